What follows belongs to an exercise in optimizing a design on an open flow for small area and a short achievable clock period; a production flow would make more cautious choices. At most, simulation tests tie the RTL to the original design; equivalence was not proved. Runs are listed by start time; runs that overlapped did not see each other's results, and the first one shown may already differ from the original design. Not every run is shown, and edits may drop behaviour that the tests do not exercise. Only the layout flow was run in runs 2 and 4; the RTL was not checked for function there. Power figures rest on the tool's default switching activity, not on a simulated workload.

==> flow/config.mk <==
export PLATFORM = sky130hd
export DESIGN_NAME = Processor
export DESIGN_NICKNAME = Processor
export VERILOG_FILES = /design/flow/design.v
export SDC_FILE = /design/flow/constraint.sdc
export NUM_CORES = 4
export LEC_CHECK = 0
export CAP_MARGIN = 20
export CELL_PAD_IN_SITES_DETAIL_PLACEMENT = 1
export CELL_PAD_IN_SITES_GLOBAL_PLACEMENT = 2
export CORE_MARGIN = 2
export CORE_UTILIZATION = 30
export GPL_ROUTABILITY_DRIVEN = 1
export PLACE_DENSITY = 0.5
export SLEW_MARGIN = 20
==> flow/constraint.sdc <==
create_clock -name core_clock -period 14.0 [get_ports {clk}]
set_input_delay 2.8000 -clock core_clock [delete_from_list [all_inputs] [get_ports {clk}]]
set_output_delay 2.8000 -clock core_clock [all_outputs]
set_load 0.01 [all_outputs]
==> flow/design.v <==
`timescale 1ns / 1ps
module mux2to1(output q,input a0,input a1,input select);
	wire d[1:0];
	assign d[0] = a0;
	assign d[1] = a1;
	assign q = d[select];
endmodule
`timescale 1ns / 1ps
module mux2to1bus(output [31:0]out,input [31:0]a,input [31:0]b,input select);
	mux2to1 M0 (out[0] ,a[0] ,b[0] ,select);
	mux2to1 M1 (out[1] ,a[1] ,b[1] ,select);
	mux2to1 M2 (out[2] ,a[2] ,b[2] ,select);
	mux2to1 M3 (out[3] ,a[3] ,b[3] ,select);
	mux2to1 M4 (out[4] ,a[4] ,b[4] ,select);
	mux2to1 M5 (out[5] ,a[5] ,b[5] ,select);
	mux2to1 M6 (out[6] ,a[6] ,b[6] ,select);
	mux2to1 M7 (out[7] ,a[7] ,b[7] ,select);
	mux2to1 M8 (out[8] ,a[8] ,b[8] ,select);
	mux2to1 M9 (out[9] ,a[9] ,b[9] ,select);
	mux2to1 M10(out[10],a[10],b[10],select);
	mux2to1 M11(out[11],a[11],b[11],select);
	mux2to1 M12(out[12],a[12],b[12],select);
	mux2to1 M13(out[13],a[13],b[13],select);
	mux2to1 M14(out[14],a[14],b[14],select);
	mux2to1 M15(out[15],a[15],b[15],select);
	mux2to1 M16(out[16],a[16],b[16],select);
	mux2to1 M17(out[17],a[17],b[17],select);
	mux2to1 M18(out[18],a[18],b[18],select);
	mux2to1 M19(out[19],a[19],b[19],select);
	mux2to1 M20(out[20],a[20],b[20],select);
	mux2to1 M21(out[21],a[21],b[21],select);
	mux2to1 M22(out[22],a[22],b[22],select);
	mux2to1 M23(out[23],a[23],b[23],select);
	mux2to1 M24(out[24],a[24],b[24],select);
	mux2to1 M25(out[25],a[25],b[25],select);
	mux2to1 M26(out[26],a[26],b[26],select);
	mux2to1 M27(out[27],a[27],b[27],select);
	mux2to1 M28(out[28],a[28],b[28],select);
	mux2to1 M29(out[29],a[29],b[29],select);
	mux2to1 M30(out[30],a[30],b[30],select);
	mux2to1 M31(out[31],a[31],b[31],select);
endmodule
`timescale 1ns / 1ps
module mux2to14bit(output [3:0]out, input [3:0]a, input [3:0] b, input select);
	mux2to1 M0 (out[0] ,a[0] ,b[0] ,select);
	mux2to1 M1 (out[1] ,a[1] ,b[1] ,select);
	mux2to1 M2 (out[2] ,a[2] ,b[2] ,select);
	mux2to1 M3 (out[3] ,a[3] ,b[3] ,select);
endmodule
`timescale 1ns / 1ps
module mux4to1bus(output [31:0]out,input [31:0]a,input [31:0]b,input [31:0]c,input [31:0]d,input [1:0]select);
	wire [31:0]out1;
	wire [31:0]out2;
	mux2to1bus M0(out1,a,b,select[0]);
	mux2to1bus M1(out2,c,d,select[0]);
	mux2to1bus M2(out,out1,out2,select[1]);
endmodule
`timescale 1ns / 1ps
module xorbus(output [31:0]out,input [31:0]A,input x);
	xor l0 (out[0] , A[0] , x);
	xor l1 (out[1] , A[1] , x);
	xor l2 (out[2] , A[2] , x);
	xor l3 (out[3] , A[3] , x);
	xor l4 (out[4] , A[4] , x);
	xor l5 (out[5] , A[5] , x);
	xor l6 (out[6] , A[6] , x);
	xor l7 (out[7] , A[7] , x);
	xor l8 (out[8] , A[8] , x);
	xor l9 (out[9] , A[9] , x);
	xor l10(out[10], A[10], x);
	xor l11(out[11], A[11], x);
	xor l12(out[12], A[12], x);
	xor l13(out[13], A[13], x);
	xor l14(out[14], A[14], x);
	xor l15(out[15], A[15], x);
	xor l16(out[16], A[16], x);
	xor l17(out[17], A[17], x);
	xor l18(out[18], A[18], x);
	xor l19(out[19], A[19], x);
	xor l20(out[20], A[20], x);
	xor l21(out[21], A[21], x);
	xor l22(out[22], A[22], x);
	xor l23(out[23], A[23], x);
	xor l24(out[24], A[24], x);
	xor l25(out[25], A[25], x);
	xor l26(out[26], A[26], x);
	xor l27(out[27], A[27], x);
	xor l28(out[28], A[28], x);
	xor l29(out[29], A[29], x);
	xor l30(out[30], A[30], x);
	xor l31(out[31], A[31], x);
endmodule
`timescale 1ns / 1ps
module generate_propogate(output G,output P,input a,input b);
	and (G,a,b);
	or  (P,a,b);
endmodule
`timescale 1ns / 1ps
module carrylookahead4bit(output [3:0]S,output g,output p,input [3:0]A,input [3:0]B,input C);
	wire [3:0]P;
	wire [3:0]G;
	generate_propogate GP0(G[0],P[0],A[0],B[0]);
	generate_propogate GP1(G[1],P[1],A[1],B[1]);
	generate_propogate GP2(G[2],P[2],A[2],B[2]);
	generate_propogate GP3(G[3],P[3],A[3],B[3]);
	wire t0,t1,t2,t3,t4,t5,t6,t7,t8,t9,C1,C2,C3,g0,g1,g2;
	and m0(t0,P[0],C);
	and m1(t1,P[1],G[0]);
	and m2(t2,P[1],P[0],C);
	and m3(t3,P[2],G[1]);
	and m4(t4,P[2],P[1],G[0]);
	and m5(t5,P[2],P[1],P[0],C);
	and m6(t6,P[3],G[2]);
	and m7(t7,P[3],P[2],G[1]);
	and m8(t8,P[3],P[2],P[1],G[0]);
	and m9(t9,P[3],P[2],P[1],P[0],C);
	or  n1(C1,G[0],t0);
	or  n2(C2,G[1],t1,t2);
	or  n3(C3,G[2],t3,t4,t5);
	xor s0(S[0],A[0],B[0],C);
	xor s1(S[1],A[1],B[1],C1);
	xor s2(S[2],A[2],B[2],C2);
	xor s3(S[3],A[3],B[3],C3);
	and f0(g0,P[3],G[2]);
	and f1(g1,P[3],P[2],G[1]);
	and f2(g2,P[3],P[2],P[1],G[0]);
	and f3(p,P[3],P[2],P[1],P[0]);
	or  f4(g,G[3],g0,g1,g2);
endmodule
`timescale 1ns / 1ps
module internibblecarrylookahead16bit(output [15:0]S, output cout, input [15:0]A, input [15:0]B, input cin);
	wire [3:1]C;
	wire [3:0]GG;
	wire [3:0]PG;
	wire t0,t2,t3,t4,t5,t6,t7,t8,t9,t10;
	carrylookahead4bit fun0(S[3:0], GG[0], PG[0], A[3:0], B[3:0], cin);
	carrylookahead4bit fun1(S[7:4], GG[1], PG[1], A[7:4], B[7:4], C[1]);
	carrylookahead4bit fun2(S[11:8], GG[2], PG[2], A[11:8], B[11:8], C[2]);
	carrylookahead4bit fun3(S[15:12], GG[3], PG[3], A[15:12], B[15:12], C[3]);
	and a0(t0, PG[0], cin);
	or  a1(C[1], GG[0], t0);
	and a2(t2, PG[1], GG[0]);		
	and a3(t3, PG[1], PG[0], cin);		
	or  a4(C[2], GG[1], t2, t3);
	and a5(t4, PG[2], GG[1]);		
	and a6(t5, PG[2], PG[1], GG[0]);
	and a7(t6, PG[2], PG[1], PG[0], cin);
	or  a8(C[3], GG[2],  t4, t5, t6);
	and a9(t7, PG[3], GG[2]);
	and a10(t8, PG[3], PG[2], GG[1]);
	and a11(t9, PG[3], PG[2], PG[1], GG[0]);
	and a12(t10, PG[3], PG[2], PG[1], PG[0], cin);
	or  a13(cout, GG[3], t7, t8, t9, t10);
endmodule
`timescale 1ns / 1ps
module adder(output[31:0] sum,output cout,input[31:0] a,input[31:0] b,input cin);
	wire c;
	internibblecarrylookahead16bit f0 (sum[15:0], c, a[15:0], b[15:0], cin);
	internibblecarrylookahead16bit f1 (sum[31:16], cout, a[31:16], b[31:16], c);
endmodule
`timescale 1ns / 1ps
module au(output [31:0]out,output cout,input [31:0]A,input [31:0]B,input [2:0]select);
	wire [31:0]one;
	assign one = 1;
	wire [31:0]temp1;	 
	wire [31:0]temp2;
	assign temp1 = 0;
	assign temp2 = 0;
	wire [31:0]in;		 
	wire [31:0]fin;
	mux4to1bus M0(in,B,temp1,one,temp2,select[1:0]);
	xorbus X120(fin,in,select[2]);
	adder A0(out,cout,A,fin,select[2]);
endmodule
`timescale 1ns / 1ps
module luunit(output out, input a, input b, input [3:0]sel);
	wire tA;
	wire tB;
	wire [3:0]t;
	not N0(tA,a);
	not N1(tB,b);
	and A0(t[0],tA,tB,sel[0]);
	and A1(t[1],tA,b,sel[1]);
	and A2(t[2],a,tB,sel[2]);
	and A3(t[3],a,b,sel[3]);
	or	O0(out,t[0],t[1],t[2],t[3]);
endmodule
`timescale 1ns / 1ps
module lu(output [31:0]out, input [31:0]A, input [31:0]B, input [3:0]sel);
	luunit l0 (out[0] , A[0] , B[0] , sel[3:0]);
	luunit l1 (out[1] , A[1] , B[1] , sel[3:0]);
	luunit l2 (out[2] , A[2] , B[2] , sel[3:0]);
	luunit l3 (out[3] , A[3] , B[3] , sel[3:0]);
	luunit l4 (out[4] , A[4] , B[4] , sel[3:0]);
	luunit l5 (out[5] , A[5] , B[5] , sel[3:0]);
	luunit l6 (out[6] , A[6] , B[6] , sel[3:0]);
	luunit l7 (out[7] , A[7] , B[7] , sel[3:0]);
	luunit l8 (out[8] , A[8] , B[8] , sel[3:0]);
	luunit l9 (out[9] , A[9] , B[9] , sel[3:0]);
	luunit l10(out[10], A[10], B[10], sel[3:0]);
	luunit l11(out[11], A[11], B[11], sel[3:0]);
	luunit l12(out[12], A[12], B[12], sel[3:0]);
	luunit l13(out[13], A[13], B[13], sel[3:0]);
	luunit l14(out[14], A[14], B[14], sel[3:0]);
	luunit l15(out[15], A[15], B[15], sel[3:0]);
	luunit l16(out[16], A[16], B[16], sel[3:0]);
	luunit l17(out[17], A[17], B[17], sel[3:0]);
	luunit l18(out[18], A[18], B[18], sel[3:0]);
	luunit l19(out[19], A[19], B[19], sel[3:0]);
	luunit l20(out[20], A[20], B[20], sel[3:0]);
	luunit l21(out[21], A[21], B[21], sel[3:0]);
	luunit l22(out[22], A[22], B[22], sel[3:0]);
	luunit l23(out[23], A[23], B[23], sel[3:0]);
	luunit l24(out[24], A[24], B[24], sel[3:0]);
	luunit l25(out[25], A[25], B[25], sel[3:0]);
	luunit l26(out[26], A[26], B[26], sel[3:0]);
	luunit l27(out[27], A[27], B[27], sel[3:0]);
	luunit l28(out[28], A[28], B[28], sel[3:0]);
	luunit l29(out[29], A[29], B[29], sel[3:0]);
	luunit l30(out[30], A[30], B[30], sel[3:0]);
	luunit l31(out[31], A[31], B[31], sel[3:0]);
endmodule
`timescale 1ns / 1ps
module su(output [31:0]out, input [31:0]A,input [1:0]select);
	supply0 gnd;
	wire temp;
	mux2to1 M0 (out[ 0],gnd  ,A[ 1],select[1]);
	mux2to1 M1 (out[ 1],A[ 0],A[ 2],select[1]);
	mux2to1 M2 (out[ 2],A[ 1],A[ 3],select[1]);
	mux2to1 M3 (out[ 3],A[ 2],A[ 4],select[1]);
	mux2to1 M4 (out[ 4],A[ 3],A[ 5],select[1]);
	mux2to1 M5 (out[ 5],A[ 4],A[ 6],select[1]);
	mux2to1 M6 (out[ 6],A[ 5],A[ 7],select[1]);
	mux2to1 M7 (out[ 7],A[ 6],A[ 8],select[1]);
	mux2to1 M8 (out[ 8],A[ 7],A[ 9],select[1]);
	mux2to1 M9 (out[ 9],A[ 8],A[10],select[1]);
	mux2to1 M10(out[10],A[ 9],A[11],select[1]);
	mux2to1 M11(out[11],A[10],A[12],select[1]);
	mux2to1 M12(out[12],A[11],A[13],select[1]);
	mux2to1 M13(out[13],A[12],A[14],select[1]);
	mux2to1 M14(out[14],A[13],A[15],select[1]);
	mux2to1 M15(out[15],A[14],A[16],select[1]);
	mux2to1 M16(out[16],A[15],A[17],select[1]);
	mux2to1 M17(out[17],A[16],A[18],select[1]);
	mux2to1 M18(out[18],A[17],A[19],select[1]);
	mux2to1 M19(out[19],A[18],A[20],select[1]);
	mux2to1 M20(out[20],A[19],A[21],select[1]);
	mux2to1 M21(out[21],A[20],A[22],select[1]);
	mux2to1 M22(out[22],A[21],A[23],select[1]);
	mux2to1 M23(out[23],A[22],A[24],select[1]);
	mux2to1 M24(out[24],A[23],A[25],select[1]);
	mux2to1 M25(out[25],A[24],A[26],select[1]);
	mux2to1 M26(out[26],A[25],A[27],select[1]);
	mux2to1 M27(out[27],A[26],A[28],select[1]);
	mux2to1 M28(out[28],A[27],A[29],select[1]);
	mux2to1 M29(out[29],A[28],A[30],select[1]);
	mux2to1 M30(out[30],A[29],A[31],select[1]);
	mux2to1 T0 (temp,A[31],gnd,select[0]);
	mux2to1 M31(out[31],A[30],temp,select[1]);
endmodule
`timescale 1ns / 1ps
module alu(output [31:0]out,output cout,input [31:0]A,input [31:0]B,input [4:0]select);
	wire [31:0]LU;
	wire [31:0]SU;
	wire [31:0]AU;
	wire [31:0]ASU;
	lu L0(LU,A,B,select[3:0]);
	au A0(AU,cout,A,B,select[2:0]);
	su S0(SU,A,select[1:0]);
	mux2to1bus M0(ASU,AU,SU,select[3]);
	mux2to1bus FM1(out,ASU,LU,select[4]);
endmodule
`timescale 1ns / 1ps
module signext(output [31:0]o, input [15:0]i);
	assign o[31] = i[15];
	assign o[30] = i[15];
	assign o[29] = i[15];
	assign o[28] = i[15];
	assign o[27] = i[15];
	assign o[26] = i[15];
	assign o[25] = i[15];
	assign o[24] = i[15];
	assign o[23] = i[15];
	assign o[22] = i[15];
	assign o[21] = i[15];
	assign o[20] = i[15];
	assign o[19] = i[15];
	assign o[18] = i[15];
	assign o[17] = i[15];
	assign o[16] = i[15];
	assign o[15:0] = i[15:0];
endmodule
`timescale 1ns / 1ps
module shiftleft2(output[31:0]out, input [31:0] in);
	supply0 gnd;
	assign out[31] = in [29];
	assign out[30] = in [28];
	assign out[29] = in [27];
	assign out[28] = in [26];
	assign out[27] = in [25];
	assign out[26] = in [24];
	assign out[25] = in [23];
	assign out[24] = in [22];
	assign out[23] = in [21];
	assign out[22] = in [20];
	assign out[21] = in [19];
	assign out[20] = in [18];
	assign out[19] = in [17];
	assign out[18] = in [16];
	assign out[17] = in [15];
	assign out[16] = in [14];
	assign out[15] = in [13];
	assign out[14] = in [12];
	assign out[13] = in [11];
	assign out[12] = in [10];
	assign out[11] = in [ 9];
	assign out[10] = in [ 8];
	assign out[ 9] = in [ 7];
	assign out[ 8] = in [ 6];
	assign out[ 7] = in [ 5];
	assign out[ 6] = in [ 4];
	assign out[ 5] = in [ 3];
	assign out[ 4] = in [ 2];
	assign out[ 3] = in [ 1];
	assign out[ 2] = in [ 0];
	assign out[ 1] = gnd;
	assign out[ 0] = gnd;
endmodule
`timescale 1ns / 1ps
module registers(output [31:0]ans, output [31:0]rd1,output [31:0]rd2,input clk,input reset,input [3:0]rs,input [3:0]rt,input [3:0]rd,input [31:0]data,input write);
	reg [31:0]R[15:0];
	integer i;
	assign rd1[31:0] = R[rs];
	assign rd2[31:0] = R[rt];
	wire test;
	assign ans = R[4];
	assign test = write && (rd!=4'b0000);
	always @(posedge clk) begin
		if(reset) begin
			for (i = 0; i < 16; i = i + 1)
				R[i] <= 0;
		end
		else if(test)
			R[rd] <= data;
	end
endmodule
`timescale 1ns / 1ps
module memory(output [31:0] data, input clk,input reset, input [31:0] addr, input [31:0] wdata, input ren, input wen);
	reg [7:0]R[63:0];
	wire [5:0] a0 = addr[5:0];
	wire [5:0] a1 = addr[5:0] + 6'd1;
	wire [5:0] a2 = addr[5:0] + 6'd2;
	wire [5:0] a3 = addr[5:0] + 6'd3;
	assign data[7:0]   = R[a0];
	assign data[15:8]  = R[a1];
	assign data[23:16] = R[a2];
	assign data[31:24] = R[a3];
	always @(posedge clk) begin
		if(~reset && wen) begin
			R[a0] <= wdata[7:0];
			R[a1] <= wdata[15:8];
			R[a2] <= wdata[23:16];
			R[a3] <= wdata[31:24];
		end
	end
endmodule
`timescale 1ns / 1ps
module Rtypeinst(output [31:0]out,output [31:0]ans,output [5:0]op, output zero, output [31:0]imem_addr, input [31:0]imem_data, input clk,input reset,input RegDst, input ALUSrc, input Mem2Reg, input MemRead, input MemWrite, input RegWrite, input PCSrc, input [4:0] ALUOp, input push, input pop, input halt);
	wire [31:0]signextout;	 
	wire [31:0]slout;			 
	wire [31:0] jsum;			 
	wire [31:0] pcsum;		 
	wire [3:0]rd;				 
	wire gnd;
	assign gnd = 1'b0;
	wire [31:0]temp;			 
	assign temp=4;			 
	wire [31:0]pcin; 			 
	reg [31:0]pc;				 
	wire [31:0]instr;			 
	wire [31:0]rwd;			 
	assign op[5:0] = instr[31:26];		 
	wire [31:0]read1;			 
	wire [31:0]read2;			 
	reg [31:0]stack;			 
	wire [31:0]pcint;					 
	wire shit1;
	wire shit2;
	wire [31:0]memout;		 
	wire [31:0]aluin2;		 
	always @(posedge clk) begin
		if (reset) begin
			pc <= 0;
			stack <= 0;
		end
		else begin
			if (~halt) begin
				if (push)
					stack <= pcsum;
				pc <= pcin;
			end
		end
	end
	assign imem_addr = pc;
	assign instr = imem_data;
	mux2to1bus rbw (rwd, out, memout, Mem2Reg);							 
	mux2to14bit rwa (rd, instr[21:18], instr [17:14],RegDst);		 
	registers R(ans,read1,read2,clk,reset,instr [25:22],instr [21:18],rd,rwd,RegWrite);
	signext s (signextout, instr[15:0]);
	mux2to1bus alui (aluin2, read2, signextout, ALUSrc); 				 
	alu A(out,zero,read1,aluin2,ALUOp);
	memory m (memout ,clk, reset, out, read2, MemRead, MemWrite);
	shiftleft2 sl (slout, signextout);
	adder apc( pcsum,shit1,pc,temp,gnd);
	adder ajmp( jsum,shit2,pc,slout,gnd);
	mux2to1bus pcnext (pcint, pcsum, jsum, PCSrc);
	mux2to1bus pcnext2 (pcin, pcint, stack, pop);
endmodule
`timescale 1ns / 1ps
module controlunit(
	output halt,
	output RegDst_w,
	output ALUSrc_w,
	output Mem2Reg_w,
	output MemRead_w,
	output MemWrite_w, 
	output RegWrite_w, 
	output PCSrc_w,
	output Push_w,
	output Pop_w,
	output [4:0]ALUOp_w,
	input reset,
	input clk, 
	output alusignal, 
	input[5:0]op_w,
	input zero, 
	input sign);
	reg RegDst,ALUSrc,Mem2Reg,MemRead,MemWrite,RegWrite,PCSrc,Push,Pop,Halt;
	reg [4:0] ALUOp;
	assign RegDst_w = RegDst;
	assign ALUSrc_w = ALUSrc;
	assign Mem2Reg_w = Mem2Reg;
	assign MemRead_w = MemRead;
	assign MemWrite_w = MemWrite;
	assign RegWrite_w = RegWrite;
	assign PCSrc_w = PCSrc;
	assign Push_w = Push;
	assign Pop_w = Pop;
	assign halt = Halt;
	assign ALUOp_w[4:0] = ALUOp[4:0];
	assign alusignal = 1'b0;
	always @* begin
		if (reset) begin
			RegDst 	= 0	;
			ALUSrc 	= 0	;
			Mem2Reg 	= 0	;
			MemRead 	= 0	;
			MemWrite = 0	;
			RegWrite = 0	;
			PCSrc 	= 0	;
			Push 		= 0	;
			Pop		= 0	;
			Halt		= 0	;
			ALUOp 	= 5'b00000;
		end
		else begin
			case(op_w)
				6'b000000 : begin  
					RegDst 	= 1	;
					ALUSrc 	= 0	;
					Mem2Reg 	= 0	;
					MemRead 	= 0	;
					MemWrite = 0	;
					RegWrite = 1	;
					PCSrc 	= 0	;
					Push 		= 0	;
					Pop		= 0	;
					Halt		= 0	;
					ALUOp 	= 5'b00000;
					end
				6'b000100 : begin  
					RegDst 	= 1	;
					ALUSrc 	= 0	;
					Mem2Reg 	= 0	;
					MemRead 	= 0	;
					MemWrite = 0	;
					RegWrite = 1	;
					PCSrc 	= 0	;
					Push 		= 0	;
					Pop		= 0	;
					Halt		= 0	;
					ALUOp 	= 5'b00100;
					end
				6'b011000 : begin  
					RegDst 	= 1	;
					ALUSrc 	= 0	;
					Mem2Reg 	= 0	;
					MemRead 	= 0	;
					MemWrite = 0	;
					RegWrite = 1	;
					PCSrc 	= 0	;
					Push 		= 0	;
					Pop		= 0	;
					Halt		= 0	;
					ALUOp 	= 5'b11000;
					end
				6'b011110 : begin  
					RegDst 	= 1	;
					ALUSrc 	= 0	;
					Mem2Reg 	= 0	;
					MemRead 	= 0	;
					MemWrite = 0	;
					RegWrite = 1	;
					PCSrc 	= 0	;
					Push 		= 0	;
					Pop		= 0	;
					Halt		= 0	;
					ALUOp 	= 5'b11110;
					end
				6'b010110 : begin  
					RegDst 	= 1	;
					ALUSrc 	= 0	;
					Mem2Reg 	= 0	;
					MemRead 	= 0	;
					MemWrite = 0	;
					RegWrite = 1	;
					PCSrc 	= 0	;
					Push 		= 0	;
					Pop		= 0	;
					Halt		= 0	;
					ALUOp 	= 5'b10110;
					end
				6'b010101 : begin  
					RegDst 	= 0	;
					ALUSrc 	= 0	;
					Mem2Reg 	= 0	;
					MemRead 	= 0	;
					MemWrite = 0	;
					RegWrite = 1	;
					PCSrc 	= 0	;
					Push 		= 0	;
					Pop		= 0	;
					Halt		= 0	;
					ALUOp 	= 5'b10101;
					end
				6'b001000 : begin  
					RegDst 	= 1	;
					ALUSrc 	= 0	;
					Mem2Reg 	= 0	;
					MemRead 	= 0	;
					MemWrite = 0	;
					RegWrite = 1	;
					PCSrc 	= 0	;
					Push 		= 0	;
					Pop		= 0	;
					Halt		= 0	;
					ALUOp 	= 5'b01000;
					end
				6'b001010 : begin  
					RegDst 	= 1	;
					ALUSrc 	= 0	;
					Mem2Reg 	= 0	;
					MemRead 	= 0	;
					MemWrite = 0	;
					RegWrite = 1	;
					PCSrc 	= 0	;
					Push 		= 0	;
					Pop		= 0	;
					Halt		= 0	;
					ALUOp 	= 5'b01010;
					end
				6'b001011 : begin  
					RegDst 	= 1	;
					ALUSrc 	= 0	;
					Mem2Reg 	= 0	;
					MemRead 	= 0	;
					MemWrite = 0	;
					RegWrite = 1	;
					PCSrc 	= 0	;
					Push 		= 0	;
					Pop		= 0	;
					Halt		= 0	;
					ALUOp 	= 5'b01011;
					end
				6'b000001 : begin  
					RegDst 	= 0	;
					ALUSrc 	= 1	;
					Mem2Reg 	= 0	;
					MemRead 	= 0	;
					MemWrite = 0	;
					RegWrite = 1	;
					PCSrc 	= 0	;
					Push 		= 0	;
					Pop		= 0	;
					Halt		= 0	;
					ALUOp 	= 5'b00000;
					end
				6'b000101 : begin  
					RegDst 	= 0	;
					ALUSrc 	= 1	;
					Mem2Reg 	= 0	;
					MemRead 	= 0	;
					MemWrite = 0	;
					RegWrite = 1	;
					PCSrc 	= 0	;
					Push 		= 0	;
					Pop		= 0	;
					Halt		= 0	;
					ALUOp 	= 5'b00100;
					end
				6'b111000 : begin  
					RegDst 	= 0	;
					ALUSrc 	= 1	;
					Mem2Reg 	= 0	;
					MemRead 	= 0	;
					MemWrite = 0	;
					RegWrite = 1	;
					PCSrc 	= 0	;
					Push 		= 0	;
					Pop		= 0	;
					Halt		= 0	;
					ALUOp 	= 5'B11000;
					end
				6'B111110 : begin  
					RegDst 	= 0	;
					ALUSrc 	= 1	;
					Mem2Reg 	= 0	;
					MemRead 	= 0	;
					MemWrite = 0	;
					RegWrite = 1	;
					PCSrc 	= 0	;
					Push 		= 0	;
					Pop		= 0	;
					Halt		= 0	;
					ALUOp 	= 5'B11110;
					end
				6'B110110 : begin  
					RegDst 	= 0	;
					ALUSrc 	= 1	;
					Mem2Reg 	= 0	;
					MemRead 	= 0	;
					MemWrite = 0	;
					RegWrite = 1	;
					PCSrc 	= 0	;
					Push 		= 0	;
					Pop		= 0	;
					Halt		= 0	;
					ALUOp 	= 5'B10110;
					end
				6'b100000 : begin  
					RegDst 	= 0	;
					ALUSrc 	= 1	;
					Mem2Reg 	= 1	;
					MemRead 	= 1	;
					MemWrite = 0	;
					RegWrite = 1	;
					PCSrc 	= 0	;
					Push 		= 0	;
					Pop		= 0	;
					Halt		= 0	;
					ALUOp 	= 5'b00000;
					end				
				6'b100001 : begin  
					RegDst 	= 0	;
					ALUSrc 	= 1	;
					Mem2Reg 	= 0	;
					MemRead 	= 0	;
					MemWrite = 1	;
					RegWrite = 0	;
					PCSrc 	= 0	;
					Push 		= 0	;
					Pop		= 0	;
					Halt		= 0	;
					ALUOp 	= 5'b00000;
					end
				6'B100100 : begin  
					RegDst 	= 0	;
					ALUSrc 	= 0	;
					Mem2Reg 	= 0	;
					MemRead 	= 0	;
					MemWrite = 0	;
					RegWrite = 0	;
					PCSrc 	= 1	;
					Push 		= 0	;
					Pop		= 0	;
					Halt		= 0	;
					ALUOp 	= 5'B00000;
					end
				6'B100101 : begin  
					RegDst 	= 0	;
					ALUSrc 	= 0	;
					Mem2Reg 	= 0	;
					MemRead 	= 0	;
					MemWrite = 0	;
					RegWrite = 0	;
					PCSrc 	= sign;			 
					Push 		= 0	;
					Pop		= 0	;
					Halt		= 0	;
					ALUOp 	= 5'B00100;
					end
				6'B100110 : begin  
					RegDst 	= 0	;
					ALUSrc 	= 0	;
					Mem2Reg 	= 0	;
					MemRead 	= 0	;
					MemWrite = 0	;
					RegWrite = 0	;
					PCSrc 	= ~sign& ~zero;			 
					Push 		= 0	;
					Pop		= 0	;
					Halt		= 0	;
					ALUOp 	= 5'B00000;
					end
				6'B100111 : begin  
					RegDst 	= 0	;
					ALUSrc 	= 0	;
					Mem2Reg 	= 0	;
					MemRead 	= 0	;
					MemWrite = 0	;
					RegWrite = 0	;
					PCSrc 	= zero;			 
					Push 		= 0	;
					Pop		= 0	;
					Halt		= 0	;
					ALUOp 	= 5'B00000;
					end
				6'b101010 : begin  
					RegDst 	= 0	;
					ALUSrc 	= 0	;
					Mem2Reg 	= 0	;
					MemRead 	= 0	;
					MemWrite = 0	;
					RegWrite = 0	;
					PCSrc 	= 1	;
					Pop		= 0	;
					Push 		= 1	;
					Halt		= 0	;
					ALUOp 	= 5'b00000;
					end
				6'b101011 : begin  
					RegDst 	= 0	;
					ALUSrc 	= 0	;
					Mem2Reg 	= 0	;
					MemRead 	= 0	;
					MemWrite = 0	;
					RegWrite = 0	;
					PCSrc 	= 0	;
					Pop		= 1	;
					Push 		= 0	;
					Halt		= 0	;
					ALUOp 	= 5'b00000;
					end
				6'b101110 : begin  
					RegDst 	= 1	;
					ALUSrc 	= 0	;
					Mem2Reg 	= 0	;
					MemRead 	= 0	;
					MemWrite = 0	;
					RegWrite = 1	;
					PCSrc 	= 0	;
					Push 		= 0	;
					Pop		= 0	;
					Halt		= 0	;
					ALUOp 	= 5'b00000;
					end
				6'b101111 : begin  
					RegDst 	= 0	;
					ALUSrc 	= 1	;
					Mem2Reg 	= 0	;
					MemRead 	= 0	;
					MemWrite = 0	;
					RegWrite = 1	;
					PCSrc 	= 0	;
					Push 		= 0	;
					Pop		= 0	;
					Halt		= 0	;
					ALUOp 	= 5'b00000;
					end
				6'b101100 : begin  
					RegDst 	= 0	;
					ALUSrc 	= 0	;
					Mem2Reg 	= 0	;
					MemRead 	= 0	;
					MemWrite = 0	;
					RegWrite = 0	;
					PCSrc 	= 0	;
					Push 		= 0	;
					Pop		= 0	;
					Halt		= 1	;
					ALUOp 	= 5'b00000;
					end
				6'b101101 : begin  
					RegDst 	= 0	;
					ALUSrc 	= 0	;
					Mem2Reg 	= 0	;
					MemRead 	= 0	;
					MemWrite = 0	;
					RegWrite = 0	;
					PCSrc 	= 0	;
					Push 		= 0	;
					Pop		= 0	;
					Halt		= 0	;
					ALUOp 	= 5'b00000;
					end
				default begin  
					RegDst 	= 0	;
					ALUSrc 	= 0	;
					Mem2Reg 	= 0	;
					MemRead 	= 0	;
					MemWrite = 0	;
					RegWrite = 0	;
					PCSrc 	= 0	;
					Push 		= 0	;
					Pop		= 0	;
					Halt		= 0	;
					ALUOp 	= 5'b00000;
					end
			endcase
		end
	end
endmodule
`timescale 1ns / 1ps
module Processor(
	output [31:0] out,
	output [31:0] ans,
	output [31:0] imem_addr,
	input [31:0] imem_data,
	input reset,
	input clk);
	wire cout;
	wire [4:0] ALUOp;
	wire [5:0] op;
	wire RegDst,ALUSrc,Mem2Reg,MemRead,MemWrite,RegWrite,PCSrc,Push,Pop;
	wire halt;
	wire alusignal;
	wire zero, temp;
	assign temp =	|out;
	assign zero = ~temp;
	wire sign;
	assign sign = out[31];
	Rtypeinst R(
		.out(out),
		.ans(ans),
		.op(op),
		.zero(cout),
		.imem_addr(imem_addr),
		.imem_data(imem_data),
		.clk(clk),
		.reset(reset),
		.RegDst(RegDst),
		.ALUSrc(ALUSrc),
		.Mem2Reg(Mem2Reg),
		.MemRead(MemRead),
		.MemWrite(MemWrite),
		.RegWrite(RegWrite),
		.PCSrc(PCSrc),
		.ALUOp(ALUOp),
		.push(Push),
		.pop(Pop),
		.halt(halt)
		);
	controlunit cu (halt,RegDst,ALUSrc,Mem2Reg,MemRead,MemWrite,RegWrite,PCSrc,Push,Pop,ALUOp,reset,clk,alusignal,op, zero, sign);
endmodule
==> flow/run.sh <==
#!/bin/bash
# synth_recipe.tcl (not shown) runs the flow's synth.tcl, then flattens the netlist and writes it again
# the make line also repeats each setting of config.mk as NAME=value (left out here)
make -C /OpenROAD-flow-scripts/flow DESIGN_CONFIG=/design/flow/config.mk WORK_HOME=/design/flow/orfs CLKGATE_MAP_FILE= SYNTH_SCRIPT=/design/flow/synth_recipe.tcl finish
==> results of run 1 <==
Yosys cell counts, drive strengths merged (10+ instances only):
master and count:
clkbuf 556, and2 95, xor2 18, a311oi 24, a21oi 282, o211ai 448, nand4 25, mux2 61
o22ai 29, a221o 10, or3 24, fa 15, mux4 440, o21ai 593, o2111ai 21, edfxtp 1024
a221oi 10, o211a 12, nor4 23, nor2 697, o21a 11, o221ai 18, xnor2 84, a31oi 45
nor3 153, mux2i 1151, a2111oi 10, a32oi 22, a22o 14, a21o 13, nand3 591, ha 138
o31ai 10, a22oi 59, nand2 1742, nor2b 21, dfxtp 64, a211o 52, buf 454, a211oi 47
and3 178, nand2b 16, inv 156
through the flow:
| stage | area [um2] | power (mW) | hold WS [ns] |
|---|---|---|---|
| floorplan | 90900 | 9.26 | 0.432 |
| global placement | 95800 | 13.5 | 0.439 |
| detailed placement | 96000 | 13.6 | 0.450 |
| CTS | 101000 | 17.6 | 0.457 |
| global route | 101000 | 18.1 | 0.481 |
| finish | 101000 | 17.9 | 0.455 |
kinds of logic after synthesis:
group / after synthesis / synth area share
AOI/OAI and AO/OA: 1818 / 0.132
xor gates and xnor gates: 102 / 0.0106
adders and majority gates: 153 / 0.0223
buffers and inverters: 1168 / 0.0616
DFF: 1088 / 0.353
muxes: 1652 / 0.245
other: 1 / 0.0000413
and+or+nand+nor: 3619 / 0.176
power groups by stage:
| stage | Combinational [mW] | Sequential (mW) | Clock, mW |
|---|---|---|---|
| after floorplan | 5.50 | 3.76 | 0 |
| after global placement | 9.74 | 3.78 | 0 |
| after detailed placement | 9.81 | 3.79 | 0 |
| after CTS | 9.83 | 3.72 | 4.02 |
| after global routing | 10.2 | 3.73 | 4.11 |
| final | 10.2 | 3.72 | 3.98 |
flip-flops by register name (all words and copies together), names as in the netlist:
| signal | cells |
|---|---|
| R.R.R | 512 |
| R.m.R | 512 |
| R.pc | 32 |
| R.stack | 32 |
path summary, 6_finish.rpt:
check,from,to,slack (ns)
min,R.stack[0],R.pc[0],0.46
max,imem_data[19],out[29],1.51
min reg2reg,R.stack[0],R.pc[0],0.46
max reg2reg,R.R.R[11][0],R.R.R[12][31],4.48
area by class of cell:
cell class              count  area (um2)
clock buffers             194        4070
fillers                 33600      200000
clock inverters            66         697
repair buffers            475        4260
flip-flops and latches   1088       32000
diodes                     43         108
inverters                 157         616
multi-input cells        7376       54300
well taps                3958        4950
per-layer routing:
metal	global-route usage	vias up
li1	-	34900
met1	0.483	45200
met2	0.605	4465
met3	0.0645	1277
met4	0.270	18
met5	0	-
critical path, stage by stage:
cell	delay [ns]
buf_6	0.44
mux4_4	0.74
mux4_4	0.79
a2111oi_4	0.43
a211o_2	0.20
xnor2_1	0.16
inv_1	0.07
ha_1	0.21
nor4b_1	0.33
o211ai_1	0.15
a21oi_1	0.29
o211a_1	0.27
nor2_1	0.13
a2111o_1	0.52
a211oi_1	0.50
o21ai_0	0.16
nand2b_1	0.12
fa_1	0.19
xor2_1	0.15
o211ai_1	0.10
o311ai_1	0.22
clkdlybuf4s50_1	0.66
==> flow_summary.json, run 1 <==
{
  "status": "no timing/DRC/antenna violations",
  "syn_to_final_growth_pct": 11.3,
  "ctsRootBufferMaster": "clkbuf_16",
  "dp_hpwl_mm": 421,
  "maximum_level_of_the_cts_h_tree": 4,
  "design.core.area_um2": 301000,
  "cts_inserted_buffers": 152,
  "crit_arrival_ns": 9.69,
  "synth.top_cells.by_area": "edfxtp_1, mux2i_1, mux4_2, nand2_1, o211ai_1",
  "final-max-slew-violation-count": 0,
  "rows": 201,
  "gp_congestion": 0.964,
  "drt_drc_violations_left": 0,
  "fin_crit_ns": 12.49,
  "tritoncts_clock_tree": "yes",
  "maxCapViolations": 0,
  "hold_violations": 0,
  "drt_first_iter_violations": 11500,
  "post-route-period-util": 0.892,
  "wl_met1_mm": 242,
  "post_cts_hold_buffer_count": 0,
  "via_count": 85800,
  "detailedRoute.firstPassIterationCount": 6,
  "synth.yosys.warnings": 5,
  "die-height_um": 554,
  "power.density_cell_area_nw_per_um2": 177,
  "worstMarginPinSlew_ns": 1.33,
  "cts_resized": 0,
  "utilization": 0.336,
  "ys_ff_latch": 1088,
  "synthDistinctLibCells": 130,
  "routed-wl-met3_mm": 44.4,
  "async_flop_share": 0,
  "grt_pass1_vias": 83500,
  "post-synth-top-area-fraction": 0.339,
  "critical_path_required_ns": 11.20,
  "drive_above_1_share": 0.140,
  "timing.final.ws_setup_ns": 1.51,
  "max-slew-margin-rel": 0.114,
  "yosysSeqAreaShare": 0.353,
  "vdd.ir_drop.worst_mv": 0.246,
  "end_kind": "output pin",
  "intPower_mw": 8.98,
  "avgRoutedWirePerCell_um": 45.7,
  "antenna_found_initial": 59,
  "final_cell_mix": "nand2_1, mux2i_1, edfxtp_1",
  "placed_cells_incl_taps": 13000,
  "power_frac_seq": 0.208,
  "rsz0062_at_grt": "false",
  "net-switching-power_mw": 8.94,
  "timing.clock.skew_ns": 0.0922,
  "grt_max_degree": 140,
  "fmaxAchievable_ghz": 0.0801,
  "power_switching_share": 0.499,
  "min_path_cells": 2,
  "overflow": 0,
  "static-leakage-power_nw": 37.4,
  "grt_first_pass_wirelength_mm": 804,
  "crit_path_max_fanout": 44,
  "drtAntennaViolNets": 0,
  "clock_insertion_delay_worst_skew_ns": 0.92,
  "netlist.top_cell.by_area": "edfxtp_1",
  "min-delay-path-class": "register to register",
  "setup_violations": 0,
  "synth_enable_flop_cells": 1024,
  "criticalPathCategory": "input port to output pin",
  "synth_area_um2": 90800,
  "detailedPlace.worstSlack_ns": 1.45,
  "detail_route.vias_per_cell": 6.43,
  "syn_inst": 9601,
  "die_area_um2": 307000,
  "clock_sink_count": 1088,
  "io_pins": 130,
  "buffers_added_on_ports": 129,
  "route.met2.wl_mm": 273,
  "worst_r2r_path_depth": 25,
  "initial_cell_density_of_the_core": 0.302,
  "die_x_um": 554,
  "share_clk_of_total_power": 0.222,
  "dr.max_layer_used": "met5",
  "layout.cells.non_filler": 13400,
  "syn_area_per_cell_um2": 9.45,
  "postRouteWirelength_mm": 610,
  "worst_setup_hold_path_clk_slew_ns": 0.06,
  "cts_post_setup_buffers_inserted": 0,
  "setup.worst_path.start_class": "input port",
  "finalSetupTns_ns": 0,
  "final_common_cell": "nand2_1",
  "global_route.usage.total": 0.386,
  "synth_ff_type": "edfxtp_1",
  "p_comb_frac": 0.570,
  "cts_max_path_buffers": 4,
  "final_net_count": 9437
}
==> run 2, diff against run 1 <==
==> flow/design.v (replaced) <==
module Processor(
	output [31:0] out,
	output [31:0] ans,
	output [31:0] imem_addr,
	input [31:0] imem_data,
	input reset,
	input clk);
	integer i;
	wire [5:0] op  = imem_data[31:26];
	wire [3:0] rs  = imem_data[25:22];
	wire [3:0] rt  = imem_data[21:18];
	wire [3:0] rdf = imem_data[17:14];
	wire [31:0] simm = {{16{imem_data[15]}}, imem_data[15:0]};
	wire op_add   = op == 6'b000000;
	wire op_sub   = op == 6'b000100;
	wire op_and   = op == 6'b011000;
	wire op_or    = op == 6'b011110;
	wire op_xor   = op == 6'b010110;
	wire op_not   = op == 6'b010101;
	wire op_sla   = op == 6'b001000;
	wire op_sra   = op == 6'b001010;
	wire op_srl   = op == 6'b001011;
	wire op_move  = op == 6'b101110;
	wire op_addi  = op == 6'b000001;
	wire op_subi  = op == 6'b000101;
	wire op_andi  = op == 6'b111000;
	wire op_ori   = op == 6'b111110;
	wire op_xori  = op == 6'b110110;
	wire op_movei = op == 6'b101111;
	wire op_ld    = op == 6'b100000;
	wire op_st    = op == 6'b100001;
	wire op_br    = op == 6'b100100;
	wire op_bmi   = op == 6'b100101;
	wire op_bpl   = op == 6'b100110;
	wire op_bz    = op == 6'b100111;
	wire op_call  = op == 6'b101010;
	wire op_ret   = op == 6'b101011;
	wire op_halt  = op == 6'b101100;
	wire alusrc = op_addi | op_subi | op_andi | op_ori | op_xori | op_movei | op_ld | op_st;
	wire regdst = op_add | op_sub | op_and | op_or | op_xor | op_sla | op_sra | op_srl | op_move;
	wire regwr  = regdst | op_not | op_addi | op_subi | op_andi | op_ori | op_xori | op_movei | op_ld;
	wire f_sub  = op_sub | op_subi | op_bmi;
	wire f_and  = op_and | op_andi;
	wire f_or   = op_or | op_ori;
	wire f_xor  = op_xor | op_xori;
	wire f_not  = op_not;
	wire f_sla  = op_sla;
	wire f_sr   = op_sra | op_srl;
	wire f_arith = ~(f_and | f_or | f_xor | f_not | f_sla | f_sr);
	reg [31:0] R [1:15];
	reg [479:0] Rf;
	always @* for (i = 1; i < 16; i = i + 1) Rf[32*(i-1) +: 32] = R[i];
	wire [15:0] rs_oh = 16'b1 << rs;
	wire [15:0] rt_oh = 16'b1 << rt;
	wire [31:0] A, RT;
	rf_read rda (.oh(rs_oh[15:1]), .R(Rf), .q(A));
	rf_read rdb (.oh(rt_oh[15:1]), .R(Rf), .q(RT));
	assign ans = R[4];
	wire [31:0] sum;
	alu u_alu (.A(A), .RT(RT), .simm(simm), .alusrc(alusrc), .f_sub(f_sub),
		.f_arith(f_arith), .f_and(f_and), .f_or(f_or), .f_xor(f_xor), .f_not(f_not),
		.f_sla(f_sla), .f_sr(f_sr), .f_sra(op_sra), .sum(sum), .out(out));
	reg [7:0] M [0:63];
	wire [1:0] s = sum[1:0];
	wire [3:0] w = sum[5:2];
	wire [3:0] w1 = w + 4'd1;
	wire [3:0] wl0 = (s != 2'd0) ? w1 : w;
	wire [3:0] wl1 = s[1] ? w1 : w;
	wire [3:0] wl2 = (s == 2'd3) ? w1 : w;
	wire [3:0] wl3 = w;
	wire [15:0] oh0 = 16'b1 << wl0;
	wire [15:0] oh1 = 16'b1 << wl1;
	wire [15:0] oh2 = 16'b1 << wl2;
	wire [15:0] oh3 = 16'b1 << wl3;
	reg [127:0] Mf0, Mf1, Mf2, Mf3;
	always @* for (i = 0; i < 16; i = i + 1) begin
		Mf0[8*i +: 8] = M[4*i+0];
		Mf1[8*i +: 8] = M[4*i+1];
		Mf2[8*i +: 8] = M[4*i+2];
		Mf3[8*i +: 8] = M[4*i+3];
	end
	wire [7:0] L0, L1, L2, L3;
	mem_lane ml0 (.oh(oh0), .M(Mf0), .q(L0));
	mem_lane ml1 (.oh(oh1), .M(Mf1), .q(L1));
	mem_lane ml2 (.oh(oh2), .M(Mf2), .q(L2));
	mem_lane ml3 (.oh(oh3), .M(Mf3), .q(L3));
	reg [31:0] memout;
	always @* begin
		case (s)
			2'd0: memout = {L3, L2, L1, L0};
			2'd1: memout = {L0, L3, L2, L1};
			2'd2: memout = {L1, L0, L3, L2};
			default: memout = {L2, L1, L0, L3};
		endcase
	end
	reg [31:0] wlane;
	always @* begin
		case (s)
			2'd0: wlane = RT;
			2'd1: wlane = {RT[23:0], RT[31:24]};
			2'd2: wlane = {RT[15:0], RT[31:16]};
			default: wlane = {RT[7:0], RT[31:8]};
		endcase
	end
	wire mwen = op_st & ~reset;
	always @(posedge clk) begin
		for (i = 0; i < 16; i = i + 1) begin
			if (mwen & oh0[i]) M[4*i+0] <= wlane[7:0];
			if (mwen & oh1[i]) M[4*i+1] <= wlane[15:8];
			if (mwen & oh2[i]) M[4*i+2] <= wlane[23:16];
			if (mwen & oh3[i]) M[4*i+3] <= wlane[31:24];
		end
	end
	wire [3:0] wa = regdst ? rdf : rt;
	wire [15:0] wa_oh = 16'b1 << wa;
	wire [31:0] rwd = op_ld ? memout : out;
	wire [31:0] rwd_r = rwd & {32{~reset}};
	always @(posedge clk) begin
		for (i = 1; i < 16; i = i + 1) begin
			if (reset | (regwr & wa_oh[i]))
				R[i] <= rwd_r;
		end
	end
	reg [29:0] pc;       
	reg [29:0] stack;
	assign imem_addr = {pc, 2'b00};
	wire [29:0] pc1 = pc + 30'd1;
	wire [29:0] pcj = pc + simm[29:0];
	wire zero = ~|sum;
	wire taken = op_br | op_call | (op_bmi & sum[31]) | (op_bpl & ~sum[31] & ~zero) | (op_bz & zero);
	wire [29:0] pcn = op_ret ? stack : taken ? pcj : pc1;
	always @(posedge clk) begin
		if (reset | ~op_halt)
			pc <= pcn & {30{~reset}};
		if (reset | (op_call & ~op_halt))
			stack <= pc1 & {30{~reset}};
	end
endmodule
module rf_read(input [15:1] oh, input [479:0] R, output reg [31:0] q);
	integer i;
	always @* begin
		q = 32'd0;
		for (i = 1; i < 16; i = i + 1)
			q = q | (R[32*(i-1) +: 32] & {32{oh[i]}});
	end
endmodule
module mem_lane(input [15:0] oh, input [127:0] M, output reg [7:0] q);
	integer i;
	always @* begin
		q = 8'd0;
		for (i = 0; i < 16; i = i + 1)
			q = q | (M[8*i +: 8] & {8{oh[i]}});
	end
endmodule
module alu(
	input [31:0] A, input [31:0] RT, input [31:0] simm,
	input alusrc, input f_sub, input f_arith, input f_and, input f_or,
	input f_xor, input f_not, input f_sla, input f_sr, input f_sra,
	output [31:0] sum, output [31:0] out);
	wire [31:0] B = alusrc ? simm : RT;
	wire [31:0] Bx = B ^ {32{f_sub}};
	wire [31:0] g0 = A & Bx;
	wire [31:0] p0 = A ^ Bx;
	wire [31:0] gg [0:5];
	wire [31:0] pp [0:5];
	assign gg[0] = {g0[31:1], g0[0] | (p0[0] & f_sub)};
	assign pp[0] = p0;
	genvar k, j;
	generate
		for (k = 0; k < 5; k = k + 1) begin : lvl
			for (j = 0; j < 32; j = j + 1) begin : bt
				if (j >= (1 << k)) begin : pf
					assign gg[k+1][j] = gg[k][j] | (pp[k][j] & gg[k][j - (1 << k)]);
					assign pp[k+1][j] = pp[k][j] & pp[k][j - (1 << k)];
				end else begin : ps
					assign gg[k+1][j] = gg[k][j];
					assign pp[k+1][j] = pp[k][j];
				end
			end
		end
	endgenerate
	wire [31:0] carry = {gg[5][30:0], f_sub};
	assign sum = p0 ^ carry;
	wire [31:0] shl = {A[30:0], 1'b0};
	wire [31:0] shr = {A[31] & f_sra, A[31:1]};
	assign out = ({32{f_arith}} & sum)
	           | ({32{f_and}} & (A & B))
	           | ({32{f_or}}  & (A | B))
	           | ({32{f_xor}} & (A ^ B))
	           | ({32{f_not}} & ~RT)
	           | ({32{f_sla}} & shl)
	           | ({32{f_sr}}  & shr);
endmodule
--- a/flow/config.mk
+++ b/flow/config.mk
@@ -12,4 +12,6 @@
 export CORE_UTILIZATION = 30
 export GPL_ROUTABILITY_DRIVEN = 1
 export PLACE_DENSITY = 0.5
+export SETUP_SLACK_MARGIN = 5
 export SLEW_MARGIN = 20
+export SYNTH_HIERARCHICAL = 1
==> run 2 against run 1 <==
  * Clock power decreased by 19%
  * Clock skew down 0.048 ns
  * Maximum frequency rose by 27%
  * Core utilization increased by 4.4 points
  * Count of clock-buffer cells in the layout decreased by 52
  * Flip-flop and latch count down 36
  * Still clean on timing, DRC and antenna
  * Register-to-register slack gained 2.6 ns
  * Final area fell by 36%
  * Combinational power fell by 14%
  * Via count is 56% lower
  * Non-clock buffer count increased by 79
  * Largest power group unchanged
==> flow_summary.json, run 2 <==
{
  "status": "no timing/DRC/antenna violations",
  "initial_cell_density_of_the_core": 0.302,
  "yosysSeqAreaShare": 0.619,
  "design.core.area_um2": 169000,
  "worst_setup_hold_path_clk_slew_ns": 0.06,
  "intPower_mw": 9.74,
  "post-synth-top-area-fraction": 0.619,
  "cts_inserted_buffers": 121,
  "ctsRootBufferMaster": "clkbuf_16",
  "detail_route.vias_per_cell": 5.86,
  "die_x_um": 416,
  "groute.layer.met2.usage": 0.406,
  "timing.clock.skew_ns": 0.0439,
  "placed_cells_incl_taps": 5899,
  "post_cts_hold_buffer_count": 0,
  "vdd.ir_drop.worst_mv": 0.199,
  "p_comb_frac": 0.521,
  "clock_sink_count": 1052,
  "final_net_count": 4286,
  "synth_ff_type": "edfxtp_1",
  "gp_congestion": 0.847,
  "top_register": "M",
  "via_count": 37700,
  "async_flop_share": 0,
  "net-switching-power_mw": 7.08,
  "global_route.usage.total": 0.247,
  "global_route.peak_usage_layer": "met2",
  "power_switching_share": 0.421,
  "io_pins": 130,
  "crit_arrival_ns": 7.07,
  "cts_max_path_buffers": 3,
  "layout.cell_area.non_filler_um2": 64300,
  "final-max-slew-violation-count": 0,
  "setup.worst_path.start_class": "input port",
  "fmaxAchievable_ghz": 0.101,
  "utilization": 0.380,
  "postRouteWirelength_mm": 218,
  "detailedRoute.firstPassIterationCount": 7,
  "max-slew-margin-rel": 0.210,
  "setup_violations": 0,
  "grt_max_degree": 64,
  "drt_first_iter_violations": 3608,
  "timing.final.ws_setup_ns": 4.13,
  "final_cell_mix": "edfxtp_1, buf_4, a22oi_1",
  "power.density_cell_area_nw_per_um2": 262,
  "post-route-period-util": 0.705,
  "clock_insertion_delay_worst_skew_ns": 0.77,
  "post_synth_most_frequent_cells": "edfxtp_1, nor2_1, a22oi_1, a221oi_1, a22o_1",
  "end_kind": "output pin",
  "detailed_place.area_um2": 54900,
  "drt_drc_violations_left": 0,
  "dp_hpwl_mm": 145,
  "avgRoutedWirePerCell_um": 34.0,
  "grt_pass1_vias": 39000,
  "criticalPathCategory": "input port to output pin",
  "fin_crit_ns": 9.87,
  "crit_path_max_fanout": 6,
  "maxCapViolations": 0,
  "tritoncts_clock_tree": "yes",
  "overflow": 0,
  "number_of_inserted_filler_cells_in_the_final_layout": 17200,
  "synth.top_cells.by_area": "edfxtp_1, a22oi_1, a221oi_1, ha_1, a22o_1",
  "syn_area_per_cell_um2": 13.8,
  "min-delay-path-class": "register to register",
  "die-height_um": 416,
  "grtUsageMet1": 0.330,
  "met3_usage": 0.0305,
  "rsz0062_at_grt": "true",
  "post-synth-top-count-cell": "edfxtp_1",
  "hold_violations": 0,
  "antenna_found_initial": 7,
  "drive_above_1_share": 0.268,
  "die_area_um2": 173000,
  "power_frac_seq": 0.287,
  "critical_path_required_ns": 11.20,
  "netlist.top_cell.by_area": "edfxtp_1",
  "final_common_cell": "edfxtp_1",
  "drtAntennaViolNets": 0,
  "rows": 151,
  "layout_top_registers": "M: 512 flops, R: 480 flops",
  "largest_register_ffs": 512,
  "buffers_added_on_ports": 127,
  "grt_first_pass_wirelength_mm": 305,
  "ys_ff_latch": 1052,
  "synth.yosys.warnings": 12,
  "worstMarginPinSlew_ns": 1.18,
  "maximum_level_of_the_cts_h_tree": 3,
  "synthDistinctLibCells": 83,
  "synth_area_um2": 51000,
  "syn_to_final_growth_pct": 26.0,
  "share_clk_of_total_power": 0.192,
  "layout.cells.non_filler": 6435,
  "static-leakage-power_nw": 22.3,
  "synth_enable_flop_cells": 1052,
  "detailedPlace.worstSlack_ns": 1.59,
  "syn_inst": 3697,
  "finalSetupTns_ns": 0
}
## run 2: cell count changes after synthesis, sizes merged, moves of 220 or more
cell	change
mux2i	-1077
a22oi	+220
nor2	-408
nand2	-1601
o21ai	-503
buf	-309
nand3	-544
mux4	-376
clkbuf	-442
o211ai	-441
## run 2: Yosys stat by module, one instance, submodules excluded
module,times used,flip-flops and latches,cells
rf_read,2,0,333
mem_lane,4,0,88
Processor,1,1052,2030
alu,1,0,649
## run 2: path summary, 6_finish.rpt
path	depth (start not counted)	startpoint	endpoint	slack (ns)
setup / recovery	21	imem_data[20]	out[30]	4.13
hold / removal	2	stack[4]	pc[4]	0.59
setup reg to reg	27	R[4][1]	R[3][28]	7.10
hold reg to reg	2	stack[4]	pc[4]	0.59
## run 2: final cells by class
cell class | instances | area [um2] | share of cell area
Antenna cell | 3 | 7.51 | 0.000117
Clock buffer | 142 | 3130 | 0.0487
Clock inverter | 79 | 880 | 0.0137
Inverter | 82 | 310 | 0.00483
Multi-Input combinational cell | 2305 | 20500 | 0.318
Sequential cell | 1052 | 31600 | 0.492
Tap cell | 2218 | 2780 | 0.0432
Timing Repair Buffer | 554 | 5110 | 0.0795
## run 2: power by group through the flow
| stage | Sequential, mW | Clock (mW) | Combinational, mW |
|---|---|---|---|
| global placement | 4.85 | 0 | 6.77 |
| global route | 4.88 | 3.42 | 9.16 |
| floorplan | 4.78 | 0 | 3.59 |
| detailed placement | 4.88 | 0 | 6.86 |
| finish | 4.82 | 3.24 | 8.76 |
| CTS | 4.82 | 3.31 | 7.92 |
## run 2: per-layer routing
layer  wire length (um)  vias to the layer above  share of wire
li1                   -                    16000              -
met1              93000                    20000           0.43
met2             103000                     1356           0.47
met3              12100                      376          0.055
met4              10800                        0          0.049
met5                  0                        -              0
## run 2: cells by family after synthesis
logic type / share of synthesized area
other cells: 0.0000735
xor+xnor: 0.0203
fa+ha+maj: 0.0337
simple gates: 0.0787
flops: 0.619
mux: 0.0430
compound gates: 0.171
buf+inv: 0.0340
## run 2: critical path, stage by stage
cell	delay, ns
buf_12	0.10
nand2b_4	0.18
nor2_4	0.08
buf_12	0.14
buf_16	0.14
buf_4	0.16
a222oi_1	0.34
and3_1	0.26
nand4_1	0.20
mux2i_2	0.27
xnor2_1	0.16
ha_2	0.34
a21o_4	0.27
a21o_1	0.20
a21oi_2	0.19
o21a_1	0.17
o21ai_0	0.14
a31o_2	0.26
xor2_2	0.16
a211o_4	0.37
buf_6	0.13
## run 2: repair_timing
item | in CTS | in global routing
setup endpoints to repair | 622 | 519
endpoints found under the hold margin | 0 | 0
resized for setup | 556 | 192
cloned | 6 | 0
buffers inserted | 232 | 74
pin swaps | 166 | 76
## run 2: per-stage QoR
step / hold slack [ns] / total power, mW
after global placement: 0.562 / 11.6
after floorplan: 0.549 / 8.36
after CTS: 0.597 / 16.1
after detailed placement: 0.575 / 11.7
final: 0.593 / 16.8
after global routing: 0.614 / 17.4
==> run 3, diff against run 2 <==
--- a/flow/design.v
+++ b/flow/design.v
@@ -52,14 +52,15 @@
 	always @* for (i = 1; i < 16; i = i + 1) Rf[32*(i-1) +: 32] = R[i];
 	wire [15:0] rs_oh = 16'b1 << rs;
 	wire [15:0] rt_oh = 16'b1 << rt;
-	wire [31:0] A, RT;
-	rf_read rda (.oh(rs_oh[15:1]), .R(Rf), .q(A));
-	rf_read rdb (.oh(rt_oh[15:1]), .R(Rf), .q(RT));
+	wire [31:0] An, RTn;
+	rf_read_n rda (.oh(rs_oh[15:1]), .R(Rf), .qn(An));
+	rf_read_n rdb (.oh(rt_oh[15:1]), .R(Rf), .qn(RTn));
+	wire [31:0] RT = ~RTn;
 	assign ans = R[4];
-	wire [31:0] sum;
-	alu u_alu (.A(A), .RT(RT), .simm(simm), .alusrc(alusrc), .f_sub(f_sub),
+	alu u_alu (.An(An), .RTn(RTn), .simm(simm), .alusrc(alusrc), .f_sub(f_sub),
 		.f_arith(f_arith), .f_and(f_and), .f_or(f_or), .f_xor(f_xor), .f_not(f_not),
-		.f_sla(f_sla), .f_sr(f_sr), .f_sra(op_sra), .sum(sum), .out(out));
+		.f_sla(f_sla), .f_sr(f_sr), .f_sra(op_sra), .out(out));
+	wire [31:0] sum = out;
 	reg [7:0] M [0:63];
 	wire [1:0] s = sum[1:0];
 	wire [3:0] w = sum[5:2];
@@ -136,13 +137,30 @@
 			stack <= pc1 & {30{~reset}};
 	end
 endmodule
-module rf_read(input [15:1] oh, input [479:0] R, output reg [31:0] q);
-	integer i;
-	always @* begin
-		q = 32'd0;
-		for (i = 1; i < 16; i = i + 1)
-			q = q | (R[32*(i-1) +: 32] & {32{oh[i]}});
-	end
+module rf_read_n(input [15:1] oh, input [479:0] R, output [31:0] qn);
+	genvar b;
+	generate
+		for (b = 0; b < 32; b = b + 1) begin : bt
+			wire [15:1] r;
+			genvar i;
+			for (i = 1; i < 16; i = i + 1) begin : rr
+				assign r[i] = R[32*(i-1) + b];
+			end
+			rd15n u_rd (.s(oh), .r(r), .yn(qn[b]));
+		end
+	endgenerate
+endmodule
+module rd15n(input [15:1] s, input [15:1] r, output yn);
+	wire [8:1] y;
+	assign y[1] = ~(s[1] & r[1] | s[2] & r[2]);
+	assign y[2] = ~(s[3] & r[3] | s[4] & r[4]);
+	assign y[3] = ~(s[5] & r[5] | s[6] & r[6]);
+	assign y[4] = ~(s[7] & r[7] | s[8] & r[8]);
+	assign y[5] = ~(s[9] & r[9] | s[10] & r[10]);
+	assign y[6] = ~(s[11] & r[11] | s[12] & r[12]);
+	assign y[7] = ~(s[13] & r[13] | s[14] & r[14]);
+	assign y[8] = ~(s[15] & r[15]);
+	assign yn = ~(~&y[4:1] | ~&y[8:5]);
 endmodule
 module mem_lane(input [15:0] oh, input [127:0] M, output reg [7:0] q);
 	integer i;
@@ -153,41 +171,95 @@
 	end
 endmodule
 module alu(
-	input [31:0] A, input [31:0] RT, input [31:0] simm,
+	input [31:0] An, input [31:0] RTn, input [31:0] simm,
 	input alusrc, input f_sub, input f_arith, input f_and, input f_or,
 	input f_xor, input f_not, input f_sla, input f_sr, input f_sra,
-	output [31:0] sum, output [31:0] out);
-	wire [31:0] B = alusrc ? simm : RT;
-	wire [31:0] Bx = B ^ {32{f_sub}};
-	wire [31:0] g0 = A & Bx;
-	wire [31:0] p0 = A ^ Bx;
-	wire [31:0] gg [0:5];
-	wire [31:0] pp [0:5];
-	assign gg[0] = {g0[31:1], g0[0] | (p0[0] & f_sub)};
-	assign pp[0] = p0;
+	output [31:0] out);
+	wire [16:0] bx0s, bx1s;
+	bpre u_bp [16:0] (.imm(simm[16:0]), .alusrc(alusrc), .inv(f_sub), .bx0(bx0s), .bx1(bx1s));
+	wire [31:0] bx0 = {{15{bx0s[16]}}, bx0s};
+	wire [31:0] bx1 = {{15{bx1s[16]}}, bx1s};
+	wire [31:0] Bxn;
+	mux2n u_bm [31:0] (.s(RTn), .d1(bx0), .d0(bx1), .y(Bxn));
+	wire [31:0] x;
+	xor2m u_x [31:0] (.a(An), .b(Bxn), .y(x));
+	wire [31:0] gl [0:5];
+	wire [31:0] tl [0:5];
+	cin_gen u_c0 (.an(An[0]), .bn(Bxn[0]), .cin(f_sub), .g(gl[0][0]));
+	assign tl[0][0] = 1'b0;
+	pg_pos u_pg [31:1] (.an(An[31:1]), .bn(Bxn[31:1]), .g(gl[0][31:1]), .t(tl[0][31:1]));
 	genvar k, j;
 	generate
-		for (k = 0; k < 5; k = k + 1) begin : lvl
+		for (k = 1; k <= 5; k = k + 1) begin : lvl
+			localparam integer D = 1 << (k - 1);
 			for (j = 0; j < 32; j = j + 1) begin : bt
-				if (j >= (1 << k)) begin : pf
-					assign gg[k+1][j] = gg[k][j] | (pp[k][j] & gg[k][j - (1 << k)]);
-					assign pp[k+1][j] = pp[k][j] & pp[k][j - (1 << k)];
-				end else begin : ps
-					assign gg[k+1][j] = gg[k][j];
-					assign pp[k+1][j] = pp[k][j];
+				if (j < D) begin : ps
+					inv1 u_i (.a(gl[k-1][j]), .y(gl[k][j]));
+					assign tl[k][j] = 1'b0;
+				end else if (j < 2 * D) begin : gonly
+					if (k % 2 == 0) begin : np
+						pre_np_g u_g (.gh(gl[k-1][j]), .th(tl[k-1][j]), .gl(gl[k-1][j-D]), .g(gl[k][j]));
+					end else begin : pn
+						pre_pn_g u_g (.gh(gl[k-1][j]), .th(tl[k-1][j]), .gl(gl[k-1][j-D]), .g(gl[k][j]));
+					end
+					assign tl[k][j] = 1'b0;
+				end else begin : full
+					if (k % 2 == 0) begin : np
+						pre_np u_p (.gh(gl[k-1][j]), .th(tl[k-1][j]), .gl(gl[k-1][j-D]), .tl(tl[k-1][j-D]), .g(gl[k][j]), .t(tl[k][j]));
+					end else begin : pn
+						pre_pn u_p (.gh(gl[k-1][j]), .th(tl[k-1][j]), .gl(gl[k-1][j-D]), .tl(tl[k-1][j-D]), .g(gl[k][j]), .t(tl[k][j]));
+					end
 				end
 			end
 		end
 	endgenerate
-	wire [31:0] carry = {gg[5][30:0], f_sub};
-	assign sum = p0 ^ carry;
-	wire [31:0] shl = {A[30:0], 1'b0};
-	wire [31:0] shr = {A[31] & f_sra, A[31:1]};
-	assign out = ({32{f_arith}} & sum)
-	           | ({32{f_and}} & (A & B))
-	           | ({32{f_or}}  & (A | B))
-	           | ({32{f_xor}} & (A ^ B))
-	           | ({32{f_not}} & ~RT)
-	           | ({32{f_sla}} & shl)
-	           | ({32{f_sr}}  & shr);
-endmodule
+	wire [31:0] cn = {gl[5][30:0], ~f_sub};
+	wire [31:0] aln = {An[30:0], 1'b1};
+	wire [31:0] arn = {~(~An[31] & f_sra), An[31:1]};
+	wire [31:0] y0n, y1n;
+	wire [3:0] m = {f_and | f_or, f_or | f_xor | f_not, f_or | f_xor, f_not};
+	res_pre u_rp [31:0] (.an(An), .bn(Bxn), .x(x), .aln(aln), .arn(arn), .f_arith(f_arith),
+		.m(m), .f_sla(f_sla), .f_sr(f_sr), .y0n(y0n), .y1n(y1n));
+	mux2n u_rm [31:0] (.s(cn), .d1(y0n), .d0(y1n), .y(out));
+endmodule
+module bpre(input imm, input alusrc, input inv, output bx0, output bx1);
+	assign bx0 = alusrc ? (imm ^ inv) : inv;
+	assign bx1 = alusrc ? (imm ^ inv) : ~inv;
+endmodule
+module mux2n(input s, input d1, input d0, output y);
+	assign y = ~(s ? d1 : d0);
+endmodule
+module xor2m(input a, input b, output y);
+	assign y = a ^ b;
+endmodule
+module inv1(input a, output y);
+	assign y = ~a;
+endmodule
+module cin_gen(input an, input bn, input cin, output g);
+	assign g = (~an & ~bn) | ((~an | ~bn) & cin);
+endmodule
+module pg_pos(input an, input bn, output g, output t);
+	assign g = ~(an | bn);
+	assign t = ~(an & bn);
+endmodule
+module pre_np(input gh, input th, input gl, input tl, output g, output t);
+	assign g = ~(gh & (th | gl));
+	assign t = ~(th | tl);
+endmodule
+module pre_np_g(input gh, input th, input gl, output g);
+	assign g = ~(gh & (th | gl));
+endmodule
+module pre_pn(input gh, input th, input gl, input tl, output g, output t);
+	assign g = ~(gh | (th & gl));
+	assign t = ~(th & tl);
+endmodule
+module pre_pn_g(input gh, input th, input gl, output g);
+	assign g = ~(gh | (th & gl));
+endmodule
+module res_pre(input an, input bn, input x, input aln, input arn, input f_arith,
+	input [3:0] m, input f_sla, input f_sr,
+	output y0n, output y1n);
+	wire l = (an ? (bn ? m[0] : m[1]) : (bn ? m[2] : m[3])) | (f_sla & ~aln) | (f_sr & ~arn);
+	assign y0n = ~((f_arith & x) | l);
+	assign y1n = ~((f_arith & ~x) | l);
+endmodule
==> flow/config.mk (replaced) <==
export PLATFORM = sky130hd
export DESIGN_NAME = Processor
export DESIGN_NICKNAME = Processor
export VERILOG_FILES = /design/flow/design.v
export SDC_FILE = /design/flow/constraint.sdc
export NUM_CORES = 4
export LEC_CHECK = 0
export CAP_MARGIN = 20
export CELL_PAD_IN_SITES_DETAIL_PLACEMENT = 0
export CELL_PAD_IN_SITES_GLOBAL_PLACEMENT = 1
export CORE_MARGIN = 2
export CORE_UTILIZATION = 60
export GPL_ROUTABILITY_DRIVEN = 1
export PLACE_DENSITY = 0.7
export SETUP_SLACK_MARGIN = 5
export SLEW_MARGIN = 20
export SYNTH_HIERARCHICAL = 1
==> run 3 against run 2 <==
  * Maximum frequency rose by 7.5%
  * Worst setup slack improved by 0.69 ns
  * Clock power decreased by about 10%
  * Synthesized area is 1.1% higher
  * First-iteration DRC count grew 74%
  * Global-route usage rose by 16 points
  * Largest cell class unchanged
  * Highest routed layer is now met5
==> flow_summary.json, run 3 <==
{
  "status": "no timing/DRC/antenna violations",
  "combinational_family_with_the_most_area_after_synthesis": "compound AO/OA/AOI/OAI gates",
  "drtAntennaViolNets": 0,
  "syn_inst": 3745,
  "timing.final.ws_setup_ns": 4.82,
  "postRouteWirelength_mm": 185,
  "buffers_added_on_ports": 127,
  "maximum_single_stage_delay_on_the_critical_path_ns": 0.45,
  "detailedRoute.firstPassIterationCount": 13,
  "end_kind": "output pin",
  "avgRoutedWirePerCell_um": 34.1,
  "final_common_cell": "edfxtp_1",
  "fmaxAchievable_ghz": 0.109,
  "power_frac_seq": 0.321,
  "min-delay-path-class": "register to register",
  "rows": 107,
  "grt_first_pass_wirelength_mm": 265,
  "final-max-slew-violation-count": 0,
  "async_flop_share": 0,
  "power.density_cell_area_nw_per_um2": 225,
  "synthAdderAreaFrac": 0.00934,
  "synthDistinctLibCells": 83,
  "layout_top_registers": "M: 512 flops, R: 480 flops",
  "reg2reg_to": "pc[29]",
  "hold_violations": 0,
  "ctsRootBufferMaster": "clkbuf_16",
  "critical_path_required_ns": 11.20,
  "path_cells": "buf_8 -> nand2b_4 -> buf_12 -> nor2_4 -> buf_4 -> buf_4 -> a22oi_1 -> nand4_1 -> nor2_4 -> mux2i_4 -> nor2_4 -> a21oi_4 -> o21ai_4 -> a21oi_2 -> o21ai_2 -> a21oi_4 -> mux2i_4 -> buf_2",
  "die_x_um": 297,
  "intPower_mw": 8.51,
  "share_clk_of_total_power": 0.203,
  "syn_area_per_cell_um2": 13.8,
  "maximum_level_of_the_cts_h_tree": 3,
  "global_route.usage.total": 0.411,
  "power_switching_share": 0.406,
  "finalSetupTns_ns": 0,
  "worstMarginPinSlew_ns": 1.02,
  "detailedPlace.worstSlack_ns": 1.54,
  "compound_gate_portion_of_the_synthesized_area": 0.177,
  "post-synth-top-area-fraction": 0.613,
  "drt_first_iter_violations": 6285,
  "overflow": 0,
  "clock_sink_count": 1052,
  "timing.clock.skew_ns": 0.0461,
  "worst_r2r_path_depth": 18,
  "timing.rr.start": "R[6][1]",
  "synth_area_um2": 51600,
  "criticalPathCategory": "input port to output pin",
  "p_comb_frac": 0.476,
  "fin_crit_ns": 9.18,
  "dp_hpwl_mm": 114,
  "synth_simple_gate_area_share": 0.0948,
  "max-slew-margin-rel": 0.319,
  "cts_inserted_buffers": 107,
  "clock_insertion_delay_worst_skew_ns": 0.73,
  "via_count": 40000,
  "synth_enable_flop_cells": 1052,
  "netlist.top_cell.by_area": "edfxtp_1",
  "detail_route.vias_per_cell": 7.37,
  "cts_max_path_buffers": 3,
  "final_cell_mix": "edfxtp_1, a22oi_1, buf_4",
  "final_net_count": 4263,
  "worst_setup_path_endpoint": "out[30]",
  "die-height_um": 297,
  "post_synth_mux_area_share": 0.0619,
  "worst_setup_path_startpoint": "imem_data[19]",
  "synth.top_cells.by_area": "edfxtp_1, a22oi_1, mux4_2, nor2_1, a22o_1",
  "synth_ff_type": "edfxtp_1",
  "die_area_um2": 88300,
  "rsz0062_at_grt": "true",
  "setup_violations": 0,
  "drive_above_1_share": 0.304,
  "worst_setup_hold_path_clk_slew_ns": 0.06,
  "crit_path_max_fanout": 9,
  "design.core.area_um2": 85100,
  "grt_max_degree": 66,
  "tritoncts_clock_tree": "yes",
  "gp_congestion": 0.975,
  "initial_cell_density_of_the_core": 0.605,
  "post_synth_most_frequent_cells": "edfxtp_1, nor2_1, a22oi_1, nand2_1, a22o_1",
  "static-leakage-power_nw": 21.5,
  "vdd.ir_drop.worst_mv": 0.174,
  "top_register": "M",
  "drt_drc_violations_left": 0,
  "ys_ff_latch": 1052,
  "fin_total_pwr_mw": 14.3,
  "synth-xor-area-share": 0.0204,
  "setup.worst_path.start_class": "input port",
  "rrSetupSlack_ns": 7.30,
  "maxCapViolations": 0,
  "hold_path_startpoint": "stack[18]",
  "antenna_found_initial": 4,
  "post-route-period-util": 0.655,
  "crit_arrival_ns": 6.38,
  "critical_path.most_common_cell": "nor2_4",
  "timing.critical_path.slowest_stage_cell": "mux2i_4",
  "syn_to_final_growth_pct": 23.4,
  "synth.yosys.warnings": 11,
  "net-switching-power_mw": 5.82,
  "largest_register_ffs": 512,
  "io_pins": 130,
  "post-synth-top-count-cell": "edfxtp_1",
  "grt_pass1_vias": 39100,
  "yosysSeqAreaShare": 0.613
}
==> run 3: cell types whose count changed after synthesis, sizes merged, moves of 74 or more <==
cell	change
a221oi	-84
a22oi	+114
ha	-98
nor2	+121
nor2b	+74
==> run 3: worst max-delay path: cells and delay by family <==
kind | cells | cell delay (ns)
AO/OA/AOI/OAI | 6 | 0.97
AND/OR/NAND/NOR | 5 | 0.83
buffers and inverters | 5 | 0.87
multiplexers | 2 | 0.86
==> run 3: cells by family after synthesis <==
| family | count (synthesis) |
|---|---|
| other cells | 2 |
| simple gates | 999 |
| mux | 201 |
| flops | 1052 |
| fa+ha+maj | 38 |
| xor+xnor | 120 |
| buf+inv | 246 |
| compound gates | 1087 |
==> run 3: Yosys stat by module, one instance, submodules excluded, excerpt <==
module	flops+latches	copies in the design	cells	cell area [um2]
mux2n	0	64	1	10.0
pg_pos	0	30	2	7.51
cin_gen	0	1	3	18.8
pre_np_g	0	10	1	5.00
Processor	1052	1	2079	38600
pre_np	0	42	2	12.5
res_pre	0	32	6	63.8
mem_lane	0	4	88	767
pre_pn_g	0	20	1	8.76
bpre	0	17	4	37.5
pre_pn	0	52	2	12.5
inv1	0	31	1	3.75
rd15n	0	64	10	70.1
alu	0	1	6	32.5
xor2m	0	32	1	8.76
==> run 3: worst min path at each step <==
stage / endpoint / slack (ns) / depth (start not counted)
after floorplan: pc[2] / 0.55 / 2
after global placement: pc[2] / 0.57 / 2
after detailed placement: pc[15] / 0.60 / 2
after CTS: pc[2] / 0.62 / 2
after global routing: pc[21] / 0.66 / 2
final: pc[18] / 0.62 / 2
==> run 3: area by class of cell <==
| type | count | area (um2) |
|---|---|---|
| clock buffer | 129 | 2780 |
| fill | 5301 | 21500 |
| multi-input combinational | 2451 | 22200 |
| antenna | 4 | 10.0 |
| clock inverter | 70 | 769 |
| timing repair buffer | 468 | 4390 |
| tap | 1144 | 1430 |
| sequential | 1052 | 31600 |
| inverter | 112 | 435 |
==> run 3: metrics by stage <==
step                cell area (um2)  utilization  hold WS, ns  std cells
floorplan                     52000            -        0.552       3746
global placement              54800        0.644        0.568       4978
detailed placement            54800        0.644        0.599       4978
CTS                           61800        0.726        0.617       5349
global route                  63600        0.747        0.658       5426
finish                        63600        0.747        0.620       5430
==> run 3: layer usage <==
| layer | up-vias | track usage | routed length, um |
|---|---|---|---|
| met1 | 19700 | 0.541 | 64500 |
| met5 | - | 0.00271 | 162 |
| met3 | 687 | 0.147 | 28300 |
| li1 | 16300 | - | - |
| met2 | 3338 | 0.601 | 81300 |
| met4 | 6 | 0.214 | 11200 |
==> run 3: power by group through the flow <==
stage	clock [mW]	combinational (mW)	sequential, mW
final	2.91	6.82	4.59
after global routing	3.03	6.95	4.63
after CTS	2.91	6.02	4.58
after detailed placement	0	5.14	4.64
after global placement	0	5.04	4.61
after floorplan	0	3.04	4.57
==> run 3: repair_timing <==
action                     in CTS  in global routing
hold buffers                    0                  0
gates cloned                    7                  6
pin swaps                     132                108
buffers inserted              165                 71
setup endpoints to repair    1344                533
resized for setup             565                237
==> run 4, diff against run 3 <==
--- a/flow/design.v
+++ b/flow/design.v
@@ -50,17 +50,22 @@
 	reg [31:0] R [1:15];
 	reg [479:0] Rf;
 	always @* for (i = 1; i < 16; i = i + 1) Rf[32*(i-1) +: 32] = R[i];
-	wire [15:0] rs_oh = 16'b1 << rs;
-	wire [15:0] rt_oh = 16'b1 << rt;
+	wire [15:0] rs_oh_lo, rs_oh_hi, rt_oh_lo, rt_oh_hi;
+	dec4 u_dsl (.a(rs), .y(rs_oh_lo));
+	dec4 u_dsh (.a(rs), .y(rs_oh_hi));
+	dec4 u_dtl (.a(rt), .y(rt_oh_lo));
+	dec4 u_dth (.a(rt), .y(rt_oh_hi));
 	wire [31:0] An, RTn;
-	rf_read_n rda (.oh(rs_oh[15:1]), .R(Rf), .qn(An));
-	rf_read_n rdb (.oh(rt_oh[15:1]), .R(Rf), .qn(RTn));
-	wire [31:0] RT = ~RTn;
+	rf_read_n rda (.ohl(rs_oh_lo[15:1]), .ohh(rs_oh_hi[15:1]), .R(Rf), .qn(An));
+	rf_read_n rdb (.ohl(rt_oh_lo[15:1]), .ohh(rt_oh_hi[15:1]), .R(Rf), .qn(RTn));
+	wire [31:0] RT;
+	inv1 u_rtinv [31:0] (.a(RTn), .y(RT));
 	assign ans = R[4];
+	wire [31:0] res;
 	alu u_alu (.An(An), .RTn(RTn), .simm(simm), .alusrc(alusrc), .f_sub(f_sub),
 		.f_arith(f_arith), .f_and(f_and), .f_or(f_or), .f_xor(f_xor), .f_not(f_not),
-		.f_sla(f_sla), .f_sr(f_sr), .f_sra(op_sra), .out(out));
-	wire [31:0] sum = out;
+		.f_sla(f_sla), .f_sr(f_sr), .f_sra(op_sra), .out(out), .res(res));
+	wire [31:0] sum = res;
 	reg [7:0] M [0:63];
 	wire [1:0] s = sum[1:0];
 	wire [3:0] w = sum[5:2];
@@ -114,7 +119,7 @@
 	end
 	wire [3:0] wa = regdst ? rdf : rt;
 	wire [15:0] wa_oh = 16'b1 << wa;
-	wire [31:0] rwd = op_ld ? memout : out;
+	wire [31:0] rwd = op_ld ? memout : res;
 	wire [31:0] rwd_r = rwd & {32{~reset}};
 	always @(posedge clk) begin
 		for (i = 1; i < 16; i = i + 1) begin
@@ -137,7 +142,21 @@
 			stack <= pc1 & {30{~reset}};
 	end
 endmodule
-module rf_read_n(input [15:1] oh, input [479:0] R, output [31:0] qn);
+module dec4(input [3:0] a, output [15:0] y);
+	wire [3:0] ln, hn;
+	pdec2n u_l (.a(a[1:0]), .yn(ln));
+	pdec2n u_h (.a(a[3:2]), .yn(hn));
+	genvar i;
+	generate
+		for (i = 0; i < 16; i = i + 1) begin : o
+			nor2m u_o (.a(ln[i % 4]), .b(hn[i / 4]), .y(y[i]));
+		end
+	endgenerate
+endmodule
+module pdec2n(input [1:0] a, output [3:0] yn);
+	assign yn = ~(4'b1 << a);
+endmodule
+module rf_read_n(input [15:1] ohl, input [15:1] ohh, input [479:0] R, output [31:0] qn);
 	genvar b;
 	generate
 		for (b = 0; b < 32; b = b + 1) begin : bt
@@ -146,7 +165,7 @@
 			for (i = 1; i < 16; i = i + 1) begin : rr
 				assign r[i] = R[32*(i-1) + b];
 			end
-			rd15n u_rd (.s(oh), .r(r), .yn(qn[b]));
+			rd15n u_rd (.s(b < 16 ? ohl : ohh), .r(r), .yn(qn[b]));
 		end
 	endgenerate
 endmodule
@@ -174,7 +193,7 @@
 	input [31:0] An, input [31:0] RTn, input [31:0] simm,
 	input alusrc, input f_sub, input f_arith, input f_and, input f_or,
 	input f_xor, input f_not, input f_sla, input f_sr, input f_sra,
-	output [31:0] out);
+	output [31:0] out, output [31:0] res);
 	wire [16:0] bx0s, bx1s;
 	bpre u_bp [16:0] (.imm(simm[16:0]), .alusrc(alusrc), .inv(f_sub), .bx0(bx0s), .bx1(bx1s));
 	wire [31:0] bx0 = {{15{bx0s[16]}}, bx0s};
@@ -185,9 +204,12 @@
 	xor2m u_x [31:0] (.a(An), .b(Bxn), .y(x));
 	wire [31:0] gl [0:5];
 	wire [31:0] tl [0:5];
+	wire [31:0] g, t;
+	pg_pos u_pg [31:0] (.an(An), .bn(Bxn), .g(g), .t(t));
 	cin_gen u_c0 (.an(An[0]), .bn(Bxn[0]), .cin(f_sub), .g(gl[0][0]));
 	assign tl[0][0] = 1'b0;
-	pg_pos u_pg [31:1] (.an(An[31:1]), .bn(Bxn[31:1]), .g(gl[0][31:1]), .t(tl[0][31:1]));
+	assign gl[0][31:1] = g[31:1];
+	assign tl[0][31:1] = t[31:1];
 	genvar k, j;
 	generate
 		for (k = 1; k <= 5; k = k + 1) begin : lvl
@@ -217,10 +239,11 @@
 	wire [31:0] aln = {An[30:0], 1'b1};
 	wire [31:0] arn = {~(~An[31] & f_sra), An[31:1]};
 	wire [31:0] y0n, y1n;
-	wire [3:0] m = {f_and | f_or, f_or | f_xor | f_not, f_or | f_xor, f_not};
-	res_pre u_rp [31:0] (.an(An), .bn(Bxn), .x(x), .aln(aln), .arn(arn), .f_arith(f_arith),
-		.m(m), .f_sla(f_sla), .f_sr(f_sr), .y0n(y0n), .y1n(y1n));
+	res_pre u_rp [31:0] (.x(x), .g(g), .t(t), .bn(Bxn), .aln(aln), .arn(arn),
+		.f_arith(f_arith), .f_ax(f_arith | f_xor), .f_xor(f_xor), .f_and(f_and), .f_or(f_or),
+		.f_not(f_not), .f_sla(f_sla), .f_sr(f_sr), .y0n(y0n), .y1n(y1n));
 	mux2n u_rm [31:0] (.s(cn), .d1(y0n), .d0(y1n), .y(out));
+	mux2n u_rm2 [31:0] (.s(cn), .d1(y0n), .d0(y1n), .y(res));
 endmodule
 module bpre(input imm, input alusrc, input inv, output bx0, output bx1);
 	assign bx0 = alusrc ? (imm ^ inv) : inv;
@@ -256,10 +279,13 @@
 module pre_pn_g(input gh, input th, input gl, output g);
 	assign g = ~(gh | (th & gl));
 endmodule
-module res_pre(input an, input bn, input x, input aln, input arn, input f_arith,
-	input [3:0] m, input f_sla, input f_sr,
-	output y0n, output y1n);
-	wire l = (an ? (bn ? m[0] : m[1]) : (bn ? m[2] : m[3])) | (f_sla & ~aln) | (f_sr & ~arn);
-	assign y0n = ~((f_arith & x) | l);
-	assign y1n = ~((f_arith & ~x) | l);
-endmodule
+module res_pre(input x, input g, input t, input bn, input aln, input arn,
+	input f_arith, input f_ax, input f_xor, input f_and, input f_or, input f_not,
+	input f_sla, input f_sr, output y0n, output y1n);
+	wire k = (f_and & g) | (f_or & t) | (f_not & bn) | (f_sla & ~aln) | (f_sr & ~arn);
+	assign y0n = ~((f_ax & x) | k);
+	assign y1n = ~((x ? f_xor : f_arith) | k);
+endmodule
+module nor2m(input a, input b, output y);
+	assign y = ~(a | b);
+endmodule
--- a/flow/config.mk
+++ b/flow/config.mk
@@ -10,6 +10,9 @@
 export CELL_PAD_IN_SITES_GLOBAL_PLACEMENT = 1
 export CORE_MARGIN = 2
 export CORE_UTILIZATION = 60
+export CTS_BUF_LIST = sky130_fd_sc_hd__clkbuf_8
+export CTS_CLUSTER_DIAMETER = 60
+export CTS_CLUSTER_SIZE = 20
 export GPL_ROUTABILITY_DRIVEN = 1
 export PLACE_DENSITY = 0.7
 export SETUP_SLACK_MARGIN = 5
==> run 4 against run 3 <==
  * Maximum frequency rose by 1.7%
  * First-iteration DRC count rose by 3.0%
  * Flip-flop and latch count did not move
  * Routed wire length fell by 4.3%
  * Sequential share of layout area rose by 2.5 points
  * Critical path depth fell by 2
  * Hold slack got worse by 0.025 ns
  * Sequential power fell by 0.9%
  * Synthesized cell count rose by 3.6%
  * Core utilization fell by 3.7 points
  * Synthesized area rose by 0.31%
  * Non-clock buffer count fell by 94
  * Critical endpoint is now out[31]
  * Largest cell class unchanged
  * Highest routed layer unchanged
==> flow_summary.json, run 4 <==
{
  "status": "no timing/DRC/antenna violations",
  "grt_pass1_vias": 38000,
  "global_route.usage.total": 0.391,
  "final_common_cell": "edfxtp_1",
  "dp_hpwl_mm": 116,
  "syn_to_final_growth_pct": 17.1,
  "final-max-slew-violation-count": 0,
  "synth.yosys.warnings": 11,
  "area.sequential_um2": 31600,
  "avgRoutedWirePerCell_um": 32.8,
  "utilization": 0.710,
  "final_net_count": 4280,
  "final_cell_mix": "edfxtp_1, a22oi_1, nor2_1",
  "crit_path_max_fanout": 16,
  "setup_violations": 0,
  "maxCapViolations": 0,
  "syn_area_per_cell_um2": 13.3,
  "vdd.ir_drop.worst_mv": 0.158,
  "min-delay-path-class": "register to register",
  "worstMarginPinSlew_ns": 1.24,
  "route.met2.wl_mm": 80.6,
  "worst_setup_hold_path_clk_slew_ns": 0.12,
  "overflow": 0,
  "post-route-period-util": 0.645,
  "criticalPathCategory": "input port to output pin",
  "multi_input_area_um2": 22100,
  "drive_above_1_share": 0.277,
  "top_register": "M",
  "detailedPlace.worstSlack_ns": 2.46,
  "drtAntennaViolNets": 0,
  "grt_first_pass_wirelength_mm": 254,
  "timing.final.ws_setup_ns": 4.98,
  "die-height_um": 298,
  "fmaxAchievable_ghz": 0.111,
  "die_area_um2": 88500,
  "cts_inserted_buffers": 80,
  "grt_max_degree": 62,
  "gp_congestion": 0.981,
  "wl_met1_mm": 62.2,
  "cts_max_path_buffers": 3,
  "ctsRootBufferMaster": "clkbuf_8",
  "rows": 107,
  "power.density_cell_area_nw_per_um2": 202,
  "die_x_um": 298,
  "fin_crit_ns": 9.02,
  "number_of_inserted_filler_cells_in_the_final_layout": 5793,
  "clock_sink_count": 1052,
  "largest_register_ffs": 512,
  "via_count": 39300,
  "initial_cell_density_of_the_core": 0.606,
  "dr.max_layer_used": "met5",
  "detail_route.vias_per_cell": 7.28,
  "end_kind": "output pin",
  "drt_first_iter_violations": 6474,
  "timing.clock.skew_ns": 0.0770,
  "syn_inst": 3879,
  "design.core.area_um2": 85300,
  "hold_violations": 0,
  "clock_insertion_delay_worst_skew_ns": 0.79,
  "setup.worst_path.start_class": "input port",
  "buffers_added_on_ports": 127,
  "critical_path_required_ns": 11.20,
  "antenna_found_initial": 7,
  "max-slew-margin-rel": 0.146,
  "crit_arrival_ns": 6.22,
  "layout_top_registers": "M: 512 flops, R: 480 flops",
  "postRouteWirelength_mm": 177,
  "detailedRoute.firstPassIterationCount": 13,
  "maximum_level_of_the_cts_h_tree": 3,
  "tritoncts_clock_tree": "yes",
  "io_pins": 130,
  "rsz0062_at_grt": "true",
  "finalSetupTns_ns": 0,
  "post_cts_hold_buffer_count": 0,
  "drt_drc_violations_left": 0,
  "fin_total_pwr_mw": 12.2,
  "routed-wl-met3_mm": 22.3,
  "static-leakage-power_nw": 20.4,
  "synth_area_um2": 51700
}
[run 4: timing repair]
action | in CTS | in global routing
pin swaps | 76 | 88
cloned | 6 | 4
endpoints found under the setup margin | 542 | 517
buffers inserted | 80 | 73
gates resized for setup | 466 | 262
[run 4: final timing paths]
check / from / cells after the start / slack, ns / to
max: imem_data[25] / 16 / 4.98 / out[31]
min: stack[2] / 2 / 0.60 / pc[2]
max reg2reg: R[6][4] / 21 / 7.30 / R[15][7]
min reg2reg: stack[2] / 2 / 0.60 / pc[2]
[run 4: area by class of cell]
| class | instances | share of cell area |
|---|---|---|
| clock buffers | 80 | 0.0182 |
| inverters | 110 | 0.00694 |
| well taps | 1144 | 0.0236 |
| flip-flops and latches | 1052 | 0.522 |
| repair buffers | 374 | 0.0547 |
| multi-input cells | 2591 | 0.365 |
| diodes | 3 | 0.000124 |
| clock inverters | 52 | 0.00959 |
[run 4: layer usage]
layer,global-route usage,vias up
li1,-,16400
met1,0.505,19300
met2,0.608,2895
met3,0.0986,736
met4,0.218,8
met5,0.00758,-
[run 4: critical path: stages]
cell and delay, ns:
clkdlybuf4s15_2 0.29, nand2b_4 0.20, nor2_1 0.05, buf_4 0.22
a222oi_1 0.45, nand3_1 0.19, nor2_4 0.31, nand2_2 0.19
a21oi_4 0.21, o21ai_2 0.11, a21oi_2 0.20, buf_4 0.16
o21ai_4 0.07, a21oi_2 0.20, mux2i_2 0.36, buf_2 0.20
[run 4: stage by stage]
stage	std cells	hold slack, ns	instance area [um2]
6_report	5406	0.596	60500
5_1_grt	5405	0.635	60500
4_1_cts	5325	0.599	58800
3_5_place_dp	5107	0.571	55000
3_3_place_gp	5105	0.564	54900
2_1_floorplan	3880	0.552	52300
[run 4: power by group]
group | internal, mW | total (mW) | switching [mW]
clock | 0.636 | 1.75 | 1.11
sequential | 4.32 | 4.55 | 0.228
combinational | 2.10 | 5.93 | 3.83
==> run 5, diff against run 4 <==
--- a/flow/design.v
+++ b/flow/design.v
@@ -62,22 +62,19 @@
 	inv1 u_rtinv [31:0] (.a(RTn), .y(RT));
 	assign ans = R[4];
 	wire [31:0] res;
-	alu u_alu (.An(An), .RTn(RTn), .simm(simm), .alusrc(alusrc), .f_sub(f_sub),
+	wire [5:0] ad;	 
+	alu u_alu (.An(An), .RTn(RTn), .simm(simm), .op(op), .alusrc(alusrc), .f_sub(f_sub),
 		.f_arith(f_arith), .f_and(f_and), .f_or(f_or), .f_xor(f_xor), .f_not(f_not),
-		.f_sla(f_sla), .f_sr(f_sr), .f_sra(op_sra), .out(out), .res(res));
+		.f_sla(f_sla), .f_sr(f_sr), .f_sra(op_sra), .out(out), .res(res), .ad(ad));
 	wire [31:0] sum = res;
 	reg [7:0] M [0:63];
-	wire [1:0] s = sum[1:0];
-	wire [3:0] w = sum[5:2];
-	wire [3:0] w1 = w + 4'd1;
-	wire [3:0] wl0 = (s != 2'd0) ? w1 : w;
-	wire [3:0] wl1 = s[1] ? w1 : w;
-	wire [3:0] wl2 = (s == 2'd3) ? w1 : w;
-	wire [3:0] wl3 = w;
-	wire [15:0] oh0 = 16'b1 << wl0;
-	wire [15:0] oh1 = 16'b1 << wl1;
-	wire [15:0] oh2 = 16'b1 << wl2;
-	wire [15:0] oh3 = 16'b1 << wl3;
+	wire [1:0] s = ad[1:0];
+	wire [15:0] ohw = 16'b1 << ad[5:2];
+	wire [15:0] ohw1 = {ohw[14:0], ohw[15]};	 
+	wire [15:0] oh0 = (s != 2'd0) ? ohw1 : ohw;
+	wire [15:0] oh1 = s[1] ? ohw1 : ohw;
+	wire [15:0] oh2 = (s == 2'd3) ? ohw1 : ohw;
+	wire [15:0] oh3 = ohw;
 	reg [127:0] Mf0, Mf1, Mf2, Mf3;
 	always @* for (i = 0; i < 16; i = i + 1) begin
 		Mf0[8*i +: 8] = M[4*i+0];
@@ -90,24 +87,11 @@
 	mem_lane ml1 (.oh(oh1), .M(Mf1), .q(L1));
 	mem_lane ml2 (.oh(oh2), .M(Mf2), .q(L2));
 	mem_lane ml3 (.oh(oh3), .M(Mf3), .q(L3));
-	reg [31:0] memout;
-	always @* begin
-		case (s)
-			2'd0: memout = {L3, L2, L1, L0};
-			2'd1: memout = {L0, L3, L2, L1};
-			2'd2: memout = {L1, L0, L3, L2};
-			default: memout = {L2, L1, L0, L3};
-		endcase
-	end
-	reg [31:0] wlane;
-	always @* begin
-		case (s)
-			2'd0: wlane = RT;
-			2'd1: wlane = {RT[23:0], RT[31:24]};
-			2'd2: wlane = {RT[15:0], RT[31:16]};
-			default: wlane = {RT[7:0], RT[31:8]};
-		endcase
-	end
+	wire [3:0] s_oh = 4'b1 << s;
+	wire [31:0] wlane;
+	ao4 u_wl [31:0] (.s0(s_oh[0]), .s1(s_oh[1]), .s2(s_oh[2]), .s3(s_oh[3]),
+		.d0(RT), .d1({RT[23:0], RT[31:24]}), .d2({RT[15:0], RT[31:16]}), .d3({RT[7:0], RT[31:8]}),
+		.y(wlane));
 	wire mwen = op_st & ~reset;
 	always @(posedge clk) begin
 		for (i = 0; i < 16; i = i + 1) begin
@@ -119,8 +103,12 @@
 	end
 	wire [3:0] wa = regdst ? rdf : rt;
 	wire [15:0] wa_oh = 16'b1 << wa;
-	wire [31:0] rwd = op_ld ? memout : res;
-	wire [31:0] rwd_r = rwd & {32{~reset}};
+	wire [3:0] ld_oh = s_oh & {4{op_ld & ~reset}};
+	wire sel_res = ~op_ld & ~reset;
+	wire [31:0] rwd_r;
+	ao5 u_wb [31:0] (.s0(ld_oh[0]), .s1(ld_oh[1]), .s2(ld_oh[2]), .s3(ld_oh[3]), .s4(sel_res),
+		.d0({L3, L2, L1, L0}), .d1({L0, L3, L2, L1}), .d2({L1, L0, L3, L2}), .d3({L2, L1, L0, L3}),
+		.d4(res), .y(rwd_r));
 	always @(posedge clk) begin
 		for (i = 1; i < 16; i = i + 1) begin
 			if (reset | (regwr & wa_oh[i]))
@@ -190,12 +178,17 @@
 	end
 endmodule
 module alu(
-	input [31:0] An, input [31:0] RTn, input [31:0] simm,
+	input [31:0] An, input [31:0] RTn, input [31:0] simm, input [5:0] op,
 	input alusrc, input f_sub, input f_arith, input f_and, input f_or,
 	input f_xor, input f_not, input f_sla, input f_sr, input f_sra,
-	output [31:0] out, output [31:0] res);
+	output [31:0] out, output [31:0] res, output [5:0] ad);
 	wire [16:0] bx0s, bx1s;
-	bpre u_bp [16:0] (.imm(simm[16:0]), .alusrc(alusrc), .inv(f_sub), .bx0(bx0s), .bx1(bx1s));
+	wire [1:0] p0, p1, q0, q1;
+	bctl u_bc [1:0] (.op(op), .p0(p0), .p1(p1), .q0(q0), .q1(q1));
+	bpre u_bpl [8:0] (.imm(simm[8:0]), .p0(p0[0]), .p1(p1[0]), .q0(q0[0]), .q1(q1[0]),
+		.bx0(bx0s[8:0]), .bx1(bx1s[8:0]));
+	bpre u_bph [16:9] (.imm(simm[16:9]), .p0(p0[1]), .p1(p1[1]), .q0(q0[1]), .q1(q1[1]),
+		.bx0(bx0s[16:9]), .bx1(bx1s[16:9]));
 	wire [31:0] bx0 = {{15{bx0s[16]}}, bx0s};
 	wire [31:0] bx1 = {{15{bx1s[16]}}, bx1s};
 	wire [31:0] Bxn;
@@ -206,10 +199,10 @@
 	wire [31:0] tl [0:5];
 	wire [31:0] g, t;
 	pg_pos u_pg [31:0] (.an(An), .bn(Bxn), .g(g), .t(t));
-	cin_gen u_c0 (.an(An[0]), .bn(Bxn[0]), .cin(f_sub), .g(gl[0][0]));
+	assign gl[0][0] = f_sub;
 	assign tl[0][0] = 1'b0;
-	assign gl[0][31:1] = g[31:1];
-	assign tl[0][31:1] = t[31:1];
+	assign gl[0][31:1] = g[30:0];
+	assign tl[0][31:1] = t[30:0];
 	genvar k, j;
 	generate
 		for (k = 1; k <= 5; k = k + 1) begin : lvl
@@ -235,7 +228,7 @@
 			end
 		end
 	endgenerate
-	wire [31:0] cn = {gl[5][30:0], ~f_sub};
+	wire [31:0] cn = gl[5];
 	wire [31:0] aln = {An[30:0], 1'b1};
 	wire [31:0] arn = {~(~An[31] & f_sra), An[31:1]};
 	wire [31:0] y0n, y1n;
@@ -244,10 +237,20 @@
 		.f_not(f_not), .f_sla(f_sla), .f_sr(f_sr), .y0n(y0n), .y1n(y1n));
 	mux2n u_rm [31:0] (.s(cn), .d1(y0n), .d0(y1n), .y(out));
 	mux2n u_rm2 [31:0] (.s(cn), .d1(y0n), .d0(y1n), .y(res));
-endmodule
-module bpre(input imm, input alusrc, input inv, output bx0, output bx1);
-	assign bx0 = alusrc ? (imm ^ inv) : inv;
-	assign bx1 = alusrc ? (imm ^ inv) : ~inv;
+	mux2n u_rm3 [5:0] (.s(cn[5:0]), .d1(y0n[5:0]), .d0(y1n[5:0]), .y(ad));
+endmodule
+module bpre(input imm, input p0, input p1, input q0, input q1, output bx0, output bx1);
+	assign bx0 = imm ? p1 : p0;
+	assign bx1 = imm ? q1 : q0;
+endmodule
+module bctl(input [5:0] op, output p0, output p1, output q0, output q1);
+	wire inv = op == 6'b000100 || op == 6'b000101 || op == 6'b100101;
+	wire as = op == 6'b000001 || op == 6'b000101 || op == 6'b111000 || op == 6'b111110
+	       || op == 6'b110110 || op == 6'b101111 || op == 6'b100000 || op == 6'b100001;
+	assign p0 = inv;
+	assign p1 = inv ^ as;
+	assign q0 = ~(inv ^ as);
+	assign q1 = ~inv;
 endmodule
 module mux2n(input s, input d1, input d0, output y);
 	assign y = ~(s ? d1 : d0);
@@ -257,9 +260,6 @@
 endmodule
 module inv1(input a, output y);
 	assign y = ~a;
-endmodule
-module cin_gen(input an, input bn, input cin, output g);
-	assign g = (~an & ~bn) | ((~an | ~bn) & cin);
 endmodule
 module pg_pos(input an, input bn, output g, output t);
 	assign g = ~(an | bn);
@@ -289,3 +289,11 @@
 module nor2m(input a, input b, output y);
 	assign y = ~(a | b);
 endmodule
+module ao4(input s0, input s1, input s2, input s3, input d0, input d1, input d2, input d3,
+	output y);
+	assign y = (s0 & d0) | (s1 & d1) | (s2 & d2) | (s3 & d3);
+endmodule
+module ao5(input s0, input s1, input s2, input s3, input s4,
+	input d0, input d1, input d2, input d3, input d4, output y);
+	assign y = (s0 & d0) | (s1 & d1) | (s2 & d2) | (s3 & d3) | (s4 & d4);
+endmodule
==> flow/flow/run.sh (new file) <==
#!/bin/bash
# The standard layout, except that the port buffers are a plain buffer cell
# (buf_4) instead of the flow's default. Each tool's output goes to its own
# log under orfs/logs; make's output goes to flow_make.log here.
set -euo pipefail
bash standard.sh "BUFFER_PORTS_ARGS=-buffer_cell sky130_fd_sc_hd__buf_4" finish > flow_make.log 2>&1
==> flow/standard.sh (new file) <==
#!/bin/bash
# synth_recipe.tcl (not shown) runs the flow's synth.tcl, then flattens the netlist and writes it again
# the make line also repeats each setting of config.mk as NAME=value (left out here)
make -C /OpenROAD-flow-scripts/flow DESIGN_CONFIG=/design/flow/config.mk WORK_HOME=/design/flow/orfs CLKGATE_MAP_FILE= SYNTH_SCRIPT=/design/flow/synth_recipe.tcl "${@:-finish}"
--- a/flow/config.mk
+++ b/flow/config.mk
@@ -11,8 +11,8 @@
 export CORE_MARGIN = 2
 export CORE_UTILIZATION = 60
 export CTS_BUF_LIST = sky130_fd_sc_hd__clkbuf_8
-export CTS_CLUSTER_DIAMETER = 60
-export CTS_CLUSTER_SIZE = 20
+export CTS_CLUSTER_DIAMETER = 50
+export CTS_CLUSTER_SIZE = 14
 export GPL_ROUTABILITY_DRIVEN = 1
 export PLACE_DENSITY = 0.7
 export SETUP_SLACK_MARGIN = 5
removed: flow/run.sh
==> run 5 against run 4 <==
  * Cell count grew 1.2%
  * Hold slack gained 0.0061 ns
  * Core utilization shrank 2.1 points
  * Count of clock-buffer cells in the layout grew 23
  * Flip-flop and latch count is the same
  * Maximum frequency shrank 0.79%
  * Non-clock buffer count shrank 18
  * Via count grew 2.4%
  * Largest cell class unchanged
  * Largest power group unchanged
==> flow_summary.json, run 5 <==
{
  "status": "no timing/DRC/antenna violations",
  "via_count": 40300,
  "drtAntennaViolNets": 0,
  "io_pins": 130,
  "synth_area_um2": 51200,
  "crit_arrival_ns": 6.30,
  "rsz0062_at_grt": "true",
  "top_register": "M",
  "worstMarginPinSlew_ns": 1.29,
  "drive_above_1_share": 0.239,
  "final-max-slew-violation-count": 0,
  "drt_drc_violations_left": 0,
  "maximum_level_of_the_cts_h_tree": 3,
  "static-leakage-power_nw": 20.2,
  "path_cells": "buf_8 -> nand2b_4 -> nor2_1 -> clkbuf_4 -> a222oi_1 -> nand3_1 -> nor2_4 -> mux2i_4 -> nor2_2 -> a21oi_2 -> o21ai_2 -> a21oi_2 -> buf_4 -> o21ai_4 -> a21oi_2 -> buf_4 -> mux2i_4 -> buf_4",
  "global_route.usage.total": 0.398,
  "cts_inserted_buffers": 101,
  "criticalPathCategory": "input port to output pin",
  "placed_cells_incl_taps": 5196,
  "end_kind": "output pin",
  "setup_violations": 0,
  "post-route-period-util": 0.650,
  "max-slew-margin-rel": 0.129,
  "vdd.ir_drop.worst_mv": 0.208,
  "layout.cell_area.non_filler_um2": 58500,
  "antenna_found_initial": 6,
  "syn_to_final_growth_pct": 14.2,
  "final_cell_mix": "edfxtp_1, a22oi_1, buf_4",
  "avgRoutedWirePerCell_um": 32.6,
  "detail_route.vias_per_cell": 7.36,
  "drt_first_iter_violations": 7618,
  "hold_violations": 0,
  "critical_path_depth": 18,
  "power.density_cell_area_nw_per_um2": 190,
  "clock_sink_count": 1052,
  "final_net_count": 4334,
  "final_common_cell": "edfxtp_1",
  "clock_insertion_delay_worst_skew_ns": 0.77,
  "synth.yosys.warnings": 11,
  "layout.cells.non_filler": 5470,
  "min-delay-path-class": "register to register",
  "timing.clock.skew_ns": 0.0460,
  "worst_setup_hold_path_clk_slew_ns": 0.08,
  "fin_crit_ns": 9.10,
  "rows": 107,
  "detailed_place.area_um2": 53900,
  "grt_first_pass_wirelength_mm": 254,
  "die-height_um": 296,
  "worst_r2r_path_depth": 17,
  "crit_path_max_fanout": 9,
  "maxCapViolations": 0,
  "min_path_cells": 2,
  "design.core.area_um2": 84900,
  "die_x_um": 296,
  "critical_path_required_ns": 11.20,
  "grt_pass1_vias": 38400,
  "largest_register_ffs": 512,
  "postRouteWirelength_mm": 178,
  "syn_area_per_cell_um2": 13.0,
  "layout_top_registers": "M: 512 flops, R: 480 flops",
  "buffers_added_on_ports": 127,
  "tritoncts_clock_tree": "yes",
  "post_cts_hold_buffer_count": 0,
  "crit_family": "compound AO/OA/AOI/OAI gates",
  "grt_max_degree": 82,
  "initial_cell_density_of_the_core": 0.603,
  "die_area_um2": 87700,
  "cts_max_path_buffers": 3,
  "fmaxAchievable_ghz": 0.110,
  "overflow": 0,
  "dp_hpwl_mm": 118,
  "ctsRootBufferMaster": "clkbuf_8",
  "worstPathBufferInverterCount": 5,
  "utilization": 0.689,
  "detailedRoute.firstPassIterationCount": 17,
  "gp_congestion": 1.04,
  "setup.worst_path.start_class": "input port",
  "timing.critical_path.slowest_stage_cell": "a222oi_1",
  "maximum_single_stage_delay_on_the_critical_path_ns": 0.46,
  "syn_inst": 3925,
  "finalSetupTns_ns": 0
}
-- run 5: through the flow --
step | power (mW) | hold WS, ns | setup WS [ns]
after floorplan | 6.72 | 0.552 | 5.27
after global placement | 8.38 | 0.566 | 2.89
after detailed placement | 8.49 | 0.590 | 3.01
after CTS | 10.7 | 0.606 | 4.95
after global routing | 11.4 | 0.638 | 4.93
final | 11.1 | 0.602 | 4.90
-- run 5: final timing paths --
check                      from  slack [ns]         to
setup / recovery  imem_data[18]        4.90    out[26]
hold / removal        stack[16]        0.60     pc[16]
setup reg to reg        R[6][2]        7.21  R[13][28]
hold reg to reg       stack[16]        0.60     pc[16]
-- run 5: what timing repair did --
action | CTS | global route
pin swaps | 69 | 91
setup buffers | 58 | 51
endpoints found under the setup margin | 512 | 512
gates cloned | 4 | 1
gates resized for setup | 236 | 147
-- run 5: area by class of cell --
type                       count  area (um2)
sequential                  1052       31600
fill                        6047       26400
multi-input combinational   2633       20300
timing repair buffer         356        2800
tap                         1144        1430
clock buffer                 103        1420
clock inverter                56         482
inverter                     124         469
timing repair inverter         1        7.51
antenna                        1        2.50
-- run 5: metal layers --
layer,vias up,GRT usage,part of all wire
met1,19600,0.541,0.37
met2,3229,0.592,0.44
li1,16700,-,-
met5,-,0,0.00045
met4,6,0.199,0.062
met3,706,0.110,0.14
-- run 5: tightest hold or removal path: stages (launching register included) --
cell and delay (ns):
edfxtp_1 0.33, nand2_1 0.04, a21oi_1 0.11
-- run 5: where the power goes --
part	leakage (nW)	total (mW)	internal [mW]	switching [mW]
Sequential	10.2	4.56	4.32	0.234
Clock	0.985	1.84	0.764	1.08
Combinational	8.99	4.73	1.44	3.29
Total	20.2	11.1	6.53	4.60
==> run 6, diff against run 5 <==
--- a/flow/design.v
+++ b/flow/design.v
@@ -237,7 +237,7 @@
 		.f_not(f_not), .f_sla(f_sla), .f_sr(f_sr), .y0n(y0n), .y1n(y1n));
 	mux2n u_rm [31:0] (.s(cn), .d1(y0n), .d0(y1n), .y(out));
 	mux2n u_rm2 [31:0] (.s(cn), .d1(y0n), .d0(y1n), .y(res));
-	mux2n u_rm3 [5:0] (.s(cn[5:0]), .d1(y0n[5:0]), .d0(y1n[5:0]), .y(ad));
+	mux2n u_rm3 [5:0] (.s(gl[3][5:0]), .d1(y0n[5:0]), .d0(y1n[5:0]), .y(ad));
 endmodule
 module bpre(input imm, input p0, input p1, input q0, input q1, output bx0, output bx1);
 	assign bx0 = imm ? p1 : p0;
==> run 6 against run 5 <==
  * Still clean
  * Clock skew increased by 0.010 ns
  * Cell count decreased by 0.15%
  * Synthesized area unchanged
  * Maximum frequency increased by 1.0%
  * Sequential power about the same
  * First-iteration DRC count decreased by 14%
  * Global-route usage decreased by 0.32 points
  * Via count decreased by 0.11%
  * Die area unchanged
  * Critical path type unchanged
  * Highest routed layer is now met4
==> flow_summary.json, run 6 <==
{
  "fmaxAchievable_ghz": 0.111,
  "grt_max_degree": 82,
  "worst_r2r_path_depth": 18,
  "criticalPathCategory": "input port to output pin",
  "avgRoutedWirePerCell_um": 32.6,
  "final-max-slew-violation-count": 0,
  "top_register": "M",
  "grt_pass1_vias": 37800,
  "rows": 107,
  "timing.rr.start": "R[8][4]",
  "timing.final.ws_setup_ns": 5.00,
  "postRouteWirelength_mm": 178,
  "synth.yosys.warnings": 11,
  "crit_path_max_fanout": 16,
  "drt_first_iter_violations": 6575,
  "largest_register_ffs": 512,
  "die_x_um": 296,
  "final_cell_mix": "edfxtp_1, a22oi_1, buf_4",
  "detail_route.vias_per_cell": 7.37,
  "status": "no timing/DRC/antenna violations",
  "hold_violations": 0,
  "maxCapViolations": 0,
  "syn_area_per_cell_um2": 13.0,
  "cts_max_path_buffers": 3,
  "critical_path_required_ns": 11.20,
  "drive_above_1_share": 0.233,
  "static-leakage-power_nw": 20.1,
  "via_count": 40200,
  "min-delay-path-class": "register to register",
  "power.density_cell_area_nw_per_um2": 192,
  "setup_violations": 0,
  "setup.worst_path.start_class": "input port",
  "detailedPlace.worstSlack_ns": 3.20,
  "utilization": 0.687,
  "vdd.ir_drop.worst_mv": 0.145,
  "synth_area_um2": 51200,
  "die_area_um2": 87700,
  "global_route.usage.total": 0.395,
  "clock_sink_count": 1052,
  "cts_inserted_buffers": 101,
  "initial_cell_density_of_the_core": 0.603,
  "worstMarginPinSlew_ns": 1.15,
  "fin_crit_ns": 9.00,
  "die-height_um": 296,
  "final_common_cell": "edfxtp_1",
  "syn_to_final_growth_pct": 13.9,
  "gp_congestion": 0.993,
  "grt_first_pass_wirelength_mm": 252,
  "ctsRootBufferMaster": "clkbuf_8",
  "worst_setup_hold_path_clk_slew_ns": 0.08,
  "design.core.area_um2": 84900,
  "rsz0062_at_grt": "true",
  "hold_path_startpoint": "stack[16]",
  "fin_total_pwr_mw": 11.2,
  "max-slew-margin-rel": 0.227,
  "io_pins": 130,
  "end_kind": "output pin",
  "layout_top_registers": "M: 512 flops, R: 480 flops",
  "tritoncts_clock_tree": "yes",
  "clock_insertion_delay_worst_skew_ns": 0.81,
  "drt_drc_violations_left": 0,
  "buffers_added_on_ports": 127,
  "dp_hpwl_mm": 117,
  "crit_arrival_ns": 6.20,
  "final_net_count": 4322,
  "drtAntennaViolNets": 0,
  "timing.clock.skew_ns": 0.0560,
  "worst_hold_path.endpoint": "pc[16]",
  "finalSetupTns_ns": 0,
  "min_path_cells": 2,
  "reg2reg_to": "R[5][26]",
  "overflow": 0,
  "syn_inst": 3925,
  "detailedRoute.firstPassIterationCount": 14,
  "rrSetupSlack_ns": 7.19,
  "detailed_place.area_um2": 53800,
  "maximum_level_of_the_cts_h_tree": 3,
  "layout.cell_area.non_filler_um2": 58300,
  "antenna_found_initial": 3,
  "post-route-period-util": 0.643
}
-- run 6: cell type report --
cell class	instances	area (um2)
Sequential cell	1052	31600
Fill cell	6016	26600
Multi-Input combinational cell	2634	20200
Timing Repair Buffer	342	2690
Clock buffer	106	1460
Tap cell	1144	1430
Clock inverter	55	492
Inverter	124	477
Timing Repair inverter	2	10.0
Antenna cell	3	7.51
-- run 6: worst max-delay path: stages --
cell      delay (ns)
buf_4           0.18
nand2b_4        0.23
nor2_2          0.04
buf_4           0.24
a22oi_1         0.24
nand4_1         0.15
nor2_2          0.45
mux2i_4         0.41
nand2_1         0.17
nand2_1         0.17
nor2_1          0.11
a21oi_2         0.17
o21ai_2         0.09
a21oi_4         0.19
mux2i_4         0.36
buf_4           0.18
-- run 6: layer usage --
layer | global-route usage | routed length, um | vias to the layer above
met4 | 0.188 | 10000 | 0
met1 | 0.545 | 65300 | 19600
li1 | - | - | 16700
met5 | 0 | 0 | -
met2 | 0.587 | 77900 | 3314
met3 | 0.105 | 24700 | 611
-- run 6: what timing repair did --
action	CTS	global route
setup buffers	55	52
gates resized for setup	209	149
pin swaps	53	77
endpoints found under the setup margin	512	512
hold buffers	0	0
gates cloned	2	4
-- run 6: worst max-delay path by stage --
stage | from | end | slack, ns | cells after the start
after global placement | imem_data[21] | R[1][12] | 3.35 | 21
after floorplan | imem_data[27] | R[10][0] | 5.27 | 22
after CTS | imem_data[21] | out[21] | 4.99 | 15
final | imem_data[19] | out[30] | 5.00 | 16
after detailed placement | imem_data[18] | R[3][12] | 3.20 | 21
after global routing | imem_data[29] | out[20] | 4.95 | 16
-- run 6: per-stage QoR --
| stage | hold slack, ns | instances |
|---|---|---|
| after floorplan | 0.552 | 3926 |
| after global placement | 0.569 | 5184 |
| after detailed placement | 0.579 | 5185 |
| after CTS | 0.606 | 5403 |
| after global routing | 0.638 | 5462 |
| final | 0.600 | 5462 |
-- run 6: power by group --
group	total (mW)	internal, mW	switching [mW]
clock network	1.89	0.813	1.07
registers	4.55	4.32	0.230
logic	4.78	1.43	3.35
total	11.2	6.56	4.65
==> run 7, diff against run 6 <==
--- a/flow/design.v
+++ b/flow/design.v
@@ -158,24 +158,44 @@
 	endgenerate
 endmodule
 module rd15n(input [15:1] s, input [15:1] r, output yn);
-	wire [8:1] y;
-	assign y[1] = ~(s[1] & r[1] | s[2] & r[2]);
-	assign y[2] = ~(s[3] & r[3] | s[4] & r[4]);
-	assign y[3] = ~(s[5] & r[5] | s[6] & r[6]);
-	assign y[4] = ~(s[7] & r[7] | s[8] & r[8]);
-	assign y[5] = ~(s[9] & r[9] | s[10] & r[10]);
-	assign y[6] = ~(s[11] & r[11] | s[12] & r[12]);
-	assign y[7] = ~(s[13] & r[13] | s[14] & r[14]);
-	assign y[8] = ~(s[15] & r[15]);
-	assign yn = ~(~&y[4:1] | ~&y[8:5]);
-endmodule
-module mem_lane(input [15:0] oh, input [127:0] M, output reg [7:0] q);
-	integer i;
-	always @* begin
-		q = 8'd0;
-		for (i = 0; i < 16; i = i + 1)
-			q = q | (M[8*i +: 8] & {8{oh[i]}});
-	end
+	wire p1, p2;
+	or8 u_lo (.s(s[8:1]), .r(r[8:1]), .y(p1));
+	or7 u_hi (.s(s[15:9]), .r(r[15:9]), .y(p2));
+	assign yn = ~(p1 | p2);
+endmodule
+module or8(input [8:1] s, input [8:1] r, output y);
+	wire [4:1] q;
+	assign q[1] = ~(s[1] & r[1] | s[2] & r[2]);
+	assign q[2] = ~(s[3] & r[3] | s[4] & r[4]);
+	assign q[3] = ~(s[5] & r[5] | s[6] & r[6]);
+	assign q[4] = ~(s[7] & r[7] | s[8] & r[8]);
+	assign y = ~&q;
+endmodule
+module or7(input [7:1] s, input [7:1] r, output y);
+	wire [4:1] q;
+	assign q[1] = ~(s[1] & r[1] | s[2] & r[2]);
+	assign q[2] = ~(s[3] & r[3] | s[4] & r[4]);
+	assign q[3] = ~(s[5] & r[5] | s[6] & r[6]);
+	assign q[4] = ~(s[7] & r[7]);
+	assign y = ~&q;
+endmodule
+module mem_lane(input [15:0] oh, input [127:0] M, output [7:0] q);
+	genvar b, i;
+	generate
+		for (b = 0; b < 8; b = b + 1) begin : bt
+			wire [16:1] r;
+			for (i = 0; i < 16; i = i + 1) begin : rr
+				assign r[i+1] = M[8*i + b];
+			end
+			wire p1, p2;
+			or8 u_lo (.s(oh[7:0]), .r(r[8:1]), .y(p1));
+			or8 u_hi (.s(oh[15:8]), .r(r[16:9]), .y(p2));
+			or2m u_o (.a(p1), .b(p2), .y(q[b]));
+		end
+	endgenerate
+endmodule
+module or2m(input a, input b, output y);
+	assign y = a | b;
 endmodule
 module alu(
 	input [31:0] An, input [31:0] RTn, input [31:0] simm, input [5:0] op,
==> run 7 against run 6 <==
  * Cell count fell by 0.59%
  * Hold slack got worse by 0.0083 ns
  * Routed wire length down 2.7%
  * Final area is 0.49% lower
  * Maximum frequency is 0.93% lower
  * Synthesized cell count unchanged
  * Largest power group is now registers
==> flow_summary.json, run 7 <==
{
  "status": "no timing/DRC/antenna violations",
  "path_cells": "buf_6 -> nor2b_4 -> a32oi_4 -> o311ai_4 -> mux2_4 -> buf_4 -> mux2i_4 -> nand2_2 -> nand2_2 -> nor2_1 -> nand2_1 -> nor2_1 -> a21oi_4 -> mux2i_4 -> buf_4",
  "met3_usage": 0.0972,
  "largest_register_ffs": 512,
  "die-height_um": 295,
  "finalSetupTns_ns": 0,
  "rows": 106,
  "overflow": 0,
  "area.sequential_um2": 31600,
  "setup_violations": 0,
  "top_register": "M",
  "global_route.usage.total": 0.392,
  "hold_violations": 0,
  "number_of_inserted_filler_cells_in_the_final_layout": 6056,
  "cts_max_path_buffers": 3,
  "buffers_added_on_ports": 127,
  "synth.yosys.warnings": 10,
  "clock_sink_count": 1052,
  "end_kind": "output pin",
  "layout.cells.non_filler": 5430,
  "drtAntennaViolNets": 0,
  "max-slew-margin-rel": 0.174,
  "drive_above_1_share": 0.220,
  "detailedRoute.firstPassIterationCount": 15,
  "detailed_place.area_um2": 53600,
  "p_comb_frac": 0.399,
  "worstMarginPinSlew_ns": 1.24,
  "antenna_found_initial": 5,
  "power_frac_seq": 0.414,
  "layout_top_registers": "M: 512 flops, R: 480 flops",
  "groute.layer.met2.usage": 0.571,
  "final_common_cell": "edfxtp_1",
  "drt_drc_violations_left": 0,
  "intPower_mw": 6.44,
  "postRouteWirelength_mm": 173,
  "timing.critical_path.slowest_stage_cell": "o311ai_4",
  "die_x_um": 295,
  "dp_hpwl_mm": 113,
  "synth_area_um2": 50700,
  "rsz0062_at_grt": "true",
  "timing.clock.skew_ns": 0.0413,
  "via_count": 39400,
  "share_clk_of_total_power": 0.186,
  "worst_setup_hold_path_clk_slew_ns": 0.07,
  "maxCapViolations": 0,
  "static-leakage-power_nw": 19.8,
  "grt_max_degree": 65,
  "setup.worst_path.start_class": "input port",
  "design.core.area_um2": 83600,
  "syn_area_per_cell_um2": 12.9,
  "initial_cell_density_of_the_core": 0.606,
  "global_route.peak_usage_layer": "met2",
  "min_path_cells": 2,
  "tritoncts_clock_tree": "yes",
  "io_pins": 130,
  "cts_inserted_buffers": 107,
  "net-switching-power_mw": 4.50,
  "die_area_um2": 86800,
  "worst_r2r_path_depth": 18,
  "maximum_single_stage_delay_on_the_critical_path_ns": 0.59,
  "grtUsageMet1": 0.553,
  "grt_first_pass_wirelength_mm": 246,
  "vdd.ir_drop.worst_mv": 0.165,
  "maximum_level_of_the_cts_h_tree": 3,
  "clock_insertion_delay_worst_skew_ns": 0.80,
  "post_cts_hold_buffer_count": 0,
  "final_net_count": 4344,
  "power.density_cell_area_nw_per_um2": 188,
  "power_switching_share": 0.411,
  "multi_input_area_um2": 20100,
  "gp_congestion": 1.00,
  "crit_arrival_ns": 6.29,
  "min-delay-path-class": "register to register",
  "layout.cell_area.non_filler_um2": 58000,
  "avgRoutedWirePerCell_um": 31.9,
  "crit_path_max_fanout": 22,
  "criticalPathCategory": "input port to output pin",
  "drt_first_iter_violations": 6386,
  "post-route-period-util": 0.649,
  "final_cell_mix": "edfxtp_1, a22oi_1, buf_4",
  "fmaxAchievable_ghz": 0.110,
  "critical_path_required_ns": 11.20,
  "syn_to_final_growth_pct": 14.6,
  "final-max-slew-violation-count": 0,
  "ctsRootBufferMaster": "clkbuf_8",
  "grt_pass1_vias": 36400,
  "detail_route.vias_per_cell": 7.26,
  "placed_cells_incl_taps": 5170,
  "fin_crit_ns": 9.09,
  "syn_inst": 3925
}
==> run 7: power by group through the flow <==
stage          Sequential (mW)  Combinational [mW]  Clock (mW)
3_3_place_gp              4.57                3.80           0
4_1_cts                   4.52                4.04        2.05
3_5_place_dp              4.59                3.84           0
2_1_floorplan             4.52                2.08           0
5_1_grt                   4.57                4.46        2.15
6_report                  4.53                4.37        2.04
==> run 7: layer usage <==
metal / vias to the layer above / share of wire
met4: 0 / 0.053
li1: 16700 / -
met3: 480 / 0.13
met5: - / 0
met1: 19300 / 0.38
met2: 2909 / 0.43
==> run 7: final timing paths <==
check / startpoint / to / slack (ns)
worst min register to register: stack[19] / pc[19] / 0.59
worst max-delay path: imem_data[30] / out[23] / 4.91
worst max register to register: R[9][4] / R[6][27] / 7.30
worst min-delay path: stack[19] / pc[19] / 0.59
==> run 7: layout make-up <==
| class | instances | area share |
|---|---|---|
| Sequential cell | 1052 | 0.544 |
| Clock inverter | 71 | 0.0124 |
| Tap cell | 1080 | 0.0233 |
| Timing Repair inverter | 1 | 0.0000863 |
| Multi-Input combinational cell | 2699 | 0.347 |
| Inverter | 124 | 0.00815 |
| Timing Repair Buffer | 294 | 0.0394 |
| Clock buffer | 107 | 0.0254 |
| Antenna cell | 2 | 0.0000863 |
==> run 7: worst max-delay path, delay by kind of cell <==
| kind | cells | cell delay (ns) |
|---|---|---|
| multiplexers | 3 | 0.75 |
| buffers and inverters | 3 | 0.52 |
| AO/OA/AOI/OAI | 3 | 0.89 |
| AND/OR/NAND/NOR | 6 | 1.30 |
==> run 7: timing repair <==
item,4_1_cts,5_1_grt
setup buffers,22,49
pin swaps,29,62
cloned,4,2
setup endpoints to repair,497,359
gates resized for setup,200,140
==> run 7: stage by stage <==
stage	util	total power [mW]	setup slack (ns)	hold WS, ns
after floorplan	-	6.61	5.28	0.552
after global placement	0.641	8.37	3.71	0.561
after detailed placement	0.641	8.43	3.69	0.576
after CTS	0.682	10.6	4.95	0.592
after global routing	0.694	11.2	4.93	0.614
final	0.694	10.9	4.91	0.592
==> run 8, diff against run 7 <==
--- a/flow/config.mk
+++ b/flow/config.mk
@@ -9,12 +9,12 @@
 export CELL_PAD_IN_SITES_DETAIL_PLACEMENT = 0
 export CELL_PAD_IN_SITES_GLOBAL_PLACEMENT = 1
 export CORE_MARGIN = 2
-export CORE_UTILIZATION = 60
+export CORE_UTILIZATION = 66
 export CTS_BUF_LIST = sky130_fd_sc_hd__clkbuf_8
 export CTS_CLUSTER_DIAMETER = 50
 export CTS_CLUSTER_SIZE = 14
 export GPL_ROUTABILITY_DRIVEN = 1
-export PLACE_DENSITY = 0.7
+export PLACE_DENSITY = 0.76
 export SETUP_SLACK_MARGIN = 5
 export SLEW_MARGIN = 20
 export SYNTH_HIERARCHICAL = 1
==> run 8 against run 7 <==
  * Routed wire length down 1.6%
  * Synthesized cell count unchanged
  * Critical path depth down 1
  * Maximum frequency down 0.32%
  * First-iteration DRC count up 9.5%
  * Sequential power about the same
  * Non-clock buffer count down 10
  * Core utilization up 6.2 points
  * Clock power down 12%
  * Flip-flop and latch count unchanged
  * Final area down 0.97%
  * Largest cell class unchanged
==> flow_summary.json, run 8 <==
{
  "final_cell_mix": "edfxtp_1, a22oi_1, buf_4",
  "die-height_um": 281,
  "drive_above_1_share": 0.208,
  "layout.cells.non_filler": 5341,
  "hold_path_startpoint": "stack[10]",
  "critical_path_required_ns": 11.20,
  "static-leakage-power_nw": 19.6,
  "multi_input_area_um2": 20100,
  "rows": 101,
  "max-slew-margin-rel": 0.0892,
  "final_common_cell": "edfxtp_1",
  "dp_hpwl_mm": 110,
  "grt_pass1_vias": 36800,
  "crit_path_max_fanout": 16,
  "synth_area_um2": 50700,
  "clock_sink_count": 1052,
  "via_count": 40100,
  "final_net_count": 4325,
  "area.sequential_um2": 31600,
  "final-max-slew-violation-count": 0,
  "drt_first_iter_violations": 6992,
  "syn_inst": 3925,
  "reg2reg_to": "R[10][12]",
  "layout.cell_area.non_filler_um2": 57500,
  "ctsRootBufferMaster": "clkbuf_8",
  "grt_first_pass_wirelength_mm": 241,
  "clock_insertion_delay_worst_skew_ns": 0.79,
  "detailedRoute.firstPassIterationCount": 11,
  "avgRoutedWirePerCell_um": 31.9,
  "timing.rr.start": "R[4][1]",
  "placed_cells_incl_taps": 5121,
  "maximum_level_of_the_cts_h_tree": 3,
  "worstMarginPinSlew_ns": 1.34,
  "cts_max_path_buffers": 3,
  "syn_to_final_growth_pct": 13.4,
  "detailed_place.area_um2": 53500,
  "initial_cell_density_of_the_core": 0.667,
  "layout_top_registers": "M: 512 flops, R: 480 flops",
  "crit_arrival_ns": 6.32,
  "top_register": "M",
  "end_kind": "output pin",
  "fin_crit_ns": 9.12,
  "tritoncts_clock_tree": "yes",
  "maxCapViolations": 0,
  "global_route.usage.total": 0.421,
  "postRouteWirelength_mm": 170,
  "min-delay-path-class": "register to register",
  "syn_area_per_cell_um2": 12.9,
  "largest_register_ffs": 512,
  "drt_drc_violations_left": 0,
  "buffers_added_on_ports": 127,
  "worst_r2r_path_depth": 19,
  "timing.clock.skew_ns": 0.0837,
  "fmaxAchievable_ghz": 0.110,
  "criticalPathCategory": "input port to output pin",
  "vdd.ir_drop.worst_mv": 0.182,
  "fin_total_pwr_mw": 10.6,
  "path_cells": "buf_4 -> nand2b_1 -> nor2_4 -> a222oi_1 -> nand3_1 -> nor2_1 -> nor2_1 -> a21oi_4 -> o21ai_2 -> a21oi_2 -> o21ai_2 -> a21oi_4 -> mux2i_4 -> buf_4",
  "finalSetupTns_ns": 0,
  "power.density_cell_area_nw_per_um2": 185,
  "design.core.area_um2": 75900,
  "maximum_single_stage_delay_on_the_critical_path_ns": 0.50,
  "timing.critical_path.slowest_stage_cell": "nor2_1",
  "die_area_um2": 79000,
  "worst_hold_path.endpoint": "pc[10]",
  "cts_inserted_buffers": 98,
  "synth.yosys.warnings": 10,
  "setup.worst_path.start_class": "input port",
  "post-route-period-util": 0.651,
  "setup_violations": 0,
  "number_of_inserted_filler_cells_in_the_final_layout": 4781,
  "worst_setup_hold_path_clk_slew_ns": 0.08,
  "grt_max_degree": 65,
  "rsz0062_at_grt": "true",
  "hold_violations": 0,
  "io_pins": 130,
  "min_path_cells": 2,
  "detailedPlace.worstSlack_ns": 3.74,
  "detail_route.vias_per_cell": 7.50,
  "gp_congestion": 1.01,
  "overflow": 0,
  "timing.final.ws_setup_ns": 4.88,
  "antenna_found_initial": 6,
  "drtAntennaViolNets": 0,
  "rrSetupSlack_ns": 7.41,
  "worstPathBufferInverterCount": 2,
  "die_x_um": 281,
  "crit_family": "simple AND/OR/NAND/NOR gates",
  "status": "no timing/DRC/antenna violations"
}
run 8: cell types whose count changed in the layout (fill, tap and decap cells not counted), sizes merged:
cell	change
diode	+3
mux2i	+1
clkinvlp	-5
clkbuf	-8
bufinv	-5
buf	-10
o311a	+1
clkinv	-15
o311ai	-1
run 8: area by class of cell:
class | count | share of cell area
multi-input cells | 2700 | 0.349
repair buffers | 284 | 0.0385
inverters | 124 | 0.00823
flip-flops and latches | 1052 | 0.550
clock inverters | 47 | 0.00775
clock buffers | 99 | 0.0237
well taps | 1030 | 0.0224
diodes | 5 | 0.000218
run 8: power by group:
part	internal [mW]	switching (mW)	leakage, nW
Clock	0.750	1.05	0.939
Sequential	4.32	0.208	10.2
Combinational	1.21	3.11	8.44
Total	6.28	4.37	19.6
run 8: stage by stage:
step,hold WS (ns),utilization
after floorplan,0.552,-
after detailed placement,0.589,0.705
after global placement,0.559,0.705
final,0.593,0.757
after CTS,0.595,0.743
after global routing,0.615,0.756
run 8: worst min-delay path: stages (launching register included):
cell and delay [ns]:
edfxtp_1 0.32, nor2_1 0.04, nor3_1 0.12
run 8: repair_timing:
item	CTS	global route
gates resized for setup	183	155
gates cloned	3	5
pin swaps	29	51
setup endpoints to repair	512	509
buffers inserted	24	37
hold buffers	0	0
run 8: metal layers:
| metal | track usage | up-vias | wire [um] |
|---|---|---|---|
| met5 | 0 | - | 134 |
| met4 | 0.226 | 2 | 10500 |
| met3 | 0.115 | 593 | 25300 |
| met2 | 0.610 | 3471 | 73500 |
| met1 | 0.584 | 19300 | 61000 |
| li1 | - | 16700 | - |
run 8: worst max-delay path by stage:
| stage | slack, ns | cells after the start | to | from |
|---|---|---|---|---|
| after floorplan | 5.28 | 21 | R[10][0] | imem_data[27] |
| after detailed placement | 3.74 | 20 | R[13][11] | imem_data[18] |
| final | 4.88 | 14 | out[23] | imem_data[24] |
| after CTS | 4.96 | 14 | out[29] | imem_data[30] |
| after global placement | 3.86 | 20 | R[12][8] | imem_data[18] |
| after global routing | 4.87 | 14 | out[21] | imem_data[24] |
==> run 9, diff against run 8 <==
--- a/flow/config.mk
+++ b/flow/config.mk
@@ -9,12 +9,12 @@
 export CELL_PAD_IN_SITES_DETAIL_PLACEMENT = 0
 export CELL_PAD_IN_SITES_GLOBAL_PLACEMENT = 1
 export CORE_MARGIN = 2
-export CORE_UTILIZATION = 66
+export CORE_UTILIZATION = 72
 export CTS_BUF_LIST = sky130_fd_sc_hd__clkbuf_8
 export CTS_CLUSTER_DIAMETER = 50
 export CTS_CLUSTER_SIZE = 14
 export GPL_ROUTABILITY_DRIVEN = 1
-export PLACE_DENSITY = 0.76
+export PLACE_DENSITY = 0.82
 export SETUP_SLACK_MARGIN = 5
 export SLEW_MARGIN = 20
 export SYNTH_HIERARCHICAL = 1
==> run 9 against run 8 <==
  * Still clean on timing, DRC and antenna
  * First-iteration DRC count up 53%
  * Clock skew down 0.010 ns
  * Maximum frequency down 1.2%
  * Global-route usage up 4.8 points
  * Count of clock-buffer cells in the layout up 1
  * Routed wire length up 3.0%
  * Critical path depth up 8
  * Die area down 8.2%
  * Synthesized area unchanged
  * Power up 1.9%
  * Critical path type is now input port to register
==> flow_summary.json, run 9 <==
{
  "syn_inst": 3925,
  "layout_top_registers": "M: 512 flops, R: 480 flops",
  "synth.yosys.warnings": 10,
  "detailedRoute.firstPassIterationCount": 15,
  "worstPathBufferInverterCount": 3,
  "post-route-period-util": 0.659,
  "max-slew-margin-rel": 0.222,
  "via_count": 41700,
  "overflow": 0,
  "largest_register_ffs": 512,
  "drt_drc_violations_left": 0,
  "initial_cell_density_of_the_core": 0.726,
  "crit_family": "simple AND/OR/NAND/NOR gates",
  "tritoncts_clock_tree": "yes",
  "grt_max_degree": 65,
  "final-max-slew-violation-count": 0,
  "grt_first_pass_wirelength_mm": 252,
  "layout.cell_area.non_filler_um2": 57400,
  "io_pins": 130,
  "final_common_cell": "edfxtp_1",
  "end_kind": "register",
  "critical_path_required_ns": 14.42,
  "top_register": "M",
  "setup.worst_path.start_class": "input port",
  "dp_hpwl_mm": 112,
  "crit_path_max_fanout": 16,
  "crit_arrival_ns": 9.65,
  "worst_setup_hold_path_clk_slew_ns": 0.08,
  "cts_inserted_buffers": 99,
  "rows": 97,
  "ctsRootBufferMaster": "clkbuf_8",
  "die-height_um": 269,
  "die_area_um2": 72500,
  "min-delay-path-class": "register to register",
  "detail_route.vias_per_cell": 7.95,
  "avgRoutedWirePerCell_um": 33.5,
  "power.density_cell_area_nw_per_um2": 189,
  "clock_sink_count": 1052,
  "hold_violations": 0,
  "drtAntennaViolNets": 0,
  "vdd.ir_drop.worst_mv": 0.143,
  "cts_max_path_buffers": 3,
  "worst_setup_path_startpoint": "imem_data[20]",
  "static-leakage-power_nw": 19.5,
  "detailed_place.area_um2": 53300,
  "timing.clock.skew_ns": 0.0736,
  "final_cell_mix": "edfxtp_1, a22oi_1, buf_4",
  "fin_crit_ns": 9.23,
  "drive_above_1_share": 0.209,
  "maxCapViolations": 0,
  "syn_to_final_growth_pct": 13.3,
  "grt_pass1_vias": 39300,
  "global_route.usage.total": 0.469,
  "worstMarginPinSlew_ns": 1.16,
  "clock_insertion_delay_worst_skew_ns": 0.79,
  "postRouteWirelength_mm": 176,
  "buffers_added_on_ports": 127,
  "setup_violations": 0,
  "final_net_count": 4312,
  "timing.critical_path.slowest_stage_cell": "nand2_1",
  "criticalPathCategory": "input port to register",
  "antenna_found_initial": 6,
  "synth_area_um2": 50700,
  "maximum_level_of_the_cts_h_tree": 3,
  "maximum_single_stage_delay_on_the_critical_path_ns": 0.66,
  "syn_area_per_cell_um2": 12.9,
  "rsz0062_at_grt": "true",
  "status": "no timing/DRC/antenna violations",
  "drt_first_iter_violations": 10700,
  "die_x_um": 269,
  "finalSetupTns_ns": 0,
  "fmaxAchievable_ghz": 0.108,
  "timing.rr.start": "R[4][5]",
  "gp_congestion": 1.12,
  "path_cells": "buf_4 -> nand2b_4 -> nor2_1 -> buf_4 -> a22oi_1 -> nand4_1 -> nor2_4 -> mux2i_4 -> xor2_1 -> mux2_2 -> nor3_1 -> mux2i_1 -> nor2b_1 -> nand3_1 -> inv_1 -> nand2_1 -> o21ai_1 -> a22oi_1 -> nand4_1 -> or2_1 -> a222oi_1 -> nand2_1",
  "hold_path_startpoint": "stack[10]",
  "design.core.area_um2": 69800
}
## run 9: layout make-up
type	instances	area, um2
inverters	124	477
repair buffers	268	2090
clock buffers	100	1380
multi-input cells	2701	20100
flip-flops and latches	1052	31600
fillers	3739	12400
clock inverters	50	572
repair inverters	1	5.00
diodes	6	15.0
well taps	940	1180
## run 9: worst min-delay path: cells and delay by family (launching register included)
family | cells | cell delay [ns]
DFF | 1 | 0.32
and+or+nand+nor | 2 | 0.15
## run 9: power breakdown
group,leakage (nW),switching [mW],total [mW],internal (mW)
combinational,8.33,3.20,4.39,1.19
clock,1.00,1.07,1.90,0.833
sequential,10.2,0.229,4.55,4.32
## run 9: through the flow
step           power (mW)  hold slack (ns)  utilization  setup slack, ns  cells
6_report             10.8            0.608        0.823             4.77   5242
5_1_grt              11.0            0.633        0.822             4.86   5239
2_1_floorplan        6.61            0.552            -             5.28   3926
3_3_place_gp         8.19            0.563        0.764             3.70   5020
3_5_place_dp         8.35            0.591        0.764             3.74   5021
4_1_cts              10.3            0.608        0.805             4.92   5193
## run 9: metal layers
layer  global-route usage  part of all wire  up-vias  wire length (um)
met4                0.291             0.080        4             14100
met2                0.669              0.42     4387             74500
met1                0.621              0.32    19500             56100
met5              0.00724           0.00096        -               169
li1                     -                 -    16700                 -
met3                0.163              0.17     1080             30700
## run 9: worst paths after layout
check	endpoint	slack [ns]	cells after the start
worst max-delay path	R[13][8]	4.77	22
worst min-delay path	pc[10]	0.61	2
worst max register to register	R[13][8]	7.08	18
worst min register to register	pc[10]	0.61	2
## run 9: repair_timing
item	in CTS	in global routing
setup endpoints to repair	512	511
hold buffers	0	0
gates resized for setup	166	165
setup buffers	15	41
cloned	7	1
pin swaps	11	59
hold endpoints to repair	0	0
==> run 10, diff against run 9 <==
==> flow/flow/run.sh (replaced) <==
#!/bin/bash
# The standard layout, except that the port buffers are a plain buffer cell
# (buf_4) instead of the flow's default. Each tool's output goes to its own
# log under orfs/logs; make's output goes to flow_make.log here.
set -euo pipefail
bash standard.sh "BUFFER_PORTS_ARGS=-buffer_cell sky130_fd_sc_hd__buf_4" SETUP_SLACK_MARGIN=5.3 finish > flow_make.log 2>&1
--- a/flow/config.mk
+++ b/flow/config.mk
@@ -9,12 +9,12 @@
 export CELL_PAD_IN_SITES_DETAIL_PLACEMENT = 0
 export CELL_PAD_IN_SITES_GLOBAL_PLACEMENT = 1
 export CORE_MARGIN = 2
-export CORE_UTILIZATION = 72
+export CORE_UTILIZATION = 66
 export CTS_BUF_LIST = sky130_fd_sc_hd__clkbuf_8
 export CTS_CLUSTER_DIAMETER = 50
 export CTS_CLUSTER_SIZE = 14
 export GPL_ROUTABILITY_DRIVEN = 1
-export PLACE_DENSITY = 0.82
+export PLACE_DENSITY = 0.76
 export SETUP_SLACK_MARGIN = 5
 export SLEW_MARGIN = 20
 export SYNTH_HIERARCHICAL = 1
==> run 10 against run 9 <==
  * Still clean
  * Sequential power hardly changed
  * Maximum frequency rose by 2.1%
  * Synthesized area unchanged
  * Via count decreased by 3.5%
  * Routed wire length shrank 3.1%
  * Largest cell class unchanged
==> flow_summary.json, run 10 <==
{
  "grt_first_pass_wirelength_mm": 243,
  "static-leakage-power_nw": 20.0,
  "end_kind": "output pin",
  "setup_violations": 0,
  "initial_cell_density_of_the_core": 0.667,
  "largest_register_ffs": 512,
  "setup.worst_path.start_class": "input port",
  "detailedRoute.firstPassIterationCount": 11,
  "die_area_um2": 79000,
  "routed-wl-met3_mm": 26.3,
  "io_pins": 130,
  "top_register": "M",
  "placed_cells_incl_taps": 5117,
  "min-delay-path-class": "register to register",
  "vdd.ir_drop.worst_mv": 0.152,
  "ctsRootBufferMaster": "clkbuf_8",
  "gp_congestion": 1.02,
  "cts_max_path_buffers": 3,
  "layout.cells.non_filler": 5380,
  "route.met2.wl_mm": 73.3,
  "path_cells": "buf_8 -> nand2b_4 -> nor2_4 -> buf_8 -> a222oi_1 -> nand3_1 -> nor2_4 -> mux2i_4 -> nand2_4 -> a21oi_4 -> o21ai_2 -> a21oi_2 -> o21ai_2 -> a21oi_4 -> mux2i_4 -> buf_6",
  "hold_violations": 0,
  "drive_above_1_share": 0.239,
  "timing.clock.skew_ns": 0.0672,
  "post_cts_hold_buffer_count": 0,
  "worstMarginPinSlew_ns": 1.20,
  "via_count": 40200,
  "die-height_um": 281,
  "drtAntennaViolNets": 0,
  "number_of_inserted_filler_cells_in_the_final_layout": 4695,
  "postRouteWirelength_mm": 170,
  "final_cell_mix": "edfxtp_1, a22oi_1, buf_4",
  "rsz0062_at_grt": "true",
  "maxCapViolations": 0,
  "syn_inst": 3925,
  "timing.critical_path.slowest_stage_cell": "a222oi_1",
  "buffers_added_on_ports": 127,
  "crit_arrival_ns": 6.24,
  "overflow": 0,
  "fmaxAchievable_ghz": 0.111,
  "cts_inserted_buffers": 102,
  "design.core.area_um2": 75900,
  "utilization": 0.775,
  "fin_crit_ns": 9.04,
  "syn_area_per_cell_um2": 12.9,
  "worst_setup_hold_path_clk_slew_ns": 0.09,
  "critical_path_required_ns": 11.20,
  "drt_drc_violations_left": 0,
  "tritoncts_clock_tree": "yes",
  "antenna_found_initial": 1,
  "detail_route.vias_per_cell": 7.47,
  "maximum_single_stage_delay_on_the_critical_path_ns": 0.52,
  "synth.yosys.warnings": 10,
  "power.density_cell_area_nw_per_um2": 187,
  "crit_path_max_fanout": 9,
  "maximum_level_of_the_cts_h_tree": 3,
  "clock_sink_count": 1052,
  "dp_hpwl_mm": 112,
  "clock_insertion_delay_worst_skew_ns": 0.79,
  "post-route-period-util": 0.645,
  "synth_area_um2": 50700,
  "finalSetupTns_ns": 0,
  "max-slew-margin-rel": 0.194,
  "layout.cell_area.non_filler_um2": 58800,
  "avgRoutedWirePerCell_um": 31.6,
  "final_net_count": 4364,
  "drt_first_iter_violations": 7839,
  "layout_top_registers": "M: 512 flops, R: 480 flops",
  "criticalPathCategory": "input port to output pin",
  "syn_to_final_growth_pct": 16.2,
  "wl_met1_mm": 60.2,
  "detailed_place.area_um2": 53500,
  "final-max-slew-violation-count": 0,
  "grt_max_degree": 65,
  "dr.max_layer_used": "met4",
  "rows": 101,
  "grt_pass1_vias": 37600,
  "status": "no timing/DRC/antenna violations",
  "final_common_cell": "edfxtp_1",
  "die_x_um": 281,
  "global_route.usage.total": 0.422
}
run 10: worst paths after layout:
| check | startpoint | to | slack, ns | depth (start not counted) |
|---|---|---|---|---|
| hold reg to reg | stack[16] | pc[16] | 0.61 | 2 |
| hold / removal | stack[16] | pc[16] | 0.61 | 2 |
| setup reg to reg | R[9][11] | pc[29] | 7.49 | 22 |
| setup / recovery | imem_data[21] | out[18] | 4.96 | 16 |
run 10: repair_timing:
action                                  in CTS  in global routing
gates cloned                                12                  0
gates resized for setup                    401                153
endpoints found under the setup margin     527                512
endpoints found under the hold margin        0                  0
buffers inserted                            74                 22
pin swaps                                  102                 40
run 10: report_power, final:
group	switching [mW]	internal (mW)
Sequential	0.219	4.32
Clock	1.10	0.812
Combinational	3.25	1.30
run 10: final cells by class:
type	instances	area, um2	area share
clock inverter	50	544	0.00925
inverter	124	477	0.00810
multi-input combinational	2697	20800	0.353
antenna	1	2.50	0.0000425
timing repair buffer	322	2760	0.0468
sequential	1052	31600	0.537
tap	1030	1290	0.0219
clock buffer	104	1430	0.0243
run 10: through the flow:
stage / hold slack [ns] / total power [mW] / setup WS, ns
2_1_floorplan: 0.552 / 6.61 / 5.33
5_1_grt: 0.636 / 11.2 / 4.98
3_5_place_dp: 0.589 / 8.39 / 3.94
3_3_place_gp: 0.561 / 8.32 / 3.78
4_1_cts: 0.610 / 10.6 / 5.25
6_report: 0.608 / 11.0 / 4.96
run 10: per-layer routing:
layer	up-vias	track usage
li1	16800	-
met1	19300	0.591
met2	3519	0.611
met3	602	0.115
met4	0	0.215
met5	-	0
run 10: critical path: cells and delay by family:
kind            cells  cell delay [ns]
buf+inv             3             0.42
compound gates      6             1.38
simple gates        5             0.86
mux                 2             0.74

separate check: timing with driven ports:
The results above use ideal ports. As a check the final layouts listed here were re-extracted and re-timed, cells and wires unchanged. Step 1 sets driving cells, clkbuf_16 on the clock port and buf_2 on the other inputs (assumed; they add their load-dependent delay and slew). Step 2, shift: input delay + t, output delay - t, t = (earliest + latest rising clock arrival at the registers) / 2. This alone moves slack from input paths to output paths. Slacks: ideal ports / drivers / drivers and shift; pairs: ideal ports / drivers.
run	t, ns	slack for setup (ns)	hold WS [ns]	worst setup path at the end
run 1	0.976	1.513 / 1.470 / 1.470	0.455 / 0.455 / 0.455	input to output
run 2	0.829	4.133 / 4.064 / 4.064	0.593 / 0.593 / 0.593	input to output
run 3	0.778	4.823 / 4.765 / 4.210	0.620 / 0.620 / 0.620	input to register
run 4	0.819	4.977 / 4.893 / 4.305	0.596 / 0.596 / 0.596	input to register
run 5	0.823	4.905 / 4.847 / 4.226	0.602 / 0.602 / 0.602	input to register
run 6	0.848	4.995 / 4.966 / 4.240	0.600 / 0.600 / 0.600	input to register
run 7	0.845	4.911 / 4.865 / 4.263	0.592 / 0.592 / 0.592	input to register
run 8	0.810	4.882 / 4.834 / 4.399	0.593 / 0.593 / 0.593	input to register
run 9	0.818	4.771 / 4.801 / 3.983	0.608 / 0.608 / 0.608	input to register
run 10	0.826	4.965 / 4.815 / 4.497	0.608 / 0.608 / 0.608	input to register
After both steps every run listed still meets setup and hold. The setup slack of run 9, which loses most, moves by +0.030 ns with the drivers and by -0.788 ns with both steps.
